From an optimization exercise on the open Yosys and OpenROAD flow, aimed at small area; shortcuts taken in it are not production practice.
Where RTL was checked, it was by simulation tests only, not by an equivalence proof against the original.
Runs are listed by start time; runs that overlapped did not see each other's results, and the first one shown may already differ from the original design.
Not every run is shown, and edits may drop behaviour that the tests do not exercise.
Function not checked in runs 2 to 9: the RTL went through the layout flow alone.
No driver is modelled on the clock port, so clocking that relies on it looks cheaper here than on a real chip.

===== flow/run.sh =====
#!/bin/bash
# synth_recipe.tcl (not shown) runs the flow's synth.tcl, then flattens the netlist and writes it again
# the make line also repeats each setting of config.mk as NAME=value (left out here)
make -C /OpenROAD-flow-scripts/flow DESIGN_CONFIG=/design/flow/config.mk WORK_HOME=/design/flow/orfs CLKGATE_MAP_FILE= SYNTH_SCRIPT=/design/flow/synth_recipe.tcl finish

===== flow/config.mk =====
export PLATFORM = sky130hd
export DESIGN_NAME = fir
export DESIGN_NICKNAME = fir
export VERILOG_FILES = /design/flow/design.v
export SDC_FILE = /design/flow/constraint.sdc
export NUM_CORES = 4
export LEC_CHECK = 0
export CAP_MARGIN = 20
export CORE_MARGIN = 2
export CORE_UTILIZATION = 40
export CTS_BUF_LIST = sky130_fd_sc_hd__clkbuf_4 sky130_fd_sc_hd__clkbuf_8
export GPL_TIMING_DRIVEN = 0
export SLEW_MARGIN = 20
export SYNTH_HIERARCHICAL = 1
export SYNTH_MINIMUM_KEEP_SIZE = 0

===== flow/constraint.sdc =====
create_clock -name core_clock -period 10.0 [get_ports {clk}]
set_input_delay 2.0000 -clock core_clock [delete_from_list [all_inputs] [get_ports {clk}]]
set_output_delay 2.0000 -clock core_clock [all_outputs]
set_load 0.01 [all_outputs]

===== flow/design.v =====
module fir (
    input  wire       clk,
    input  wire       rst_n,
    input  wire [3:0] din,
    output wire [3:0] dout
);
reg [3:0] sr0;
reg [3:0] sr1;
reg [3:0] sr2;
reg [3:0] sr3;
reg [3:0] sr4;
reg [3:0] sr5;
reg [3:0] sr6;
reg [3:0] sr7;
reg [3:0] sr8;
reg [3:0] sr9;
reg [3:0] sr10;
reg [3:0] sr11;
reg [3:0] sr12;
reg [3:0] sr13;
reg [3:0] sr14;
reg [3:0] sr15;
reg [3:0] sr16;
reg [3:0] sr17;
reg [3:0] sr18;
reg [3:0] sr19;
reg [3:0] sr20;
reg [3:0] sr21;
reg [3:0] sr22;
reg [3:0] sr23;
reg [3:0] sr24;
reg [3:0] sr25;
reg [3:0] dout_r;
wire [3:0] dout_nx;
always @(posedge clk or negedge rst_n) begin
    if (!rst_n) begin
        sr0 <= 4'b1000;
        sr1 <= 4'b1000;
        sr2 <= 4'b1000;
        sr3 <= 4'b1000;
        sr4 <= 4'b1000;
        sr5 <= 4'b1000;
        sr6 <= 4'b1000;
        sr7 <= 4'b1000;
        sr8 <= 4'b1000;
        sr9 <= 4'b1000;
        sr10 <= 4'b1000;
        sr11 <= 4'b1000;
        sr12 <= 4'b1000;
        sr13 <= 4'b1000;
        sr14 <= 4'b1000;
        sr15 <= 4'b1000;
        sr16 <= 4'b1000;
        sr17 <= 4'b1000;
        sr18 <= 4'b1000;
        sr19 <= 4'b1000;
        sr20 <= 4'b1000;
        sr21 <= 4'b1000;
        sr22 <= 4'b1000;
        sr23 <= 4'b1000;
        sr24 <= 4'b1000;
        sr25 <= 4'b1000;
        dout_r <= 4'b1000;
    end else begin
        sr0 <= din;
        sr1 <= sr0;
        sr2 <= sr1;
        sr3 <= sr2;
        sr4 <= sr3;
        sr5 <= sr4;
        sr6 <= sr5;
        sr7 <= sr6;
        sr8 <= sr7;
        sr9 <= sr8;
        sr10 <= sr9;
        sr11 <= sr10;
        sr12 <= sr11;
        sr13 <= sr12;
        sr14 <= sr13;
        sr15 <= sr14;
        sr16 <= sr15;
        sr17 <= sr16;
        sr18 <= sr17;
        sr19 <= sr18;
        sr20 <= sr19;
        sr21 <= sr20;
        sr22 <= sr21;
        sr23 <= sr22;
        sr24 <= sr23;
        sr25 <= sr24;
        dout_r <= dout_nx;
    end
end
wire c10, c102, c104, c106, c108, c110, c112, c114, c116, c118, c12, c120;
wire c122, c124, c126, c128, c130, c132, c136, c138, c14, c140, c142, c144;
wire c146, c148, c150, c152, c154, c156, c158, c16, c160, c162, c164, c166;
wire c168, c170, c172, c175, c177, c179, c18, c181, c183, c185, c187, c189;
wire c191, c193, c195, c197, c199, c2, c20, c201, c203, c205, c207, c209;
wire c211, c215, c217, c219, c22, c221, c223, c225, c227, c229, c231, c233;
wire c235, c237, c239, c24, c241, c243, c245, c249, c251, c253, c255, c257;
wire c259, c26, c261, c263, c265, c267, c269, c271, c273, c276, c278, c28;
wire c280, c282, c284, c286, c288, c290, c292, c296, c298, c30, c300, c302;
wire c304, c306, c309, c311, c313, c315, c318, c32, c320, c322, c326, c328;
wire c330, c332, c334, c336, c338, c34, c340, c342, c344, c346, c36, c38;
wire c4, c40, c42, c44, c46, c48, c50, c52, c54, c56, c58, c6;
wire c60, c62, c65, c67, c69, c71, c73, c75, c77, c8, c80, c82;
wire c84, c86, c88, c90, c92, c94, c96, c98, n100, n133, n134, n173;
wire n212, n213, n246, n247, n274, n293, n294, n307, n316, n324, n63, n78;
wire n99, s1, s101, s103, s105, s107, s109, s11, s111, s113, s115, s117;
wire s119, s121, s123, s125, s127, s129, s13, s131, s135, s137, s139, s141;
wire s143, s145, s147, s149, s15, s151, s153, s155, s157, s159, s161, s163;
wire s165, s167, s169, s17, s171, s174, s176, s178, s180, s182, s184, s186;
wire s188, s19, s190, s192, s194, s196, s198, s200, s202, s204, s206, s208;
wire s21, s210, s214, s216, s218, s220, s222, s224, s226, s228, s23, s230;
wire s232, s234, s236, s238, s240, s242, s244, s248, s25, s250, s252, s254;
wire s256, s258, s260, s262, s264, s266, s268, s27, s270, s272, s275, s277;
wire s279, s281, s283, s285, s287, s289, s29, s291, s295, s297, s299, s3;
wire s301, s303, s305, s308, s31, s310, s312, s314, s317, s319, s321, s325;
wire s327, s329, s33, s331, s333, s335, s337, s339, s341, s343, s345, s35;
wire s37, s39, s41, s43, s45, s47, s49, s5, s51, s53, s55, s57;
wire s59, s61, s64, s66, s68, s7, s70, s72, s74, s76, s79, s81;
wire s83, s85, s87, s89, s9, s91, s93, s95, s97, x323, x347;
ha us1 (.a(sr2[0]), .b(sr22[0]), .s(s1), .co(c2));
fa us3 (.a(sr2[1]), .b(sr22[1]), .c(c2), .s(s3), .co(c4));
fa us5 (.a(sr2[2]), .b(sr22[2]), .c(c4), .s(s5), .co(c6));
fa us7 (.a(sr2[3]), .b(sr22[3]), .c(c6), .s(s7), .co(c8));
ha us9 (.a(sr6[0]), .b(sr18[0]), .s(s9), .co(c10));
fa us11 (.a(sr6[1]), .b(sr18[1]), .c(c10), .s(s11), .co(c12));
fa us13 (.a(sr6[2]), .b(sr18[2]), .c(c12), .s(s13), .co(c14));
fa us15 (.a(sr6[3]), .b(sr18[3]), .c(c14), .s(s15), .co(c16));
ha us17 (.a(sr7[0]), .b(sr17[0]), .s(s17), .co(c18));
fa us19 (.a(sr7[1]), .b(sr17[1]), .c(c18), .s(s19), .co(c20));
fa us21 (.a(sr7[2]), .b(sr17[2]), .c(c20), .s(s21), .co(c22));
fa us23 (.a(sr7[3]), .b(sr17[3]), .c(c22), .s(s23), .co(c24));
ha us25 (.a(sr8[0]), .b(sr16[0]), .s(s25), .co(c26));
fa us27 (.a(sr8[1]), .b(sr16[1]), .c(c26), .s(s27), .co(c28));
fa us29 (.a(sr8[2]), .b(sr16[2]), .c(c28), .s(s29), .co(c30));
fa us31 (.a(sr8[3]), .b(sr16[3]), .c(c30), .s(s31), .co(c32));
ha us33 (.a(sr9[0]), .b(sr15[0]), .s(s33), .co(c34));
fa us35 (.a(sr9[1]), .b(sr15[1]), .c(c34), .s(s35), .co(c36));
fa us37 (.a(sr9[2]), .b(sr15[2]), .c(c36), .s(s37), .co(c38));
fa us39 (.a(sr9[3]), .b(sr15[3]), .c(c38), .s(s39), .co(c40));
ha us41 (.a(sr10[0]), .b(sr14[0]), .s(s41), .co(c42));
fa us43 (.a(sr10[1]), .b(sr14[1]), .c(c42), .s(s43), .co(c44));
fa us45 (.a(sr10[2]), .b(sr14[2]), .c(c44), .s(s45), .co(c46));
fa us47 (.a(sr10[3]), .b(sr14[3]), .c(c46), .s(s47), .co(c48));
ha us49 (.a(sr11[0]), .b(sr13[0]), .s(s49), .co(c50));
fa us51 (.a(sr11[1]), .b(sr13[1]), .c(c50), .s(s51), .co(c52));
fa us53 (.a(sr11[2]), .b(sr13[2]), .c(c52), .s(s53), .co(c54));
fa us55 (.a(sr11[3]), .b(sr13[3]), .c(c54), .s(s55), .co(c56));
fa us57 (.a(sr3[0]), .b(sr21[0]), .c(s33), .s(s57), .co(c58));
fa us59 (.a(sr25[0]), .b(s9), .c(s25), .s(s59), .co(c60));
fa us61 (.a(s49), .b(s59), .c(din[0]), .s(s61), .co(c62));
assign n63 = ~s61;
assign s64 = ~(s57 ^ n63);
assign c65 = s57 | n63;
fa us66 (.a(sr3[1]), .b(sr21[1]), .c(s1), .s(s66), .co(c67));
fa us68 (.a(s17), .b(s35), .c(c58), .s(s68), .co(c69));
fa us70 (.a(s66), .b(s68), .c(c65), .s(s70), .co(c71));
fa us72 (.a(sr25[1]), .b(s11), .c(s27), .s(s72), .co(c73));
fa us74 (.a(s51), .b(c60), .c(s72), .s(s74), .co(c75));
fa us76 (.a(din[1]), .b(s74), .c(c62), .s(s76), .co(c77));
assign n78 = ~s76;
fa us79 (.a(sr0[0]), .b(sr24[0]), .c(sr3[2]), .s(s79), .co(c80));
fa us81 (.a(sr21[2]), .b(s41), .c(s79), .s(s81), .co(c82));
fa us83 (.a(s3), .b(s19), .c(c67), .s(s83), .co(c84));
fa us85 (.a(s81), .b(s37), .c(c69), .s(s85), .co(c86));
fa us87 (.a(s83), .b(s85), .c(c71), .s(s87), .co(c88));
fa us89 (.a(sr25[2]), .b(sr5[0]), .c(sr19[0]), .s(s89), .co(c90));
fa us91 (.a(sr12[0]), .b(s25), .c(s89), .s(s91), .co(c92));
fa us93 (.a(s91), .b(s13), .c(s29), .s(s93), .co(c94));
fa us95 (.a(s53), .b(c73), .c(c75), .s(s95), .co(c96));
fa us97 (.a(s93), .b(din[2]), .c(s95), .s(s97), .co(c98));
assign n99 = ~c77;
assign n100 = ~s97;
assign s101 = ~(n99 ^ n100);
assign c102 = n99 | n100;
fa us103 (.a(sr0[1]), .b(sr24[1]), .c(sr3[3]), .s(s103), .co(c104));
fa us105 (.a(sr21[3]), .b(sr4[0]), .c(sr20[0]), .s(s105), .co(c106));
fa us107 (.a(s17), .b(s33), .c(c80), .s(s107), .co(c108));
fa us109 (.a(s103), .b(s105), .c(s43), .s(s109), .co(c110));
fa us111 (.a(c82), .b(s107), .c(s5), .s(s111), .co(c112));
fa us113 (.a(s21), .b(c84), .c(s109), .s(s113), .co(c114));
fa us115 (.a(s39), .b(c86), .c(s111), .s(s115), .co(c116));
fa us117 (.a(s113), .b(s115), .c(c102), .s(s117), .co(c118));
fa us119 (.a(sr25[3]), .b(sr5[1]), .c(sr19[1]), .s(s119), .co(c120));
fa us121 (.a(sr12[1]), .b(s1), .c(s9), .s(s121), .co(c122));
fa us123 (.a(c90), .b(s119), .c(s27), .s(s123), .co(c124));
fa us125 (.a(s121), .b(c92), .c(s123), .s(s125), .co(c126));
fa us127 (.a(s15), .b(s31), .c(s55), .s(s127), .co(c128));
fa us129 (.a(c94), .b(din[3]), .c(s125), .s(s129), .co(c130));
fa us131 (.a(c96), .b(s127), .c(s129), .s(s131), .co(c132));
assign n133 = ~c98;
assign n134 = ~s131;
fa us135 (.a(n133), .b(n134), .c(c88), .s(s135), .co(c136));
fa us137 (.a(sr0[2]), .b(sr24[2]), .c(sr4[1]), .s(s137), .co(c138));
fa us139 (.a(sr20[1]), .b(sr12[0]), .c(s25), .s(s139), .co(c140));
fa us141 (.a(s49), .b(c104), .c(c106), .s(s141), .co(c142));
fa us143 (.a(s137), .b(s19), .c(s35), .s(s143), .co(c144));
fa us145 (.a(s139), .b(c108), .c(s141), .s(s145), .co(c146));
fa us147 (.a(s45), .b(c110), .c(s143), .s(s147), .co(c148));
fa us149 (.a(s145), .b(c40), .c(s7), .s(s149), .co(c150));
fa us151 (.a(s23), .b(c112), .c(c114), .s(s151), .co(c152));
fa us153 (.a(s147), .b(c116), .c(s149), .s(s153), .co(c154));
fa us155 (.a(s151), .b(s153), .c(c118), .s(s155), .co(c156));
fa us157 (.a(sr5[2]), .b(sr19[2]), .c(sr12[2]), .s(s157), .co(c158));
fa us159 (.a(s41), .b(c120), .c(s157), .s(s159), .co(c160));
fa us161 (.a(s3), .b(s11), .c(c122), .s(s161), .co(c162));
fa us163 (.a(s159), .b(s29), .c(c124), .s(s163), .co(c164));
fa us165 (.a(s161), .b(c16), .c(c32), .s(s165), .co(c166));
fa us167 (.a(c56), .b(c126), .c(s163), .s(s167), .co(c168));
fa us169 (.a(c128), .b(s165), .c(c130), .s(s169), .co(c170));
fa us171 (.a(s167), .b(c132), .c(s169), .s(s171), .co(c172));
assign n173 = ~s171;
assign s174 = ~(n173 ^ c136);
assign c175 = n173 | c136;
fa us176 (.a(sr0[3]), .b(sr24[3]), .c(sr4[2]), .s(s176), .co(c177));
fa us178 (.a(sr20[2]), .b(sr12[1]), .c(c138), .s(s178), .co(c179));
fa us180 (.a(s176), .b(s27), .c(s51), .s(s180), .co(c181));
fa us182 (.a(c140), .b(c142), .c(s178), .s(s182), .co(c183));
fa us184 (.a(s21), .b(s37), .c(c144), .s(s184), .co(c185));
fa us186 (.a(s180), .b(c146), .c(s182), .s(s186), .co(c187));
fa us188 (.a(c8), .b(c24), .c(s47), .s(s188), .co(c189));
fa us190 (.a(c148), .b(s184), .c(s186), .s(s190), .co(c191));
fa us192 (.a(c150), .b(c152), .c(s188), .s(s192), .co(c193));
fa us194 (.a(s190), .b(c154), .c(s192), .s(s194), .co(c195));
fa us196 (.a(s194), .b(c156), .c(c175), .s(s196), .co(c197));
fa us198 (.a(sr5[3]), .b(sr19[3]), .c(sr12[3]), .s(s198), .co(c199));
fa us200 (.a(s33), .b(c158), .c(s198), .s(s200), .co(c201));
fa us202 (.a(s43), .b(c160), .c(s200), .s(s202), .co(c203));
fa us204 (.a(s5), .b(s13), .c(c162), .s(s204), .co(c205));
fa us206 (.a(s202), .b(s31), .c(c164), .s(s206), .co(c207));
fa us208 (.a(s204), .b(c166), .c(c168), .s(s208), .co(c209));
fa us210 (.a(s206), .b(c170), .c(s208), .s(s210), .co(c211));
assign n212 = ~c172;
assign n213 = ~s210;
fa us214 (.a(n212), .b(n213), .c(s196), .s(s214), .co(c215));
fa us216 (.a(sr4[3]), .b(sr20[3]), .c(sr12[2]), .s(s216), .co(c217));
fa us218 (.a(s49), .b(c177), .c(s216), .s(s218), .co(c219));
fa us220 (.a(c179), .b(s218), .c(s29), .s(s220), .co(c221));
fa us222 (.a(s53), .b(c181), .c(c183), .s(s222), .co(c223));
fa us224 (.a(c48), .b(s23), .c(s39), .s(s224), .co(c225));
fa us226 (.a(c185), .b(s220), .c(c187), .s(s226), .co(c227));
fa us228 (.a(s222), .b(c189), .c(s224), .s(s228), .co(c229));
fa us230 (.a(c191), .b(s226), .c(c193), .s(s230), .co(c231));
fa us232 (.a(s228), .b(c195), .c(s230), .s(s232), .co(c233));
fa us234 (.a(s232), .b(c197), .c(c215), .s(s234), .co(c235));
fa us236 (.a(c199), .b(s35), .c(c201), .s(s236), .co(c237));
fa us238 (.a(s45), .b(c203), .c(s236), .s(s238), .co(c239));
fa us240 (.a(c32), .b(s7), .c(s15), .s(s240), .co(c241));
fa us242 (.a(c205), .b(s238), .c(c207), .s(s242), .co(c243));
fa us244 (.a(s240), .b(c209), .c(s242), .s(s244), .co(c245));
assign n246 = ~c211;
assign n247 = ~s244;
fa us248 (.a(n246), .b(n247), .c(s234), .s(s248), .co(c249));
fa us250 (.a(sr12[3]), .b(sr12[0]), .c(c217), .s(s250), .co(c251));
fa us252 (.a(s51), .b(c219), .c(s250), .s(s252), .co(c253));
fa us254 (.a(s252), .b(c24), .c(c40), .s(s254), .co(c255));
fa us256 (.a(s31), .b(s55), .c(c221), .s(s256), .co(c257));
fa us258 (.a(c223), .b(c225), .c(s254), .s(s258), .co(c259));
fa us260 (.a(s256), .b(c227), .c(c229), .s(s260), .co(c261));
fa us262 (.a(s258), .b(c231), .c(s260), .s(s262), .co(c263));
fa us264 (.a(c233), .b(s262), .c(c235), .s(s264), .co(c265));
fa us266 (.a(s37), .b(c237), .c(c8), .s(s266), .co(c267));
fa us268 (.a(c16), .b(s47), .c(c239), .s(s268), .co(c269));
fa us270 (.a(c241), .b(s266), .c(s268), .s(s270), .co(c271));
fa us272 (.a(c243), .b(s270), .c(c245), .s(s272), .co(c273));
assign n274 = ~s272;
assign s275 = ~(n274 ^ c249);
assign c276 = n274 | c249;
fa us277 (.a(sr12[1]), .b(c251), .c(s53), .s(s277), .co(c278));
fa us279 (.a(c253), .b(c32), .c(c56), .s(s279), .co(c280));
fa us281 (.a(s277), .b(c255), .c(c257), .s(s281), .co(c282));
fa us283 (.a(s279), .b(c259), .c(s281), .s(s283), .co(c284));
fa us285 (.a(c261), .b(s283), .c(c263), .s(s285), .co(c286));
fa us287 (.a(s285), .b(c265), .c(c276), .s(s287), .co(c288));
fa us289 (.a(c48), .b(s39), .c(c267), .s(s289), .co(c290));
fa us291 (.a(c269), .b(s289), .c(c271), .s(s291), .co(c292));
assign n293 = ~c273;
assign n294 = ~s291;
fa us295 (.a(n294), .b(n293), .c(s287), .s(s295), .co(c296));
fa us297 (.a(sr12[2]), .b(s55), .c(c278), .s(s297), .co(c298));
fa us299 (.a(c280), .b(s297), .c(c282), .s(s299), .co(c300));
fa us301 (.a(c284), .b(s299), .c(c286), .s(s301), .co(c302));
fa us303 (.a(s301), .b(c288), .c(c296), .s(s303), .co(c304));
fa us305 (.a(c40), .b(c290), .c(c292), .s(s305), .co(c306));
assign n307 = ~s305;
assign s308 = ~(n307 ^ s303);
assign c309 = n307 | s303;
fa us310 (.a(sr12[3]), .b(c56), .c(c298), .s(s310), .co(c311));
fa us312 (.a(s310), .b(c300), .c(c302), .s(s312), .co(c313));
fa us314 (.a(s312), .b(c304), .c(c309), .s(s314), .co(c315));
assign n316 = ~c306;
assign s317 = ~(n316 ^ s314);
assign c318 = n316 | s314;
fa us319 (.a(c311), .b(c313), .c(c315), .s(s319), .co(c320));
assign s321 = ~(c318 ^ s319);
assign c322 = c318 | s319;
assign x323 = c320 ^ c322;
assign n324 = ~x323;
ha us325 (.a(n78), .b(s70), .s(s325), .co(c326));
fa us327 (.a(s101), .b(c326), .c(s87), .s(s327), .co(c328));
fa us329 (.a(s117), .b(s135), .c(c328), .s(s329), .co(c330));
fa us331 (.a(s155), .b(s174), .c(c330), .s(s331), .co(c332));
ha us333 (.a(c332), .b(s214), .s(s333), .co(c334));
ha us335 (.a(c334), .b(s248), .s(s335), .co(c336));
fa us337 (.a(s264), .b(s275), .c(c336), .s(s337), .co(c338));
ha us339 (.a(c338), .b(s295), .s(s339), .co(c340));
ha us341 (.a(c340), .b(s308), .s(s341), .co(c342));
ha us343 (.a(c342), .b(s317), .s(s343), .co(c344));
ha us345 (.a(c344), .b(s321), .s(s345), .co(c346));
assign x347 = c346 ^ n324;
wire [4:0] q = {x347, s345, s343, s341, s339};
assign dout_nx = q[4] ? {1'b1, {3{q[3]}} | q[2:0]} : {1'b0, {3{q[3]}} & q[2:0]};
assign dout = dout_r;
endmodule
module fa (input wire a, input wire b, input wire c, output wire s, output wire co);
assign s = a ^ b ^ c;
assign co = (a & b) | (a & c) | (b & c);
endmodule
module ha (input wire a, input wire b, output wire s, output wire co);
assign s = a ^ b;
assign co = a & b;
endmodule

==> summary.md, run 1 <==
| Metric | Value |
|---|---|
| Worst Setup Path Type | flop to flop |
| TritonCTS clock tree | built |
| Gr ovfl total | 0 |
| Syn Nets | 476 |
| Period utilisation layout | 94.26% |
| Design Area, Final | 6553 um2 |
| Final wirelength | 10.58 mm |
| Area of the multi-input gates | 3179 um2 |
| H-tree depth | 3 |
| Post-detail-place hpwl | 9.043 mm |
| Routed wire per std cell | 20.46 um |
| Reg2reg path depth | 31 |
| Worst Hold Class | flop to flop |
| Mux contribution to synthesized area | 0% |
| Worst-Margin Slew | 0.3703 ns |
| Final hold vios | 0 |
| Final setup viols | 0 |
| Maxcap violations | 0 |
| Required time of the critical path | 10.31 ns |
| CP dominant cell by count | fa_1 |
| # DRC | 0 |
| Crit path DAT | 9.74 ns |
| CTS Hold Bufs | 0 |
| Layout cell share with drive strength beyond 1 | 13.51% |
| CTS buffer count | 9 |
| Synth top area cells | fa_1 (48%), dfrtp_1 (34%), dfstp_2 (12%) |
| Postcts setup bufs | 0 |
| Core Region | 14,590 um2 |
| Hold depth | 0 |
| Sequential share of the synthesized area | 45.53% |
| TNS Setup | 0 ns |
| Global-route wire length before repair | 17.28 mm |
| Status | timing/DRC/antenna clean |
| Cell variety after synth | 10 |
| Final GP Congestion | 0.8108 |
| IO buf count | 9 |
| #FFs+latches synth | 108 |
| Slew HR | 75.31% |
| Complex-gate fraction of the synthesized area | 0.2498% |
| Netlist area before placement | 6010 um2 |
| # fillers | 1,252 |
| Max-slew violation count | 0 |
| Final WS setup | 0.5736 ns |
| Clk sinks | 108 |
| Post-Place Worst Slack | 0.2278 ns |
| Highest clock rate | 106.1 MHz |
| Vias | 2,417 |
| Latest clock arrival within the worst-skew pair | 0.38 ns |
| Row cnt | 44 |
| Post-DP Area | 6359 um2 |
| Die Ht | 126.6 um |
| Slowest cell on the critical path | fa_1 |
| Root buffer cell | clkbuf_8 |
| Synth Area in Simple Gates | 0.4789% |
| Starting Density | 41.19% |
| Longest Clk Path Bufs | 2 |
| Post-Synth Adder-Cell Area | 51.80% |
| First-pass DRT Iterations | 4 |
| Largest family of logic cells by synthesized area | adder cells |
| Crit Path Max Fanout | 4 |
| Remaining antenna violation count | 0 |
| RSZ-0062 raised after global routing | false |
| Vias per cell | 4.675 |
| Die extent in x | 126.6 um |
| # IOs | 10 |
| Min Tclk post-route | 9.426 ns |
| Seq. cell area | 2736 um2 |
| Layout Area Growth over Synthesis | 9.036% |
| Clk_skew | 0.01113 ns |
| Largest net degree at the start of global routing | 77 |
| Initial antenna violation count | 0 |
| CP max stage delay | 0.65 ns |
| Post-CTS Resized | 0 |
| Initial DRC count | 107 |
| Mapped Cells | 307 |
| Largest area contributor in the netlist | fa_1 |
| Final nets | 497 |
| Yosys top cell area share | 47.64% |
| Ys Warns | 7 |
| Vias in the first global route | 3,069 |
| Worst Setup End Kind | flop |
| Die Area | 16,020 um2 |
| Worst-path clk slew | 0.11 ns |
| Overall routing resource usage | 15.13% |
| Avg Inst Size Synth | 19.57 um2 |
| Post-synthesis xor/xnor area fraction | 0.3748% |
| N_diodes | 0 |
| Worst setup SP type | flop |
-- modules after synthesis (local to each module, per instance) --
module | area (um2) | copies in the design | cells | flops+latches
fir | 2972 | 1 | 150 | 108
fa | 20.02 | 143 | 1 | 0
ha | 12.51 | 14 | 1 | 0
-- worst max-delay path: cells and delay by family (launching register included) --
kind                       cells  cell delay (ns)
buffers and inverters          7             0.36
DFF                            1             0.41
AOI/OAI and AO/OA              1             0.16
adders and majority gates     22             8.15
xor gates and xnor gates       1             0.27
-- Yosys cell counts (all sizes together) --
cell type / n
fa: 143
dfrtp: 81
dfstp: 27
inv: 25
ha: 20
a21oi: 3
nand2: 3
nor2: 3
nand2b: 1
xnor3: 1
-- final timing paths --
path	startpoint	to	slack, ns
worst max-delay path	sr8[0]	dout_r[2]	0.57
worst min-delay path	sr23[0]	sr24[0]	0.36
worst max register to register	sr8[0]	dout_r[2]	0.57
worst min register to register	sr23[0]	sr24[0]	0.36
max in group asynchronous	rst_n	sr5[3]	7.82
min in group asynchronous	rst_n	sr2[2]	1.49
-- through the flow --
step | std cells | hold slack (ns) | util, %
CTS | 517 | 0.3612 | 44.91
finish | 517 | 0.3574 | 44.91
detailed placement | 501 | 0.3379 | 43.58
global route | 517 | 0.3698 | 44.91
global placement | 500 | 0.3345 | 43.39
floorplan | 307 | 0.3312 | -
-- routing by layer --
layer / vias to the layer above / part of all wire (%) / GRT usage [%]
li1: 968 / - / -
met1: 1410 / 46 / 22.66
met2: 28 / 49 / 22.81
met3: 11 / 3.0 / 3.627
met4: 0 / 1.1 / 3.555
met5: - / 0 / 0
-- layout by cell type, fill, tap and decap left out, types with 3 or more instances in the layout --
cell             count
clkbuf_8             9
clkdlybuf4s50_1      8
nor2_1               3
inv_1               25
clkinv_4             4
dfstp_2             27
a21oi_1              3
nand2_1              3
dfrtp_1             81
fa_1               143
ha_1                20
-- cell families after synthesis --
logic type                 after synthesis
xor gates and xnor gates                 1
buffers and inverters                   25
DFF                                    108
AOI/OAI and AO/OA                        3
adders and majority gates              163
and+or+nand+nor                          7
-- final cells by class --
class	instances	share of cell area, %
inverter	25	1.432
tap	184	3.513
sequential	108	41.76
multi-input combinational	174	48.52
clock buffer	10	2.005
clock inverter	6	0.9547
timing repair buffer	10	1.814
Power of run 1 is left out: the tool's default activity adds up to more than one toggle a clock period on the data nets, which glitch-free logic cannot reach.
==> inputs of run 2 (changes only) <==
==> flow/design.v (replaced) <==
module fir (
    input  wire       clk,
    input  wire       rst_n,
    input  wire [3:0] din,
    output wire [3:0] dout
);
reg [3:0] sr0;
reg [3:0] sr1;
reg [3:0] sr2;
reg [3:0] sr3;
reg [3:0] sr4;
reg [3:0] sr5;
reg [3:0] sr6;
reg [3:0] sr7;
reg [3:0] sr8;
reg [3:0] sr9;
reg [3:0] sr10;
reg [3:0] sr11;
reg [3:0] sr12;
reg [3:0] sr13;
reg [3:0] sr14;
reg [3:0] sr15;
reg [3:0] sr16;
reg [3:0] sr17;
reg [3:0] sr18;
reg [3:0] sr19;
reg [3:0] sr20;
reg [3:0] sr21;
reg [3:0] sr22;
reg [3:0] sr23;
reg [3:0] sr24;
reg [3:0] sr25;
reg [3:0] dout_r;
wire [3:0] dout_nx;
always @(posedge clk or negedge rst_n) begin
    if (!rst_n) begin
        sr0 <= 4'b1000;
        sr1 <= 4'b1000;
        sr2 <= 4'b1000;
        sr3 <= 4'b1000;
        sr4 <= 4'b1000;
        sr5 <= 4'b1000;
        sr6 <= 4'b1000;
        sr7 <= 4'b1000;
        sr8 <= 4'b1000;
        sr9 <= 4'b1000;
        sr10 <= 4'b1000;
        sr11 <= 4'b1000;
        sr12 <= 4'b1000;
        sr13 <= 4'b1000;
        sr14 <= 4'b1000;
        sr15 <= 4'b1000;
        sr16 <= 4'b1000;
        sr17 <= 4'b1000;
        sr18 <= 4'b1000;
        sr19 <= 4'b1000;
        sr20 <= 4'b1000;
        sr21 <= 4'b1000;
        sr22 <= 4'b1000;
        sr23 <= 4'b1000;
        sr24 <= 4'b1000;
        sr25 <= 4'b1000;
        dout_r <= 4'b1000;
    end else begin
        sr0 <= din;
        sr1 <= sr0;
        sr2 <= sr1;
        sr3 <= sr2;
        sr4 <= sr3;
        sr5 <= sr4;
        sr6 <= sr5;
        sr7 <= sr6;
        sr8 <= sr7;
        sr9 <= sr8;
        sr10 <= sr9;
        sr11 <= sr10;
        sr12 <= sr11;
        sr13 <= sr12;
        sr14 <= sr13;
        sr15 <= sr14;
        sr16 <= sr15;
        sr17 <= sr16;
        sr18 <= sr17;
        sr19 <= sr18;
        sr20 <= sr19;
        sr21 <= sr20;
        sr22 <= sr21;
        sr23 <= sr22;
        sr24 <= sr23;
        sr25 <= sr24;
        dout_r <= dout_nx;
    end
end
wire c10, c100, c102, c104, c106, c108, c111, c113, c115, c117, c119, c12;
wire c121, c123, c125, c127, c129, c131, c133, c135, c137, c139, c14, c141;
wire c144, c146, c148, c150, c152, c154, c156, c158, c16, c160, c162, c164;
wire c166, c168, c170, c172, c174, c176, c178, c18, c181, c183, c185, c187;
wire c189, c191, c193, c195, c197, c199, c2, c20, c201, c203, c205, c207;
wire c209, c211, c213, c216, c218, c22, c220, c222, c224, c226, c228, c230;
wire c232, c234, c236, c238, c24, c240, c244, c246, c248, c250, c252, c254;
wire c256, c258, c26, c260, c262, c264, c266, c268, c270, c273, c275, c277;
wire c279, c28, c281, c283, c285, c287, c291, c293, c295, c297, c30, c301;
wire c303, c305, c307, c309, c311, c313, c315, c317, c319, c32, c321, c323;
wire c325, c327, c34, c36, c38, c4, c40, c42, c44, c46, c48, c50;
wire c52, c54, c56, c58, c6, c60, c62, c64, c66, c68, c70, c72;
wire c75, c77, c79, c8, c81, c83, c85, c87, c90, c92, c94, c96;
wire c98, n109, n142, n179, n214, n241, n242, n271, n288, n289, n298, n299;
wire n73, n88, s1, s101, s103, s105, s107, s11, s110, s112, s114, s116;
wire s118, s120, s122, s124, s126, s128, s13, s130, s132, s134, s136, s138;
wire s140, s143, s145, s147, s149, s15, s151, s153, s155, s157, s159, s161;
wire s163, s165, s167, s169, s17, s171, s173, s175, s177, s180, s182, s184;
wire s186, s188, s19, s190, s192, s194, s196, s198, s200, s202, s204, s206;
wire s208, s21, s210, s212, s215, s217, s219, s221, s223, s225, s227, s229;
wire s23, s231, s233, s235, s237, s239, s243, s245, s247, s249, s25, s251;
wire s253, s255, s257, s259, s261, s263, s265, s267, s269, s27, s272, s274;
wire s276, s278, s280, s282, s284, s286, s29, s290, s292, s294, s296, s3;
wire s300, s302, s304, s306, s308, s31, s310, s312, s314, s316, s318, s320;
wire s322, s324, s326, s33, s35, s37, s39, s41, s43, s45, s47, s49;
wire s5, s51, s53, s55, s57, s59, s61, s63, s65, s67, s69, s7;
wire s71, s74, s76, s78, s80, s82, s84, s86, s89, s9, s91, s93;
wire s95, s97, s99;
ha us1 (.a(sr2[0]), .b(sr22[0]), .s(s1), .co(c2));
fa us3 (.a(sr2[1]), .b(sr22[1]), .c(c2), .s(s3), .co(c4));
fa us5 (.a(sr2[2]), .b(sr22[2]), .c(c4), .s(s5), .co(c6));
fa us7 (.a(sr2[3]), .b(sr22[3]), .c(c6), .s(s7), .co(c8));
ha us9 (.a(sr6[0]), .b(sr18[0]), .s(s9), .co(c10));
fa us11 (.a(sr6[1]), .b(sr18[1]), .c(c10), .s(s11), .co(c12));
fa us13 (.a(sr6[2]), .b(sr18[2]), .c(c12), .s(s13), .co(c14));
fa us15 (.a(sr6[3]), .b(sr18[3]), .c(c14), .s(s15), .co(c16));
ha us17 (.a(sr7[0]), .b(sr17[0]), .s(s17), .co(c18));
fa us19 (.a(sr7[1]), .b(sr17[1]), .c(c18), .s(s19), .co(c20));
fa us21 (.a(sr7[2]), .b(sr17[2]), .c(c20), .s(s21), .co(c22));
fa us23 (.a(sr7[3]), .b(sr17[3]), .c(c22), .s(s23), .co(c24));
ha us25 (.a(sr9[0]), .b(sr15[0]), .s(s25), .co(c26));
fa us27 (.a(sr9[1]), .b(sr15[1]), .c(c26), .s(s27), .co(c28));
fa us29 (.a(sr9[2]), .b(sr15[2]), .c(c28), .s(s29), .co(c30));
fa us31 (.a(sr9[3]), .b(sr15[3]), .c(c30), .s(s31), .co(c32));
ha us33 (.a(sr10[0]), .b(sr14[0]), .s(s33), .co(c34));
fa us35 (.a(sr10[1]), .b(sr14[1]), .c(c34), .s(s35), .co(c36));
fa us37 (.a(sr10[2]), .b(sr14[2]), .c(c36), .s(s37), .co(c38));
fa us39 (.a(sr10[3]), .b(sr14[3]), .c(c38), .s(s39), .co(c40));
ha us41 (.a(sr11[0]), .b(sr13[0]), .s(s41), .co(c42));
fa us43 (.a(sr11[1]), .b(sr13[1]), .c(c42), .s(s43), .co(c44));
fa us45 (.a(sr11[2]), .b(sr13[2]), .c(c44), .s(s45), .co(c46));
fa us47 (.a(sr11[3]), .b(sr13[3]), .c(c46), .s(s47), .co(c48));
ha us49 (.a(sr8[0]), .b(sr16[0]), .s(s49), .co(c50));
fa us51 (.a(sr8[1]), .b(sr16[1]), .c(c50), .s(s51), .co(c52));
fa us53 (.a(sr8[2]), .b(sr16[2]), .c(c52), .s(s53), .co(c54));
fa us55 (.a(sr8[3]), .b(sr16[3]), .c(c54), .s(s55), .co(c56));
ha us57 (.a(sr12[0]), .b(s49), .s(s57), .co(c58));
fa us59 (.a(sr12[1]), .b(c58), .c(s51), .s(s59), .co(c60));
fa us61 (.a(sr12[2]), .b(s53), .c(c60), .s(s61), .co(c62));
fa us63 (.a(sr12[3]), .b(s55), .c(c62), .s(s63), .co(c64));
ha us65 (.a(c56), .b(c64), .s(s65), .co(c66));
fa us67 (.a(sr3[0]), .b(sr21[0]), .c(s25), .s(s67), .co(c68));
fa us69 (.a(sr25[0]), .b(s9), .c(s41), .s(s69), .co(c70));
fa us71 (.a(s49), .b(s69), .c(din[0]), .s(s71), .co(c72));
assign n73 = ~s71;
assign s74 = ~(s67 ^ n73);
assign c75 = s67 | n73;
fa us76 (.a(sr3[1]), .b(sr21[1]), .c(s1), .s(s76), .co(c77));
fa us78 (.a(s17), .b(s27), .c(c68), .s(s78), .co(c79));
fa us80 (.a(s76), .b(s78), .c(c75), .s(s80), .co(c81));
fa us82 (.a(sr25[1]), .b(s11), .c(s43), .s(s82), .co(c83));
fa us84 (.a(s51), .b(c70), .c(s82), .s(s84), .co(c85));
fa us86 (.a(din[1]), .b(s84), .c(c72), .s(s86), .co(c87));
assign n88 = ~s86;
fa us89 (.a(sr0[0]), .b(sr24[0]), .c(sr3[2]), .s(s89), .co(c90));
fa us91 (.a(sr21[2]), .b(s89), .c(s57), .s(s91), .co(c92));
fa us93 (.a(s3), .b(s19), .c(c77), .s(s93), .co(c94));
fa us95 (.a(s29), .b(s91), .c(c79), .s(s95), .co(c96));
fa us97 (.a(s93), .b(s95), .c(c81), .s(s97), .co(c98));
fa us99 (.a(sr25[2]), .b(sr5[0]), .c(sr19[0]), .s(s99), .co(c100));
fa us101 (.a(s33), .b(s99), .c(s13), .s(s101), .co(c102));
fa us103 (.a(s45), .b(s53), .c(c83), .s(s103), .co(c104));
fa us105 (.a(c85), .b(s101), .c(s103), .s(s105), .co(c106));
fa us107 (.a(din[2]), .b(s105), .c(c87), .s(s107), .co(c108));
assign n109 = ~s107;
fa us110 (.a(sr0[1]), .b(sr24[1]), .c(sr3[3]), .s(s110), .co(c111));
fa us112 (.a(sr21[3]), .b(sr4[0]), .c(sr20[0]), .s(s112), .co(c113));
fa us114 (.a(s17), .b(c90), .c(s110), .s(s114), .co(c115));
fa us116 (.a(s112), .b(s57), .c(s114), .s(s116), .co(c117));
fa us118 (.a(c92), .b(s5), .c(s21), .s(s118), .co(c119));
fa us120 (.a(c94), .b(s59), .c(s116), .s(s120), .co(c121));
fa us122 (.a(s31), .b(c96), .c(s118), .s(s122), .co(c123));
fa us124 (.a(s120), .b(s122), .c(c98), .s(s124), .co(c125));
fa us126 (.a(sr25[3]), .b(sr5[1]), .c(sr19[1]), .s(s126), .co(c127));
fa us128 (.a(s1), .b(s9), .c(s25), .s(s128), .co(c129));
fa us130 (.a(s33), .b(c100), .c(s126), .s(s130), .co(c131));
fa us132 (.a(s35), .b(s128), .c(s130), .s(s132), .co(c133));
fa us134 (.a(s132), .b(s15), .c(s47), .s(s134), .co(c135));
fa us136 (.a(s55), .b(c102), .c(c104), .s(s136), .co(c137));
fa us138 (.a(din[3]), .b(c106), .c(s134), .s(s138), .co(c139));
fa us140 (.a(s136), .b(s138), .c(c108), .s(s140), .co(c141));
assign n142 = ~s140;
fa us143 (.a(sr0[2]), .b(sr24[2]), .c(sr4[1]), .s(s143), .co(c144));
fa us145 (.a(sr20[1]), .b(s41), .c(c111), .s(s145), .co(c146));
fa us147 (.a(c113), .b(s143), .c(s19), .s(s147), .co(c148));
fa us149 (.a(c115), .b(s145), .c(s59), .s(s149), .co(c150));
fa us151 (.a(s147), .b(c117), .c(c32), .s(s151), .co(c152));
fa us153 (.a(s7), .b(s23), .c(c119), .s(s153), .co(c154));
fa us155 (.a(s61), .b(s149), .c(c121), .s(s155), .co(c156));
fa us157 (.a(s151), .b(c123), .c(s153), .s(s157), .co(c158));
fa us159 (.a(s155), .b(s157), .c(c125), .s(s159), .co(c160));
fa us161 (.a(sr5[2]), .b(sr19[2]), .c(s25), .s(s161), .co(c162));
fa us163 (.a(c127), .b(s3), .c(s11), .s(s163), .co(c164));
fa us165 (.a(s27), .b(s35), .c(c129), .s(s165), .co(c166));
fa us167 (.a(s161), .b(c131), .c(s37), .s(s167), .co(c168));
fa us169 (.a(s163), .b(s165), .c(c133), .s(s169), .co(c170));
fa us171 (.a(c16), .b(c48), .c(c56), .s(s171), .co(c172));
fa us173 (.a(s167), .b(s169), .c(c135), .s(s173), .co(c174));
fa us175 (.a(c137), .b(s171), .c(c139), .s(s175), .co(c176));
fa us177 (.a(s173), .b(s175), .c(c141), .s(s177), .co(c178));
assign n179 = ~s177;
fa us180 (.a(sr0[3]), .b(sr24[3]), .c(sr4[2]), .s(s180), .co(c181));
fa us182 (.a(sr20[2]), .b(c144), .c(s180), .s(s182), .co(c183));
fa us184 (.a(s43), .b(c146), .c(s182), .s(s184), .co(c185));
fa us186 (.a(s21), .b(c148), .c(s184), .s(s186), .co(c187));
fa us188 (.a(c8), .b(c24), .c(s61), .s(s188), .co(c189));
fa us190 (.a(c150), .b(c152), .c(s186), .s(s190), .co(c191));
fa us192 (.a(c154), .b(s63), .c(s188), .s(s192), .co(c193));
fa us194 (.a(c156), .b(s190), .c(c158), .s(s194), .co(c195));
fa us196 (.a(s192), .b(s194), .c(c160), .s(s196), .co(c197));
fa us198 (.a(sr5[3]), .b(sr19[3]), .c(s27), .s(s198), .co(c199));
fa us200 (.a(c162), .b(s5), .c(s13), .s(s200), .co(c201));
fa us202 (.a(s29), .b(s37), .c(c164), .s(s202), .co(c203));
fa us204 (.a(c166), .b(s198), .c(s39), .s(s204), .co(c205));
fa us206 (.a(c168), .b(s200), .c(s202), .s(s206), .co(c207));
fa us208 (.a(c170), .b(c172), .c(s204), .s(s208), .co(c209));
fa us210 (.a(s206), .b(c174), .c(s208), .s(s210), .co(c211));
fa us212 (.a(c176), .b(s210), .c(c178), .s(s212), .co(c213));
assign n214 = ~s212;
fa us215 (.a(sr4[3]), .b(sr20[3]), .c(s41), .s(s215), .co(c216));
fa us217 (.a(c181), .b(s215), .c(c183), .s(s217), .co(c218));
fa us219 (.a(s45), .b(c185), .c(s217), .s(s219), .co(c220));
fa us221 (.a(s23), .b(c187), .c(s219), .s(s221), .co(c222));
fa us223 (.a(s63), .b(c189), .c(s65), .s(s223), .co(c224));
fa us225 (.a(c191), .b(s221), .c(c193), .s(s225), .co(c226));
fa us227 (.a(s223), .b(c195), .c(s225), .s(s227), .co(c228));
fa us229 (.a(s29), .b(c199), .c(c40), .s(s229), .co(c230));
fa us231 (.a(s7), .b(s15), .c(s31), .s(s231), .co(c232));
fa us233 (.a(s39), .b(c201), .c(c203), .s(s233), .co(c234));
fa us235 (.a(c205), .b(s229), .c(c207), .s(s235), .co(c236));
fa us237 (.a(s231), .b(s233), .c(c209), .s(s237), .co(c238));
fa us239 (.a(s235), .b(c211), .c(s237), .s(s239), .co(c240));
assign n241 = ~c213;
assign n242 = ~s239;
fa us243 (.a(s227), .b(n242), .c(n241), .s(s243), .co(c244));
assign s245 = ~(c197 ^ s243);
assign c246 = c197 | s243;
fa us247 (.a(sr12[0]), .b(s43), .c(c216), .s(s247), .co(c248));
fa us249 (.a(s247), .b(c218), .c(c24), .s(s249), .co(c250));
fa us251 (.a(s47), .b(c220), .c(s249), .s(s251), .co(c252));
fa us253 (.a(c66), .b(s65), .c(c222), .s(s253), .co(c254));
fa us255 (.a(s251), .b(c224), .c(s253), .s(s255), .co(c256));
fa us257 (.a(c226), .b(s255), .c(c228), .s(s257), .co(c258));
fa us259 (.a(s257), .b(c244), .c(c246), .s(s259), .co(c260));
fa us261 (.a(c8), .b(c16), .c(c32), .s(s261), .co(c262));
fa us263 (.a(c40), .b(s31), .c(c230), .s(s263), .co(c264));
fa us265 (.a(c232), .b(c234), .c(s261), .s(s265), .co(c266));
fa us267 (.a(s263), .b(c236), .c(s265), .s(s267), .co(c268));
fa us269 (.a(c238), .b(s267), .c(c240), .s(s269), .co(c270));
assign n271 = ~s269;
assign s272 = ~(n271 ^ s259);
assign c273 = n271 | s259;
fa us274 (.a(sr12[1]), .b(s45), .c(c248), .s(s274), .co(c275));
fa us276 (.a(c48), .b(s274), .c(c250), .s(s276), .co(c277));
fa us278 (.a(c66), .b(c252), .c(s276), .s(s278), .co(c279));
fa us280 (.a(c254), .b(s278), .c(c256), .s(s280), .co(c281));
fa us282 (.a(s280), .b(c258), .c(c260), .s(s282), .co(c283));
fa us284 (.a(c32), .b(c262), .c(c264), .s(s284), .co(c285));
fa us286 (.a(c266), .b(s284), .c(c268), .s(s286), .co(c287));
assign n288 = ~c270;
assign n289 = ~s286;
fa us290 (.a(n289), .b(n288), .c(c273), .s(s290), .co(c291));
fa us292 (.a(sr12[2]), .b(s47), .c(c275), .s(s292), .co(c293));
fa us294 (.a(s292), .b(c277), .c(c279), .s(s294), .co(c295));
fa us296 (.a(s294), .b(c281), .c(c283), .s(s296), .co(c297));
assign n298 = ~c285;
assign n299 = ~c287;
fa us300 (.a(n298), .b(n299), .c(c291), .s(s300), .co(c301));
fa us302 (.a(sr12[3]), .b(c48), .c(c293), .s(s302), .co(c303));
fa us304 (.a(s302), .b(c295), .c(c297), .s(s304), .co(c305));
ha us306 (.a(n88), .b(s80), .s(s306), .co(c307));
fa us308 (.a(n109), .b(c307), .c(s97), .s(s308), .co(c309));
fa us310 (.a(n142), .b(s124), .c(c309), .s(s310), .co(c311));
fa us312 (.a(n179), .b(s159), .c(c311), .s(s312), .co(c313));
fa us314 (.a(n214), .b(s196), .c(c313), .s(s314), .co(c315));
ha us316 (.a(s245), .b(c315), .s(s316), .co(c317));
ha us318 (.a(c317), .b(s272), .s(s318), .co(c319));
fa us320 (.a(s282), .b(c319), .c(s290), .s(s320), .co(c321));
fa us322 (.a(s296), .b(s300), .c(c321), .s(s322), .co(c323));
fa us324 (.a(c301), .b(s304), .c(c323), .s(s324), .co(c325));
fa us326 (.a(c303), .b(c305), .c(c325), .s(s326), .co(c327));
wire [4:0] q = {c327, s326, s324, s322, s320};
assign dout_nx = q[4] ? {1'b1, {3{q[3]}} | q[2:0]} : {1'b0, {3{q[3]}} & q[2:0]};
assign dout = dout_r;
endmodule
module fa (input wire a, input wire b, input wire c, output wire s, output wire co);
assign s = a ^ b ^ c;
assign co = (a & b) | (a & c) | (b & c);
endmodule
module ha (input wire a, input wire b, output wire s, output wire co);
assign s = a ^ b;
assign co = a & b;
endmodule
==> run 2 against run 1 <==
Compared with the run above: fmax up 11%; global-route usage up 0.99 points; worst hold slack worse by 0.00077 ns; via count down 7.0%; critical path type is now input pin to flop; critical path depth down 9; count of clock-buffer cells in the layout up 2; sequential share of layout area up 0.71 points; wire length up 0.21%; synthesized area down 2.5%.
==> summary.md, run 2 <==
| Metric | Value |
|---|---|
| Commonest non-fill, non-tap cell in the layout | fa_1 |
| # DRC | 0 (unchanged) |
| Root buffer cell | clkbuf_8 |
| Worst-Margin Slew | 0.4141 ns (+0.04384 ns) |
| Clk sinks | 108 (unchanged) |
| Postcts setup bufs | 0 (unchanged) |
| Clk_skew | 0.009953 ns (-0.001178 ns) |
| Initial antenna violation count | 0 (unchanged) |
| Buffers and inverters on the worst path | 6 (-1) |
| Die Ht | 125.1 um (-1.2%) |
| TNS Setup | 0 ns (unchanged) |
| Post-detail-place hpwl | 8.948 mm (-1.0%) |
| Min Tclk post-route | 8.509 ns (-0.9173 ns) |
| Worst setup SP type | input pin |
| Routed wire per std cell | 21.37 um (+4.5%) |
| Post-CTS Resized | 0 (unchanged) |
| Largest area contributor in the netlist | fa_1 |
| Asr flop ratio synth | 100.0% (unchanged) |
| Global-route wire length before repair | 17.75 mm (+2.7%) |
| Most frequent cells after synthesis | fa_1 (142), dfrtp_1 (81), dfstp_2 (27) |
| Vias per cell | 4.532 (-3.1%) |
| First-pass DRT Iterations | 4 (unchanged) |
| Maxcap violations | 0 (unchanged) |
| Vias | 2,248 (-7.0%) |
| Yosys top cell area share | 48.50% (+0.86 points) |
| Avg Inst Size Synth | 20.50 um2 (+4.7%) |
| Final wirelength | 10.60 mm (+0.21%) |
| Overall routing resource usage | 16.12% (+0.99 points) |
| Cell variety after synth | 7 (-3) |
| Slew HR | 72.39% (-2.9 points) |
| Period utilisation layout | 85.09% (-9.2 points) |
| Latest clock arrival within the worst-skew pair | 0.39 ns (about the same) |
| Worst-path clk slew | 0.09 ns (-0.02 ns) |
| Final nets | 469 (-5.6%) |
| Die extent in x | 125.1 um (-1.2%) |
| Syn Nets | 448 (-5.9%) |
| Worst Setup End Kind | flop |
| Reg-to-reg slack, setup | 1.54 ns (+0.97 ns) |
| Die Area | 15,640 um2 (-2.4%) |
| Final setup viols | 0 (unchanged) |
| Netlist area before placement | 5862 um2 (-2.5%) |
| Ys Warns | 7 (unchanged) |
| CP max stage delay | 0.50 ns (-0.15 ns) |
| Status | timing/DRC/antenna clean |
| Highest clock rate | 117.5 MHz (+11%) |
| Mapped Cells | 286 (-6.8%) |
| # fillers | 1,242 (-0.80%) |
| Largest net degree at the start of global routing | 86 (+12%) |
| Max-slew violation count | 0 (unchanged) |
| CP dominant cell by count | fa_1 |
| Longest Clk Path Bufs | 2 (unchanged) |
| Final GP Congestion | 0.8233 (+1.5%) |
| # IOs | 10 (unchanged) |
| Layout Area Growth over Synthesis | 9.904% |
| Final hold vios | 0 (unchanged) |
| Worst Hold Class | flop to flop |
| CTS buffer count | 9 (unchanged) |
| Number of flops mapped to enable cells by yosys | 0 (unchanged) |
| CTS Hold Bufs | 0 (unchanged) |
| Synth top area cells | fa_1 (48%), dfrtp_1 (35%), dfstp_2 (12%) |
| Crit Path Max Fanout | 3 (-1) |
| Initial DRC count | 71 (-34%) |
| Required time of the critical path | 10.28 ns (-0.03 ns) |
| N_diodes | 0 (unchanged) |
| IO buf count | 9 (unchanged) |
| RSZ-0062 raised after global routing | false |
| Crit path DAT | 8.79 ns (-0.95 ns) |
| Layout cell share with drive strength beyond 1 | 15.06% (+1.6 points) |
| Gr ovfl total | 0 (unchanged) |
| Slowest cell on the critical path | fa_1 |
| Worst Setup Path Type | input pin to flop |
| Sequential share of the synthesized area | 46.68% (+1.1 points) |
| TritonCTS clock tree | built |
| H-tree depth | 3 (unchanged) |
| Most frequent cells in the layout | fa_1 (142), dfrtp_1 (81), dfstp_2 (27) |
| Row cnt | 44 (unchanged) |
| Top FF cell, synth | dfrtp_1 |
| Most common cell in the netlist | fa_1 |
| #FFs+latches synth | 108 (unchanged) |
| Crit path cell chain | clkdlybuf4s50_1 > fa_1 > fa_1 > fa_1 > fa_1 > fa_1 > fa_1 > inv_1 > fa_1 > inv_1 > ha_1 > inv_1 > fa_1 > inv_1 > ha_1 > inv_1 > fa_1 > fa_1 > fa_1 > fa_1 > fa_1 > maj3_2 |
| Starting Density | 40.64% (-0.55 points) |
| Largest delay contributor family on the critical path | adder cells |
| Vias in the first global route | 2,887 (-5.9%) |
| Remaining antenna violation count | 0 (unchanged) |
| Core Region | 14,420 um2 (-1.1%) |
## run 2: final timing paths
kind / cells after the start / start / to
setup / recovery: 22 / din[0] / dout_r[1]
hold / removal: 0 / sr1[1] / sr2[1]
setup reg to reg: 24 / sr11[0] / dout_r[1]
hold reg to reg: 0 / sr1[1] / sr2[1]
max in group asynchronous: 2 / rst_n / sr7[3]
min in group asynchronous: 1 / rst_n / sr21[2]
## run 2: cells by family after synthesis
group,share of synthesized area (%)
flip-flops,46.68
adder cells (fa/ha/maj),52.06
buffers and inverters,1.153
AND/OR/NAND/NOR,0.1068
## run 2: routing by layer
metal / wire [um] / vias up / share of wire, % / GRT usage, %
met5: 0 / - / 0 / 0
met4: 153 / 0 / 1.4 / 4.706
met3: 400 / 11 / 3.8 / 4.493
met2: 5301 / 30 / 50 / 24.55
met1: 4744 / 1303 / 45 / 23.10
li1: - / 904 / - / -
## run 2: final cells by class
cell class                 count  area [um2]  area share, %
clock buffer                  12       158.9          2.466
clock inverter                 4       72.57          1.126
inverter                      18       67.56          1.049
multi-input combinational    160        3058          47.47
sequential                   108        2736          42.47
tap                          184       230.2          3.574
timing repair buffer          10       118.9          1.845
## run 2: per-module statistics from Yosys (local to each module, per instance)
module  cell area [um2]  cells
fa                20.02      1
fir                2869    132
ha                12.51      1
## run 2: metrics by stage
stage          utilization, %  instance area [um2]  setup slack, ns  instances  hold WS, ns
2_1_floorplan               -                 5862            1.868        286       0.3312
3_3_place_gp            42.86                 6182            1.013        479       0.3336
3_5_place_dp            43.06                 6211           0.9868        480       0.3355
4_1_cts                 44.67                 6442            1.432        496       0.3581
5_1_grt                 44.67                 6442            1.146        496       0.3654
6_report                44.67                 6442            1.491        496       0.3566
Power of run 2 is left out for the same reason.
==> inputs of run 3 (changes only) <==
==> flow/config.mk (replaced) <==
export PLATFORM = sky130hd
export DESIGN_NAME = fir
export DESIGN_NICKNAME = fir
export VERILOG_FILES = /design/flow/design.v
export SDC_FILE = /design/flow/constraint.sdc
export NUM_CORES = 4
export LEC_CHECK = 0
export CAP_MARGIN = 0
export CORE_MARGIN = 2
export CORE_UTILIZATION = 65
export CTS_BUF_LIST = sky130_fd_sc_hd__clkbuf_8
export GPL_TIMING_DRIVEN = 0
export SLEW_MARGIN = 0
export SYNTH_HIERARCHICAL = 1
export SYNTH_MINIMUM_KEEP_SIZE = 0
==> run 3 against run 2 <==
Compared with the run above: clock skew rose by 0.0028 ns; final cell count down 16%; fmax is essentially flat; count of clock-buffer cells in the layout is 3 lower; critical path depth unchanged; synthesized area is the same; sequential cell count unchanged; setup slack got worse by 0.0055 ns; wire length shrank 5.2%; non-clock buffer count unchanged; design area down 2.3%; worst hold slack gained 0.0015 ns; critical endpoint unchanged; largest cell class unchanged.
==> summary.md, run 3 <==
| Metric | Value |
|---|---|
| Status | timing/DRC/antenna clean |
| Root buffer cell | clkbuf_8 |
| Ys Warns | 7 (unchanged) |
| Slew HR | 63.10% (-9.3 points) |
| Min Tclk post-route | 8.515 ns (+0.005460 ns) |
| CTS Hold Bufs | 0 (unchanged) |
| Yosys top cell area share | 48.50% (unchanged) |
| Latest clock arrival within the worst-skew pair | 0.37 ns (-0.02 ns) |
| First-pass DRT Iterations | 4 (unchanged) |
| Placed Cells | 404 (-16%) |
| Clk_skew | 0.01271 ns (+0.002754 ns) |
| Synth top area cells | fa_1 (48%), dfrtp_1 (35%), dfstp_2 (12%) |
| Global-route wire length before repair | 17.05 mm (-3.9%) |
| Core Region | 8721 um2 (-40%) |
| Clk sinks | 108 (unchanged) |
| CP max stage delay | 0.50 ns (about the same) |
| Postcts setup bufs | 0 (unchanged) |
| Required time of the critical path | 10.26 ns (-0.02 ns) |
| Max-slew violation count | 0 (unchanged) |
| Number of flops mapped to enable cells by yosys | 0 (unchanged) |
| Worst setup endpoint | dout_r[1] |
| Hold Path Origin | sr23[3] |
| Cell variety after synth | 7 (unchanged) |
| Worst setup SP type | input pin |
| #FFs+latches synth | 108 (unchanged) |
| Die extent in x | 98.97 um (-21%) |
| Layout cell share with drive strength beyond 1 | 15.11% (+0.048 points) |
| # fillers | 526 (-58%) |
| Worst flop-to-flop path startpoint | sr11[0] |
| R2R Path End | dout_r[1] |
| Syn Nets | 448 (unchanged) |
| Final hold vios | 0 (unchanged) |
| Row cnt | 34 (-23%) |
| Routed wire per std cell | 23.98 um (+12%) |
| Maxcap violations | 0 (unchanged) |
| Die Area | 9794 um2 (-37%) |
| TritonCTS clock tree | built |
| Largest area contributor in the netlist | fa_1 |
| Final setup viols | 0 (unchanged) |
| Vias | 2,263 (+0.67%) |
| Most common cell in the netlist | fa_1 |
| Avg Inst Size Synth | 20.50 um2 (unchanged) |
| Largest net degree at the start of global routing | 68 (-21%) |
| Slowest cell on the critical path | fa_1 |
| Final cell count without fillers | 419 (-16%) |
| N_diodes | 0 (unchanged) |
| IO buf count | 9 (unchanged) |
| Commonest non-fill, non-tap cell in the layout | fa_1 |
| Starting Density | 67.22% (+27 points) |
| Worst-path clk slew | 0.11 ns (+0.02 ns) |
| Reg2reg path depth | 24 (unchanged) |
| Overall routing resource usage | 24.93% (+8.8 points) |
| Asr flop ratio synth | 100.0% (unchanged) |
| Mapped Cells | 286 (unchanged) |
| Most frequent cells in the layout | fa_1 (142), dfrtp_1 (81), dfstp_2 (27) |
| Period utilisation layout | 85.15% (about the same) |
| Highest clock rate | 117.4 MHz (about the same) |
| Top FF cell, synth | dfrtp_1 |
| Crit Path Max Fanout | 3 (unchanged) |
| CTS buffer count | 9 (unchanged) |
| Initial antenna violation count | 0 (unchanged) |
| Vias per cell | 5.401 (+19%) |
| RSZ-0062 raised after global routing | false |
| Post-detail-place hpwl | 8.628 mm (-3.6%) |
| # DRC | 0 (unchanged) |
| Final nets | 469 (unchanged) |
| Final wirelength | 10.05 mm (-5.2%) |
| Worst-Margin Slew | 0.5536 ns (+0.1394 ns) |
| # IOs | 10 (unchanged) |
| Vias in the first global route | 3,022 (+4.7%) |
| TNS Setup | 0 ns (unchanged) |
| Sequential share of the synthesized area | 46.68% (unchanged) |
| Crit. Startpoint | din[0] |
| Reg-to-reg slack, setup | 1.50 ns (-0.04 ns) |
| Crit path cell chain | clkdlybuf4s50_1 > fa_1 > fa_1 > fa_1 > fa_1 > fa_1 > fa_1 > inv_1 > fa_1 > inv_1 > ha_1 > inv_1 > fa_1 > inv_1 > ha_1 > inv_1 > fa_1 > fa_1 > fa_1 > fa_1 > fa_1 > maj3_2 |
| Worst Hold Class | flop to flop |
| Worst Setup Path Type | input pin to flop |
| Netlist area before placement | 5862 um2 (unchanged) |
| H-tree depth | 3 (unchanged) |
| Post-CTS Resized | 0 (unchanged) |
| Worst Setup End Kind | flop |
| Crit path DAT | 8.78 ns (about the same) |
| Longest Clk Path Bufs | 2 (unchanged) |
| Gr ovfl total | 0 (unchanged) |
| CP dominant cell by count | fa_1 |
| Layout Area Growth over Synthesis | 7.343% |
| Die Ht | 98.97 um (-21%) |
| Remaining antenna violation count | 0 (unchanged) |
| Final GP Congestion | 0.8910 (+8.2%) |
| Most frequent cells after synthesis | fa_1 (142), dfrtp_1 (81), dfstp_2 (27) |
| Initial DRC count | 52 (-27%) |
run 3: changes by cell type in the layout (fill, tap and decap cells not counted):
cell        change
clkinvlp_4      +1
buf_6           -1
clkinv_1        -1
buf_4           +1
inv_8           +2
clkbuf_4        -1
inv_6           +2
clkbuf_8        -2
bufinv_16       -2
run 3: cell families (layout without fill, tap and decap cells):
| logic type | count (synthesis) | after routing | synth area share, % |
|---|---|---|---|
| adder cells (fa/ha/maj) | 159 | 159 | 52.06 |
| buffers and inverters | 18 | 43 | 1.153 |
| flip-flops | 108 | 108 | 46.68 |
| AND/OR/NAND/NOR | 1 | 1 | 0.1068 |
run 3: final cells by class:
cell class / instances / area, um2 / share of cell area, %
Multi-Input combinational cell: 160 / 3058 / 48.60
Sequential cell: 108 / 2736 / 43.49
Tap cell: 108 / 135.1 / 2.148
Clock buffer: 9 / 123.9 / 1.969
Timing Repair Buffer: 10 / 115.1 / 1.829
Inverter: 18 / 67.56 / 1.074
Clock inverter: 6 / 56.30 / 0.8948
run 3: modules after synthesis (local to each module, per instance):
module	flip-flops and latches	area, um2
fa	0	20.02
fir	108	2869
ha	0	12.51
run 3: how the worst min path moves through the flow:
stage	slack, ns	end	cells past startpoint
after floorplan	0.33	sr24[0]	0
after global placement	0.33	sr2[2]	0
after detailed placement	0.34	sr24[1]	0
after CTS	0.36	sr24[3]	0
after global routing	0.36	sr24[3]	0
final	0.36	sr24[3]	0
run 3: critical path, delay by kind of cell:
| family | cells | cell delay (ns) |
|---|---|---|
| fa+ha+maj | 16 | 6.00 |
| buf+inv | 6 | 0.78 |
run 3: metrics by stage:
stage               util, %  worst slack (ns)  hold WS, ns  cell area (um2)
floorplan                 -             1.868       0.3312             5862
global placement      69.80             1.097       0.3338             6087
detailed placement    70.09             1.023       0.3355             6112
CTS                   72.15             1.389       0.3639             6292
global route          72.15             1.171       0.3635             6292
finish                72.15             1.485       0.3581             6292
run 3: layer usage:
metal | vias up | share of wire [%] | GRT usage (%) | routed length [um]
li1 | 901 | - | - | -
met1 | 1304 | 40 | 34.36 | 4039
met2 | 46 | 53 | 40.12 | 5372
met3 | 12 | 5.0 | 7.447 | 506
met4 | 0 | 1.3 | 6.744 | 129
met5 | - | 0 | 0 | 0
Power of run 3 is left out for the same reason.
==> inputs of run 4 (changes only) <==
--- a/flow/design.v
+++ b/flow/design.v
@@ -114,11 +114,10 @@
 wire s23, s231, s233, s235, s237, s239, s243, s245, s247, s249, s25, s251;
 wire s253, s255, s257, s259, s261, s263, s265, s267, s269, s27, s272, s274;
 wire s276, s278, s280, s282, s284, s286, s29, s290, s292, s294, s296, s3;
-wire s300, s302, s304, s306, s308, s31, s310, s312, s314, s316, s318, s320;
-wire s322, s324, s326, s33, s35, s37, s39, s41, s43, s45, s47, s49;
-wire s5, s51, s53, s55, s57, s59, s61, s63, s65, s67, s69, s7;
-wire s71, s74, s76, s78, s80, s82, s84, s86, s89, s9, s91, s93;
-wire s95, s97, s99;
+wire s300, s302, s304, s31, s320, s322, s324, s326, s33, s35, s37, s39;
+wire s41, s43, s45, s47, s49, s5, s51, s53, s55, s57, s59, s61;
+wire s63, s65, s67, s69, s7, s71, s76, s78, s80, s82, s84, s86;
+wire s89, s9, s91, s93, s95, s97, s99;
 ha us1 (.a(sr2[0]), .b(sr22[0]), .s(s1), .co(c2));
 fa us3 (.a(sr2[1]), .b(sr22[1]), .c(c2), .s(s3), .co(c4));
 fa us5 (.a(sr2[2]), .b(sr22[2]), .c(c4), .s(s5), .co(c6));
@@ -156,7 +155,6 @@
 fa us69 (.a(sr25[0]), .b(s9), .c(s41), .s(s69), .co(c70));
 fa us71 (.a(s49), .b(s69), .c(din[0]), .s(s71), .co(c72));
 assign n73 = ~s71;
-assign s74 = ~(s67 ^ n73);
 assign c75 = s67 | n73;
 fa us76 (.a(sr3[1]), .b(sr21[1]), .c(s1), .s(s76), .co(c77));
 fa us78 (.a(s17), .b(s27), .c(c68), .s(s78), .co(c79));
@@ -281,13 +279,13 @@
 fa us300 (.a(n298), .b(n299), .c(c291), .s(s300), .co(c301));
 fa us302 (.a(sr12[3]), .b(c48), .c(c293), .s(s302), .co(c303));
 fa us304 (.a(s302), .b(c295), .c(c297), .s(s304), .co(c305));
-ha us306 (.a(n88), .b(s80), .s(s306), .co(c307));
-fa us308 (.a(n109), .b(c307), .c(s97), .s(s308), .co(c309));
-fa us310 (.a(n142), .b(s124), .c(c309), .s(s310), .co(c311));
-fa us312 (.a(n179), .b(s159), .c(c311), .s(s312), .co(c313));
-fa us314 (.a(n214), .b(s196), .c(c313), .s(s314), .co(c315));
-ha us316 (.a(s245), .b(c315), .s(s316), .co(c317));
-ha us318 (.a(c317), .b(s272), .s(s318), .co(c319));
+assign c307 = n88 & s80;
+assign c309 = (n109 & c307) | (n109 & s97) | (c307 & s97);
+assign c311 = (n142 & s124) | (n142 & c309) | (s124 & c309);
+assign c313 = (n179 & s159) | (n179 & c311) | (s159 & c311);
+assign c315 = (n214 & s196) | (n214 & c313) | (s196 & c313);
+assign c317 = s245 & c315;
+assign c319 = c317 & s272;
 fa us320 (.a(s282), .b(c319), .c(s290), .s(s320), .co(c321));
 fa us322 (.a(s296), .b(s300), .c(c321), .s(s322), .co(c323));
 fa us324 (.a(c301), .b(s304), .c(c323), .s(s324), .co(c325));
==> run 4 against run 3 <==
Compared with the run above: count of clock-buffer cells in the layout stayed put; critical path depth stayed put; sequential share of layout area is 0.39 points higher; fmax hardly changed; design area is 0.89% lower; sequential cell count stayed put.
==> summary.md, run 4 <==
| Metric | Value |
|---|---|
| Layout cell share with drive strength beyond 1 | 15.16% (+0.049 points) |
| N_diodes | 0 (unchanged) |
| Most common cell in the netlist | fa_1 |
| Required time of the critical path | 10.27 ns (about the same) |
| Post-Synth Adder-Cell Area | 50.88% (-1.2 points) |
| Vias in the first global route | 2,891 (-4.3%) |
| Worst setup SP type | input pin |
| Most frequent cells in the layout | fa_1 (138), dfrtp_1 (81), dfstp_2 (27) |
| Ys Warns | 7 (unchanged) |
| Highest clock rate | 117.4 MHz (about the same) |
| Post-synthesis xor/xnor area fraction | 0% (unchanged) |
| Hold depth | 0 (unchanged) |
| Initial DRC count | 74 (+42%) |
| Die Ht | 98.47 um (-0.51%) |
| Final GP Congestion | 0.8182 (-8.2%) |
| Maxcap violations | 0 (unchanged) |
| Netlist area before placement | 5801 um2 (-1.0%) |
| Core Region | 8678 um2 (-0.49%) |
| Postcts setup bufs | 0 (unchanged) |
| Longest Clk Path Bufs | 2 (unchanged) |
| Max-slew violation count | 0 (unchanged) |
| Status | timing/DRC/antenna clean |
| Number of flops mapped to enable cells by yosys | 0 (unchanged) |
| Syn Nets | 439 (-2.0%) |
| #FFs+latches synth | 108 (unchanged) |
| Avg Inst Size Synth | 20.42 um2 (-0.35%) |
| TNS Setup | 0 ns (unchanged) |
| H-tree depth | 3 (unchanged) |
| Most frequent cells after synthesis | fa_1 (138), dfrtp_1 (81), dfstp_2 (27) |
| Die Area | 9695 um2 (-1.0%) |
| # IOs | 10 (unchanged) |
| Clk_skew | 0.01815 ns (+0.005447 ns) |
| # DRC | 0 (unchanged) |
| Asr flop ratio synth | 100.0% (unchanged) |
| RSZ-0062 raised after global routing | false |
| Global-route wire length before repair | 16.99 mm (-0.36%) |
| Crit path DAT | 8.79 ns (about the same) |
| Final wirelength | 9.983 mm (-0.64%) |
| Yosys top cell area share | 47.63% (-0.87 points) |
| Layout Area Growth over Synthesis | 7.506% |
| Vias | 2,278 (+0.66%) |
| Initial antenna violation count | 0 (unchanged) |
| Post-Place Worst Slack | 1.087 ns (+0.06358 ns) |
| Final hold vios | 0 (unchanged) |
| Vias per cell | 5.450 (+0.90%) |
| Complex-gate fraction of the synthesized area | 0.6040% (+0.60 points) |
| TritonCTS clock tree | built |
| Final nets | 460 (-1.9%) |
| Worst Hold Class | flop to flop |
| Final WS setup | 1.484 ns (-0.001440 ns) |
| # fillers | 549 (+4.4%) |
| Largest area contributor in the netlist | fa_1 |
| Largest family of logic cells by synthesized area | adder cells |
| Synth Area in Simple Gates | 0.3667% (+0.26 points) |
| Remaining antenna violation count | 0 (unchanged) |
| Routed wire per std cell | 23.88 um (-0.40%) |
| Final setup viols | 0 (unchanged) |
| Worst-Margin Slew | 0.4472 ns (-0.1064 ns) |
| IO buf count | 9 (unchanged) |
| Top FF cell, synth | dfrtp_1 |
| Commonest non-fill, non-tap cell in the layout | fa_1 |
| Mapped Cells | 284 (-0.70%) |
| Mux contribution to synthesized area | 0% (unchanged) |
| Largest net degree at the start of global routing | 76 (+12%) |
| Worst Setup Path Type | input pin to flop |
| Clk sinks | 108 (unchanged) |
| Sequential share of the synthesized area | 47.17% (+0.49 points) |
| Crit Path Max Fanout | 3 (unchanged) |
| Worst-path clk slew | 0.12 ns (about the same) |
| Root buffer cell | clkbuf_8 |
| Post-CTS Resized | 0 (unchanged) |
| Worst Setup End Kind | flop |
| CTS buffer count | 9 (unchanged) |
| Gr ovfl total | 0 (unchanged) |
| CTS Hold Bufs | 0 (unchanged) |
| Post-detail-place hpwl | 8.591 mm (-0.43%) |
| Row cnt | 34 (unchanged) |
| Slew HR | 70.13% (+7.0 points) |
| Synth top area cells | fa_1 (48%), dfrtp_1 (35%), dfstp_2 (12%) |
| Reg2reg path depth | 24 (unchanged) |
| Die extent in x | 98.47 um (-0.51%) |
| Starting Density | 66.84% (-0.38 points) |
| Latest clock arrival within the worst-skew pair | 0.38 ns (about the same) |
| Period utilisation layout | 85.16% (about the same) |
| Overall routing resource usage | 25.10% (+0.17 points) |
| Min Tclk post-route | 8.516 ns (+0.001440 ns) |
| Cell variety after synth | 14 (+7) |
| First-pass DRT Iterations | 4 (unchanged) |
## run 4: changes by cell type after synthesis, moves of 2 or more
cell / change
maj3_2: -2
inv_1: -3
maj3_1: +4
ha_1: -3
fa_1: -4
## run 4: area by class of cell
class                      count  area (um2)  area share [%]
clock buffer                   9       123.9           1.986
clock inverter                 7       61.31          0.9831
inverter                      15       56.30          0.9029
multi-input combinational    161        3008           48.23
sequential                   108        2736           43.88
tap                          108       135.1           2.167
timing repair buffer          10       115.1           1.846
## run 4: path summary, 6_finish.rpt
kind	to	start	slack, ns
worst max-delay path	dout_r[1]	din[0]	1.48
worst min-delay path	sr2[1]	sr1[1]	0.36
worst max register to register	dout_r[1]	sr11[0]	1.57
worst min register to register	sr2[1]	sr1[1]	0.36
max in group asynchronous	sr12[3]	rst_n	7.71
min in group asynchronous	dout_r[2]	rst_n	1.56
## run 4: kinds of logic after synthesis
group	Yosys count
and+or+nand+nor	3
AOI/OAI and AO/OA	4
adders and majority gates	154
buffers and inverters	15
DFF	108
## run 4: Yosys stat by module (local to each module, per instance)
module  cells  area (um2)  times used  flip-flops and latches
fir       137        2925           1                     108
fa          1       20.02         138                       0
ha          1       12.51           9                       0
## run 4: worst max-delay path: stages
cell	delay [ns]
clkdlybuf4s50_1	0.45
fa_1	0.39
fa_1	0.39
fa_1	0.41
fa_1	0.40
fa_1	0.40
fa_1	0.36
inv_1	0.07
fa_1	0.40
inv_1	0.07
ha_1	0.15
inv_1	0.05
fa_1	0.47
inv_1	0.04
ha_1	0.20
inv_1	0.07
fa_1	0.42
fa_1	0.39
fa_1	0.39
fa_1	0.39
fa_1	0.50
maj3_1	0.38
## run 4: routing by layer
| layer | up-vias | share of wire, % | track usage, % |
|---|---|---|---|
| met5 | - | 0 | 0 |
| met4 | 0 | 2.0 | 6.217 |
| met3 | 17 | 2.8 | 5.532 |
| met2 | 26 | 52 | 38.78 |
| met1 | 1319 | 43 | 38.31 |
| li1 | 916 | - | - |
## run 4: per-stage QoR
stage	area [um2]	hold slack [ns]	util, %	std cells
6_report	6236	0.3581	71.86	418
5_1_grt	6236	0.3692	71.86	418
4_1_cts	6236	0.3643	71.86	418
3_5_place_dp	6051	0.3373	69.72	402
3_3_place_gp	6026	0.3321	69.43	401
2_1_floorplan	5801	0.3312	-	284
Power of run 4 is left out for the same reason.
==> inputs of run 5 (changes only) <==
==> flow/flow/run.sh (new file) <==
#!/bin/bash
# Own layout flow: the standard ORFS flow (standard.sh) with smaller port buffers
# and no CTS dummy loads. Everything else, including synthesis, is the standard flow.
set -euo pipefail
bash standard.sh \
  BUFFER_PORTS_ARGS="-buffer_cell sky130_fd_sc_hd__buf_1" \
  CTS_ARGS="-sink_clustering_enable -repair_clock_nets -buf_list sky130_fd_sc_hd__clkbuf_8 -dont_use_dummy_load" \
  finish > standard_flow.log 2>&1
==> flow/standard.sh (new file) <==
#!/bin/bash
# synth_recipe.tcl (not shown) runs the flow's synth.tcl, then flattens the netlist and writes it again
# the make line also repeats each setting of config.mk as NAME=value (left out here)
make -C /OpenROAD-flow-scripts/flow DESIGN_CONFIG=/design/flow/config.mk WORK_HOME=/design/flow/orfs CLKGATE_MAP_FILE= SYNTH_SCRIPT=/design/flow/synth_recipe.tcl "${@:-finish}"
--- a/flow/config.mk
+++ b/flow/config.mk
@@ -8,7 +8,6 @@
 export CAP_MARGIN = 0
 export CORE_MARGIN = 2
 export CORE_UTILIZATION = 65
-export CTS_BUF_LIST = sky130_fd_sc_hd__clkbuf_8
 export GPL_TIMING_DRIVEN = 0
 export SLEW_MARGIN = 0
 export SYNTH_HIERARCHICAL = 1
removed: flow/run.sh
==> run 5 against run 4 <==
Compared with the run above: die area stayed put; wire length is 1.6% lower; sequential cell count stayed put; setup slack better by 0.10 ns.
==> summary.md, run 5 <==
| Metric | Value |
|---|---|
| Status | timing/DRC/antenna clean |
| Remaining antenna violation count | 0 (unchanged) |
| Layout Area Growth over Synthesis | 5.759% |
| Worst Setup End Kind | flop |
| CTS buffer count | 9 (unchanged) |
| Avg Inst Size Synth | 20.42 um2 (unchanged) |
| Worst-Margin Slew | 0.7489 ns (+0.3016 ns) |
| Gr ovfl total | 0 (unchanged) |
| Reg2reg path depth | 24 (unchanged) |
| H-tree depth | 3 (unchanged) |
| Starting Density | 66.84% (unchanged) |
| TritonCTS clock tree | built |
| Hold Path Origin | sr23[2] |
| TNS Setup | 0 ns (unchanged) |
| Final wirelength | 9.822 mm (-1.6%) |
| Global-route wire length before repair | 16.82 mm (-1.0%) |
| Top FF cell, synth | dfrtp_1 |
| #FFs+latches synth | 108 (unchanged) |
| Syn Nets | 439 (unchanged) |
| Vias per cell | 5.468 (+0.34%) |
| Worst flop-to-flop path startpoint | sr11[0] |
| Worst Hold Class | flop to flop |
| Largest net degree at the start of global routing | 42 (-45%) |
| Ys Warns | 7 (unchanged) |
| Most frequent cells in the layout | fa_1 (138), dfrtp_1 (81), dfstp_2 (27) |
| Sequential share of the synthesized area | 47.17% (unchanged) |
| Row cnt | 34 (unchanged) |
| Hold EP | sr24[2] |
| Max-slew violation count | 0 (unchanged) |
| RSZ-0062 raised after global routing | false |
| Worst Setup Path Type | flop to flop |
| Wire length on met2 | 5.083 mm (-1.9%) |
| Slew HR | 50.08% (-20 points) |
| Mapped Cells | 284 (unchanged) |
| Cell variety after synth | 14 (unchanged) |
| Die Ht | 98.47 um (unchanged) |
| Period utilisation layout | 84.11% (-1.0 points) |
| WL met1 | 4.315 mm (-0.28%) |
| Final GP Congestion | 0.8199 (+0.21%) |
| Overall routing resource usage | 24.74% (-0.35 points) |
| Crit Path Max Fanout | 3 (unchanged) |
| DR WL met3 | 310 um (+12%) |
| Final hold vios | 0 (unchanged) |
| Min Tclk post-route | 8.411 ns (-0.1049 ns) |
| Die extent in x | 98.47 um (unchanged) |
| CTS Hold Bufs | 0 (unchanged) |
| Yosys top cell area share | 47.63% (unchanged) |
| Latest clock arrival within the worst-skew pair | 0.36 ns (-0.02 ns) |
| R2R Path End | dout_r[0] |
| # fillers | 552 (+0.55%) |
| Vias | 2,253 (-1.1%) |
| Number of flops mapped to enable cells by yosys | 0 (unchanged) |
| Required time of the critical path | 10.23 ns (-0.04 ns) |
| Highest Signal Layer | met4 |
| Netlist area before placement | 5801 um2 (unchanged) |
| Largest area contributor in the netlist | fa_1 |
| Final nets | 461 (+0.22%) |
| Postcts setup bufs | 0 (unchanged) |
| Highest clock rate | 118.9 MHz (+1.2%) |
| Longest Clk Path Bufs | 2 (unchanged) |
| Maxcap violations | 0 (unchanged) |
| Post-CTS Resized | 0 (unchanged) |
| # DRC | 0 (unchanged) |
| Synth top area cells | fa_1 (48%), dfrtp_1 (35%), dfstp_2 (12%) |
| Commonest non-fill, non-tap cell in the layout | fa_1 |
| First-pass DRT Iterations | 4 (unchanged) |
| # IOs | 10 (unchanged) |
| Final setup viols | 0 (unchanged) |
| Worst setup SP type | flop |
| Worst-path clk slew | 0.10 ns (-0.02 ns) |
| Layout cell share with drive strength beyond 1 | 14.14% (-1.0 points) |
| Core Region | 8678 um2 (unchanged) |
| Crit path DAT | 8.64 ns (-0.15 ns) |
| Reg-to-reg slack, setup | 1.59 ns (+0.02 ns) |
| Vias in the first global route | 2,855 (-1.2%) |
| Clk_skew | 0.02201 ns (+0.003858 ns) |
| Asr flop ratio synth | 100.0% (unchanged) |
| Most common cell in the netlist | fa_1 |
| Post-detail-place hpwl | 8.550 mm (-0.48%) |
| Initial antenna violation count | 0 (unchanged) |
| Routed wire per std cell | 23.84 um (-0.18%) |
| Hold depth | 0 (unchanged) |
| Root buffer cell | clkbuf_8 |
| IO buf count | 9 (unchanged) |
| Initial DRC count | 101 (+36%) |
| Die Area | 9695 um2 (unchanged) |
| N_diodes | 0 (unchanged) |
| Most frequent cells after synthesis | fa_1 (138), dfrtp_1 (81), dfstp_2 (27) |
| Clk sinks | 108 (unchanged) |
[run 5: cell counts after synthesis]
No cell type changed its count.
[run 5: routing by layer]
layer  GRT usage, %  vias to the layer above
met5              0                        -
met4          5.374                        0
met3          5.106                        8
met2          38.41                       37
met1          38.18                     1298
li1               -                      910
[run 5: how the worst max path moves through the flow]
stage	start	to	slack (ns)	cells after the start
floorplan	din[0]	dout_r[0]	1.84	21
global placement	din[0]	dout_r[0]	1.51	22
detailed placement	din[0]	dout_r[0]	1.49	22
CTS	sr11[0]	dout_r[0]	1.51	24
global route	sr11[0]	dout_r[0]	1.20	24
finish	sr11[0]	dout_r[0]	1.59	24
[run 5: worst max-delay path, cell delays in order (launching register included)]
cell	delay (ns)
dfrtp_1	0.40
ha_1	0.21
fa_1	0.68
fa_1	0.49
fa_1	0.41
fa_1	0.45
fa_1	0.41
fa_1	0.47
fa_1	0.42
fa_1	0.36
inv_1	0.07
fa_1	0.40
inv_1	0.07
ha_1	0.14
inv_1	0.05
fa_1	0.48
inv_1	0.04
ha_1	0.19
inv_1	0.06
fa_1	0.42
fa_1	0.40
fa_1	0.40
fa_1	0.40
fa_1	0.49
maj3_1	0.37
[run 5: per-module statistics from Yosys, one instance, submodules excluded]
| module | cell area (um2) | cells inside | times used | flops+latches |
|---|---|---|---|---|
| fir | 2925 | 137 | 1 | 108 |
| ha | 12.51 | 1 | 9 | 0 |
| fa | 20.02 | 1 | 138 | 0 |
[run 5: stage by stage]
stage	setup WS, ns	hold WS (ns)	area (um2)	utilization, %	std cells
2_1_floorplan	1.835	0.3312	5801	-	284
3_3_place_gp	1.510	0.3320	5969	68.79	401
3_5_place_dp	1.486	0.3347	6011	69.26	403
4_1_cts	1.508	0.3439	6135	70.69	412
5_1_grt	1.195	0.3493	6135	70.69	412
6_report	1.589	0.3398	6135	70.69	412
[run 5: cells by family (layout without fill, tap and decap cells)]
kind of cell             after synthesis  after routing  synth area share, %
adder cells (fa/ha/maj)              154            154                50.88
AND/OR/NAND/NOR                        3              3               0.3669
flip-flops                           108            108                47.17
AO/OA/AOI/OAI                          4              4               0.6039
buffers and inverters                 15             35               0.9706
[run 5: cell type report]
cell class | instances | area [um2] | area share [%]
well taps | 108 | 135.1 | 2.203
flip-flops and latches | 108 | 2736 | 44.61
repair buffers | 11 | 75.07 | 1.224
multi-input cells | 161 | 3008 | 49.03
clock buffers | 9 | 123.9 | 2.019
inverters | 15 | 56.30 | 0.9178
Power of run 5 is left out for the same reason.
==> inputs of run 6 (changes only) <==
==> flow/flow/run.sh (replaced) <==
#!/bin/bash
# Own layout flow: the standard ORFS flow (standard.sh) with smaller port buffers
# and no CTS dummy loads. Everything else, including synthesis, is the standard flow.
set -euo pipefail
bash standard.sh \
  BUFFER_PORTS_ARGS="-buffer_cell sky130_fd_sc_hd__buf_1" \
  CTS_ARGS="-sink_clustering_enable -repair_clock_nets -buf_list sky130_fd_sc_hd__clkbuf_16 -sink_clustering_size 100 -sink_clustering_max_diameter 400 -dont_use_dummy_load" \
  finish > standard_flow.log 2>&1
==> run 6 against run 5 <==
Compared with the run above: still clean; sequential cell count stayed put; global-route usage is 0.27 points higher; fmax is 0.23% lower; first-iteration DRC count is 6.9% higher; die area stayed put; wire length is 0.68% higher; final cell count stayed put; critical path depth stayed put; register-to-register slack worse by 0.02 ns; worst hold slack better by 0.0014 ns; synthesized cell count stayed put; clock skew is 0.0081 ns lower.
==> summary.md, run 6 <==
| Metric | Value |
|---|---|
| Longest Clk Path Bufs | 2 (unchanged) |
| Largest net degree at the start of global routing | 42 (unchanged) |
| Initial antenna violation count | 0 (unchanged) |
| Worst flop-to-flop path startpoint | sr11[0] |
| Layout Area Growth over Synthesis | 7.506% |
| Clk sinks | 108 (unchanged) |
| Post-detail-place hpwl | 8.550 mm (unchanged) |
| Root buffer cell | clkbuf_16 |
| Synth Area in Simple Gates | 0.3667% (unchanged) |
| Core Util, Final | 71.86% (+1.2 points) |
| Final hold vios | 0 (unchanged) |
| Commonest non-fill, non-tap cell in the layout | fa_1 |
| Starting Density | 66.84% (unchanged) |
| TNS Setup | 0 ns (unchanged) |
| Worst-Margin Slew | 0.7527 ns (+0.003867 ns) |
| Number of flops mapped to enable cells by yosys | 0 (unchanged) |
| Min Tclk post-route | 8.430 ns (+0.01905 ns) |
| Worst setup endpoint | dout_r[0] |
| RSZ-0062 raised after global routing | false |
| Worst-path clk slew | 0.07 ns (-0.03 ns) |
| Cell variety after synth | 14 (unchanged) |
| Required time of the critical path | 10.21 ns (-0.02 ns) |
| IO buf count | 9 (unchanged) |
| H-tree depth | 3 (unchanged) |
| Initial DRC count | 108 (+6.9%) |
| Routed wire per std cell | 24.00 um (+0.68%) |
| Sequential share of the synthesized area | 47.17% (unchanged) |
| Vias | 2,261 (+0.36%) |
| Crit. Startpoint | sr11[0] |
| Final nets | 461 (unchanged) |
| Crit Path Max Fanout | 3 (unchanged) |
| Row cnt | 34 (unchanged) |
| Avg Inst Size Synth | 20.42 um2 (unchanged) |
| Worst Hold Class | flop to flop |
| CTS Hold Bufs | 0 (unchanged) |
| Die extent in x | 98.47 um (unchanged) |
| Final GP Congestion | 0.8199 (unchanged) |
| CTS buffer count | 9 (unchanged) |
| Final setup viols | 0 (unchanged) |
| Post-synthesis xor/xnor area fraction | 0% (unchanged) |
| Gr ovfl total | 0 (unchanged) |
| Die Area | 9695 um2 (unchanged) |
| # IOs | 10 (unchanged) |
| Clk_skew | 0.01390 ns (-0.008109 ns) |
| Period utilisation layout | 84.30% (+0.19 points) |
| Layout cell share with drive strength beyond 1 | 14.14% (unchanged) |
| Slew HR | 49.82% (-0.26 points) |
| Status | timing/DRC/antenna clean |
| Remaining antenna violation count | 0 (unchanged) |
| Mux contribution to synthesized area | 0% (unchanged) |
| Latest clock arrival within the worst-skew pair | 0.34 ns (-0.02 ns) |
| Yosys top cell area share | 47.63% (unchanged) |
| Most frequent cells after synthesis | fa_1 (138), dfrtp_1 (81), dfstp_2 (27) |
| Synth top area cells | fa_1 (48%), dfrtp_1 (35%), dfstp_2 (12%) |
| Die Ht | 98.47 um (unchanged) |
| #FFs+latches synth | 108 (unchanged) |
| Min Hold Slack | 0.3412 ns (+0.001405 ns) |
| Largest family of logic cells by synthesized area | adder cells |
| Syn Nets | 439 (unchanged) |
| Largest area contributor in the netlist | fa_1 |
| Vias in the first global route | 2,883 (+0.98%) |
| Mapped Cells | 284 (unchanged) |
| Top FF cell, synth | dfrtp_1 |
| Asr flop ratio synth | 100.0% (unchanged) |
| Postcts setup bufs | 0 (unchanged) |
| Post-Synth Adder-Cell Area | 50.88% (unchanged) |
| Most common cell in the netlist | fa_1 |
| Netlist area before placement | 5801 um2 (unchanged) |
| # DRC | 0 (unchanged) |
| Reg-to-reg slack, setup | 1.57 ns (-0.02 ns) |
| Highest clock rate | 118.6 MHz (-0.23%) |
| Reg2reg path depth | 24 (unchanged) |
| Worst setup SP type | flop |
| First-pass DRT Iterations | 5 (+1) |
| Crit path DAT | 8.64 ns (about the same) |
| Complex-gate fraction of the synthesized area | 0.6040% (unchanged) |
| Global-route wire length before repair | 16.98 mm (+0.98%) |
| Post-CTS Resized | 0 (unchanged) |
| Worst Setup End Kind | flop |
| Max-slew violation count | 0 (unchanged) |
| Core Region | 8678 um2 (unchanged) |
| N_diodes | 0 (unchanged) |
| R2R Path End | dout_r[0] |
| Overall routing resource usage | 25.01% (+0.27 points) |
| # fillers | 541 (-2.0%) |
| Worst Setup Path Type | flop to flop |
| TritonCTS clock tree | built |
| Vias per cell | 5.488 (+0.36%) |
| Hold depth | 0 (unchanged) |
| Ys Warns | 7 (unchanged) |
| Maxcap violations | 0 (unchanged) |
| Final wirelength | 9.889 mm (+0.68%) |
| Most frequent cells in the layout | fa_1 (138), dfrtp_1 (81), dfstp_2 (27) |
==> run 6: cell types whose count changed in the layout (fill, tap and decap cells not counted) <==
cell / delta
clkbuf_16: +9
clkbuf_8: -9
==> run 6: Yosys stat by module (local to each module, per instance) <==
module / flip-flops and latches / times used / cell area [um2]
fa: 0 / 138 / 20.02
ha: 0 / 9 / 12.51
fir: 108 / 1 / 2925
==> run 6: how the worst min path moves through the flow <==
stage	from	end	slack, ns
6_report	sr23[2]	sr24[2]	0.34
5_1_grt	sr1[2]	sr2[2]	0.35
4_1_cts	sr23[2]	sr24[2]	0.34
3_5_place_dp	sr1[1]	sr2[1]	0.33
3_3_place_gp	sr23[2]	sr24[2]	0.33
2_1_floorplan	sr23[0]	sr24[0]	0.33
==> run 6: metrics by stage <==
step / instance area (um2) / setup WS (ns) / std cells
after CTS: 6236 / 1.518 / 412
after detailed placement: 6011 / 1.486 / 403
after floorplan: 5801 / 1.835 / 284
after global placement: 5969 / 1.510 / 401
final: 6236 / 1.570 / 412
after global routing: 6236 / 1.220 / 412
==> run 6: cells by family (layout without fill, tap and decap cells) <==
logic type      count (synthesis)  after routing
fa+ha+maj                     154            154
compound gates                  4              4
simple gates                    3              3
buf+inv                        15             35
flops                         108            108
==> run 6: final cells by class <==
cell class	instances	area [um2]	area share, %
inverters	15	56.30	0.9029
repair buffers	11	75.07	1.204
well taps	108	135.1	2.167
multi-input cells	161	3008	48.23
flip-flops and latches	108	2736	43.88
clock buffers	9	225.2	3.612
==> run 6: worst max-delay path, cell delays in order, from the launching register on <==
cell     delay [ns]
dfrtp_1        0.40
ha_1           0.22
fa_1           0.67
fa_1           0.48
fa_1           0.41
fa_1           0.45
fa_1           0.49
fa_1           0.43
fa_1           0.39
fa_1           0.36
inv_1          0.07
fa_1           0.40
inv_1          0.07
ha_1           0.14
inv_1          0.05
fa_1           0.48
inv_1          0.04
ha_1           0.19
inv_1          0.06
fa_1           0.42
fa_1           0.40
fa_1           0.40
fa_1           0.40
fa_1           0.49
maj3_1         0.37
==> run 6: layer usage <==
| metal | wire length, um | up-vias | GRT usage [%] |
|---|---|---|---|
| met2 | 5164 | 39 | 39.46 |
| met5 | 0 | - | 0 |
| met4 | 82 | 0 | 4.426 |
| li1 | - | 912 | - |
| met1 | 4268 | 1301 | 38.37 |
| met3 | 374 | 9 | 5.248 |
Power of run 6 is left out for the same reason.
==> inputs of run 7 (changes only) <==
==> flow/flow/run.sh (replaced) <==
#!/bin/bash
# Own layout flow: the standard ORFS flow (standard.sh) with smaller port buffers
# and no CTS dummy loads. Everything else, including synthesis, is the standard flow.
set -euo pipefail
bash standard.sh \
  BUFFER_PORTS_ARGS="-buffer_cell sky130_fd_sc_hd__buf_1" \
  CTS_ARGS="-repair_clock_nets -buf_list sky130_fd_sc_hd__clkbuf_16 -root_buf sky130_fd_sc_hd__clkbuf_16 -distance_between_buffers 500 -dont_use_dummy_load" \
  finish > standard_flow.log 2>&1
==> run 7 against run 6 <==
Compared with the run above: die area stayed put; clock skew stayed put; largest cell class unchanged; final cell count stayed put; critical path type unchanged; sequential share of layout area stayed put; critical path depth stayed put; register-to-register slack hardly changed; still clean.
==> summary.md, run 7 <==
| Metric | Value |
|---|---|
| Status | timing/DRC/antenna clean |
| #FFs+latches synth | 108 (unchanged) |
| Worst setup SP type | flop |
| Layout cell share with drive strength beyond 1 | 14.14% (unchanged) |
| CTS Hold Bufs | 0 (unchanged) |
| Synth Area in Simple Gates | 0.3667% (unchanged) |
| Global-route wire length before repair | 16.98 mm (unchanged) |
| Die Area | 9695 um2 (unchanged) |
| Number of flops mapped to enable cells by yosys | 0 (unchanged) |
| Clk sinks | 108 (unchanged) |
| H-tree depth | 3 (unchanged) |
| Highest clock rate | 118.6 MHz (unchanged) |
| CP dominant cell by count | fa_1 |
| Period utilisation layout | 84.30% (unchanged) |
| Commonest non-fill, non-tap cell in the layout | fa_1 |
| Final setup viols | 0 (unchanged) |
| Post-CTS Resized | 0 (unchanged) |
| Gr ovfl total | 0 (unchanged) |
| Most common cell in the netlist | fa_1 |
| TritonCTS clock tree | built |
| CTS buffer count | 9 (unchanged) |
| Crit Path Max Fanout | 3 (unchanged) |
| Longest Clk Path Bufs | 2 (unchanged) |
| Starting Density | 66.84% (unchanged) |
| Row cnt | 34 (unchanged) |
| Worst-Margin Slew | 0.7527 ns (unchanged) |
| IO buf count | 9 (unchanged) |
| Most frequent cells in the layout | fa_1 (138), dfrtp_1 (81), dfstp_2 (27) |
| Largest area contributor in the netlist | fa_1 |
| Die extent in x | 98.47 um (unchanged) |
| Sequential share of the synthesized area | 47.17% (unchanged) |
| Hold Path Origin | sr23[2] |
| Max-slew violation count | 0 (unchanged) |
| Hold EP | sr24[2] |
| Remaining antenna violation count | 0 (unchanged) |
| Core Region | 8678 um2 (unchanged) |
| Asr flop ratio synth | 100.0% (unchanged) |
| Crit path DAT | 8.64 ns (about the same) |
| Post-detail-place hpwl | 8.550 mm (unchanged) |
| Vias | 2,261 (unchanged) |
| Clk_skew | 0.01390 ns (unchanged) |
| # IOs | 10 (unchanged) |
| Min Tclk post-route | 8.430 ns (unchanged) |
| Largest family of logic cells by synthesized area | adder cells |
| Die Ht | 98.47 um (unchanged) |
| Maxcap violations | 0 (unchanged) |
| Slowest cell on the critical path | fa_1 |
| Yosys top cell area share | 47.63% (unchanged) |
| Complex-gate fraction of the synthesized area | 0.6040% (unchanged) |
| Buffers and inverters on the worst path | 5 (unchanged) |
| Vias per cell | 5.488 (unchanged) |
| Placed Cells | 403 (unchanged) |
| Synth top area cells | fa_1 (48%), dfrtp_1 (35%), dfstp_2 (12%) |
| Initial antenna violation count | 0 (unchanged) |
| Worst Hold Class | flop to flop |
| Final cell count without fillers | 412 (unchanged) |
| Mux contribution to synthesized area | 0% (unchanged) |
| Worst flop-to-flop path startpoint | sr11[0] |
| Final WS setup | 1.570 ns (unchanged) |
| Crit path cell chain | ha_1 > fa_1 > fa_1 > fa_1 > fa_1 > fa_1 > fa_1 > fa_1 > fa_1 > inv_1 > fa_1 > inv_1 > ha_1 > inv_1 > fa_1 > inv_1 > ha_1 > inv_1 > fa_1 > fa_1 > fa_1 > fa_1 > fa_1 > maj3_1 |
| Latest clock arrival within the worst-skew pair | 0.34 ns (about the same) |
| Largest delay contributor family on the critical path | adder cells |
| Slew HR | 49.82% (unchanged) |
| Post-Synth Adder-Cell Area | 50.88% (unchanged) |
| Final wirelength | 9.889 mm (unchanged) |
| Initial DRC count | 108 (unchanged) |
| Avg Inst Size Synth | 20.42 um2 (unchanged) |
| N_diodes | 0 (unchanged) |
| Final hold vios | 0 (unchanged) |
| Netlist area before placement | 5801 um2 (unchanged) |
| Worst Setup Path Type | flop to flop |
| Final nets | 461 (unchanged) |
| Mapped Cells | 284 (unchanged) |
| # DRC | 0 (unchanged) |
| Hold depth | 0 (unchanged) |
| Cell variety after synth | 14 (unchanged) |
| Vias in the first global route | 2,883 (unchanged) |
| Required time of the critical path | 10.21 ns (about the same) |
| Post-synthesis xor/xnor area fraction | 0% (unchanged) |
| Syn Nets | 439 (unchanged) |
| TNS Setup | 0 ns (unchanged) |
| Reg-to-reg slack, setup | 1.57 ns (about the same) |
| Layout Area Growth over Synthesis | 7.506% (unchanged) |
| Worst-path clk slew | 0.07 ns (about the same) |
| Worst Setup End Kind | flop |
| Postcts setup bufs | 0 (unchanged) |
| Top FF cell, synth | dfrtp_1 |
| R2R Path End | dout_r[0] |
| RSZ-0062 raised after global routing | false |
| Root buffer cell | clkbuf_16 |
| CP max stage delay | 0.67 ns (about the same) |
| Most frequent cells after synthesis | fa_1 (138), dfrtp_1 (81), dfstp_2 (27) |
| Largest net degree at the start of global routing | 42 (unchanged) |
| Ys Warns | 7 (unchanged) |
| Reg2reg path depth | 24 (unchanged) |
| Post-Place Worst Slack | 1.486 ns (unchanged) |
| First-pass DRT Iterations | 5 (unchanged) |
| Overall routing resource usage | 25.01% (unchanged) |
| Routed wire per std cell | 24.00 um (unchanged) |
| Final GP Congestion | 0.8199 (unchanged) |
-- run 7: cell counts in the layout (fill, tap and decap cells not counted) --
Identical to the previous run, type by type.
-- run 7: per-module statistics from Yosys (local to each module, per instance) --
| module | copies in the design | area (um2) |
|---|---|---|
| ha | 9 | 12.51 |
| fa | 138 | 20.02 |
| fir | 1 | 2925 |
-- run 7: kinds of logic (layout without fill, tap and decap cells) --
kind of cell,after synthesis,in the layout
simple gates,3,3
compound gates,4,4
fa+ha+maj,154,154
flops,108,108
buf+inv,15,35
-- run 7: stage by stage --
step                util, %  area (um2)  hold slack, ns
finish                71.86        6236          0.3412
global route          71.86        6236          0.3491
floorplan                 -        5801          0.3312
global placement      68.79        5969          0.3320
CTS                   71.86        6236          0.3435
detailed placement    69.26        6011          0.3347
-- run 7: cell type report --
class / count / area (um2)
clock buffer: 9 / 225.2
fill: 541 / 2442
inverter: 15 / 56.30
multi-input combinational: 161 / 3008
sequential: 108 / 2736
tap: 108 / 135.1
timing repair buffer: 11 / 75.07
-- run 7: layer usage --
layer	vias up	GRT usage, %	share of wire (%)
li1	912	-	-
met1	1301	38.37	43
met2	39	39.46	52
met3	9	5.248	3.8
met4	0	4.426	0.83
met5	-	0	0
-- run 7: worst reg2reg max path, cell delays in order (launching register included) --
cell and delay [ns]:
dfrtp_1 0.40, ha_1 0.22, fa_1 0.67, fa_1 0.49, fa_1 0.41, fa_1 0.45
fa_1 0.49, fa_1 0.43, fa_1 0.39, fa_1 0.36, inv_1 0.07, fa_1 0.40
inv_1 0.07, ha_1 0.14, inv_1 0.05, fa_1 0.48, inv_1 0.04, ha_1 0.19
inv_1 0.06, fa_1 0.42, fa_1 0.40, fa_1 0.40, fa_1 0.40, fa_1 0.49
maj3_1 0.37
-- run 7: worst max path at each step --
stage / slack (ns) / startpoint / cells after the start / endpoint
after global routing: 1.22 / sr11[0] / 24 / dout_r[0]
after detailed placement: 1.49 / din[0] / 22 / dout_r[0]
final: 1.57 / sr11[0] / 24 / dout_r[0]
after floorplan: 1.84 / din[0] / 21 / dout_r[0]
after global placement: 1.51 / din[0] / 22 / dout_r[0]
after CTS: 1.52 / sr11[0] / 24 / dout_r[0]
Power of run 7 is left out for the same reason.
==> inputs of run 8 (changes only) <==
==> flow/flow/run.sh (replaced) <==
#!/bin/bash
# Own layout flow: the standard ORFS flow (standard.sh) with smaller port buffers
# and no CTS dummy loads. Everything else, including synthesis, is the standard flow.
set -euo pipefail
bash standard.sh \
  BUFFER_PORTS_ARGS="-buffer_cell sky130_fd_sc_hd__buf_1" \
  CTS_ARGS="-sink_clustering_enable -repair_clock_nets -buf_list sky130_fd_sc_hd__clkbuf_8 -dont_use_dummy_load" \
  finish > standard_flow.log 2>&1
--- a/flow/config.mk
+++ b/flow/config.mk
@@ -7,7 +7,7 @@
 export LEC_CHECK = 0
 export CAP_MARGIN = 0
 export CORE_MARGIN = 2
-export CORE_UTILIZATION = 65
+export CORE_UTILIZATION = 80
 export GPL_TIMING_DRIVEN = 0
 export SLEW_MARGIN = 0
 export SYNTH_HIERARCHICAL = 1
==> run 8 against run 7 <==
Compared with the run above: still clean on timing, DRC and antenna; clock skew up 0.0024 ns; register-to-register slack worse by 0.11 ns; via count is 8.4% higher; design area shrank 1.8%; utilization rose by 14 points; global-route usage grew 9.5 points.
==> summary.md, run 8 <==
| Metric | Value |
|---|---|
| CTS Hold Bufs | 0 (unchanged) |
| Vias | 2,450 (+8.4%) |
| Clk_skew | 0.01635 ns (+0.002450 ns) |
| Most frequent cells after synthesis | fa_1 (138), dfrtp_1 (81), dfstp_2 (27) |
| Routed wire per std cell | 27.64 um (+15%) |
| Vias per cell | 6.079 (+11%) |
| Overall routing resource usage | 34.51% (+9.5 points) |
| Post-detail-place hpwl | 9.360 mm (+9.5%) |
| Design Area, Final | 6123 um2 (-1.8%) |
| Postcts setup bufs | 0 (unchanged) |
| Avg Inst Size Synth | 20.42 um2 (unchanged) |
| Synth top area cells | fa_1 (48%), dfrtp_1 (35%), dfstp_2 (12%) |
| Root buffer cell | clkbuf_8 |
| # fillers | 314 (-42%) |
| Row cnt | 31 (-8.8%) |
| Vias in the first global route | 3,071 (+6.5%) |
| Hold depth | 0 (unchanged) |
| #FFs+latches synth | 108 (unchanged) |
| Crit Path Max Fanout | 3 (unchanged) |
| Maxcap violations | 0 (unchanged) |
| Max-slew violation count | 0 (unchanged) |
| Status | timing/DRC/antenna clean |
| Clk sinks | 108 (unchanged) |
| Number of flops mapped to enable cells by yosys | 0 (unchanged) |
| Final nets | 461 (unchanged) |
| First-pass DRT Iterations | 4 (-1) |
| Mapped Cells | 284 (unchanged) |
| Die extent in x | 89.15 um (-9.5%) |
| Layout cell share with drive strength beyond 1 | 14.14% (unchanged) |
| CP dominant cell by count | fa_1 |
| Longest Clk Path Bufs | 2 (unchanged) |
| Remaining antenna violation count | 0 (unchanged) |
| Initial antenna violation count | 0 (unchanged) |
| Latest clock arrival within the worst-skew pair | 0.37 ns (+0.03 ns) |
| TNS Setup | 0 ns (unchanged) |
| Required time of the critical path | 10.25 ns (+0.04 ns) |
| Final wirelength | 11.14 mm (+13%) |
| Period utilisation layout | 85.41% (+1.1 points) |
| Worst Hold Class | flop to flop |
| Starting Density | 81.28% (+14 points) |
| Crit path DAT | 8.79 ns (+0.15 ns) |
| # DRC | 0 (unchanged) |
| Post-DP Area | 6000 um2 (-0.19%) |
| Syn Nets | 439 (unchanged) |
| Final hold vios | 0 (unchanged) |
| Worst setup SP type | flop |
| IO buf count | 9 (unchanged) |
| R2R Path End | dout_r[1] |
| Asr flop ratio synth | 100.0% (unchanged) |
| Ys Warns | 7 (unchanged) |
| Final setup viols | 0 (unchanged) |
| Worst Setup Path Type | flop to flop |
| Slew HR | 49.93% (+0.12 points) |
| Initial DRC count | 173 (+60%) |
| Netlist area before placement | 5801 um2 (unchanged) |
| Largest area contributor in the netlist | fa_1 |
| Top FF cell, synth | dfrtp_1 |
| Yosys top cell area share | 47.63% (unchanged) |
| Layout Area Growth over Synthesis | 5.565% |
| Cell variety after synth | 14 (unchanged) |
| CTS buffer count | 9 (unchanged) |
| Gr ovfl total | 0 (unchanged) |
| CP max stage delay | 0.70 ns (+0.03 ns) |
| Min Tclk post-route | 8.541 ns (+0.1107 ns) |
| Min Hold Slack | 0.3409 ns (-0.0003100 ns) |
| Global-route wire length before repair | 17.90 mm (+5.4%) |
| Core Region | 7137 um2 (-18%) |
| Post-CTS Resized | 0 (unchanged) |
| Worst flop-to-flop path startpoint | sr11[0] |
| Most common cell in the netlist | fa_1 |
| Sequential share of the synthesized area | 47.17% (unchanged) |
| Die Area | 7948 um2 (-18%) |
| Die Ht | 89.15 um (-9.5%) |
| Hold EP | sr2[2] |
| Largest net degree at the start of global routing | 43 (+2.4%) |
| Highest clock rate | 117.1 MHz (-1.3%) |
| N_diodes | 0 (unchanged) |
| Commonest non-fill, non-tap cell in the layout | fa_1 |
| H-tree depth | 3 (unchanged) |
| Hold Path Origin | sr1[2] |
| Worst-path clk slew | 0.09 ns (+0.02 ns) |
| Reg-to-reg slack, setup | 1.46 ns (-0.11 ns) |
| Crit path cell chain | ha_1 > fa_1 > fa_1 > fa_1 > fa_1 > fa_1 > fa_1 > fa_1 > fa_1 > inv_1 > fa_1 > inv_1 > ha_1 > inv_1 > fa_1 > inv_1 > ha_1 > inv_1 > fa_1 > fa_1 > fa_1 > fa_1 > fa_1 > maj3_1 |
| # IOs | 10 (unchanged) |
| Slowest cell on the critical path | fa_1 |
| Most frequent cells in the layout | fa_1 (138), dfrtp_1 (81), dfstp_2 (27) |
| RSZ-0062 raised after global routing | false |
| Worst-Margin Slew | 0.7510 ns (-0.001726 ns) |
| Worst Setup End Kind | flop |
| TritonCTS clock tree | built |
| Reg2reg path depth | 24 (unchanged) |
| Final GP Congestion | 0.8672 (+5.8%) |
run 8: how the worst max path moves through the flow:
stage	startpoint	to	slack [ns]	cells past startpoint
after floorplan	din[0]	dout_r[0]	1.84	21
after global placement	din[0]	dout_r[0]	1.53	22
after detailed placement	din[0]	dout_r[1]	1.40	22
after CTS	sr11[0]	dout_r[1]	1.44	24
after global routing	sr13[0]	dout_r[1]	1.16	24
final	sr11[0]	dout_r[1]	1.46	24
run 8: kinds of logic (layout without fill, tap and decap cells):
group	count (synthesis)	after routing	synth area share, %
adder cells (fa/ha/maj)	154	154	50.88
AND/OR/NAND/NOR	3	3	0.3669
buffers and inverters	15	35	0.9706
flip-flops	108	108	47.17
AO/OA/AOI/OAI	4	4	0.6039
run 8: through the flow:
| stage | setup WS [ns] | utilization [%] | std cells |
|---|---|---|---|
| 3_3_place_gp | 1.533 | 83.49 | 392 |
| 3_5_place_dp | 1.404 | 84.06 | 394 |
| 5_1_grt | 1.159 | 85.80 | 403 |
| 2_1_floorplan | 1.835 | - | 284 |
| 6_report | 1.459 | 85.80 | 403 |
| 4_1_cts | 1.445 | 85.80 | 403 |
run 8: layout make-up:
class	count	area, um2	share of cell area, %
inverter	15	56.30	0.9195
timing repair buffer	11	75.07	1.226
clock buffer	9	123.9	2.023
tap	99	123.9	2.023
multi-input combinational	161	3008	49.12
sequential	108	2736	44.69
run 8: modules after synthesis (local to each module, per instance):
module	copies in the design	area, um2
fir	1	2925
ha	9	12.51
fa	138	20.02
run 8: layer usage:
| metal | track usage [%] | wire length (um) | share of wire [%] | up-vias |
|---|---|---|---|---|
| met1 | 46.28 | 3976 | 36 | 1386 |
| li1 | - | - | - | 908 |
| met3 | 8.033 | 724 | 6.5 | 42 |
| met2 | 55.35 | 5892 | 53 | 114 |
| met5 | 0 | 0 | 0 | - |
| met4 | 16.55 | 544 | 4.9 | 0 |
run 8: critical path: cells and delay by family (launching register included):
| family | cells | cell delay [ns] |
|---|---|---|
| buffers and inverters | 5 | 0.34 |
| adder cells (fa/ha/maj) | 19 | 7.68 |
| flip-flops | 1 | 0.41 |
Power of run 8 is left out for the same reason.
==> inputs of run 9 (changes only) <==
--- a/flow/config.mk
+++ b/flow/config.mk
@@ -7,8 +7,9 @@
 export LEC_CHECK = 0
 export CAP_MARGIN = 0
 export CORE_MARGIN = 2
-export CORE_UTILIZATION = 80
+export CORE_UTILIZATION = 72
 export GPL_TIMING_DRIVEN = 0
+export PLACE_DENSITY = 0.85
 export SLEW_MARGIN = 0
 export SYNTH_HIERARCHICAL = 1
 export SYNTH_MINIMUM_KEEP_SIZE = 0
==> run 9 against run 8 <==
Compared with the run above: setup slack better by 0.021 ns; count of clock-buffer cells in the layout stayed put; sequential cell count stayed put; global-route usage is 5.7 points lower; final cell count is 0.99% higher; non-clock buffer count is 1 higher; worst hold slack better by 0.017 ns; synthesized cell count stayed put; clock skew is 0.012 ns higher; sequential share of layout area is 0.17 points lower; utilization is 6.7 points lower; critical endpoint unchanged.
==> summary.md, run 9 <==
| Metric | Value |
|---|---|
| Status | timing/DRC/antenna clean |
| Gr ovfl total | 0 (unchanged) |
| Postcts setup bufs | 0 (unchanged) |
| Synth Area in Simple Gates | 0.3667% (unchanged) |
| Most frequent cells after synthesis | fa_1 (138), dfrtp_1 (81), dfstp_2 (27) |
| Post-synthesis xor/xnor area fraction | 0% (unchanged) |
| Final setup viols | 0 (unchanged) |
| Worst-Margin Slew | 0.4441 ns (-0.3069 ns) |
| Clk_skew | 0.02851 ns (+0.01216 ns) |
| Core Region | 7767 um2 (+8.8%) |
| Die Area | 8790 um2 (+11%) |
| Slew HR | 70.33% (+20 points) |
| Period utilisation layout | 85.20% (-0.21 points) |
| Most frequent cells in the layout | fa_1 (138), dfrtp_1 (81), dfstp_2 (27) |
| Initial antenna violation count | 0 (unchanged) |
| Longest Clk Path Bufs | 2 (unchanged) |
| Maxcap violations | 0 (unchanged) |
| CTS Hold Bufs | 0 (unchanged) |
| # IOs | 10 (unchanged) |
| Vias per cell | 5.767 (-5.1%) |
| Max-slew violation count | 0 (unchanged) |
| Final GP Congestion | 0.8616 (-0.65%) |
| Initial DRC count | 139 (-20%) |
| Worst flop-to-flop path startpoint | sr11[0] |
| Mux contribution to synthesized area | 0% (unchanged) |
| # DRC | 0 (unchanged) |
| Post-Synth Adder-Cell Area | 50.88% (unchanged) |
| Layout cell share with drive strength beyond 1 | 14.43% (+0.28 points) |
| Avg Inst Size Synth | 20.42 um2 (unchanged) |
| Min Tclk post-route | 8.520 ns (-0.02055 ns) |
| Reg-to-reg slack, setup | 1.48 ns (+0.02 ns) |
| Most common cell in the netlist | fa_1 |
| Worst Hold Class | flop to flop |
| Starting Density | 74.68% (-6.6 points) |
| Worst-path clk slew | 0.10 ns (about the same) |
| Largest net degree at the start of global routing | 39 (-9.3%) |
| Complex-gate fraction of the synthesized area | 0.6040% (unchanged) |
| Number of flops mapped to enable cells by yosys | 0 (unchanged) |
| Clk sinks | 108 (unchanged) |
| Die Ht | 93.76 um (+5.2%) |
| RSZ-0062 raised after global routing | false |
| Post-CTS Resized | 0 (unchanged) |
| Commonest non-fill, non-tap cell in the layout | fa_1 |
| H-tree depth | 3 (unchanged) |
| Synth top area cells | fa_1 (48%), dfrtp_1 (35%), dfstp_2 (12%) |
| Vias in the first global route | 2,969 (-3.3%) |
| First-pass DRT Iterations | 4 (unchanged) |
| Crit. Startpoint | sr11[0] |
| Highest clock rate | 117.4 MHz (+0.24%) |
| Row cnt | 32 (+3.2%) |
| Worst setup SP type | flop |
| TNS Setup | 0 ns (unchanged) |
| Largest family of logic cells by synthesized area | adder cells |
| Ys Warns | 7 (unchanged) |
| Post-Place Worst Slack | 1.361 ns (-0.04346 ns) |
| Routed wire per std cell | 25.31 um (-8.4%) |
| Final hold vios | 0 (unchanged) |
| # fillers | 398 (+27%) |
| Post-detail-place hpwl | 8.824 mm (-5.7%) |
| CTS buffer count | 9 (unchanged) |
| Largest area contributor in the netlist | fa_1 |
| Final wirelength | 10.30 mm (-7.5%) |
| Die extent in x | 93.76 um (+5.2%) |
| Remaining antenna violation count | 0 (unchanged) |
| Min Hold Slack | 0.3583 ns (+0.01738 ns) |
| Root buffer cell | clkbuf_8 |
| Required time of the critical path | 10.22 ns (-0.03 ns) |
| Latest clock arrival within the worst-skew pair | 0.36 ns (about the same) |
| Top FF cell, synth | dfrtp_1 |
| Final nets | 462 (+0.22%) |
| Crit Path Max Fanout | 3 (unchanged) |
| #FFs+latches synth | 108 (unchanged) |
| IO buf count | 9 (unchanged) |
| Netlist area before placement | 5801 um2 (unchanged) |
| Yosys top cell area share | 47.63% (unchanged) |
| Worst Setup Path Type | flop to flop |
| Vias | 2,347 (-4.2%) |
| Worst Setup End Kind | flop |
| Mapped Cells | 284 (unchanged) |
| Global-route wire length before repair | 16.97 mm (-5.2%) |
| Cell variety after synth | 14 (unchanged) |
| Hold Path Origin | sr17[3] |
| Sequential share of the synthesized area | 47.17% (unchanged) |
| Crit path DAT | 8.74 ns (-0.05 ns) |
| Syn Nets | 439 (unchanged) |
| Asr flop ratio synth | 100.0% (unchanged) |
| TritonCTS clock tree | built |
| N_diodes | 0 (unchanged) |
| Final WS setup | 1.480 ns (+0.02055 ns) |
| Overall routing resource usage | 28.84% (-5.7 points) |
| Layout Area Growth over Synthesis | 5.975% |
==> run 9: cell counts after synthesis <==
Identical to the previous run, type by type.
==> run 9: Yosys stat by module, one instance, submodules excluded <==
module	flops+latches	times used	cells inside
fir	108	1	137
ha	0	9	1
fa	0	138	1
==> run 9: area by class of cell <==
cell class | instances | area, um2 | area share, %
timing repair buffer | 12 | 95.09 | 1.547
sequential | 108 | 2736 | 44.51
tap | 102 | 127.6 | 2.076
clock buffer | 9 | 123.9 | 2.015
multi-input combinational | 161 | 3008 | 48.93
inverter | 15 | 56.30 | 0.9159
==> run 9: final timing paths <==
path | end | depth (start not counted)
max | dout_r[1] | 24
min | sr18[3] | 0
max reg2reg | dout_r[1] | 24
min reg2reg | sr18[3] | 0
max in group asynchronous | sr24[1] | 4
min in group asynchronous | dout_r[2] | 1
==> run 9: layer usage <==
layer | vias to the layer above | share of wire, % | global-route usage (%)
met5 | - | 0 | 0
met4 | 0 | 2.9 | 10.27
met3 | 18 | 3.8 | 5.377
met2 | 49 | 53 | 45.65
met1 | 1372 | 40 | 42.07
li1 | 908 | - | -
==> run 9: cell families (layout without fill, tap and decap cells) <==
kind of cell,after synthesis,after routing
AND/OR/NAND/NOR,3,3
AO/OA/AOI/OAI,4,4
adder cells (fa/ha/maj),154,154
buffers and inverters,15,36
flip-flops,108,108
==> run 9: worst max-delay path, stage by stage (launching register included) <==
cell     delay (ns)
dfrtp_1        0.40
ha_1           0.22
fa_1           0.70
fa_1           0.50
fa_1           0.40
fa_1           0.46
fa_1           0.49
fa_1           0.43
fa_1           0.39
fa_1           0.40
inv_1          0.08
fa_1           0.40
inv_1          0.06
ha_1           0.14
inv_1          0.05
fa_1           0.47
inv_1          0.04
ha_1           0.19
inv_1          0.06
fa_1           0.42
fa_1           0.40
fa_1           0.40
fa_1           0.39
fa_1           0.49
maj3_1         0.38
==> run 9: stage by stage <==
stage | cells | instance area [um2] | utilization (%)
after floorplan | 284 | 5801 | -
after global placement | 395 | 5962 | 76.76
after detailed placement | 398 | 6023 | 77.55
after CTS | 407 | 6147 | 79.14
after global routing | 407 | 6147 | 79.14
final | 407 | 6147 | 79.14
Power of run 9 is left out for the same reason.
==> inputs of run 10 (changes only) <==
--- a/flow/design.v
+++ b/flow/design.v
@@ -291,7 +291,7 @@
 fa us324 (.a(c301), .b(s304), .c(c323), .s(s324), .co(c325));
 fa us326 (.a(c303), .b(c305), .c(c325), .s(s326), .co(c327));
 wire [4:0] q = {c327, s326, s324, s322, s320};
-assign dout_nx = q[4] ? {1'b1, {3{q[3]}} | q[2:0]} : {1'b0, {3{q[3]}} & q[2:0]};
+assign dout_nx = {q[4], ({3{q[4]}} & {3{q[3]}}) | ({3{q[4]}} & q[2:0]) | ({3{q[3]}} & q[2:0])};
 assign dout = dout_r;
 endmodule
 module fa (input wire a, input wire b, input wire c, output wire s, output wire co);
--- a/flow/config.mk
+++ b/flow/config.mk
@@ -7,9 +7,8 @@
 export LEC_CHECK = 0
 export CAP_MARGIN = 0
 export CORE_MARGIN = 2
-export CORE_UTILIZATION = 72
+export CORE_UTILIZATION = 65
 export GPL_TIMING_DRIVEN = 0
-export PLACE_DENSITY = 0.85
 export SLEW_MARGIN = 0
 export SYNTH_HIERARCHICAL = 1
 export SYNTH_MINIMUM_KEEP_SIZE = 0
==> run 10 against run 9 <==
Compared with the run above: worst hold slack worse by 0.019 ns; first-iteration DRC count down 32%; synthesized cell count did not move; utilization decreased by 8.5 points; setup slack improved by 0.11 ns; wire length fell by 4.1%; non-clock buffer count fell by 1; sequential share of layout area up 0.091 points; fmax grew 1.3%; global-route usage is 3.9 points lower; via count decreased by 3.4%.
==> summary.md, run 10 <==
| Metric | Value |
|---|---|
| Met2 usage | 40.29% (-5.4 points) |
| Cell variety after synth | 14 (unchanged) |
| CTS buffer count | 9 (unchanged) |
| Worst-Margin Slew | 0.5594 ns (+0.1153 ns) |
| Netlist area before placement | 5801 um2 (unchanged) |
| Worst Setup Path Type | flop to flop |
| Vias per cell | 5.505 (-4.5%) |
| Die extent in x | 98.47 um (+5.0%) |
| Largest net degree at the start of global routing | 45 (+15%) |
| Die Ht | 98.47 um (+5.0%) |
| Core Region | 8678 um2 (+12%) |
| H-tree depth | 3 (unchanged) |
| RSZ-0062 raised after global routing | false |
| Crit path DAT | 8.66 ns (-0.08 ns) |
| Root buffer cell | clkbuf_8 |
| Final GP Congestion | 0.8393 (-2.6%) |
| TNS Setup | 0 ns (unchanged) |
| Slew HR | 62.71% (-7.6 points) |
| Worst setup SP type | flop |
| Buffers and inverters on the worst path | 5 (unchanged) |
| Avg Inst Size Synth | 20.42 um2 (unchanged) |
| Met1 usage | 37.17% (-4.9 points) |
| N_diodes | 0 (unchanged) |
| Gr ovfl total | 0 (unchanged) |
| Initial antenna violation count | 0 (unchanged) |
| CP max stage delay | 0.69 ns (about the same) |
| Commonest non-fill, non-tap cell in the layout | fa_1 |
| Asr flop ratio synth | 100.0% (unchanged) |
| Latest clock arrival within the worst-skew pair | 0.37 ns (about the same) |
| Global-route wire length before repair | 16.79 mm (-1.0%) |
| Longest Clk Path Bufs | 2 (unchanged) |
| Crit. Startpoint | sr11[0] |
| Max-slew violation count | 0 (unchanged) |
| First-pass DRT Iterations | 4 (unchanged) |
| Ys Warns | 7 (unchanged) |
| Min Tclk post-route | 8.408 ns (-0.1123 ns) |
| CP dominant cell by count | fa_1 |
| Status | timing/DRC/antenna clean |
| Syn Nets | 439 (unchanged) |
| Postcts setup bufs | 0 (unchanged) |
| Vias | 2,268 (-3.4%) |
| Most frequent cells after synthesis | fa_1 (138), dfrtp_1 (81), dfstp_2 (27) |
| Period utilisation layout | 84.08% (-1.1 points) |
| Sequential share of the synthesized area | 47.17% (unchanged) |
| Starting Density | 66.84% (-7.8 points) |
| Remaining antenna violation count | 0 (unchanged) |
| Initial DRC count | 95 (-32%) |
| Most Crowded Layer GR | met2 |
| Worst-path clk slew | 0.10 ns (about the same) |
| Final nets | 461 (-0.22%) |
| Worst Setup End Kind | flop |
| Required time of the critical path | 10.25 ns (+0.03 ns) |
| Most common cell in the netlist | fa_1 |
| CTS Hold Bufs | 0 (unchanged) |
| # fillers | 559 (+40%) |
| Slowest cell on the critical path | fa_1 |
| TritonCTS clock tree | built |
| Final wirelength | 9.883 mm (-4.1%) |
| Synth top area cells | fa_1 (48%), dfrtp_1 (35%), dfstp_2 (12%) |
| Crit path cell chain | ha_1 > fa_1 > fa_1 > fa_1 > fa_1 > fa_1 > fa_1 > fa_1 > fa_1 > inv_1 > fa_1 > inv_1 > ha_1 > inv_1 > fa_1 > inv_1 > ha_1 > inv_1 > fa_1 > fa_1 > fa_1 > fa_1 > fa_1 > maj3_1 |
| Clk_skew | 0.02320 ns (-0.005308 ns) |
| Post-detail-place hpwl | 8.535 mm (-3.3%) |
| Routed wire per std cell | 23.99 um (-5.2%) |
| Layout cell share with drive strength beyond 1 | 14.14% (-0.28 points) |
| # DRC | 0 (unchanged) |
| Yosys top cell area share | 47.63% (unchanged) |
| Maxcap violations | 0 (unchanged) |
| #FFs+latches synth | 108 (unchanged) |
| Post-CTS Resized | 0 (unchanged) |
| Top FF cell, synth | dfrtp_1 |
| Layout Area Growth over Synthesis | 5.759% |
| Die Area | 9695 um2 (+10%) |
| Crit Path Max Fanout | 3 (unchanged) |
| # IOs | 10 (unchanged) |
| Reg-to-reg slack, setup | 1.59 ns (+0.11 ns) |
| Worst flop-to-flop path startpoint | sr11[0] |
| Mapped Cells | 284 (unchanged) |
| Worst Hold Class | flop to flop |
| Met3 GRT Util | 4.326% (-1.1 points) |
| Overall routing resource usage | 24.98% (-3.9 points) |
| Largest area contributor in the netlist | fa_1 |
| Final setup viols | 0 (unchanged) |
| Largest delay contributor family on the critical path | adder cells |
| Row cnt | 34 (+6.3%) |
| Final hold vios | 0 (unchanged) |
| Vias in the first global route | 2,869 (-3.4%) |
| IO buf count | 9 (unchanged) |
| Number of flops mapped to enable cells by yosys | 0 (unchanged) |
| Clk sinks | 108 (unchanged) |
| Most frequent cells in the layout | fa_1 (138), dfrtp_1 (81), dfstp_2 (27) |
| Hold Path Origin | sr1[1] |
| Highest clock rate | 118.9 MHz (+1.3%) |
==> run 10: cell counts after synthesis <==
Identical to the previous run, type by type.
==> run 10: final timing paths <==
| check | to | cells after the start |
|---|---|---|
| worst max-delay path | dout_r[1] | 24 |
| worst min-delay path | sr2[1] | 0 |
| worst max register to register | dout_r[1] | 24 |
| worst min register to register | sr2[1] | 0 |
| max in group asynchronous | sr17[3] | 3 |
| min in group asynchronous | sr23[2] | 1 |
==> run 10: modules after synthesis (local to each module, per instance) <==
module | cells | cell area [um2] | flops+latches | copies in the design
ha | 1 | 12.51 | 0 | 9
fa | 1 | 20.02 | 0 | 138
fir | 137 | 2925 | 108 | 1
==> run 10: per-layer routing <==
metal | up-vias | routed length (um) | share of wire, %
li1 | 911 | - | -
met1 | 1309 | 4224 | 43
met2 | 36 | 5237 | 53
met3 | 12 | 287 | 2.9
met4 | 0 | 133 | 1.3
met5 | - | 0 | 0
==> run 10: area by class of cell <==
type	instances	area [um2]	area share [%]
multi-input cells	161	3008	49.03
flip-flops and latches	108	2736	44.61
well taps	108	135.1	2.203
clock buffers	9	123.9	2.019
repair buffers	11	75.07	1.224
inverters	15	56.30	0.9178
==> run 10: cells by family (layout without fill, tap and decap cells) <==
| group | after synthesis | after routing | synth area share [%] |
|---|---|---|---|
| flops | 108 | 108 | 47.17 |
| fa+ha+maj | 154 | 154 | 50.88 |
| compound gates | 4 | 4 | 0.6039 |
| simple gates | 3 | 3 | 0.3669 |
| buf+inv | 15 | 35 | 0.9706 |
==> run 10: per-stage QoR <==
stage	utilization [%]	cell area [um2]	instances	setup WS [ns]	hold slack [ns]
after floorplan	-	5801	284	1.862	0.3312
after global placement	68.79	5969	401	1.529	0.3322
after detailed placement	69.26	6011	403	1.527	0.3378
after CTS	70.69	6135	412	1.557	0.3431
after global routing	70.69	6135	412	1.241	0.3491
final	70.69	6135	412	1.592	0.3396
Power of run 10 is left out for the same reason.
==> inputs of run 11 (changes only) <==
==> flow/flow/run.sh (replaced) <==
#!/bin/bash
# Own layout flow: the standard ORFS flow (standard.sh, including its synthesis) with
#  - the smallest buffer on the data ports (every port still gets its buffer),
#  - one buf_8 as the reset input buffer (set before repair_design, so no reset buffer tree),
#  - no CTS dummy loads.
# Each make step's full log stays under orfs/logs/; make's own output goes to standard_flow.log.
set -euo pipefail
bash standard.sh \
  BUFFER_PORTS_ARGS="-buffer_cell sky130_fd_sc_hd__buf_1" \
  PRE_RESIZE_TCL="$PWD/flow/pre_resize.tcl" \
  CTS_ARGS="-sink_clustering_enable -repair_clock_nets -buf_list sky130_fd_sc_hd__clkbuf_8 -dont_use_dummy_load" \
  finish > standard_flow.log 2>&1
==> flow/flow/pre_resize.tcl (new file) <==
# Drive the reset net from its (strong) input buffer alone, instead of a weak
# input buffer followed by a tree of repair buffers.
set block [ord::get_db_block]
set master [[ord::get_db] findMaster sky130_fd_sc_hd__buf_8]
set net [$block findNet rst_n]
foreach iterm [$net getITerms] {
  set inst [$iterm getInst]
  if {[string match "sky130_fd_sc_hd__buf_*" [[$inst getMaster] getName]]} {
    puts "pre_resize: [$inst getName] -> sky130_fd_sc_hd__buf_8"
    $inst swapMaster $master
  }
}
==> run 11 against run 10 <==
Compared with the run above: design area is 0.49% lower; still clean; largest cell class unchanged; non-clock buffer count is 2 lower; synthesized cell count stayed put; highest routed layer unchanged.
==> summary.md, run 11 <==
| Metric | Value |
|---|---|
| Vias in the first global route | 2,806 (-2.2%) |
| Min Tclk post-route | 8.400 ns (-0.008310 ns) |
| Ys Warns | 7 (unchanged) |
| RSZ-0062 raised after global routing | false |
| Starting Density | 66.84% (unchanged) |
| Yosys top cell area share | 47.63% (unchanged) |
| Post-detail-place hpwl | 8.373 mm (-1.9%) |
| Die Ht | 98.47 um (unchanged) |
| Most frequent cells after synthesis | fa_1 (138), dfrtp_1 (81), dfstp_2 (27) |
| Layout Area Growth over Synthesis | 5.242% |
| Global-route wire length before repair | 16.57 mm (-1.3%) |
| Core Util, Final | 70.34% (-0.35 points) |
| Gr ovfl total | 0 (unchanged) |
| Routed wire per std cell | 23.85 um (-0.58%) |
| Status | timing/DRC/antenna clean |
| Vias | 2,208 (-2.6%) |
| Cell variety after synth | 14 (unchanged) |
| Final nets | 459 (-0.43%) |
| IO buf count | 9 (unchanged) |
| Crit path DAT | 8.65 ns (about the same) |
| Initial DRC count | 84 (-12%) |
| Initial antenna violation count | 0 (unchanged) |
| Worst Hold Class | flop to flop |
| Root buffer cell | clkbuf_8 |
| Sequential share of the synthesized area | 47.17% (unchanged) |
| Post-CTS Resized | 0 (unchanged) |
| #FFs+latches synth | 108 (unchanged) |
| Avg Inst Size Synth | 20.42 um2 (unchanged) |
| Period utilisation layout | 84.00% (about the same) |
| Row cnt | 34 (unchanged) |
| Top FF cell, synth | dfrtp_1 |
| Min Hold Slack | 0.3423 ns (+0.002762 ns) |
| Final setup viols | 0 (unchanged) |
| Largest area contributor in the netlist | fa_1 |
| Vias per cell | 5.385 (-2.2%) |
| Remaining antenna violation count | 0 (unchanged) |
| N_diodes | 0 (unchanged) |
| TritonCTS clock tree | built |
| Postcts setup bufs | 0 (unchanged) |
| Clk sinks | 108 (unchanged) |
| Most common cell in the netlist | fa_1 |
| Die Area | 9695 um2 (unchanged) |
| Overall routing resource usage | 24.70% (-0.28 points) |
| Core Region | 8678 um2 (unchanged) |
| Required time of the critical path | 10.25 ns (about the same) |
| Syn Nets | 439 (unchanged) |
| # IOs | 10 (unchanged) |
| Longest Clk Path Bufs | 2 (unchanged) |
| # DRC | 0 (unchanged) |
| Synth top area cells | fa_1 (48%), dfrtp_1 (35%), dfstp_2 (12%) |
| Asr flop ratio synth | 100.0% (unchanged) |
| Worst setup SP type | flop |
| Crit Path Max Fanout | 3 (unchanged) |
| Slew HR | 49.63% (-13 points) |
| Worst Setup Path Type | flop to flop |
| Most frequent cells in the layout | fa_1 (138), dfrtp_1 (81), dfstp_2 (27) |
| H-tree depth | 3 (unchanged) |
| Worst Setup End Kind | flop |
| Number of flops mapped to enable cells by yosys | 0 (unchanged) |
| TNS Setup | 0 ns (unchanged) |
| Die extent in x | 98.47 um (unchanged) |
| Worst-Margin Slew | 0.7555 ns (+0.1961 ns) |
| First-pass DRT Iterations | 4 (unchanged) |
| Final wirelength | 9.778 mm (-1.1%) |
| Mapped Cells | 284 (unchanged) |
| Layout cell share with drive strength beyond 1 | 13.58% (-0.57 points) |
| Commonest non-fill, non-tap cell in the layout | fa_1 |
| Latest clock arrival within the worst-skew pair | 0.37 ns (about the same) |
| CTS buffer count | 9 (unchanged) |
| Final hold vios | 0 (unchanged) |
| Netlist area before placement | 5801 um2 (unchanged) |
| Clk_skew | 0.02243 ns (-0.0007657 ns) |
| Final GP Congestion | 0.8393 (unchanged) |
| Largest net degree at the start of global routing | 109 (+140%) |
| Highest clock rate | 119.1 MHz (about the same) |
| Worst-path clk slew | 0.09 ns (about the same) |
| Max-slew violation count | 0 (unchanged) |
| # fillers | 559 (unchanged) |
| Maxcap violations | 0 (unchanged) |
| CTS Hold Bufs | 0 (unchanged) |
## run 11: cell counts after synthesis
Identical to the previous run, type by type.
## run 11: metrics by stage
step | area, um2 | worst slack (ns) | std cells
after floorplan | 5801 | 1.862 | 284
after global placement | 5969 | 1.529 | 401
after detailed placement | 5981 | 1.523 | 401
after CTS | 6105 | 1.568 | 410
after global routing | 6105 | 1.271 | 410
final | 6105 | 1.600 | 410
## run 11: final cells by class
cell class / instances / area, um2 / share of cell area [%]
Tap cell: 108 / 135.1 / 2.214
Clock buffer: 9 / 123.9 / 2.029
Sequential cell: 108 / 2736 / 44.82
Inverter: 15 / 56.30 / 0.9223
Timing Repair Buffer: 9 / 45.04 / 0.7379
Multi-Input combinational cell: 161 / 3008 / 49.27
## run 11: metal layers
| layer | up-vias | wire length (um) | track usage (%) |
|---|---|---|---|
| met3 | 13 | 263 | 5.319 |
| met1 | 1265 | 4291 | 37.30 |
| met5 | - | 0 | 0 |
| met4 | 0 | 201 | 6.639 |
| li1 | 905 | - | - |
| met2 | 25 | 5022 | 38.30 |
## run 11: logic make-up after synthesis
family	after synthesis	synth area share [%]
AND/OR/NAND/NOR	3	0.3669
adder cells (fa/ha/maj)	154	50.88
buffers and inverters	15	0.9706
flip-flops	108	47.17
AO/OA/AOI/OAI	4	0.6039
## run 11: per-module statistics from Yosys, one instance, submodules excluded
module / cell area [um2] / copies in the design / flip-flops and latches / cells
fa: 20.02 / 138 / 0 / 1
fir: 2925 / 1 / 108 / 137
ha: 12.51 / 9 / 0 / 1
## run 11: critical path: stages, from the launching register on
cell     delay, ns
dfrtp_1       0.40
ha_1          0.22
fa_1          0.68
fa_1          0.50
fa_1          0.41
fa_1          0.46
fa_1          0.42
fa_1          0.47
fa_1          0.42
fa_1          0.36
inv_1         0.07
fa_1          0.41
inv_1         0.07
ha_1          0.14
inv_1         0.05
fa_1          0.48
inv_1         0.05
ha_1          0.19
inv_1         0.06
fa_1          0.43
fa_1          0.39
fa_1          0.39
fa_1          0.39
fa_1          0.48
maj3_1        0.35
## run 11: path summary, 6_finish.rpt
check	start	to	cells after the start	slack [ns]
worst min register to register	sr1[2]	sr2[2]	0	0.34
worst max-delay path	sr11[0]	dout_r[1]	24	1.60
worst min-delay path	sr1[2]	sr2[2]	0	0.34
worst max register to register	sr11[0]	dout_r[1]	24	1.60
min in group asynchronous	rst_n	sr23[2]	1	1.66
max in group asynchronous	rst_n	sr6[2]	1	7.79
Power of run 11 is left out for the same reason.
==> inputs of run 12 (changes only) <==
--- a/flow/flow/run.sh
+++ b/flow/flow/run.sh
@@ -1,7 +1,7 @@
 #!/bin/bash
 # Own layout flow: the standard ORFS flow (standard.sh, including its synthesis) with
 #  - the smallest buffer on the data ports (every port still gets its buffer),
-#  - one buf_8 as the reset input buffer (set before repair_design, so no reset buffer tree),
+#  - one buf_4 as the reset input buffer (set before repair_design, so no reset buffer tree),
 #  - no CTS dummy loads.
 # Each make step's full log stays under orfs/logs/; make's own output goes to standard_flow.log.
 set -euo pipefail
==> flow/flow/pre_resize.tcl (replaced) <==
# Drive the reset net from its (strong) input buffer alone, instead of a weak
# input buffer followed by a tree of repair buffers.
set block [ord::get_db_block]
set master [[ord::get_db] findMaster sky130_fd_sc_hd__buf_4]
set net [$block findNet rst_n]
foreach iterm [$net getITerms] {
  set inst [$iterm getInst]
  if {[string match "sky130_fd_sc_hd__buf_*" [[$inst getMaster] getName]]} {
    puts "pre_resize: [$inst getName] -> sky130_fd_sc_hd__buf_4"
    $inst swapMaster $master
  }
}
==> run 12 against run 11 <==
Compared with the run above: synthesized cell count stayed put; non-clock buffer count rose by 1; final cell count increased by 0.24%; clock skew down 0.0022 ns; critical path type unchanged; highest routed layer unchanged.
==> summary.md, run 12 <==
| Metric | Value |
|---|---|
| Crit path DAT | 8.66 ns (about the same) |
| Final nets | 460 (+0.22%) |
| Initial DRC count | 88 (+4.8%) |
| TNS Setup | 0 ns (unchanged) |
| H-tree depth | 3 (unchanged) |
| Final wirelength | 9.745 mm (-0.34%) |
| Layout cell share with drive strength beyond 1 | 13.86% (+0.29 points) |
| Most frequent cells in the layout | fa_1 (138), dfrtp_1 (81), dfstp_2 (27) |
| First-pass DRT Iterations | 4 (unchanged) |
| Clk sinks | 108 (unchanged) |
| Final WS setup | 1.589 ns (-0.01180 ns) |
| Crit path cell chain | ha_1 > fa_1 > fa_1 > fa_1 > fa_1 > fa_1 > fa_1 > fa_1 > fa_1 > inv_1 > fa_1 > inv_1 > ha_1 > inv_1 > fa_1 > inv_1 > ha_1 > inv_1 > fa_1 > fa_1 > fa_1 > fa_1 > fa_1 > maj3_1 |
| Most common cell in the netlist | fa_1 |
| Overall routing resource usage | 24.89% (+0.19 points) |
| Worst-Margin Slew | 0.4887 ns (-0.2668 ns) |
| Worst Setup End Kind | flop |
| Crit Path Max Fanout | 3 (unchanged) |
| Netlist area before placement | 5801 um2 (unchanged) |
| Sequential share of the synthesized area | 47.17% (unchanged) |
| Mapped Cells | 284 (unchanged) |
| #FFs+latches synth | 108 (unchanged) |
| Layout Area Growth over Synthesis | 5.651% |
| N_diodes | 0 (unchanged) |
| Highest clock rate | 118.9 MHz (-0.14%) |
| Required time of the critical path | 10.24 ns (about the same) |
| Largest net degree at the start of global routing | 109 (unchanged) |
| Post-detail-place hpwl | 8.370 mm (about the same) |
| Initial antenna violation count | 0 (unchanged) |
| CP dominant cell by count | fa_1 |
| Vias in the first global route | 2,845 (+1.4%) |
| Commonest non-fill, non-tap cell in the layout | fa_1 |
| Slew HR | 67.42% (+18 points) |
| Global-route wire length before repair | 16.68 mm (+0.67%) |
| Slowest cell on the critical path | fa_1 |
| Die Ht | 98.47 um (unchanged) |
| Synth top area cells | fa_1 (48%), dfrtp_1 (35%), dfstp_2 (12%) |
| CTS buffer count | 9 (unchanged) |
| Cell variety after synth | 14 (unchanged) |
| Most frequent cells after synthesis | fa_1 (138), dfrtp_1 (81), dfstp_2 (27) |
| Status | timing/DRC/antenna clean |
| # DRC | 0 (unchanged) |
| Routed wire per std cell | 23.71 um (-0.58%) |
| Final setup viols | 0 (unchanged) |
| Period utilisation layout | 84.11% (+0.12 points) |
| Row cnt | 34 (unchanged) |
| Final GP Congestion | 0.8393 (unchanged) |
| Ys Warns | 7 (unchanged) |
| Number of flops mapped to enable cells by yosys | 0 (unchanged) |
| Min Tclk post-route | 8.411 ns (+0.01180 ns) |
| Clk_skew | 0.02026 ns (-0.002178 ns) |
| Die Area | 9695 um2 (unchanged) |
| Worst setup SP type | flop |
| Core Region | 8678 um2 (unchanged) |
| Asr flop ratio synth | 100.0% (unchanged) |
| Longest Clk Path Bufs | 2 (unchanged) |
| Buffers and inverters on the worst path | 5 (unchanged) |
| Top FF cell, synth | dfrtp_1 |
| RSZ-0062 raised after global routing | false |
| Final hold vios | 0 (unchanged) |
| Vias per cell | 5.382 (about the same) |
| Largest area contributor in the netlist | fa_1 |
| CTS Hold Bufs | 0 (unchanged) |
| Starting Density | 66.84% (unchanged) |
| Gr ovfl total | 0 (unchanged) |
| Largest delay contributor family on the critical path | adder cells |
| Vias | 2,212 (+0.18%) |
| Avg Inst Size Synth | 20.42 um2 (unchanged) |
| IO buf count | 9 (unchanged) |
| Maxcap violations | 0 (unchanged) |
| Die extent in x | 98.47 um (unchanged) |
| Latest clock arrival within the worst-skew pair | 0.36 ns (about the same) |
| Worst Hold Class | flop to flop |
| CP max stage delay | 0.69 ns (about the same) |
| Post-Place Worst Slack | 1.529 ns (+0.006720 ns) |
| Syn Nets | 439 (unchanged) |
| Postcts setup bufs | 0 (unchanged) |
| Yosys top cell area share | 47.63% (unchanged) |
| # IOs | 10 (unchanged) |
| Post-CTS Resized | 0 (unchanged) |
| Remaining antenna violation count | 0 (unchanged) |
| TritonCTS clock tree | built |
| Root buffer cell | clkbuf_8 |
| Max-slew violation count | 0 (unchanged) |
| Worst Setup Path Type | flop to flop |
| Worst-path clk slew | 0.09 ns (about the same) |
run 12: cell counts after synthesis:
Identical to the previous run, type by type.
run 12: cell families after synthesis:
family,count (synthesis),synth area share [%]
DFF,108,47.17
buffers and inverters,15,0.9706
adders and majority gates,154,50.88
and+or+nand+nor,3,0.3669
AOI/OAI and AO/OA,4,0.6039
run 12: area by class of cell:
class / instances / area, um2
Multi-Input combinational cell: 161 / 3008
Timing Repair Buffer: 10 / 68.82
Sequential cell: 108 / 2736
Clock buffer: 9 / 123.9
Inverter: 15 / 56.30
Tap cell: 108 / 135.1
Fill cell: 557 / 2550
run 12: modules after synthesis (local to each module, per instance):
module | times used | area [um2] | cells inside
fir | 1 | 2925 | 137
fa | 138 | 20.02 | 1
ha | 9 | 12.51 | 1
run 12: path summary, 6_finish.rpt:
kind / startpoint / to / slack [ns] / cells after the start
max in group asynchronous: rst_n / sr7[3] / 7.91 / 2
worst min register to register: sr1[1] / sr2[1] / 0.34 / 0
worst min-delay path: sr1[1] / sr2[1] / 0.34 / 0
worst max-delay path: sr11[0] / dout_r[1] / 1.59 / 24
min in group asynchronous: rst_n / sr4[2] / 1.40 / 1
worst max register to register: sr11[0] / dout_r[1] / 1.59 / 24
run 12: through the flow:
stage	instance area, um2	cells	util [%]	hold WS [ns]
finish	6128	411	70.62	0.3425
global route	6128	411	70.62	0.3459
CTS	6097	410	70.26	0.3442
detailed placement	5973	401	68.83	0.3363
global placement	5969	401	68.79	0.3322
floorplan	5801	284	-	0.3312
run 12: layer usage:
layer,wire length [um],global-route usage [%]
met5,0,0
met3,312,6.241
met1,4196,37.28
met4,142,6.217
met2,5093,38.51
Power of run 12 is left out for the same reason.
==> inputs of run 13 (changes only) <==
--- a/flow/flow/run.sh
+++ b/flow/flow/run.sh
@@ -1,7 +1,7 @@
 #!/bin/bash
 # Own layout flow: the standard ORFS flow (standard.sh, including its synthesis) with
 #  - the smallest buffer on the data ports (every port still gets its buffer),
-#  - one buf_4 as the reset input buffer (set before repair_design, so no reset buffer tree),
+#  - one buf_6 as the reset input buffer (set before repair_design, so no reset buffer tree),
 #  - no CTS dummy loads.
 # Each make step's full log stays under orfs/logs/; make's own output goes to standard_flow.log.
 set -euo pipefail
==> flow/flow/pre_resize.tcl (replaced) <==
# Drive the reset net from its (strong) input buffer alone, instead of a weak
# input buffer followed by a tree of repair buffers.
set block [ord::get_db_block]
set master [[ord::get_db] findMaster sky130_fd_sc_hd__buf_6]
set net [$block findNet rst_n]
foreach iterm [$net getITerms] {
  set inst [$iterm getInst]
  if {[string match "sky130_fd_sc_hd__buf_*" [[$inst getMaster] getName]]} {
    puts "pre_resize: [$inst getName] -> sky130_fd_sc_hd__buf_6"
    $inst swapMaster $master
  }
}
==> run 13 against run 12 <==
Compared with the run above: wire length rose by 0.37%; fmax rose by 0.19%; final cell count decreased by 0.24%; first-iteration DRC count fell by 25%; register-to-register slack better by 0.02 ns; critical path type unchanged; critical endpoint unchanged.
==> summary.md, run 13 <==
| Metric | Value |
|---|---|
| Status | timing/DRC/antenna clean |
| Crit Path Max Fanout | 3 (unchanged) |
| Yosys top cell area share | 47.63% (unchanged) |
| Max-slew violation count | 0 (unchanged) |
| Highest clock rate | 119.1 MHz (+0.19%) |
| Slowest cell on the critical path | fa_1 |
| Sequential share of the synthesized area | 47.17% (unchanged) |
| Crit path DAT | 8.65 ns (about the same) |
| Global-route wire length before repair | 16.63 mm (-0.33%) |
| Most frequent cells in the layout | fa_1 (138), dfrtp_1 (81), dfstp_2 (27) |
| Commonest non-fill, non-tap cell in the layout | fa_1 |
| Layout Area Growth over Synthesis | 5.177% |
| Final nets | 459 (-0.22%) |
| Post-detail-place hpwl | 8.377 mm (about the same) |
| Most frequent cells after synthesis | fa_1 (138), dfrtp_1 (81), dfstp_2 (27) |
| Reg-to-reg slack, setup | 1.60 ns (+0.02 ns) |
| Routed wire per std cell | 23.86 um (+0.61%) |
| Worst setup SP type | flop |
| Latest clock arrival within the worst-skew pair | 0.36 ns (about the same) |
| Top FF cell, synth | dfrtp_1 |
| Clk_skew | 0.02250 ns (+0.002246 ns) |
| Largest delay contributor family on the critical path | adder cells |
| CP max stage delay | 0.69 ns (about the same) |
| CP dominant cell by count | fa_1 |
| TritonCTS clock tree | built |
| Hold EP | sr2[2] |
| Worst-Margin Slew | 0.9098 ns (+0.4211 ns) |
| Post-CTS Resized | 0 (unchanged) |
| Largest area contributor in the netlist | fa_1 |
| Worst flop-to-flop path startpoint | sr11[0] |
| Core Region | 8678 um2 (unchanged) |
| Starting Density | 66.84% (unchanged) |
| Root buffer cell | clkbuf_8 |
| Cell variety after synth | 14 (unchanged) |
| Hold Path Origin | sr1[2] |
| Maxcap violations | 0 (unchanged) |
| N_diodes | 0 (unchanged) |
| Post-Place Worst Slack | 1.526 ns (-0.003460 ns) |
| Gr ovfl total | 0 (unchanged) |
| Overall routing resource usage | 24.83% (-0.056 points) |
| Asr flop ratio synth | 100.0% (unchanged) |
| Row cnt | 34 (unchanged) |
| Synth top area cells | fa_1 (48%), dfrtp_1 (35%), dfstp_2 (12%) |
| Longest Clk Path Bufs | 2 (unchanged) |
| Worst Setup Path Type | flop to flop |
| Final setup viols | 0 (unchanged) |
| Die extent in x | 98.47 um (unchanged) |
| First-pass DRT Iterations | 4 (unchanged) |
| Final wirelength | 9.781 mm (+0.37%) |
| # IOs | 10 (unchanged) |
| Mapped Cells | 284 (unchanged) |
| Netlist area before placement | 5801 um2 (unchanged) |
| Postcts setup bufs | 0 (unchanged) |
| #FFs+latches synth | 108 (unchanged) |
| Initial DRC count | 66 (-25%) |
| Layout cell share with drive strength beyond 1 | 13.58% (-0.29 points) |
| Remaining antenna violation count | 0 (unchanged) |
| Avg Inst Size Synth | 20.42 um2 (unchanged) |
| IO buf count | 9 (unchanged) |
| Die Area | 9695 um2 (unchanged) |
| Vias per cell | 5.439 (+1.1%) |
| Hold depth | 0 (unchanged) |
| Required time of the critical path | 10.25 ns (about the same) |
| Vias in the first global route | 2,824 (-0.74%) |
| Worst Setup End Kind | flop |
| RSZ-0062 raised after global routing | false |
| Die Ht | 98.47 um (unchanged) |
| Crit path cell chain | ha_1 > fa_1 > fa_1 > fa_1 > fa_1 > fa_1 > fa_1 > fa_1 > fa_1 > inv_1 > fa_1 > inv_1 > ha_1 > inv_1 > fa_1 > inv_1 > ha_1 > inv_1 > fa_1 > fa_1 > fa_1 > fa_1 > fa_1 > maj3_1 |
| Min Tclk post-route | 8.396 ns (-0.01582 ns) |
| H-tree depth | 3 (unchanged) |
| Number of flops mapped to enable cells by yosys | 0 (unchanged) |
| Reg2reg path depth | 24 (unchanged) |
| R2R Path End | dout_r[1] |
| Critical path depth in cells | 24 (unchanged) |
| Final WS setup | 1.604 ns (+0.01582 ns) |
| Initial antenna violation count | 0 (unchanged) |
| Vias | 2,230 (+0.81%) |
| Buffers and inverters on the worst path | 5 (unchanged) |
| Final hold vios | 0 (unchanged) |
| Most common cell in the netlist | fa_1 |
| Period utilisation layout | 83.96% (-0.16 points) |
| Clk sinks | 108 (unchanged) |
| # DRC | 0 (unchanged) |
| CTS Hold Bufs | 0 (unchanged) |
| Worst Hold Class | flop to flop |
| Largest net degree at the start of global routing | 109 (unchanged) |
| Ys Warns | 7 (unchanged) |
| Crit. Startpoint | sr11[0] |
| TNS Setup | 0 ns (unchanged) |
| Worst-path clk slew | 0.09 ns (about the same) |
| CTS buffer count | 9 (unchanged) |
| Final GP Congestion | 0.8393 (unchanged) |
| Slew HR | 39.35% (-28 points) |
| Syn Nets | 439 (unchanged) |
## run 13: cell counts after synthesis
No cell type changed its count.
## run 13: per-layer routing
layer	GRT usage, %	share of wire (%)	vias to the layer above
li1	-	-	903
met1	37.60	43	1288
met2	37.78	51	26
met3	5.816	2.8	13
met4	7.376	2.5	0
met5	0	0	-
## run 13: cell type report
cell class	count	area, um2
well taps	108	135.1
clock buffers	9	123.9
repair buffers	9	41.29
flip-flops and latches	108	2736
fillers	563	2577
multi-input cells	161	3008
inverters	15	56.30
## run 13: stage by stage
stage               instance area (um2)  cells  hold slack, ns  utilization [%]
CTS                                6101    410          0.3417            70.30
global placement                   5969    401          0.3322            68.79
finish                             6101    410          0.3414            70.30
global route                       6101    410          0.3574            70.30
floorplan                          5801    284          0.3312                -
detailed placement                 5977    401          0.3363            68.87
## run 13: worst max path at each step
stage,to,slack [ns]
floorplan,dout_r[0],1.86
global placement,dout_r[1],1.53
detailed placement,dout_r[1],1.53
CTS,dout_r[2],1.55
global route,dout_r[1],1.27
finish,dout_r[1],1.60
## run 13: kinds of logic (layout without fill, tap and decap cells)
kind of cell / Yosys count / after routing / synth area share [%]
AO/OA/AOI/OAI: 4 / 4 / 0.6039
adder cells (fa/ha/maj): 154 / 154 / 50.88
buffers and inverters: 15 / 33 / 0.9706
flip-flops: 108 / 108 / 47.17
AND/OR/NAND/NOR: 3 / 3 / 0.3669
## run 13: per-module statistics from Yosys, one instance, submodules excluded
module / cells inside / cell area (um2) / times used / flops+latches
fa: 1 / 20.02 / 138 / 0
fir: 137 / 2925 / 1 / 108
ha: 1 / 12.51 / 9 / 0
Power of run 13 is left out for the same reason.
==> inputs of run 14 (changes only) <==
--- a/flow/config.mk
+++ b/flow/config.mk
@@ -5,6 +5,7 @@
 export SDC_FILE = /design/flow/constraint.sdc
 export NUM_CORES = 4
 export LEC_CHECK = 0
+export ABC_AREA = 1
 export CAP_MARGIN = 0
 export CORE_MARGIN = 2
 export CORE_UTILIZATION = 65
==> run 14 against run 13 <==
Compared with the run above: sequential share of layout area decreased by 0.13 points; synthesized area increased by 0.30%; utilization decreased by 0.14 points; final cell count increased by 3.9%; wire length increased by 4.0%; via count increased by 4.8%; still clean; fmax increased by 0.20%; critical endpoint is now dout_r[2]; design area increased by 0.29%.
==> summary.md, run 14 <==
| Metric | Value |
|---|---|
| Post-detail-place hpwl | 8.516 mm (+1.7%) |
| Final setup viols | 0 (unchanged) |
| Post-DP Area | 5995 um2 (+0.29%) |
| Worst Setup End Kind | flop |
| Complex-gate fraction of the synthesized area | 0.7527% (+0.15 points) |
| Clk sinks | 108 (unchanged) |
| Worst Hold Class | flop to flop |
| Root buffer cell | clkbuf_8 |
| H-tree depth | 3 (unchanged) |
| # DRC | 0 (unchanged) |
| Final wirelength | 10.17 mm (+4.0%) |
| TNS Setup | 0 ns (unchanged) |
| Required time of the critical path | 10.25 ns (about the same) |
| Final GP Congestion | 0.8534 (+1.7%) |
| # fillers | 584 (+3.7%) |
| Clk_skew | 0.02583 ns (+0.003327 ns) |
| Most frequent cells in the layout | fa_1 (138), dfrtp_1 (81), dfstp_2 (27) |
| Slew HR | 37.40% (-1.9 points) |
| Layout Area Growth over Synthesis | 5.161% (about the same) |
| Avg Inst Size Synth | 19.39 um2 (-5.0%) |
| Yosys top cell area share | 47.48% (-0.14 points) |
| Crit path DAT | 8.62 ns (-0.03 ns) |
| #FFs+latches synth | 108 (unchanged) |
| N_diodes | 0 (unchanged) |
| Ys Warns | 7 (unchanged) |
| Asr flop ratio synth | 100.0% (unchanged) |
| Starting Density | 66.71% (-0.13 points) |
| # IOs | 10 (unchanged) |
| Die Ht | 98.61 um (+0.15%) |
| TritonCTS clock tree | built |
| Layout cell share with drive strength beyond 1 | 12.58% (-1.0 points) |
| Core Util, Final | 70.16% (-0.14 points) |
| Most common cell in the netlist | fa_1 |
| Worst Setup Path Type | flop to flop |
| Maxcap violations | 0 (unchanged) |
| Min Tclk post-route | 8.379 ns (-0.01691 ns) |
| Largest family of logic cells by synthesized area | adder cells |
| IO buf count | 9 (unchanged) |
| Core Region | 8721 um2 (+0.49%) |
| Longest Clk Path Bufs | 2 (unchanged) |
| Die extent in x | 98.61 um (+0.15%) |
| Highest clock rate | 119.4 MHz (+0.20%) |
| Vias | 2,337 (+4.8%) |
| Vias in the first global route | 2,973 (+5.3%) |
| Mux contribution to synthesized area | 0% (unchanged) |
| Crit Path Max Fanout | 3 (unchanged) |
| Final nets | 475 (+3.5%) |
| Largest net degree at the start of global routing | 109 (unchanged) |
| Status | timing/DRC/antenna clean |
| Top FF cell, synth | dfrtp_1 |
| Design Area, Final | 6118 um2 (+0.29%) |
| RSZ-0062 raised after global routing | false |
| Min Hold Slack | 0.3530 ns (+0.01162 ns) |
| Largest area contributor in the netlist | fa_1 |
| Sequential share of the synthesized area | 47.03% (-0.14 points) |
| Most frequent cells after synthesis | fa_1 (138), dfrtp_1 (81), dfstp_2 (27) |
| Initial antenna violation count | 0 (unchanged) |
| Post-synthesis xor/xnor area fraction | 0% (unchanged) |
| Mapped Cells | 300 (+5.6%) |
| Synth Area in Simple Gates | 0.8817% (+0.52 points) |
| Vias per cell | 5.486 (+0.86%) |
| Postcts setup bufs | 0 (unchanged) |
| CTS buffer count | 9 (unchanged) |
| Final hold vios | 0 (unchanged) |
| Worst setup SP type | flop |
| Initial DRC count | 91 (+38%) |
| Syn Nets | 455 (+3.6%) |
| Latest clock arrival within the worst-skew pair | 0.36 ns (about the same) |
| Max-slew violation count | 0 (unchanged) |
| Global-route wire length before repair | 16.95 mm (+1.9%) |
| Remaining antenna violation count | 0 (unchanged) |
| Die Area | 9724 um2 (+0.29%) |
| Worst-Margin Slew | 0.9390 ns (+0.02915 ns) |
| Overall routing resource usage | 25.32% (+0.49 points) |
| Number of flops mapped to enable cells by yosys | 0 (unchanged) |
| CTS Hold Bufs | 0 (unchanged) |
| Worst-path clk slew | 0.10 ns (about the same) |
| Commonest non-fill, non-tap cell in the layout | fa_1 |
| First-pass DRT Iterations | 4 (unchanged) |
| Period utilisation layout | 83.79% (-0.17 points) |
| Cell variety after synth | 13 (-1) |
| Netlist area before placement | 5818 um2 (+0.30%) |
| Gr ovfl total | 0 (unchanged) |
| Post-Synth Adder-Cell Area | 49.85% (-1.0 points) |
| Post-CTS Resized | 0 (unchanged) |
| Routed wire per std cell | 23.87 um (about the same) |
| Row cnt | 34 (unchanged) |
| Synth top area cells | fa_1 (47%), dfrtp_1 (35%), dfstp_2 (12%) |
==> run 14: cell count changes in the layout (fill, tap and decap cells not counted), moves of 2 or more <==
cell     previous run  this run
nand2_1             0        11
inv_1              15        23
maj3_1              4         0
a21oi_1             1         3
==> run 14: path summary, 6_finish.rpt <==
path / start / to / slack (ns) / cells after the start
max reg2reg: sr11[0] / dout_r[2] / 1.62 / 25
min: sr23[3] / sr24[3] / 0.35 / 0
min in group asynchronous: rst_n / sr1[2] / 1.73 / 1
min reg2reg: sr23[3] / sr24[3] / 0.35 / 0
max in group asynchronous: rst_n / sr13[2] / 7.59 / 1
max: sr11[0] / dout_r[2] / 1.62 / 25
==> run 14: routing by layer <==
| layer | share of wire [%] | global-route usage (%) |
|---|---|---|
| met1 | 41 | 36.72 |
| met4 | 1.9 | 6.744 |
| met2 | 52 | 39.87 |
| met5 | 0 | 0 |
| met3 | 4.8 | 6.738 |
==> run 14: modules after synthesis, one instance, submodules excluded <==
module  cells inside  copies in the design  flops+latches
ha                 1                     9              0
fa                 1                   138              0
fir              153                     1            108
==> run 14: area by class of cell <==
type	count	area (um2)	share of cell area [%]
clock buffer	9	123.9	2.025
sequential	108	2736	44.72
inverter	23	86.33	1.411
multi-input combinational	169	2995	48.96
tap	108	135.1	2.209
timing repair buffer	9	41.29	0.6748
==> run 14: cells by family after synthesis <==
group / after synthesis
and+or+nand+nor: 13
adders and majority gates: 149
buffers and inverters: 23
AOI/OAI and AO/OA: 7
DFF: 108
==> run 14: worst max-delay path: stages, from the launching register on <==
cell	delay, ns
dfrtp_1	0.40
ha_1	0.21
fa_1	0.73
fa_1	0.50
fa_1	0.41
fa_1	0.45
fa_1	0.42
fa_1	0.47
fa_1	0.41
fa_1	0.40
inv_1	0.08
fa_1	0.40
inv_1	0.07
ha_1	0.14
inv_1	0.06
fa_1	0.50
inv_1	0.05
ha_1	0.18
inv_1	0.06
fa_1	0.42
fa_1	0.40
fa_1	0.39
fa_1	0.38
fa_1	0.46
nor2_1	0.20
a21oi_1	0.07
==> run 14: metrics by stage <==
step                worst slack [ns]  cells
finish                         1.621    426
global route                   1.247    426
CTS                            1.567    426
detailed placement             1.493    417
global placement               1.625    417
floorplan                      2.016    300
Power of run 14 is left out for the same reason.
==> inputs of run 15 (changes only) <==
==> flow/design.v (replaced) <==
module fir (
    input  wire       clk,
    input  wire       rst_n,
    input  wire [3:0] din,
    output wire [3:0] dout
);
reg [3:0] sr0;
reg [3:0] sr1;
reg [3:0] sr2;
reg [3:0] sr3;
reg [3:0] sr4;
reg [3:0] sr5;
reg [3:0] sr6;
reg [3:0] sr7;
reg [3:0] sr8;
reg [3:0] sr9;
reg [3:0] sr10;
reg [3:0] sr11;
reg [3:0] sr12;
reg [3:0] sr13;
reg [3:0] sr14;
reg [3:0] sr15;
reg [3:0] sr16;
reg [3:0] sr17;
reg [3:0] sr18;
reg [3:0] sr19;
reg [3:0] sr20;
reg [3:0] sr21;
reg [3:0] sr22;
reg [3:0] sr23;
reg [3:0] sr24;
reg [3:0] sr25;
reg [3:0] dout_r;
wire [3:0] dout_nx;
always @(posedge clk or negedge rst_n) begin
    if (!rst_n) begin
        sr0 <= 4'b1000;
        sr1 <= 4'b1000;
        sr2 <= 4'b1000;
        sr3 <= 4'b1000;
        sr4 <= 4'b1000;
        sr5 <= 4'b1000;
        sr6 <= 4'b1000;
        sr7 <= 4'b1000;
        sr8 <= 4'b1000;
        sr9 <= 4'b1000;
        sr10 <= 4'b1000;
        sr11 <= 4'b1000;
        sr12 <= 4'b1000;
        sr13 <= 4'b1000;
        sr14 <= 4'b1000;
        sr15 <= 4'b1000;
        sr16 <= 4'b1000;
        sr17 <= 4'b1000;
        sr18 <= 4'b1000;
        sr19 <= 4'b1000;
        sr20 <= 4'b1000;
        sr21 <= 4'b1000;
        sr22 <= 4'b1000;
        sr23 <= 4'b1000;
        sr24 <= 4'b1000;
        sr25 <= 4'b1000;
        dout_r <= 4'b1000;
    end else begin
        sr0 <= din;
        sr1 <= sr0;
        sr2 <= sr1;
        sr3 <= sr2;
        sr4 <= sr3;
        sr5 <= sr4;
        sr6 <= sr5;
        sr7 <= sr6;
        sr8 <= sr7;
        sr9 <= sr8;
        sr10 <= sr9;
        sr11 <= sr10;
        sr12 <= sr11;
        sr13 <= sr12;
        sr14 <= sr13;
        sr15 <= sr14;
        sr16 <= sr15;
        sr17 <= sr16;
        sr18 <= sr17;
        sr19 <= sr18;
        sr20 <= sr19;
        sr21 <= sr20;
        sr22 <= sr21;
        sr23 <= sr22;
        sr24 <= sr23;
        sr25 <= sr24;
        dout_r <= dout_nx;
    end
end
wire c10, c100, c102, c104, c106, c108, c110, c112, c114, c117, c119, c12;
wire c121, c123, c125, c127, c129, c131, c133, c135, c137, c139, c14, c141;
wire c143, c145, c148, c150, c152, c154, c156, c158, c16, c160, c162, c164;
wire c166, c168, c170, c172, c174, c176, c178, c18, c180, c183, c185, c187;
wire c189, c191, c193, c195, c197, c199, c2, c20, c201, c203, c205, c207;
wire c209, c211, c213, c216, c218, c22, c220, c222, c224, c226, c228, c230;
wire c232, c234, c236, c238, c24, c240, c242, c245, c247, c249, c251, c253;
wire c255, c257, c259, c26, c261, c263, c267, c269, c271, c273, c275, c277;
wire c279, c28, c281, c283, c287, c289, c291, c293, c297, c299, c30, c303;
wire c306, c308, c310, c312, c314, c316, c318, c32, c320, c322, c324, c326;
wire c328, c34, c36, c38, c4, c40, c42, c44, c46, c48, c50, c52;
wire c54, c56, c58, c6, c60, c62, c64, c66, c68, c70, c72, c74;
wire c76, c78, c8, c80, c83, c85, c87, c89, c91, c94, c96, c98;
wire n115, n146, n181, n214, n243, n264, n265, n284, n285, n294, n295, n300;
wire n301, n304, n81, n92, s1, s101, s103, s105, s107, s109, s11, s111;
wire s113, s116, s118, s120, s122, s124, s126, s128, s13, s130, s132, s134;
wire s136, s138, s140, s142, s144, s147, s149, s15, s151, s153, s155, s157;
wire s159, s161, s163, s165, s167, s169, s17, s171, s173, s175, s177, s179;
wire s182, s184, s186, s188, s19, s190, s192, s194, s196, s198, s200, s202;
wire s204, s206, s208, s21, s210, s212, s215, s217, s219, s221, s223, s225;
wire s227, s229, s23, s231, s233, s235, s237, s239, s241, s244, s246, s248;
wire s25, s250, s252, s254, s256, s258, s260, s262, s266, s268, s27, s270;
wire s272, s274, s276, s278, s280, s282, s286, s288, s29, s290, s292, s296;
wire s298, s3, s302, s31, s321, s323, s325, s327, s33, s35, s37, s39;
wire s41, s43, s45, s47, s49, s5, s51, s53, s55, s57, s59, s61;
wire s63, s65, s67, s69, s7, s71, s73, s75, s77, s79, s82, s84;
wire s86, s88, s9, s90, s93, s95, s97, s99;
ha us1 (.a(sr0[0]), .b(sr24[0]), .s(s1), .co(c2));
fa us3 (.a(sr0[1]), .b(sr24[1]), .c(c2), .s(s3), .co(c4));
fa us5 (.a(sr0[2]), .b(sr24[2]), .c(c4), .s(s5), .co(c6));
fa us7 (.a(sr0[3]), .b(sr24[3]), .c(c6), .s(s7), .co(c8));
ha us9 (.a(sr2[0]), .b(sr22[0]), .s(s9), .co(c10));
fa us11 (.a(sr2[1]), .b(sr22[1]), .c(c10), .s(s11), .co(c12));
fa us13 (.a(sr2[2]), .b(sr22[2]), .c(c12), .s(s13), .co(c14));
fa us15 (.a(sr2[3]), .b(sr22[3]), .c(c14), .s(s15), .co(c16));
ha us17 (.a(sr6[0]), .b(sr18[0]), .s(s17), .co(c18));
fa us19 (.a(sr6[1]), .b(sr18[1]), .c(c18), .s(s19), .co(c20));
fa us21 (.a(sr6[2]), .b(sr18[2]), .c(c20), .s(s21), .co(c22));
fa us23 (.a(sr6[3]), .b(sr18[3]), .c(c22), .s(s23), .co(c24));
ha us25 (.a(sr7[0]), .b(sr17[0]), .s(s25), .co(c26));
fa us27 (.a(sr7[1]), .b(sr17[1]), .c(c26), .s(s27), .co(c28));
fa us29 (.a(sr7[2]), .b(sr17[2]), .c(c28), .s(s29), .co(c30));
fa us31 (.a(sr7[3]), .b(sr17[3]), .c(c30), .s(s31), .co(c32));
ha us33 (.a(sr9[0]), .b(sr15[0]), .s(s33), .co(c34));
fa us35 (.a(sr9[1]), .b(sr15[1]), .c(c34), .s(s35), .co(c36));
fa us37 (.a(sr9[2]), .b(sr15[2]), .c(c36), .s(s37), .co(c38));
fa us39 (.a(sr9[3]), .b(sr15[3]), .c(c38), .s(s39), .co(c40));
ha us41 (.a(sr10[0]), .b(sr14[0]), .s(s41), .co(c42));
fa us43 (.a(sr10[1]), .b(sr14[1]), .c(c42), .s(s43), .co(c44));
fa us45 (.a(sr10[2]), .b(sr14[2]), .c(c44), .s(s45), .co(c46));
fa us47 (.a(sr10[3]), .b(sr14[3]), .c(c46), .s(s47), .co(c48));
ha us49 (.a(sr11[0]), .b(sr13[0]), .s(s49), .co(c50));
fa us51 (.a(sr11[1]), .b(sr13[1]), .c(c50), .s(s51), .co(c52));
fa us53 (.a(sr11[2]), .b(sr13[2]), .c(c52), .s(s53), .co(c54));
fa us55 (.a(sr11[3]), .b(sr13[3]), .c(c54), .s(s55), .co(c56));
ha us57 (.a(sr8[0]), .b(sr16[0]), .s(s57), .co(c58));
fa us59 (.a(sr8[1]), .b(sr16[1]), .c(c58), .s(s59), .co(c60));
fa us61 (.a(sr8[2]), .b(sr16[2]), .c(c60), .s(s61), .co(c62));
fa us63 (.a(sr8[3]), .b(sr16[3]), .c(c62), .s(s63), .co(c64));
ha us65 (.a(sr12[0]), .b(s57), .s(s65), .co(c66));
fa us67 (.a(sr12[1]), .b(c66), .c(s59), .s(s67), .co(c68));
fa us69 (.a(sr12[2]), .b(s61), .c(c68), .s(s69), .co(c70));
fa us71 (.a(sr12[3]), .b(s63), .c(c70), .s(s71), .co(c72));
ha us73 (.a(c64), .b(c72), .s(s73), .co(c74));
fa us75 (.a(sr25[0]), .b(s17), .c(s49), .s(s75), .co(c76));
fa us77 (.a(s57), .b(s75), .c(din[0]), .s(s77), .co(c78));
fa us79 (.a(sr3[0]), .b(sr21[0]), .c(s33), .s(s79), .co(c80));
assign n81 = ~s79;
fa us82 (.a(sr25[1]), .b(s9), .c(s19), .s(s82), .co(c83));
fa us84 (.a(s51), .b(s59), .c(c76), .s(s84), .co(c85));
fa us86 (.a(s82), .b(s84), .c(din[1]), .s(s86), .co(c87));
fa us88 (.a(sr3[1]), .b(sr21[1]), .c(s25), .s(s88), .co(c89));
fa us90 (.a(s35), .b(c80), .c(s88), .s(s90), .co(c91));
assign n92 = ~s90;
fa us93 (.a(n92), .b(c78), .c(s86), .s(s93), .co(c94));
fa us95 (.a(sr25[2]), .b(sr5[0]), .c(sr19[0]), .s(s95), .co(c96));
fa us97 (.a(s9), .b(s95), .c(s11), .s(s97), .co(c98));
fa us99 (.a(s21), .b(s53), .c(s61), .s(s99), .co(c100));
fa us101 (.a(c83), .b(c85), .c(s97), .s(s101), .co(c102));
fa us103 (.a(s99), .b(din[2]), .c(s101), .s(s103), .co(c104));
fa us105 (.a(c87), .b(s103), .c(c94), .s(s105), .co(c106));
fa us107 (.a(sr3[2]), .b(sr21[2]), .c(s1), .s(s107), .co(c108));
fa us109 (.a(s41), .b(s65), .c(s27), .s(s109), .co(c110));
fa us111 (.a(c89), .b(s107), .c(s37), .s(s111), .co(c112));
fa us113 (.a(s109), .b(c91), .c(s111), .s(s113), .co(c114));
assign n115 = ~s113;
fa us116 (.a(sr25[3]), .b(sr5[1]), .c(sr19[1]), .s(s116), .co(c117));
fa us118 (.a(s17), .b(s33), .c(c96), .s(s118), .co(c119));
fa us120 (.a(s116), .b(s11), .c(s118), .s(s120), .co(c121));
fa us122 (.a(s13), .b(c98), .c(s120), .s(s122), .co(c123));
fa us124 (.a(s23), .b(s55), .c(s63), .s(s124), .co(c125));
fa us126 (.a(c100), .b(c102), .c(din[3]), .s(s126), .co(c127));
fa us128 (.a(s122), .b(s124), .c(c104), .s(s128), .co(c129));
fa us130 (.a(s126), .b(s128), .c(c106), .s(s130), .co(c131));
fa us132 (.a(sr3[3]), .b(sr21[3]), .c(sr4[0]), .s(s132), .co(c133));
fa us134 (.a(sr20[0]), .b(s25), .c(s132), .s(s134), .co(c135));
fa us136 (.a(s65), .b(s3), .c(s43), .s(s136), .co(c137));
fa us138 (.a(c108), .b(s134), .c(s29), .s(s138), .co(c139));
fa us140 (.a(c110), .b(s67), .c(s136), .s(s140), .co(c141));
fa us142 (.a(s39), .b(c112), .c(s138), .s(s142), .co(c143));
fa us144 (.a(s140), .b(c114), .c(s142), .s(s144), .co(c145));
assign n146 = ~s144;
fa us147 (.a(sr5[2]), .b(sr19[2]), .c(s33), .s(s147), .co(c148));
fa us149 (.a(s41), .b(c117), .c(s19), .s(s149), .co(c150));
fa us151 (.a(s35), .b(s147), .c(c119), .s(s151), .co(c152));
fa us153 (.a(s13), .b(s149), .c(c121), .s(s153), .co(c154));
fa us155 (.a(s151), .b(c24), .c(c56), .s(s155), .co(c156));
fa us157 (.a(c64), .b(s15), .c(c123), .s(s157), .co(c158));
fa us159 (.a(s153), .b(c125), .c(s155), .s(s159), .co(c160));
fa us161 (.a(c127), .b(s157), .c(s159), .s(s161), .co(c162));
fa us163 (.a(c129), .b(s161), .c(c131), .s(s163), .co(c164));
fa us165 (.a(sr4[1]), .b(sr20[1]), .c(s49), .s(s165), .co(c166));
fa us167 (.a(c133), .b(s27), .c(s165), .s(s167), .co(c168));
fa us169 (.a(c135), .b(s5), .c(s45), .s(s169), .co(c170));
fa us171 (.a(c137), .b(s67), .c(s167), .s(s171), .co(c172));
fa us173 (.a(c40), .b(s31), .c(c139), .s(s173), .co(c174));
fa us175 (.a(s69), .b(c141), .c(s169), .s(s175), .co(c176));
fa us177 (.a(s171), .b(c143), .c(s173), .s(s177), .co(c178));
fa us179 (.a(s175), .b(c145), .c(s177), .s(s179), .co(c180));
assign n181 = ~s179;
fa us182 (.a(sr5[3]), .b(sr19[3]), .c(s35), .s(s182), .co(c183));
fa us184 (.a(s43), .b(c148), .c(s21), .s(s184), .co(c185));
fa us186 (.a(s37), .b(c150), .c(s182), .s(s186), .co(c187));
fa us188 (.a(c152), .b(c16), .c(s15), .s(s188), .co(c189));
fa us190 (.a(s184), .b(s186), .c(c154), .s(s190), .co(c191));
fa us192 (.a(c156), .b(s188), .c(c158), .s(s192), .co(c193));
fa us194 (.a(s190), .b(c160), .c(s192), .s(s194), .co(c195));
fa us196 (.a(c162), .b(s194), .c(c164), .s(s196), .co(c197));
fa us198 (.a(sr4[2]), .b(sr20[2]), .c(s51), .s(s198), .co(c199));
fa us200 (.a(c166), .b(s29), .c(s198), .s(s200), .co(c201));
fa us202 (.a(c168), .b(c32), .c(s7), .s(s202), .co(c203));
fa us204 (.a(s47), .b(c170), .c(s69), .s(s204), .co(c205));
fa us206 (.a(s200), .b(c172), .c(c174), .s(s206), .co(c207));
fa us208 (.a(s71), .b(c176), .c(s202), .s(s208), .co(c209));
fa us210 (.a(s204), .b(c178), .c(s206), .s(s210), .co(c211));
fa us212 (.a(s208), .b(c180), .c(s210), .s(s212), .co(c213));
assign n214 = ~s212;
fa us215 (.a(s37), .b(s45), .c(c183), .s(s215), .co(c216));
fa us217 (.a(c16), .b(s23), .c(s39), .s(s217), .co(c218));
fa us219 (.a(c185), .b(c187), .c(s215), .s(s219), .co(c220));
fa us221 (.a(c189), .b(s217), .c(s219), .s(s221), .co(c222));
fa us223 (.a(c191), .b(s221), .c(c193), .s(s223), .co(c224));
fa us225 (.a(c195), .b(s223), .c(c197), .s(s225), .co(c226));
fa us227 (.a(sr4[3]), .b(sr20[3]), .c(s49), .s(s227), .co(c228));
fa us229 (.a(s227), .b(s53), .c(c199), .s(s229), .co(c230));
fa us231 (.a(c8), .b(c48), .c(s31), .s(s231), .co(c232));
fa us233 (.a(c201), .b(s229), .c(c203), .s(s233), .co(c234));
fa us235 (.a(s71), .b(c205), .c(s231), .s(s235), .co(c236));
fa us237 (.a(s73), .b(c207), .c(c209), .s(s237), .co(c238));
fa us239 (.a(s233), .b(s235), .c(c211), .s(s239), .co(c240));
fa us241 (.a(s237), .b(c213), .c(s239), .s(s241), .co(c242));
assign n243 = ~s241;
fa us244 (.a(c24), .b(c40), .c(s39), .s(s244), .co(c245));
fa us246 (.a(s47), .b(c216), .c(c218), .s(s246), .co(c247));
fa us248 (.a(c220), .b(s244), .c(s246), .s(s248), .co(c249));
fa us250 (.a(c222), .b(s248), .c(c224), .s(s250), .co(c251));
fa us252 (.a(sr12[0]), .b(s51), .c(c228), .s(s252), .co(c253));
fa us254 (.a(s252), .b(c32), .c(s55), .s(s254), .co(c255));
fa us256 (.a(c230), .b(c232), .c(s254), .s(s256), .co(c257));
fa us258 (.a(c74), .b(s73), .c(c234), .s(s258), .co(c259));
fa us260 (.a(c236), .b(s256), .c(c238), .s(s260), .co(c261));
fa us262 (.a(s258), .b(c240), .c(s260), .s(s262), .co(c263));
assign n264 = ~c242;
assign n265 = ~s262;
fa us266 (.a(s250), .b(n264), .c(n265), .s(s266), .co(c267));
assign s268 = ~(s266 ^ c226);
assign c269 = s266 | c226;
fa us270 (.a(c40), .b(c48), .c(c245), .s(s270), .co(c271));
fa us272 (.a(c247), .b(s270), .c(c249), .s(s272), .co(c273));
fa us274 (.a(s272), .b(c251), .c(c267), .s(s274), .co(c275));
fa us276 (.a(sr12[1]), .b(s53), .c(c253), .s(s276), .co(c277));
fa us278 (.a(c56), .b(s276), .c(c255), .s(s278), .co(c279));
fa us280 (.a(c74), .b(c257), .c(s278), .s(s280), .co(c281));
fa us282 (.a(c259), .b(s280), .c(c261), .s(s282), .co(c283));
assign n284 = ~c263;
assign n285 = ~s282;
fa us286 (.a(n284), .b(n285), .c(s274), .s(s286), .co(c287));
fa us288 (.a(c271), .b(c273), .c(c275), .s(s288), .co(c289));
fa us290 (.a(sr12[2]), .b(s55), .c(c277), .s(s290), .co(c291));
fa us292 (.a(s290), .b(c279), .c(c281), .s(s292), .co(c293));
assign n294 = ~c283;
assign n295 = ~s292;
fa us296 (.a(n295), .b(n294), .c(c287), .s(s296), .co(c297));
fa us298 (.a(sr12[3]), .b(c56), .c(c291), .s(s298), .co(c299));
assign n300 = ~c293;
assign n301 = ~s298;
fa us302 (.a(n301), .b(n300), .c(c289), .s(s302), .co(c303));
assign n304 = ~c299;
assign c306 = n81 & s77;
assign c308 = c306 & s93;
assign c310 = (n115 & c308) | (n115 & s105) | (c308 & s105);
assign c312 = (n146 & s130) | (n146 & c310) | (s130 & c310);
assign c314 = (n181 & s163) | (n181 & c312) | (s163 & c312);
assign c316 = (n214 & s196) | (n214 & c314) | (s196 & c314);
assign c318 = (n243 & s225) | (n243 & c316) | (s225 & c316);
assign c320 = s268 & c318;
fa us321 (.a(c269), .b(s286), .c(c320), .s(s321), .co(c322));
fa us323 (.a(s288), .b(s296), .c(c322), .s(s323), .co(c324));
fa us325 (.a(c297), .b(s302), .c(c324), .s(s325), .co(c326));
fa us327 (.a(n304), .b(c303), .c(c326), .s(s327), .co(c328));
wire [4:0] q = {~c328, ~s327, ~s325, ~s323, ~s321};
assign dout_nx = {q[4], ({3{q[4]}} & {3{q[3]}}) | ({3{q[4]}} & q[2:0]) | ({3{q[3]}} & q[2:0])};
assign dout = dout_r;
endmodule
module fa (input wire a, input wire b, input wire c, output wire s, output wire co);
assign s = a ^ b ^ c;
assign co = (a & b) | (a & c) | (b & c);
endmodule
module ha (input wire a, input wire b, output wire s, output wire co);
assign s = a ^ b;
assign co = a & b;
endmodule
--- a/flow/config.mk
+++ b/flow/config.mk
@@ -5,7 +5,6 @@
 export SDC_FILE = /design/flow/constraint.sdc
 export NUM_CORES = 4
 export LEC_CHECK = 0
-export ABC_AREA = 1
 export CAP_MARGIN = 0
 export CORE_MARGIN = 2
 export CORE_UTILIZATION = 65
==> run 15 against run 14 <==
Compared with the run above: still clean on timing, DRC and antenna; global-route usage decreased by 1.2 points; utilization is 0.099 points higher; worst hold slack worse by 0.0013 ns; first-iteration DRC count increased by 3.3%; clock skew grew 0.0059 ns; non-clock buffer count stayed put; design area fell by 0.35%; wire length down 3.5%; register-to-register slack better by 0.47 ns; sequential share of layout area rose by 0.16 points; fmax is 5.9% higher; critical path type unchanged; critical endpoint is now dout_r[1].
==> summary.md, run 15 <==
| Metric | Value |
|---|---|
| Synth Area in Simple Gates | 0.4749% (-0.41 points) |
| Final setup viols | 0 (unchanged) |
| Crit Path Max Fanout | 6 (+3) |
| Max-slew violation count | 0 (unchanged) |
| Mux contribution to synthesized area | 0% (unchanged) |
| CTS buffer count | 9 (unchanged) |
| Number of flops mapped to enable cells by yosys | 0 (unchanged) |
| Mapped Cells | 294 (-2.0%) |
| Crit path DAT | 8.12 ns (-0.50 ns) |
| Buffers and inverters on the worst path | 1 (-4) |
| Worst flop-to-flop path startpoint | sr8[0] |
| Worst Hold Class | flop to flop |
| Post-Synth Adder-Cell Area | 49.69% (-0.16 points) |
| Die extent in x | 98.44 um (-0.18%) |
| Yosys top cell area share | 47.31% (-0.17 points) |
| H-tree depth | 3 (unchanged) |
| Cell variety after synth | 15 (+2) |
| Overall routing resource usage | 24.13% (-1.2 points) |
| Post-CTS Resized | 0 (unchanged) |
| Worst Setup End Kind | flop |
| Hold depth | 0 (unchanged) |
| Routed wire per std cell | 23.36 um (-2.1%) |
| Highest clock rate | 126.5 MHz (+5.9%) |
| First-pass DRT Iterations | 4 (unchanged) |
| Asr flop ratio synth | 100.0% (unchanged) |
| Post-synthesis xor/xnor area fraction | 0% (unchanged) |
| Clk_skew | 0.03176 ns (+0.005929 ns) |
| Hold EP | sr20[3] |
| TNS Setup | 0 ns (unchanged) |
| Syn Nets | 448 (-1.5%) |
| Layout Area Growth over Synthesis | 5.180% (about the same) |
| Largest family of logic cells by synthesized area | adder cells |
| N_diodes | 0 (unchanged) |
| Largest delay contributor family on the critical path | adder cells |
| Global-route wire length before repair | 16.37 mm (-3.4%) |
| Remaining antenna violation count | 0 (unchanged) |
| CP max stage delay | 0.60 ns (-0.13 ns) |
| Hold Path Origin | sr19[3] |
| CTS Hold Bufs | 0 (unchanged) |
| # IOs | 10 (unchanged) |
| Die Area | 9689 um2 (-0.35%) |
| Vias per cell | 5.519 (+0.60%) |
| Most common cell in the netlist | fa_1 |
| Initial antenna violation count | 0 (unchanged) |
| Met2 usage | 38.15% (-1.7 points) |
| #FFs+latches synth | 108 (unchanged) |
| Sequential share of the synthesized area | 47.20% (+0.17 points) |
| Most frequent cells after synthesis | fa_1 (137), dfrtp_1 (81), dfstp_2 (27) |
| Root buffer cell | clkbuf_8 |
| RSZ-0062 raised after global routing | false |
| Clk sinks | 108 (unchanged) |
| CP dominant cell by count | fa_1 |
| Core Util, Final | 70.26% (+0.099 points) |
| Min Hold Slack | 0.3517 ns (-0.001330 ns) |
| Top FF cell, synth | dfrtp_1 |
| TritonCTS clock tree | built |
| Worst-path clk slew | 0.10 ns (about the same) |
| Die Ht | 98.44 um (-0.18%) |
| Vias in the first global route | 2,902 (-2.4%) |
| Postcts setup bufs | 0 (unchanged) |
| R2R Path End | dout_r[1] |
| Avg Inst Size Synth | 19.72 um2 (+1.7%) |
| Complex-gate fraction of the synthesized area | 1.273% (+0.52 points) |
| Most Crowded Layer GR | met2 |
| Reg2reg path depth | 20 (-20%) |
| Worst Setup Path Type | flop to flop |
| Reg-to-reg slack, setup | 2.09 ns (+0.47 ns) |
| # fillers | 574 (-1.7%) |
| Latest clock arrival within the worst-skew pair | 0.35 ns (about the same) |
| Netlist area before placement | 5797 um2 (-0.37%) |
| Crit path cell chain | ha_1 > fa_1 > fa_1 > fa_1 > fa_1 > fa_1 > fa_1 > fa_1 > fa_1 > inv_1 > fa_1 > fa_1 > fa_1 > fa_1 > fa_1 > fa_1 > fa_1 > nand2_1 > nand2_1 > o21ai_0 |
| Vias | 2,318 (-0.81%) |
| Period utilisation layout | 79.08% (-4.7 points) |
| Largest area contributor in the netlist | fa_1 |
| Min Tclk post-route | 7.908 ns (-0.4705 ns) |
| Crit. Startpoint | sr8[0] |
| Initial DRC count | 94 (+3.3%) |
| Starting Density | 66.80% (+0.082 points) |
| Final wirelength | 9.812 mm (-3.5%) |
| Longest Clk Path Bufs | 2 (unchanged) |
| Met3 GRT Util | 5.248% (-1.5 points) |
| Worst-Margin Slew | 0.9186 ns (-0.02034 ns) |
| Slew HR | 38.76% (+1.4 points) |
| Largest net degree at the start of global routing | 109 (unchanged) |
| Layout cell share with drive strength beyond 1 | 12.50% (-0.079 points) |
| Post-detail-place hpwl | 8.211 mm (-3.6%) |
| Final GP Congestion | 0.8802 (+3.1%) |
| Row cnt | 34 (unchanged) |
| Core Region | 8678 um2 (-0.49%) |
| Final nets | 468 (-1.5%) |
| Commonest non-fill, non-tap cell in the layout | fa_1 |
| # DRC | 0 (unchanged) |
| Slowest cell on the critical path | fa_1 |
| Maxcap violations | 0 (unchanged) |
| IO buf count | 9 (unchanged) |
| Ys Warns | 7 (unchanged) |
| Status | timing/DRC/antenna clean |
| Final hold vios | 0 (unchanged) |
| Most frequent cells in the layout | fa_1 (137), dfrtp_1 (81), dfstp_2 (27) |
| Gr ovfl total | 0 (unchanged) |
| Met1 usage | 36.01% (-0.71 points) |
| Synth top area cells | fa_1 (47%), dfrtp_1 (35%), dfstp_2 (12%) |
| Worst setup SP type | flop |
| Required time of the critical path | 10.21 ns (-0.04 ns) |
==> run 15: per-stage QoR <==
step                      area [um2]  setup slack, ns  std cells
after floorplan                 5797            2.506        294
final                           6097            2.092        420
after CTS                       6097            2.028        420
after detailed placement        5973            2.052        411
after global placement          5966            2.111        411
after global routing            6097            1.754        420
==> run 15: worst max path at each step <==
stage                            to  cells after the start
after floorplan           dout_r[0]                     20
after global placement    dout_r[0]                     20
after detailed placement  dout_r[1]                     20
after CTS                 dout_r[1]                     20
after global routing      dout_r[1]                     20
final                     dout_r[1]                     20
==> run 15: cell families after synthesis <==
| family | after synthesis |
|---|---|
| AOI/OAI and AO/OA | 10 |
| and+or+nand+nor | 7 |
| adders and majority gates | 148 |
| DFF | 108 |
| buffers and inverters | 21 |
==> run 15: worst reg2reg max path, cell delays in order, from the launching register on <==
cell and delay, ns:
dfrtp_1 0.40, ha_1 0.22, fa_1 0.60, fa_1 0.52, fa_1 0.47, fa_1 0.43
fa_1 0.42, fa_1 0.39, fa_1 0.46, fa_1 0.50, inv_1 0.05, fa_1 0.37
fa_1 0.52, fa_1 0.44, fa_1 0.41, fa_1 0.39, fa_1 0.39, fa_1 0.59
nand2_1 0.07, nand2_1 0.06, o21ai_0 0.07
==> run 15: final cells by class <==
| cell class | instances | area (um2) | area share (%) |
|---|---|---|---|
| clock buffers | 9 | 123.9 | 2.032 |
| inverters | 21 | 78.83 | 1.293 |
| multi-input cells | 165 | 2982 | 48.90 |
| well taps | 108 | 135.1 | 2.216 |
| flip-flops and latches | 108 | 2736 | 44.88 |
| repair buffers | 9 | 41.29 | 0.6772 |
==> run 15: layer usage <==
layer / up-vias / share of wire, %
met5: - / 0
met4: 0 / 1.6
met3: 11 / 4.5
met2: 39 / 52
met1: 1332 / 42
li1: 936 / -
==> run 15: modules after synthesis, one instance, submodules excluded <==
module,cells inside,flops+latches,cell area [um2],times used
ha,1,0,12.51,10
fir,147,108,2929,1
fa,1,0,20.02,137
Power of run 15 is left out for the same reason.
==> inputs of run 16 (changes only) <==
--- a/flow/flow/run.sh
+++ b/flow/flow/run.sh
@@ -8,5 +8,5 @@
 bash standard.sh \
   BUFFER_PORTS_ARGS="-buffer_cell sky130_fd_sc_hd__buf_1" \
   PRE_RESIZE_TCL="$PWD/flow/pre_resize.tcl" \
-  CTS_ARGS="-sink_clustering_enable -repair_clock_nets -buf_list sky130_fd_sc_hd__clkbuf_8 -dont_use_dummy_load" \
+  CTS_ARGS="-sink_clustering_enable -repair_clock_nets -buf_list sky130_fd_sc_hd__clkbuf_4 -root_buf sky130_fd_sc_hd__clkbuf_8 -sink_clustering_size 10 -sink_clustering_max_diameter 30 -sink_clustering_buffer sky130_fd_sc_hd__clkbuf_4 -dont_use_dummy_load" \
   finish > standard_flow.log 2>&1
==> run 16 against run 15 <==
Compared with the run above: still clean; synthesized area unchanged; critical path depth is the same; synthesized cell count stayed put; critical endpoint unchanged.
==> summary.md, run 16 <==
| Metric | Value |
|---|---|
| Global-route wire length before repair | 16.37 mm (unchanged) |
| Crit path DAT | 8.12 ns (about the same) |
| CP dominant cell by count | fa_1 |
| Clk_skew | 0.03176 ns (unchanged) |
| Row cnt | 34 (unchanged) |
| Vias per cell | 5.519 (unchanged) |
| Highest clock rate | 126.5 MHz (unchanged) |
| Min Tclk post-route | 7.908 ns (unchanged) |
| Sequential share of the synthesized area | 47.20% (unchanged) |
| Most frequent cells after synthesis | fa_1 (137), dfrtp_1 (81), dfstp_2 (27) |
| # IOs | 10 (unchanged) |
| Required time of the critical path | 10.21 ns (about the same) |
| CP max stage delay | 0.60 ns (about the same) |
| Netlist area before placement | 5797 um2 (unchanged) |
| Reg2reg path depth | 20 (unchanged) |
| Post-DP Area | 5973 um2 (unchanged) |
| Maxcap violations | 0 (unchanged) |
| Vias | 2,318 (unchanged) |
| Slowest cell on the critical path | fa_1 |
| Max-slew violation count | 0 (unchanged) |
| Vias in the first global route | 2,902 (unchanged) |
| Worst Setup End Kind | flop |
| Worst-Margin Slew | 0.9186 ns (unchanged) |
| Final wirelength | 9.812 mm (unchanged) |
| Worst-path clk slew | 0.10 ns (about the same) |
| First-pass DRT Iterations | 4 (unchanged) |
| Largest area contributor in the netlist | fa_1 |
| Number of flops mapped to enable cells by yosys | 0 (unchanged) |
| Initial antenna violation count | 0 (unchanged) |
| Crit Path Max Fanout | 6 (unchanged) |
| TNS Setup | 0 ns (unchanged) |
| Die Ht | 98.44 um (unchanged) |
| Synth top area cells | fa_1 (47%), dfrtp_1 (35%), dfstp_2 (12%) |
| Starting Density | 66.80% (unchanged) |
| Layout cell share with drive strength beyond 1 | 12.50% (unchanged) |
| Worst flop-to-flop path startpoint | sr8[0] |
| CTS buffer count | 9 (unchanged) |
| Final hold vios | 0 (unchanged) |
| Final setup viols | 0 (unchanged) |
| Avg Inst Size Synth | 19.72 um2 (unchanged) |
| #FFs+latches synth | 108 (unchanged) |
| Core Region | 8678 um2 (unchanged) |
| Post-detail-place hpwl | 8.211 mm (unchanged) |
| # DRC | 0 (unchanged) |
| Root buffer cell | clkbuf_8 |
| Slew HR | 38.76% (unchanged) |
| Crit. Startpoint | sr8[0] |
| Commonest non-fill, non-tap cell in the layout | fa_1 |
| Most frequent cells in the layout | fa_1 (137), dfrtp_1 (81), dfstp_2 (27) |
| Routed wire per std cell | 23.36 um (unchanged) |
| Design Area, Final | 6097 um2 (unchanged) |
| TritonCTS clock tree | built |
| Final GP Congestion | 0.8802 (unchanged) |
| Die Area | 9689 um2 (unchanged) |
| Initial DRC count | 94 (unchanged) |
| Latest clock arrival within the worst-skew pair | 0.35 ns (about the same) |
| Syn Nets | 448 (unchanged) |
| Status | timing/DRC/antenna clean |
| Final nets | 468 (unchanged) |
| Ys Warns | 7 (unchanged) |
| Longest Clk Path Bufs | 2 (unchanged) |
| Worst setup endpoint | dout_r[1] |
| N_diodes | 0 (unchanged) |
| CTS Hold Bufs | 0 (unchanged) |
| R2R Path End | dout_r[1] |
| Most common cell in the netlist | fa_1 |
| Gr ovfl total | 0 (unchanged) |
| Largest net degree at the start of global routing | 109 (unchanged) |
| Clk sinks | 108 (unchanged) |
| Period utilisation layout | 79.08% (unchanged) |
| Worst setup SP type | flop |
| Layout Area Growth over Synthesis | 5.180% (unchanged) |
| Asr flop ratio synth | 100.0% (unchanged) |
| Post-CTS Resized | 0 (unchanged) |
| Crit path cell chain | ha_1 > fa_1 > fa_1 > fa_1 > fa_1 > fa_1 > fa_1 > fa_1 > fa_1 > inv_1 > fa_1 > fa_1 > fa_1 > fa_1 > fa_1 > fa_1 > fa_1 > nand2_1 > nand2_1 > o21ai_0 |
| Overall routing resource usage | 24.13% (unchanged) |
| IO buf count | 9 (unchanged) |
| Yosys top cell area share | 47.31% (unchanged) |
| Cell variety after synth | 15 (unchanged) |
| RSZ-0062 raised after global routing | false |
| Top FF cell, synth | dfrtp_1 |
| H-tree depth | 3 (unchanged) |
| Worst Hold Class | flop to flop |
| Postcts setup bufs | 0 (unchanged) |
| Mapped Cells | 294 (unchanged) |
| Die extent in x | 98.44 um (unchanged) |
| Worst Setup Path Type | flop to flop |
| Remaining antenna violation count | 0 (unchanged) |
| Reg-to-reg slack, setup | 2.09 ns (about the same) |
==> run 16: per-stage QoR <==
stage	hold slack (ns)	std cells	util [%]	setup slack (ns)
after global routing	0.3494	420	70.26	1.754
after CTS	0.3532	420	70.26	2.028
after global placement	0.3329	411	68.74	2.111
after floorplan	0.3312	294	-	2.506
final	0.3517	420	70.26	2.092
after detailed placement	0.3355	411	68.83	2.052
==> run 16: worst min-delay path by stage <==
stage / from / to / slack [ns] / cells after the start
after CTS: sr19[3] / sr20[3] / 0.35 / 0
after floorplan: sr23[0] / sr24[0] / 0.33 / 0
after detailed placement: sr1[2] / sr2[2] / 0.34 / 0
final: sr19[3] / sr20[3] / 0.35 / 0
after global placement: sr23[2] / sr24[2] / 0.33 / 0
after global routing: sr19[3] / sr20[3] / 0.35 / 0
==> run 16: area by class of cell <==
| type | count | area (um2) |
|---|---|---|
| inverters | 21 | 78.83 |
| clock buffers | 9 | 123.9 |
| well taps | 108 | 135.1 |
| fillers | 574 | 2581 |
| multi-input cells | 165 | 2982 |
| flip-flops and latches | 108 | 2736 |
| repair buffers | 9 | 41.29 |
==> run 16: kinds of logic after synthesis <==
| kind of cell | share of synthesized area, % |
|---|---|
| adder cells (fa/ha/maj) | 49.69 |
| flip-flops | 47.20 |
| buffers and inverters | 1.360 |
| AO/OA/AOI/OAI | 1.273 |
| AND/OR/NAND/NOR | 0.4747 |
==> run 16: per-module statistics from Yosys (local to each module, per instance) <==
module / area [um2] / times used
fir: 2929 / 1
fa: 20.02 / 137
ha: 12.51 / 10
==> run 16: worst max-delay path, delay by kind of cell (launching register included) <==
| family | cells | cell delay [ns] |
|---|---|---|
| buffers and inverters | 1 | 0.05 |
| DFF | 1 | 0.40 |
| and+or+nand+nor | 2 | 0.13 |
| AOI/OAI and AO/OA | 1 | 0.07 |
| adders and majority gates | 16 | 7.11 |
==> run 16: layer usage <==
layer  wire length (um)  vias to the layer above  track usage (%)
li1                   -                      936                -
met3                441                       11            5.248
met2               5086                       39            38.15
met1               4129                     1332            36.01
met5                  0                        -                0
met4                155                        0            6.006
Power of run 16 is left out for the same reason.
==> inputs of run 17 (changes only) <==
--- a/flow/flow/run.sh
+++ b/flow/flow/run.sh
@@ -8,5 +8,5 @@
 bash standard.sh \
   BUFFER_PORTS_ARGS="-buffer_cell sky130_fd_sc_hd__buf_1" \
   PRE_RESIZE_TCL="$PWD/flow/pre_resize.tcl" \
-  CTS_ARGS="-sink_clustering_enable -repair_clock_nets -buf_list sky130_fd_sc_hd__clkbuf_4 -root_buf sky130_fd_sc_hd__clkbuf_8 -sink_clustering_size 10 -sink_clustering_max_diameter 30 -sink_clustering_buffer sky130_fd_sc_hd__clkbuf_4 -dont_use_dummy_load" \
+  CTS_ARGS="-sink_clustering_enable -repair_clock_nets -buf_list sky130_fd_sc_hd__clkbuf_8 -sink_clustering_levels 1 -sink_clustering_size 20 -sink_clustering_buffer sky130_fd_sc_hd__clkbuf_8 -dont_use_dummy_load" \
   finish > standard_flow.log 2>&1
==> run 17 against run 16 <==
Compared with the run above: still clean on timing, DRC and antenna; worst hold slack is the same; first-iteration DRC count did not move; via count unchanged; utilization unchanged; final cell count stayed put; critical path type unchanged; critical endpoint unchanged; highest routed layer unchanged.
==> summary.md, run 17 <==
| Metric | Value |
|---|---|
| Status | timing/DRC/antenna clean |
| Commonest non-fill, non-tap cell in the layout | fa_1 |
| Synth Area in Simple Gates | 0.4749% (unchanged) |
| Mux contribution to synthesized area | 0% (unchanged) |
| First-pass DRT Iterations | 4 (unchanged) |
| Netlist area before placement | 5797 um2 (unchanged) |
| Gr ovfl total | 0 (unchanged) |
| Worst-path clk slew | 0.10 ns (about the same) |
| Asr flop ratio synth | 100.0% (unchanged) |
| Post-detail-place hpwl | 8.211 mm (unchanged) |
| Final setup viols | 0 (unchanged) |
| Sequential share of the synthesized area | 47.20% (unchanged) |
| Vias in the first global route | 2,902 (unchanged) |
| Post-CTS Resized | 0 (unchanged) |
| # DRC | 0 (unchanged) |
| Initial antenna violation count | 0 (unchanged) |
| Number of flops mapped to enable cells by yosys | 0 (unchanged) |
| H-tree depth | 3 (unchanged) |
| Clk_skew | 0.03176 ns (unchanged) |
| Complex-gate fraction of the synthesized area | 1.273% (unchanged) |
| # fillers | 574 (unchanged) |
| CTS buffer count | 9 (unchanged) |
| Clk sinks | 108 (unchanged) |
| Yosys top cell area share | 47.31% (unchanged) |
| Worst setup SP type | flop |
| Area of the multi-input gates | 2982 um2 (unchanged) |
| Crit Path Max Fanout | 6 (unchanged) |
| Seq. cell area | 2736 um2 (unchanged) |
| Mapped Cells | 294 (unchanged) |
| Period utilisation layout | 79.08% (unchanged) |
| Final wirelength | 9.812 mm (unchanged) |
| Initial DRC count | 94 (unchanged) |
| Top FF cell, synth | dfrtp_1 |
| Vias per cell | 5.519 (unchanged) |
| Vias | 2,318 (unchanged) |
| Reg2reg path depth | 20 (unchanged) |
| Worst Setup Path Type | flop to flop |
| Most common cell in the netlist | fa_1 |
| Die extent in x | 98.44 um (unchanged) |
| Worst-Margin Slew | 0.9186 ns (unchanged) |
| Synth top area cells | fa_1 (47%), dfrtp_1 (35%), dfstp_2 (12%) |
| Most frequent cells after synthesis | fa_1 (137), dfrtp_1 (81), dfstp_2 (27) |
| Largest net degree at the start of global routing | 109 (unchanged) |
| Required time of the critical path | 10.21 ns (about the same) |
| Maxcap violations | 0 (unchanged) |
| Max-slew violation count | 0 (unchanged) |
| Global-route wire length before repair | 16.37 mm (unchanged) |
| Overall routing resource usage | 24.13% (unchanged) |
| N_diodes | 0 (unchanged) |
| Ys Warns | 7 (unchanged) |
| Latest clock arrival within the worst-skew pair | 0.35 ns (about the same) |
| Largest family of logic cells by synthesized area | adder cells |
| Routed wire per std cell | 23.36 um (unchanged) |
| RSZ-0062 raised after global routing | false |
| Crit path DAT | 8.12 ns (about the same) |
| CTS Hold Bufs | 0 (unchanged) |
| TNS Setup | 0 ns (unchanged) |
| Most frequent cells in the layout | fa_1 (137), dfrtp_1 (81), dfstp_2 (27) |
| Post-Synth Adder-Cell Area | 49.69% (unchanged) |
| TritonCTS clock tree | built |
| Layout cell share with drive strength beyond 1 | 12.50% (unchanged) |
| Post-synthesis xor/xnor area fraction | 0% (unchanged) |
| Min Tclk post-route | 7.908 ns (unchanged) |
| Starting Density | 66.80% (unchanged) |
| Slew HR | 38.76% (unchanged) |
| Die Ht | 98.44 um (unchanged) |
| Cell variety after synth | 15 (unchanged) |
| Worst Hold Class | flop to flop |
| Syn Nets | 448 (unchanged) |
| Die Area | 9689 um2 (unchanged) |
| Remaining antenna violation count | 0 (unchanged) |
| Largest area contributor in the netlist | fa_1 |
| Final hold vios | 0 (unchanged) |
| Core Region | 8678 um2 (unchanged) |
| Row cnt | 34 (unchanged) |
| #FFs+latches synth | 108 (unchanged) |
| Longest Clk Path Bufs | 2 (unchanged) |
| Avg Inst Size Synth | 19.72 um2 (unchanged) |
| Postcts setup bufs | 0 (unchanged) |
| Root buffer cell | clkbuf_8 |
| IO buf count | 9 (unchanged) |
| Layout Area Growth over Synthesis | 5.180% (unchanged) |
| # IOs | 10 (unchanged) |
| Final GP Congestion | 0.8802 (unchanged) |
| Hold depth | 0 (unchanged) |
| Final nets | 468 (unchanged) |
| Highest clock rate | 126.5 MHz (unchanged) |
| Worst Setup End Kind | flop |
==> run 17: cell families (layout without fill, tap and decap cells) <==
| kind of cell | Yosys count | in the layout |
|---|---|---|
| AOI/OAI and AO/OA | 10 | 10 |
| DFF | 108 | 108 |
| buffers and inverters | 21 | 39 |
| adders and majority gates | 148 | 148 |
| and+or+nand+nor | 7 | 7 |
==> run 17: layer usage <==
metal	part of all wire [%]	GRT usage, %
met4	1.6	6.006
met3	4.5	5.248
met2	52	38.15
met1	42	36.01
met5	0	0
==> run 17: modules after synthesis (local to each module, per instance) <==
module | cells inside | flip-flops and latches
fa | 1 | 0
ha | 1 | 0
fir | 147 | 108
==> run 17: final timing paths <==
kind | startpoint | end | slack, ns
setup reg to reg | sr8[0] | dout_r[1] | 2.09
min in group asynchronous | rst_n | sr2[2] | 1.77
hold reg to reg | sr19[3] | sr20[3] | 0.35
hold / removal | sr19[3] | sr20[3] | 0.35
max in group asynchronous | rst_n | dout_r[1] | 7.61
setup / recovery | sr8[0] | dout_r[1] | 2.09
==> run 17: per-stage QoR <==
| step | hold slack, ns | instances | setup WS, ns | instance area (um2) | utilization (%) |
|---|---|---|---|---|---|
| floorplan | 0.3312 | 294 | 2.506 | 5797 | - |
| global placement | 0.3329 | 411 | 2.111 | 5966 | 68.74 |
| detailed placement | 0.3355 | 411 | 2.052 | 5973 | 68.83 |
| CTS | 0.3532 | 420 | 2.028 | 6097 | 70.26 |
| global route | 0.3494 | 420 | 1.754 | 6097 | 70.26 |
| finish | 0.3517 | 420 | 2.092 | 6097 | 70.26 |
==> run 17: area by class of cell <==
cell class | instances | share of cell area [%]
clock buffer | 9 | 2.032
inverter | 21 | 1.293
multi-input combinational | 165 | 48.90
sequential | 108 | 44.88
tap | 108 | 2.216
timing repair buffer | 9 | 0.6772
==> run 17: critical path, stage by stage, from the launching register on <==
cell     delay [ns]
dfrtp_1        0.40
ha_1           0.22
fa_1           0.60
fa_1           0.52
fa_1           0.47
fa_1           0.43
fa_1           0.42
fa_1           0.39
fa_1           0.45
fa_1           0.50
inv_1          0.05
fa_1           0.37
fa_1           0.52
fa_1           0.44
fa_1           0.41
fa_1           0.39
fa_1           0.39
fa_1           0.59
nand2_1        0.07
nand2_1        0.06
o21ai_0        0.07
Power of run 17 is left out for the same reason.
==> inputs of run 18 (changes only) <==
==> flow/run.sh (new file) <==
#!/bin/bash
# synth_recipe.tcl (not shown) runs the flow's synth.tcl, then flattens the netlist and writes it again
# the make line also repeats each setting of config.mk as NAME=value (left out here)
make -C /OpenROAD-flow-scripts/flow DESIGN_CONFIG=/design/flow/config.mk WORK_HOME=/design/flow/orfs CLKGATE_MAP_FILE= SYNTH_SCRIPT=/design/flow/synth_recipe.tcl finish
--- a/flow/config.mk
+++ b/flow/config.mk
@@ -8,6 +8,7 @@
 export CAP_MARGIN = 0
 export CORE_MARGIN = 2
 export CORE_UTILIZATION = 65
+export CTS_BUF_LIST = sky130_fd_sc_hd__clkbuf_8
 export GPL_TIMING_DRIVEN = 0
 export SLEW_MARGIN = 0
 export SYNTH_HIERARCHICAL = 1
removed: flow/flow/run.sh
removed: flow/flow/pre_resize.tcl
removed: flow/standard.sh
==> run 18 against run 17 <==
Compared with the run above: sequential cell count unchanged; synthesized area unchanged; design area increased by 2.7%; via count increased by 1.2%; critical path depth unchanged; fmax decreased by 0.60%; wire length increased by 4.6%; utilization increased by 1.9 points; die area unchanged; worst hold slack improved by 0.0073 ns; global-route usage increased by 0.80 points; critical endpoint is now dout_r[2].
==> summary.md, run 18 <==
| Metric | Value |
|---|---|
| Top FF cell, synth | dfrtp_1 |
| R2R Path End | dout_r[2] |
| Remaining antenna violation count | 0 (unchanged) |
| Asr flop ratio synth | 100.0% (unchanged) |
| Largest delay contributor family on the critical path | adder cells |
| Largest area contributor in the netlist | fa_1 |
| CTS buffer count | 9 (unchanged) |
| Overall routing resource usage | 24.93% (+0.80 points) |
| Required time of the critical path | 10.26 ns (+0.05 ns) |
| Maxcap violations | 0 (unchanged) |
| # DRC | 0 (unchanged) |
| Post-Place Worst Slack | 1.914 ns (-0.1379 ns) |
| Final WS setup | 2.044 ns (-0.04774 ns) |
| Slowest cell on the critical path | fa_1 |
| N_diodes | 0 (unchanged) |
| Reg2reg path depth | 20 (unchanged) |
| TNS Setup | 0 ns (unchanged) |
| Postcts setup bufs | 0 (unchanged) |
| RSZ-0062 raised after global routing | false |
| Max-slew violation count | 0 (unchanged) |
| Layout Area Growth over Synthesis | 8.073% |
| Initial DRC count | 75 (-20%) |
| Most common cell in the netlist | fa_1 |
| Seq. cell area | 2736 um2 (unchanged) |
| Largest family of logic cells by synthesized area | adder cells |
| Mapped Cells | 294 (unchanged) |
| Final hold vios | 0 (unchanged) |
| Mux contribution to synthesized area | 0% (unchanged) |
| Synth top area cells | fa_1 (47%), dfrtp_1 (35%), dfstp_2 (12%) |
| Largest net degree at the start of global routing | 56 (-49%) |
| Cell variety after synth | 15 (unchanged) |
| Critical path depth in cells | 20 (unchanged) |
| Worst-Margin Slew | 0.6967 ns (-0.2220 ns) |
| Final cell count without fillers | 428 (+1.9%) |
| Ys Warns | 7 (unchanged) |
| Longest Clk Path Bufs | 2 (unchanged) |
| CP max stage delay | 0.60 ns (about the same) |
| Most frequent cells in the layout | fa_1 (137), dfrtp_1 (81), dfstp_2 (27) |
| Post-synthesis xor/xnor area fraction | 0% (unchanged) |
| Worst setup endpoint | dout_r[2] |
| # fillers | 548 (-4.5%) |
| # IOs | 10 (unchanged) |
| CTS Hold Bufs | 0 (unchanged) |
| Number of flops mapped to enable cells by yosys | 0 (unchanged) |
| Die extent in x | 98.44 um (unchanged) |
| Worst setup SP type | flop |
| Vias per cell | 5.479 (-0.73%) |
| TritonCTS clock tree | built |
| Status | timing/DRC/antenna clean |
| Clk sinks | 108 (unchanged) |
| Initial antenna violation count | 0 (unchanged) |
| Post-detail-place hpwl | 8.665 mm (+5.5%) |
| H-tree depth | 3 (unchanged) |
| Routed wire per std cell | 23.99 um (+2.7%) |
| Vias | 2,345 (+1.2%) |
| Crit path DAT | 8.22 ns (+0.10 ns) |
| Latest clock arrival within the worst-skew pair | 0.38 ns (+0.03 ns) |
| Netlist area before placement | 5797 um2 (unchanged) |
| First-pass DRT Iterations | 4 (unchanged) |
| Crit. Startpoint | sr8[0] |
| Area of the multi-input gates | 2982 um2 (unchanged) |
| Post-DP Area | 6047 um2 (+1.2%) |
| Buffers and inverters on the worst path | 1 (unchanged) |
| Worst-path clk slew | 0.12 ns (+0.02 ns) |
| Crit Path Max Fanout | 6 (unchanged) |
| Starting Density | 66.80% (unchanged) |
| Worst Setup Path Type | flop to flop |
| Row cnt | 34 (unchanged) |
| Global-route wire length before repair | 16.82 mm (+2.7%) |
| #FFs+latches synth | 108 (unchanged) |
| Final nets | 469 (+0.21%) |
| Yosys top cell area share | 47.31% (unchanged) |
| Highest clock rate | 125.7 MHz (-0.60%) |
| Root buffer cell | clkbuf_8 |
| CP dominant cell by count | fa_1 |
| Placed Cells | 412 (+0.24%) |
| Core Region | 8678 um2 (unchanged) |
| Post-Synth Adder-Cell Area | 49.69% (unchanged) |
| Post-CTS Resized | 0 (unchanged) |
| Clk_skew | 0.01327 ns (-0.01849 ns) |
| Syn Nets | 448 (unchanged) |
| Final wirelength | 10.27 mm (+4.6%) |
| Commonest non-fill, non-tap cell in the layout | fa_1 |
| Worst Setup End Kind | flop |
| Final GP Congestion | 0.8824 (+0.25%) |
| Crit path cell chain | ha_1 > fa_1 > fa_1 > fa_1 > fa_1 > fa_1 > fa_1 > fa_1 > fa_1 > inv_1 > fa_1 > fa_1 > fa_1 > fa_1 > fa_1 > fa_1 > fa_1 > nand2_1 > nand2_1 > o21ai_0 |
| Min Tclk post-route | 7.956 ns (+0.04774 ns) |
| Avg Inst Size Synth | 19.72 um2 (unchanged) |
| Worst flop-to-flop path startpoint | sr8[0] |
| Design Area, Final | 6265 um2 (+2.7%) |
| Sequential share of the synthesized area | 47.20% (unchanged) |
| Gr ovfl total | 0 (unchanged) |
| Most frequent cells after synthesis | fa_1 (137), dfrtp_1 (81), dfstp_2 (27) |
| Period utilisation layout | 79.56% (+0.48 points) |
| Die Area | 9689 um2 (unchanged) |
| Hold depth | 0 (unchanged) |
| Reg-to-reg slack, setup | 2.04 ns (-0.05 ns) |
| Complex-gate fraction of the synthesized area | 1.273% (unchanged) |
| Final setup viols | 0 (unchanged) |
| Layout cell share with drive strength beyond 1 | 14.69% (+2.2 points) |
| Slew HR | 53.55% (+15 points) |
| IO buf count | 9 (unchanged) |
| Die Ht | 98.44 um (unchanged) |
| Synth Area in Simple Gates | 0.4749% (unchanged) |
| Hold Path Origin | sr23[0] |
| Worst Hold Class | flop to flop |
| Vias in the first global route | 3,021 (+4.1%) |
==> run 18: changes by cell type in the layout (fill, tap and decap cells not counted) <==
cell	change
buf_1	-8
clkdlybuf4s50_1	+8
clkinv_8	+3
inv_6	+2
buf_16	+1
buf_4	+1
buf_6	-1
inv_12	+1
inv_8	+1
==> run 18: worst min-delay path by stage <==
stage,to,slack (ns)
4_1_cts,sr24[0],0.36
3_5_place_dp,sr24[0],0.34
6_report,sr24[0],0.36
2_1_floorplan,sr24[0],0.33
3_3_place_gp,sr24[2],0.33
5_1_grt,sr24[0],0.37
==> run 18: cells by family after synthesis <==
group / count (synthesis)
compound gates: 10
fa+ha+maj: 148
buf+inv: 21
flops: 108
simple gates: 7
==> run 18: metrics by stage <==
step | utilization [%] | hold slack [ns]
finish | 72.19 | 0.3590
global route | 72.19 | 0.3656
CTS | 72.19 | 0.3614
detailed placement | 69.68 | 0.3362
global placement | 69.39 | 0.3326
floorplan | - | 0.3312
==> run 18: layer usage <==
metal	vias up	routed length (um)	track usage, %
li1	941	-	-
met1	1359	4319	35.70
met2	33	5323	39.51
met3	12	413	6.738
met4	0	210	6.955
met5	-	0	0
==> run 18: Yosys stat by module, one instance, submodules excluded <==
| module | cells inside | times used |
|---|---|---|
| fa | 1 | 137 |
| fir | 147 | 1 |
| ha | 1 | 10 |
==> run 18: area by class of cell <==
type / count / share of cell area (%)
clock buffers: 9 / 1.977
clock inverters: 7 / 1.498
inverters: 21 / 1.258
multi-input cells: 165 / 47.59
flip-flops and latches: 108 / 43.68
well taps: 108 / 2.157
repair buffers: 10 / 1.837
Power of run 18 is left out for the same reason.
==> inputs of run 19 (changes only) <==
==> flow/flow/run.sh (new file) <==
#!/bin/bash
# Own layout flow: the standard ORFS flow (standard.sh, including its synthesis) with
#  - the smallest buffer on the data ports (every port still gets its buffer),
#  - one buf_6 as the reset input buffer (set before repair_design, so no reset buffer tree),
#  - a small hand-built clock tree (pre_cts.tcl) and no CTS dummy loads.
# Each make step's full log stays under orfs/logs/; make's own output goes to standard_flow.log.
set -euo pipefail
bash standard.sh \
  BUFFER_PORTS_ARGS="-buffer_cell sky130_fd_sc_hd__buf_1" \
  PRE_RESIZE_TCL="$PWD/flow/pre_resize.tcl" \
  PRE_CTS_TCL="$PWD/flow/pre_cts.tcl" \
  CTS_ARGS="-sink_clustering_enable -repair_clock_nets -buf_list sky130_fd_sc_hd__clkbuf_16 -dont_use_dummy_load" \
  finish > standard_flow.log 2>&1
==> flow/flow/pre_cts.tcl (new file) <==
set NC 3
set block [ord::get_db_block]
set pts {}
foreach pin [get_pins -of_objects [get_nets clk]] {
  if {[get_property $pin direction] ne "input"} { continue }
  set inst [$block findInst [get_full_name [get_property $pin instance]]]
  set bb [$inst getBBox]
  lappend pts [list [expr {([$bb xMin] + [$bb xMax]) / 2.0}] [expr {([$bb yMin] + [$bb yMax]) / 2.0}] $pin]
}
puts "manual_cts: [llength $pts] clock sinks"
# k-means, seeded along x
set xs [lsort -real [lmap p $pts {lindex $p 0}]]
set ys [lmap p $pts {lindex $p 1}]
set ymid [expr {([tcl::mathfunc::min {*}$ys] + [tcl::mathfunc::max {*}$ys]) / 2.0}]
set cen {}
for {set i 0} {$i < $NC} {incr i} {
  lappend cen [list [lindex $xs [expr {int(($i + 0.5) * [llength $xs] / $NC)}]] $ymid]
}
for {set it 0} {$it < 50} {incr it} {
  set grp {}
  for {set i 0} {$i < $NC} {incr i} { lappend grp {} }
  foreach p $pts {
    set best 0; set bd 1e30
    for {set i 0} {$i < $NC} {incr i} {
      set c [lindex $cen $i]
      set d [expr {abs([lindex $p 0] - [lindex $c 0]) + abs([lindex $p 1] - [lindex $c 1])}]
      if {$d < $bd} { set bd $d; set best $i }
    }
    lset grp $best [concat [lindex $grp $best] [list $p]]
  }
  set cen {}
  foreach g $grp {
    set sx 0; set sy 0
    foreach p $g { set sx [expr {$sx + [lindex $p 0]}]; set sy [expr {$sy + [lindex $p 1]}] }
    set n [expr {max(1, [llength $g])}]
    lappend cen [list [expr {$sx / $n}] [expr {$sy / $n}]]
  }
}
set dbu [$block getDbUnitsPerMicron]
for {set i 0} {$i < $NC} {incr i} {
  set g [lindex $grp $i]
  set c [lindex $cen $i]
  set pins [lmap p $g {lindex $p 2}]
  puts "manual_cts: group $i: [llength $pins] sinks at [expr {[lindex $c 0] / $dbu}] [expr {[lindex $c 1] / $dbu}]"
  insert_buffer -buffer_cell sky130_fd_sc_hd__clkbuf_16 -net clk -load_pins $pins \
    -location [list [expr {[lindex $c 0] / $dbu}] [expr {[lindex $c 1] / $dbu}]] \
    -buffer_name manual_clkbuf_$i -net_name manual_clknet_$i
}
==> flow/flow/pre_resize.tcl (new file) <==
# Drive the reset net from its (strong) input buffer alone, instead of a weak
# input buffer followed by a tree of repair buffers.
set block [ord::get_db_block]
set master [[ord::get_db] findMaster sky130_fd_sc_hd__buf_6]
set net [$block findNet rst_n]
foreach iterm [$net getITerms] {
  set inst [$iterm getInst]
  if {[string match "sky130_fd_sc_hd__buf_*" [[$inst getMaster] getName]]} {
    puts "pre_resize: [$inst getName] -> sky130_fd_sc_hd__buf_6"
    $inst swapMaster $master
  }
}
==> flow/standard.sh (new file) <==
#!/bin/bash
# synth_recipe.tcl (not shown) runs the flow's synth.tcl, then flattens the netlist and writes it again
# the make line also repeats each setting of config.mk as NAME=value (left out here)
make -C /OpenROAD-flow-scripts/flow DESIGN_CONFIG=/design/flow/config.mk WORK_HOME=/design/flow/orfs CLKGATE_MAP_FILE= SYNTH_SCRIPT=/design/flow/synth_recipe.tcl "${@:-finish}"
--- a/flow/config.mk
+++ b/flow/config.mk
@@ -8,7 +8,6 @@
 export CAP_MARGIN = 0
 export CORE_MARGIN = 2
 export CORE_UTILIZATION = 65
-export CTS_BUF_LIST = sky130_fd_sc_hd__clkbuf_8
 export GPL_TIMING_DRIVEN = 0
 export SLEW_MARGIN = 0
 export SYNTH_HIERARCHICAL = 1
removed: flow/run.sh
==> run 19 against run 18 <==
Compared with the run above: the run now fails in 4_1_cts; synthesized cell count did not move; synthesized area is the same.
==> summary.md, run 19 <==
| Metric | Value |
|---|---|
| Status | stopped before the end |
| Halt Stage | 4_1_cts |
| Run-stopping error | Error: cts.tcl, 6 pin objects do not have a instance property. |
| Most common cell in the netlist | fa_1 |
| Placed Cells | 411 (-0.24%) |
| Die extent in x | 98.44 um (unchanged) |
| Ys Warns | 7 (unchanged) |
| Netlist area before placement | 5797 um2 (unchanged) |
| Largest area contributor in the netlist | fa_1 |
| Synth top area cells | fa_1 (47%), dfrtp_1 (35%), dfstp_2 (12%) |
| Row cnt | 34 (unchanged) |
| Avg Inst Size Synth | 19.72 um2 (unchanged) |
| Post-DP Area | 5973 um2 (-1.2%) |
| Final GP Congestion | 0.8802 (-0.25%) |
| Post-detail-place hpwl | 8.211 mm (-5.2%) |
| IO buf count | 9 (unchanged) |
| Syn Nets | 448 (unchanged) |
| Sequential share of the synthesized area | 47.20% (unchanged) |
| Number of flops mapped to enable cells by yosys | 0 (unchanged) |
| Die Ht | 98.44 um (unchanged) |
| # IOs | 10 (unchanged) |
| Mapped Cells | 294 (unchanged) |
| Yosys top cell area share | 47.31% (unchanged) |
| Starting Density | 66.80% (unchanged) |
| Cell variety after synth | 15 (unchanged) |
| #FFs+latches synth | 108 (unchanged) |
| Most frequent cells after synthesis | fa_1 (137), dfrtp_1 (81), dfstp_2 (27) |
| Asr flop ratio synth | 100.0% (unchanged) |
| Top FF cell, synth | dfrtp_1 |
## run 19: cell counts after synthesis
No cell type changed its count.
## run 19: logic make-up after synthesis
logic type	synth area share [%]
fa+ha+maj	49.69
flops	47.20
buf+inv	1.360
compound gates	1.273
simple gates	0.4747
## run 19: modules after synthesis (local to each module, per instance)
module | flops+latches | cell area [um2] | cells inside | copies in the design
ha | 0 | 12.51 | 1 | 10
fir | 108 | 2929 | 147 | 1
fa | 0 | 20.02 | 1 | 137
## run 19: worst min path at each step
stage,from,endpoint,slack [ns],cells past startpoint
3_5_place_dp,sr1[2],sr2[2],0.34,0
3_3_place_gp,sr23[2],sr24[2],0.33,0
2_1_floorplan,sr23[0],sr24[0],0.33,0
## run 19: metrics by stage
stage / hold WS [ns] / setup slack (ns)
after floorplan: 0.3312 / 2.506
after global placement: 0.3329 / 2.111
after detailed placement: 0.3355 / 2.052
==> inputs of run 20 (changes only) <==
--- a/flow/flow/pre_cts.tcl
+++ b/flow/flow/pre_cts.tcl
@@ -3,7 +3,8 @@
 set pts {}
 foreach pin [get_pins -of_objects [get_nets clk]] {
   if {[get_property $pin direction] ne "input"} { continue }
-  set inst [$block findInst [get_full_name [get_property $pin instance]]]
+  set pn [get_full_name $pin]
+  set inst [$block findInst [string range $pn 0 [expr {[string last "/" $pn] - 1}]]]
   set bb [$inst getBBox]
   lappend pts [list [expr {([$bb xMin] + [$bb xMax]) / 2.0}] [expr {([$bb yMin] + [$bb yMax]) / 2.0}] $pin]
 }
==> run 20 against run 19 <==
Compared with the run above: the run again fails in 4_1_cts; synthesized cell count is the same; synthesized area stayed put.
==> summary.md, run 20 <==
| Metric | Value |
|---|---|
| Starting Density | 66.80% (unchanged) |
| Synth top area cells | fa_1 (47%), dfrtp_1 (35%), dfstp_2 (12%) |
| Ys Warns | 7 (unchanged) |
| Row cnt | 34 (unchanged) |
| Yosys top cell area share | 47.31% (unchanged) |
| Top FF cell, synth | dfrtp_1 |
| Die Ht | 98.44 um (unchanged) |
| Cell variety after synth | 15 (unchanged) |
| Status | stopped before the end |
| Syn Nets | 448 (unchanged) |
| Post-detail-place hpwl | 8.211 mm (unchanged) |
| Final GP Congestion | 0.8802 (unchanged) |
| Avg Inst Size Synth | 19.72 um2 (unchanged) |
| Halt Stage | 4_1_cts |
| Sequential share of the synthesized area | 47.20% (unchanged) |
| Asr flop ratio synth | 100.0% (unchanged) |
| Most frequent cells after synthesis | fa_1 (137), dfrtp_1 (81), dfstp_2 (27) |
| Largest area contributor in the netlist | fa_1 |
| Run-stopping error | Error: cts.tcl, 6 invalid command name "NULL" |
| Most common cell in the netlist | fa_1 |
| #FFs+latches synth | 108 (unchanged) |
| Netlist area before placement | 5797 um2 (unchanged) |
| Number of flops mapped to enable cells by yosys | 0 (unchanged) |
| Mapped Cells | 294 (unchanged) |
| IO buf count | 9 (unchanged) |
| # IOs | 10 (unchanged) |
| Die extent in x | 98.44 um (unchanged) |
-- run 20: cell counts after synthesis --
No cell type changed its count.
-- run 20: how the worst max path moves through the flow --
stage                     slack [ns]         to  depth (start not counted)
after floorplan                 2.51  dout_r[0]                         20
after global placement          2.11  dout_r[0]                         20
after detailed placement        2.05  dout_r[1]                         20
-- run 20: through the flow --
step	std cells	setup WS, ns	area, um2	utilization, %
floorplan	294	2.506	5797	-
global placement	411	2.111	5966	68.74
detailed placement	411	2.052	5973	68.83
-- run 20: kinds of logic after synthesis --
group / synth area share (%)
adders and majority gates: 49.69
AOI/OAI and AO/OA: 1.273
DFF: 47.20
and+or+nand+nor: 0.4747
buffers and inverters: 1.360
-- run 20: Yosys stat by module (local to each module, per instance) --
module  cells  flops+latches  copies in the design  area, um2
fa          1              0                   137      20.02
ha          1              0                    10      12.51
fir       147            108                     1       2929
==> inputs of run 21 (changes only) <==
==> flow/flow/pre_cts.tcl (replaced) <==
set CAPS {32 32 32 12}
set CELLS {sky130_fd_sc_hd__clkbuf_16 sky130_fd_sc_hd__clkbuf_16 sky130_fd_sc_hd__clkbuf_16 sky130_fd_sc_hd__clkbuf_8}
set NC [llength $CAPS]
set block [ord::get_db_block]
set pts {}
foreach pin [get_pins -of_objects [get_nets clk]] {
  if {[get_property $pin direction] ne "input"} { continue }
  set inst [[sta::sta_to_db_pin $pin] getInst]
  set bb [$inst getBBox]
  lappend pts [list [expr {([$bb xMin] + [$bb xMax]) / 2.0}] [expr {([$bb yMin] + [$bb yMax]) / 2.0}] $pin]
}
puts "manual_cts: [llength $pts] clock sinks"
# k-means, seeded along x
set xs [lsort -real [lmap p $pts {lindex $p 0}]]
set ys [lmap p $pts {lindex $p 1}]
set ymid [expr {([tcl::mathfunc::min {*}$ys] + [tcl::mathfunc::max {*}$ys]) / 2.0}]
set cen {}
for {set i 0} {$i < $NC} {incr i} {
  lappend cen [list [lindex $xs [expr {int(($i + 0.5) * [llength $xs] / $NC)}]] $ymid]
}
# k-means where group i takes at most [lindex $CAPS $i] sinks
for {set it 0} {$it < 50} {incr it} {
  set pairs {}
  for {set j 0} {$j < [llength $pts]} {incr j} {
    set p [lindex $pts $j]
    for {set i 0} {$i < $NC} {incr i} {
      set c [lindex $cen $i]
      lappend pairs [list [expr {abs([lindex $p 0] - [lindex $c 0]) + abs([lindex $p 1] - [lindex $c 1])}] $j $i]
    }
  }
  set pairs [lsort -real -index 0 $pairs]
  set asg [lrepeat [llength $pts] -1]
  set cnt [lrepeat $NC 0]
  foreach pr $pairs {
    lassign $pr d j i
    if {[lindex $asg $j] >= 0 || [lindex $cnt $i] >= [lindex $CAPS $i]} { continue }
    lset asg $j $i
    lset cnt $i [expr {[lindex $cnt $i] + 1}]
  }
  set grp {}
  for {set i 0} {$i < $NC} {incr i} { lappend grp {} }
  for {set j 0} {$j < [llength $pts]} {incr j} {
    set i [lindex $asg $j]
    lset grp $i [concat [lindex $grp $i] [list [lindex $pts $j]]]
  }
  set cen {}
  foreach g $grp {
    set sx 0; set sy 0
    foreach p $g { set sx [expr {$sx + [lindex $p 0]}]; set sy [expr {$sy + [lindex $p 1]}] }
    set n [expr {max(1, [llength $g])}]
    lappend cen [list [expr {$sx / $n}] [expr {$sy / $n}]]
  }
}
set dbu [$block getDbUnitsPerMicron]
for {set i 0} {$i < $NC} {incr i} {
  set g [lindex $grp $i]
  set c [lindex $cen $i]
  set pins [lmap p $g {lindex $p 2}]
  puts "manual_cts: group $i: [llength $pins] sinks at [expr {[lindex $c 0] / $dbu}] [expr {[lindex $c 1] / $dbu}]"
  insert_buffer -buffer_cell [lindex $CELLS $i] -net clk -load_pins $pins \
    -location [list [expr {[lindex $c 0] / $dbu}] [expr {[lindex $c 1] / $dbu}]] \
    -buffer_name manual_clkbuf_$i -net_name manual_clknet_$i
}
==> run 21 against run 20 <==
Compared with the run above: the run now finishes clean; synthesized area did not move; synthesized cell count did not move.
==> summary.md, run 21 <==
| Metric | Value |
|---|---|
| Worst setup SP type | flop |
| Vias | 2,306 |
| CTS Hold Bufs | 0 |
| Worst-path clk slew | 0.12 ns |
| Worst Hold Class | flop to flop |
| Max-slew violation count | 0 |
| Commonest non-fill, non-tap cell in the layout | fa_1 |
| Post-detail-place hpwl | 8.211 mm (unchanged) |
| Largest area contributor in the netlist | fa_1 |
| Status | timing/DRC/antenna clean |
| Core Region | 8678 um2 |
| Reg-to-reg slack, setup | 2.11 ns |
| Netlist area before placement | 5797 um2 (unchanged) |
| Final GP Congestion | 0.8802 (unchanged) |
| Most frequent cells in the layout | fa_1 (137), dfrtp_1 (81), dfstp_2 (27) |
| Period utilisation layout | 78.87% |
| Die extent in x | 98.44 um (unchanged) |
| Vias in the first global route | 2,925 |
| Worst flop-to-flop path startpoint | sr8[0] |
| Postcts setup bufs | 0 |
| Die Area | 9689 um2 |
| Final setup viols | 0 |
| Global-route wire length before repair | 16.35 mm |
| Row cnt | 34 (unchanged) |
| Avg Inst Size Synth | 19.72 um2 (unchanged) |
| Worst Setup Path Type | flop to flop |
| Mapped Cells | 294 (unchanged) |
| # fillers | 572 |
| Ys Warns | 7 (unchanged) |
| Sequential share of the synthesized area | 47.20% (unchanged) |
| Layout Area Growth over Synthesis | 5.871% |
| Reg2reg path depth | 20 |
| Starting Density | 66.80% (unchanged) |
| Final hold vios | 0 |
| Final nets | 466 |
| Top FF cell, synth | dfrtp_1 |
| Worst Setup End Kind | flop |
| Die Ht | 98.44 um (unchanged) |
| Buffers and inverters on the worst path | 1 |
| Crit path DAT | 7.96 ns |
| Critical path depth in cells | 20 |
| N_diodes | 0 |
| Latest clock arrival within the worst-skew pair | 0.35 ns |
| Crit Path Max Fanout | 6 |
| Asr flop ratio synth | 100.0% (unchanged) |
| Synth top area cells | fa_1 (47%), dfrtp_1 (35%), dfstp_2 (12%) |
| Maxcap violations | 0 |
| First-pass DRT Iterations | 5 |
| Required time of the critical path | 10.07 ns |
| Largest delay contributor family on the critical path | adder cells |
| Hold EP | sr24[3] |
| Hold depth | 0 |
| Final wirelength | 9.766 mm |
| Initial DRC count | 73 |
| #FFs+latches synth | 108 (unchanged) |
| IO buf count | 9 (unchanged) |
| Overall routing resource usage | 23.33% |
| CP dominant cell by count | fa_1 |
| Crit path cell chain | ha_1 > fa_1 > fa_1 > fa_1 > fa_1 > fa_1 > fa_1 > fa_1 > fa_1 > inv_1 > fa_1 > fa_1 > fa_1 > fa_1 > fa_1 > fa_1 > fa_1 > nand2_1 > nand2_1 > o21ai_0 |
| Slowest cell on the critical path | fa_1 |
| Most common cell in the netlist | fa_1 |
| Most frequent cells after synthesis | fa_1 (137), dfrtp_1 (81), dfstp_2 (27) |
| Post-CTS Resized | 0 |
| TNS Setup | 0 ns |
| Vias per cell | 5.517 |
| Highest clock rate | 126.8 MHz |
| CP max stage delay | 0.60 ns |
| # DRC | 0 |
| Cell variety after synth | 15 (unchanged) |
| Number of flops mapped to enable cells by yosys | 0 (unchanged) |
| Initial antenna violation count | 0 |
| Layout cell share with drive strength beyond 1 | 11.94% |
| Worst-Margin Slew | 0.9339 ns |
| Slew HR | 37.74% |
| Hold Path Origin | sr23[3] |
| Remaining antenna violation count | 0 |
| R2R Path End | dout_r[2] |
| Clk_skew | 0.1833 ns |
| # IOs | 10 (unchanged) |
| RSZ-0062 raised after global routing | false |
| Min Tclk post-route | 7.887 ns |
| TritonCTS clock tree | built |
| Yosys top cell area share | 47.31% (unchanged) |
| Routed wire per std cell | 23.36 um |
| Largest net degree at the start of global routing | 109 |
| Syn Nets | 448 (unchanged) |
| Gr ovfl total | 0 |
| CTS buffer count | 3 |
## run 21: cell counts after synthesis
No cell type changed its count.
## run 21: worst max-delay path by stage
stage	slack (ns)	start	end
after floorplan	2.51	sr8[0]	dout_r[0]
after global placement	2.11	sr8[0]	dout_r[0]
after detailed placement	2.05	sr8[0]	dout_r[1]
after CTS	2.06	sr8[0]	dout_r[1]
after global routing	1.79	sr8[0]	dout_r[0]
final	2.11	sr8[0]	dout_r[2]
## run 21: metrics by stage
step | setup slack [ns] | instances | cell area (um2) | hold WS, ns | utilization [%]
6_report | 2.113 | 418 | 6137 | 0.2245 | 70.72
5_1_grt | 1.786 | 418 | 6137 | 0.2398 | 70.72
4_1_cts | 2.061 | 418 | 6137 | 0.2255 | 70.72
3_5_place_dp | 2.052 | 411 | 5973 | 0.3355 | 68.83
3_3_place_gp | 2.111 | 411 | 5966 | 0.3329 | 68.74
2_1_floorplan | 2.506 | 294 | 5797 | 0.3312 | -
## run 21: cell families after synthesis
logic type,after synthesis,synth area share [%]
compound gates,10,1.273
fa+ha+maj,148,49.69
buf+inv,21,1.360
flops,108,47.20
simple gates,7,0.4747
## run 21: final cells by class, clock buffers not listed
class                   instances  area (um2)  area share [%]
inverters                      21       78.83           1.284
well taps                     108       135.1           2.202
repair buffers                  9       41.29          0.6728
flip-flops and latches        108        2736           44.59
multi-input cells             165        2982           48.58
## run 21: modules after synthesis, one instance, submodules excluded
module	cells inside	cell area, um2	flops+latches
ha	1	12.51	0
fa	1	20.02	0
fir	147	2929	108
## run 21: per-layer routing
metal / GRT usage [%] / part of all wire, % / vias to the layer above
li1: - / - / 934
met1: 35.28 / 42 / 1324
met2: 37.36 / 51 / 34
met3: 4.255 / 4.4 / 14
met4: 5.163 / 2.5 / 0
met5: 0 / 0 / -
Power of run 21 is left out for the same reason.
==> inputs of run 22 (changes only) <==
==> flow/flow/pre_cts.tcl (replaced) <==
set NC 4
set block [ord::get_db_block]
set pts {}
foreach pin [get_pins -of_objects [get_nets clk]] {
  if {[get_property $pin direction] ne "input"} { continue }
  set inst [[sta::sta_to_db_pin $pin] getInst]
  set bb [$inst getBBox]
  lappend pts [list [expr {([$bb xMin] + [$bb xMax]) / 2.0}] [expr {([$bb yMin] + [$bb yMax]) / 2.0}] $pin]
}
puts "manual_cts: [llength $pts] clock sinks"
# k-means, seeded along x
set xs [lsort -real [lmap p $pts {lindex $p 0}]]
set ys [lmap p $pts {lindex $p 1}]
set ymid [expr {([tcl::mathfunc::min {*}$ys] + [tcl::mathfunc::max {*}$ys]) / 2.0}]
set cen {}
for {set i 0} {$i < $NC} {incr i} {
  lappend cen [list [lindex $xs [expr {int(($i + 0.5) * [llength $xs] / $NC)}]] $ymid]
}
for {set it 0} {$it < 50} {incr it} {
  set grp {}
  for {set i 0} {$i < $NC} {incr i} { lappend grp {} }
  foreach p $pts {
    set best 0; set bd 1e30
    for {set i 0} {$i < $NC} {incr i} {
      set c [lindex $cen $i]
      set d [expr {abs([lindex $p 0] - [lindex $c 0]) + abs([lindex $p 1] - [lindex $c 1])}]
      if {$d < $bd} { set bd $d; set best $i }
    }
    lset grp $best [concat [lindex $grp $best] [list $p]]
  }
  set cen {}
  foreach g $grp {
    set sx 0; set sy 0
    foreach p $g { set sx [expr {$sx + [lindex $p 0]}]; set sy [expr {$sy + [lindex $p 1]}] }
    set n [expr {max(1, [llength $g])}]
    lappend cen [list [expr {$sx / $n}] [expr {$sy / $n}]]
  }
}
set dbu [$block getDbUnitsPerMicron]
for {set i 0} {$i < $NC} {incr i} {
  set g [lindex $grp $i]
  set c [lindex $cen $i]
  set pins [lmap p $g {lindex $p 2}]
  puts "manual_cts: group $i: [llength $pins] sinks at [expr {[lindex $c 0] / $dbu}] [expr {[lindex $c 1] / $dbu}]"
  insert_buffer -buffer_cell sky130_fd_sc_hd__clkbuf_16 -net clk -load_pins $pins \
    -location [list [expr {[lindex $c 0] / $dbu}] [expr {[lindex $c 1] / $dbu}]] \
    -buffer_name manual_clkbuf_$i -net_name manual_clknet_$i
}
==> run 22 against run 21 <==
Compared with the run above: first-iteration DRC count is 47% higher; wire length down 1.3%; sequential cell count stayed put; global-route usage shrank 0.45 points; via count fell by 1.0%; critical path depth is the same; worst hold slack gained 0.13 ns; clock skew shrank 0.16 ns; setup slack got worse by 0.018 ns; critical endpoint unchanged; still clean.
==> summary.md, run 22 <==
| Metric | Value |
|---|---|
| Post-synthesis xor/xnor area fraction | 0% (unchanged) |
| Most common cell in the netlist | fa_1 |
| Yosys top cell area share | 47.31% (unchanged) |
| Synth top area cells | fa_1 (47%), dfrtp_1 (35%), dfstp_2 (12%) |
| Worst-path clk slew | 0.10 ns (-0.02 ns) |
| Clk_skew | 0.02480 ns (-0.1585 ns) |
| Min Tclk post-route | 7.905 ns (+0.01815 ns) |
| CTS Hold Bufs | 0 (unchanged) |
| Avg Inst Size Synth | 19.72 um2 (unchanged) |
| Top FF cell, synth | dfrtp_1 |
| Final GP Congestion | 0.8802 (unchanged) |
| Highest clock rate | 126.5 MHz (-0.23%) |
| Commonest non-fill, non-tap cell in the layout | fa_1 |
| Post-CTS Resized | 0 (unchanged) |
| Number of flops mapped to enable cells by yosys | 0 (unchanged) |
| Final setup viols | 0 (unchanged) |
| #FFs+latches synth | 108 (unchanged) |
| Gr ovfl total | 0 (unchanged) |
| Asr flop ratio synth | 100.0% (unchanged) |
| Crit Path Max Fanout | 6 (unchanged) |
| Period utilisation layout | 79.05% (+0.18 points) |
| Latest clock arrival within the worst-skew pair | 0.16 ns (-0.19 ns) |
| Final wirelength | 9.640 mm (-1.3%) |
| First-pass DRT Iterations | 4 (-1) |
| Crit path DAT | 7.96 ns (about the same) |
| Worst Setup End Kind | flop |
| N_diodes | 0 (unchanged) |
| Post-detail-place hpwl | 8.211 mm (unchanged) |
| Post-Synth Adder-Cell Area | 49.69% (unchanged) |
| Initial DRC count | 107 (+47%) |
| Worst Setup Path Type | flop to flop |
| Sequential share of the synthesized area | 47.20% (unchanged) |
| Status | timing/DRC/antenna clean |
| Worst-Margin Slew | 0.9362 ns (+0.002337 ns) |
| Ys Warns | 7 (unchanged) |
| Slew HR | 37.59% (-0.16 points) |
| Mux contribution to synthesized area | 0% (unchanged) |
| Vias in the first global route | 2,882 (-1.5%) |
| RSZ-0062 raised after global routing | false |
| Remaining antenna violation count | 0 (unchanged) |
| Most frequent cells after synthesis | fa_1 (137), dfrtp_1 (81), dfstp_2 (27) |
| Largest family of logic cells by synthesized area | adder cells |
| Vias per cell | 5.501 (-0.28%) |
| Hold Path Origin | sr23[2] |
| Initial antenna violation count | 0 (unchanged) |
| Vias | 2,283 (-1.0%) |
| Largest area contributor in the netlist | fa_1 |
| Mapped Cells | 294 (unchanged) |
| TNS Setup | 0 ns (unchanged) |
| Worst setup SP type | flop |
| Final hold vios | 0 (unchanged) |
| # IOs | 10 (unchanged) |
| Row cnt | 34 (unchanged) |
| Worst Hold Class | flop to flop |
| Global-route wire length before repair | 16.18 mm (-1.0%) |
| Most frequent cells in the layout | fa_1 (137), dfrtp_1 (81), dfstp_2 (27) |
| Netlist area before placement | 5797 um2 (unchanged) |
| Synth Area in Simple Gates | 0.4749% (unchanged) |
| Crit. Startpoint | sr8[0] |
| Die extent in x | 98.44 um (unchanged) |
| Die Ht | 98.44 um (unchanged) |
| Largest net degree at the start of global routing | 109 (unchanged) |
| Cell variety after synth | 15 (unchanged) |
| Required time of the critical path | 10.05 ns (-0.02 ns) |
| Core Region | 8678 um2 (unchanged) |
| Starting Density | 66.80% (unchanged) |
| Layout cell share with drive strength beyond 1 | 11.07% (-0.86 points) |
| Syn Nets | 448 (unchanged) |
| # DRC | 0 (unchanged) |
| IO buf count | 9 (unchanged) |
| Final nets | 463 (-0.64%) |
| Complex-gate fraction of the synthesized area | 1.273% (unchanged) |
| Routed wire per std cell | 23.23 um (-0.58%) |
| Maxcap violations | 0 (unchanged) |
| Overall routing resource usage | 22.88% (-0.45 points) |
| Max-slew violation count | 0 (unchanged) |
| Postcts setup bufs | 0 (unchanged) |
| Layout Area Growth over Synthesis | 4.770% |
| Worst flop-to-flop path startpoint | sr8[0] |
| Die Area | 9689 um2 (unchanged) |
## run 22: cell counts after synthesis
Identical to the previous run, type by type.
## run 22: logic make-up after synthesis
logic type	Yosys count
buffers and inverters	21
AOI/OAI and AO/OA	10
DFF	108
adders and majority gates	148
and+or+nand+nor	7
## run 22: metrics by stage
step,cells,hold WS (ns),cell area (um2),setup WS [ns],util (%)
2_1_floorplan,294,0.3312,5797,2.506,-
3_3_place_gp,411,0.3329,5966,2.111,68.74
3_5_place_dp,411,0.3355,5973,2.052,68.83
4_1_cts,415,0.3364,6073,2.055,69.98
5_1_grt,415,0.3628,6073,1.760,69.98
6_report,415,0.3567,6073,2.095,69.98
## run 22: layer usage
metal  vias up  part of all wire [%]  global-route usage (%)
li1        928                     -                       -
met1      1306                    42                   35.10
met2        34                    51                   36.84
met3        15                   4.6                   3.688
met4         0                   2.6                   4.426
met5         -                     0                       0
## run 22: worst paths after layout
check	slack, ns	depth (start not counted)	endpoint
max	2.10	20	dout_r[2]
min	0.36	0	sr24[2]
max reg2reg	2.10	20	dout_r[2]
min reg2reg	0.36	0	sr24[2]
max in group asynchronous	7.44	1	dout_r[0]
min in group asynchronous	1.95	1	sr23[0]
## run 22: critical path: stages (launching register included)
cell,delay [ns]
dfrtp_1,0.41
ha_1,0.22
fa_1,0.60
fa_1,0.52
fa_1,0.47
fa_1,0.43
fa_1,0.42
fa_1,0.39
fa_1,0.45
fa_1,0.50
inv_1,0.05
fa_1,0.37
fa_1,0.52
fa_1,0.44
fa_1,0.41
fa_1,0.39
fa_1,0.39
fa_1,0.60
nand2_1,0.08
nand2_1,0.07
o21ai_0,0.07
## run 22: per-module statistics from Yosys (local to each module, per instance)
module | area, um2 | copies in the design
fa | 20.02 | 137
fir | 2929 | 1
ha | 12.51 | 10
## run 22: area by class of cell, clock buffers not listed
cell class	count	area (um2)
well taps	108	135.1
flip-flops and latches	108	2736
multi-input cells	165	2982
inverters	21	78.83
fillers	576	2605
repair buffers	9	41.29
Power of run 22 is left out for the same reason.
==> inputs of run 23 (changes only) <==
--- a/flow/flow/run.sh
+++ b/flow/flow/run.sh
@@ -9,5 +9,5 @@
   BUFFER_PORTS_ARGS="-buffer_cell sky130_fd_sc_hd__buf_1" \
   PRE_RESIZE_TCL="$PWD/flow/pre_resize.tcl" \
   PRE_CTS_TCL="$PWD/flow/pre_cts.tcl" \
-  CTS_ARGS="-sink_clustering_enable -repair_clock_nets -buf_list sky130_fd_sc_hd__clkbuf_16 -dont_use_dummy_load" \
+  CTS_ARGS="-sink_clustering_enable -repair_clock_nets -buf_list {sky130_fd_sc_hd__clkbuf_8 sky130_fd_sc_hd__clkbuf_16} -dont_use_dummy_load" \
   finish > standard_flow.log 2>&1
--- a/flow/flow/pre_cts.tcl
+++ b/flow/flow/pre_cts.tcl
@@ -1,4 +1,6 @@
-set NC 4
+set CAPS {32 32 32 12}
+set CELLS {sky130_fd_sc_hd__clkbuf_16 sky130_fd_sc_hd__clkbuf_16 sky130_fd_sc_hd__clkbuf_16 sky130_fd_sc_hd__clkbuf_8}
+set NC [llength $CAPS]
 set block [ord::get_db_block]
 set pts {}
 foreach pin [get_pins -of_objects [get_nets clk]] {
@@ -16,17 +18,30 @@
 for {set i 0} {$i < $NC} {incr i} {
   lappend cen [list [lindex $xs [expr {int(($i + 0.5) * [llength $xs] / $NC)}]] $ymid]
 }
+# k-means where group i takes at most [lindex $CAPS $i] sinks
 for {set it 0} {$it < 50} {incr it} {
+  set pairs {}
+  for {set j 0} {$j < [llength $pts]} {incr j} {
+    set p [lindex $pts $j]
+    for {set i 0} {$i < $NC} {incr i} {
+      set c [lindex $cen $i]
+      lappend pairs [list [expr {abs([lindex $p 0] - [lindex $c 0]) + abs([lindex $p 1] - [lindex $c 1])}] $j $i]
+    }
+  }
+  set pairs [lsort -real -index 0 $pairs]
+  set asg [lrepeat [llength $pts] -1]
+  set cnt [lrepeat $NC 0]
+  foreach pr $pairs {
+    lassign $pr d j i
+    if {[lindex $asg $j] >= 0 || [lindex $cnt $i] >= [lindex $CAPS $i]} { continue }
+    lset asg $j $i
+    lset cnt $i [expr {[lindex $cnt $i] + 1}]
+  }
   set grp {}
   for {set i 0} {$i < $NC} {incr i} { lappend grp {} }
-  foreach p $pts {
-    set best 0; set bd 1e30
-    for {set i 0} {$i < $NC} {incr i} {
-      set c [lindex $cen $i]
-      set d [expr {abs([lindex $p 0] - [lindex $c 0]) + abs([lindex $p 1] - [lindex $c 1])}]
-      if {$d < $bd} { set bd $d; set best $i }
-    }
-    lset grp $best [concat [lindex $grp $best] [list $p]]
+  for {set j 0} {$j < [llength $pts]} {incr j} {
+    set i [lindex $asg $j]
+    lset grp $i [concat [lindex $grp $i] [list [lindex $pts $j]]]
   }
   set cen {}
   foreach g $grp {
@@ -42,7 +57,7 @@
   set c [lindex $cen $i]
   set pins [lmap p $g {lindex $p 2}]
   puts "manual_cts: group $i: [llength $pins] sinks at [expr {[lindex $c 0] / $dbu}] [expr {[lindex $c 1] / $dbu}]"
-  insert_buffer -buffer_cell sky130_fd_sc_hd__clkbuf_16 -net clk -load_pins $pins \
+  insert_buffer -buffer_cell [lindex $CELLS $i] -net clk -load_pins $pins \
     -location [list [expr {[lindex $c 0] / $dbu}] [expr {[lindex $c 1] / $dbu}]] \
     -buffer_name manual_clkbuf_$i -net_name manual_clknet_$i
 }
==> run 23 against run 22 <==
Compared with the run above: critical endpoint unchanged; design area down 0.19%; first-iteration DRC count decreased by 20%; die area unchanged; register-to-register slack gained 0.03 ns; critical path depth unchanged; worst hold slack lost 0.026 ns; largest cell class unchanged; via count is 0.44% higher; sequential cell count is the same; utilization down 0.13 points.
==> summary.md, run 23 <==
| Metric | Value |
|---|---|
| Gr ovfl total | 0 (unchanged) |
| Worst flop-to-flop path startpoint | sr8[0] |
| TNS Setup | 0 ns (unchanged) |
| Initial antenna violation count | 0 (unchanged) |
| Starting Density | 66.80% (unchanged) |
| Max-slew violation count | 0 (unchanged) |
| Postcts setup bufs | 0 (unchanged) |
| Vias in the first global route | 2,897 (+0.52%) |
| Top FF cell, synth | dfrtp_1 |
| RSZ-0062 raised after global routing | false |
| Routed wire per std cell | 23.52 um (+1.2%) |
| Remaining antenna violation count | 0 (unchanged) |
| Crit Path Max Fanout | 6 (unchanged) |
| Largest area contributor in the netlist | fa_1 |
| Final wirelength | 9.760 mm (+1.2%) |
| Yosys top cell area share | 47.31% (unchanged) |
| N_diodes | 0 (unchanged) |
| Worst Setup Path Type | flop to flop |
| Worst setup SP type | flop |
| Worst Setup End Kind | flop |
| Most common cell in the netlist | fa_1 |
| Core Region | 8678 um2 (unchanged) |
| Die Ht | 98.44 um (unchanged) |
| Avg Inst Size Synth | 19.72 um2 (unchanged) |
| Reg-to-reg slack, setup | 2.13 ns (+0.03 ns) |
| Vias | 2,293 (+0.44%) |
| IO buf count | 9 (unchanged) |
| Seq. cell area | 2736 um2 (unchanged) |
| Most frequent cells after synthesis | fa_1 (137), dfrtp_1 (81), dfstp_2 (27) |
| Status | timing/DRC/antenna clean |
| Netlist area before placement | 5797 um2 (unchanged) |
| Most frequent cells in the layout | fa_1 (137), dfrtp_1 (81), dfstp_2 (27) |
| Mapped Cells | 294 (unchanged) |
| Post-detail-place hpwl | 8.211 mm (unchanged) |
| Cell variety after synth | 15 (unchanged) |
| Worst-path clk slew | 0.12 ns (+0.02 ns) |
| Latest clock arrival within the worst-skew pair | 0.18 ns (+0.02 ns) |
| Row cnt | 34 (unchanged) |
| Ys Warns | 7 (unchanged) |
| Layout cell share with drive strength beyond 1 | 11.07% (unchanged) |
| Buffers and inverters on the worst path | 1 (unchanged) |
| Asr flop ratio synth | 100.0% (unchanged) |
| Final hold vios | 0 (unchanged) |
| Worst Hold Class | flop to flop |
| Clk_skew | 0.04503 ns (+0.02023 ns) |
| Commonest non-fill, non-tap cell in the layout | fa_1 |
| Syn Nets | 448 (unchanged) |
| Min Tclk post-route | 7.872 ns (-0.03261 ns) |
| Crit path cell chain | ha_1 > fa_1 > fa_1 > fa_1 > fa_1 > fa_1 > fa_1 > fa_1 > fa_1 > inv_1 > fa_1 > fa_1 > fa_1 > fa_1 > fa_1 > fa_1 > fa_1 > nand2_1 > nand2_1 > o21ai_0 |
| Crit path DAT | 7.95 ns (about the same) |
| Post-CTS Resized | 0 (unchanged) |
| # DRC | 0 (unchanged) |
| Slew HR | 37.71% (+0.12 points) |
| Slowest cell on the critical path | fa_1 |
| Initial DRC count | 86 (-20%) |
| Final setup viols | 0 (unchanged) |
| # IOs | 10 (unchanged) |
| Overall routing resource usage | 22.97% (+0.092 points) |
| Design Area, Final | 6062 um2 (-0.19%) |
| Synth top area cells | fa_1 (47%), dfrtp_1 (35%), dfstp_2 (12%) |
| First-pass DRT Iterations | 5 (+1) |
| CTS Hold Bufs | 0 (unchanged) |
| Period utilisation layout | 78.72% (-0.33 points) |
| #FFs+latches synth | 108 (unchanged) |
| Vias per cell | 5.525 (+0.44%) |
| Sequential share of the synthesized area | 47.20% (unchanged) |
| Number of flops mapped to enable cells by yosys | 0 (unchanged) |
| Highest clock rate | 127.0 MHz (+0.41%) |
| Crit. Startpoint | sr8[0] |
| Post-DP Area | 5973 um2 (unchanged) |
| Die Area | 9689 um2 (unchanged) |
| Worst-Margin Slew | 0.9344 ns (-0.001829 ns) |
| Layout Area Growth over Synthesis | 4.576% |
| Area of the multi-input gates | 2982 um2 (unchanged) |
| Final cell count without fillers | 415 (unchanged) |
| Global-route wire length before repair | 16.22 mm (+0.22%) |
| Final GP Congestion | 0.8802 (unchanged) |
| Die extent in x | 98.44 um (unchanged) |
| CP dominant cell by count | fa_1 |
| # fillers | 580 (+0.69%) |
| Maxcap violations | 0 (unchanged) |
| Final nets | 463 (unchanged) |
| Required time of the critical path | 10.07 ns (+0.02 ns) |
| Placed Cells | 411 (unchanged) |
| Hold Path Origin | sr0[3] |
| Largest delay contributor family on the critical path | adder cells |
| Largest net degree at the start of global routing | 109 (unchanged) |
| CP max stage delay | 0.60 ns (about the same) |
## run 23: layer usage
| layer | global-route usage (%) | up-vias | part of all wire (%) |
|---|---|---|---|
| li1 | - | 927 | - |
| met1 | 34.86 | 1313 | 42 |
| met2 | 37.26 | 39 | 51 |
| met3 | 3.901 | 14 | 4.4 |
| met4 | 4.320 | 0 | 2.6 |
| met5 | 0 | - | 0 |
## run 23: through the flow
| step | utilization [%] | hold slack, ns | worst slack [ns] |
|---|---|---|---|
| floorplan | - | 0.3312 | 2.506 |
| global placement | 68.74 | 0.3329 | 2.111 |
| detailed placement | 68.83 | 0.3355 | 2.052 |
| CTS | 69.85 | 0.3364 | 2.055 |
| global route | 69.85 | 0.3292 | 1.786 |
| finish | 69.85 | 0.3307 | 2.128 |
## run 23: worst paths after layout
| kind | cells past startpoint | end |
|---|---|---|
| setup / recovery | 20 | dout_r[2] |
| hold / removal | 0 | sr1[3] |
| setup reg to reg | 20 | dout_r[2] |
| hold reg to reg | 0 | sr1[3] |
| max in group asynchronous | 1 | sr12[2] |
| min in group asynchronous | 1 | sr21[2] |
## run 23: final cells by class, clock buffers not listed
type,count,share of cell area (%)
Inverter,21,1.300
Multi-Input combinational cell,165,49.18
Sequential cell,108,45.14
Tap cell,108,2.229
Timing Repair Buffer,9,0.6811
## run 23: modules after synthesis (local to each module, per instance)
module,times used,flip-flops and latches
fa,137,0
fir,1,108
ha,10,0
## run 23: cell families (layout without fill, tap and decap cells)
group,count (synthesis),in the layout,synth area share [%]
DFF,108,108,47.20
and+or+nand+nor,7,7,0.4747
AOI/OAI and AO/OA,10,10,1.273
buffers and inverters,21,34,1.360
adders and majority gates,148,148,49.69
Power of run 23 is left out for the same reason.

-- port drivers added, routing unchanged --
Ports are ideal in the flow. The routed layouts listed here were re-timed in OpenROAD.
Step 1: set_driving_cell puts a clkbuf_16 on clk and a buf_2 on each other input, an assumption about the parent block.
Step 2, shift: input delay + t, output delay - t, t = (earliest + latest rising clock arrival at the registers) / 2. This alone moves slack from input paths to output paths.
Slacks: no drivers / after step 1 / after step 2; pairs: no drivers / after step 1.
run | t (ns) | setup WS [ns] | slew at the worst register clock pin (ns) | worst slew at a driven data input, ns
run 1 | 0.408 | 0.574 / 0.574 / 0.220 | 0.11 / 0.11 | 0.04
run 2 | 0.418 | 1.491 / 1.503 / 1.085 | 0.10 / 0.10 | 0.04
run 3 | 0.395 | 1.485 / 1.495 / 1.100 | 0.11 / 0.11 | 0.03
run 4 | 0.402 | 1.484 / 1.492 / 1.090 | 0.12 / 0.12 | 0.04
run 5 | 0.382 | 1.589 / 1.589 / 1.484 | 0.11 / 0.11 | 0.03
run 6 | 0.367 | 1.570 / 1.570 / 1.445 | 0.07 / 0.07 | 0.03
run 7 | 0.367 | 1.570 / 1.570 / 1.445 | 0.07 / 0.07 | 0.03
run 8 | 0.396 | 1.459 / 1.459 / 1.432 | 0.09 / 0.09 | 0.03
run 9 | 0.385 | 1.480 / 1.480 / 1.389 | 0.10 / 0.10 | 0.03
run 10 | 0.391 | 1.592 / 1.592 / 1.530 | 0.10 / 0.10 | 0.03
run 11 | 0.390 | 1.600 / 1.600 / 1.514 | 0.10 / 0.10 | 0.05
run 12 | 0.388 | 1.589 / 1.589 / 1.531 | 0.10 / 0.10 | 0.04
run 13 | 0.388 | 1.604 / 1.604 / 1.548 | 0.10 / 0.10 | 0.04
run 14 | 0.386 | 1.621 / 1.621 / 1.540 | 0.10 / 0.10 | 0.04
run 15 | 0.371 | 2.092 / 2.092 / 2.092 | 0.11 / 0.11 | 0.04
run 16 | 0.371 | 2.092 / 2.092 / 2.092 | 0.11 / 0.11 | 0.04
run 17 | 0.371 | 2.092 / 2.092 / 2.092 | 0.11 / 0.11 | 0.04
run 18 | 0.409 | 2.044 / 2.044 / 1.965 | 0.12 / 0.12 | 0.03
run 21 | 0.332 | 2.113 / 2.113 / 2.113 | 0.12 / 0.12 | 0.04
run 22 | 0.233 | 2.095 / 2.095 / 2.095 | 0.10 / 0.10 | 0.04
run 23 | 0.235 | 2.128 / 2.128 / 2.128 | 0.12 / 0.12 | 0.04
After both steps setup and hold are still met in every run listed. The setup slack of run 2, which loses most, moves by +0.012 ns with the drivers and by -0.406 ns with both steps.
